Context: an optimization exercise on an open-source flow, tuned for small area. The choices shown serve that exercise and are no tape-out recipe.
At most, simulation tests tie the RTL to the original design; equivalence was not proved.
Runs are listed by start time; runs that overlapped did not see each other's results, and the first one shown may already differ from the original design.
The series may have gaps, and a smaller design here may also do less where the tests do not look.
Function not checked in runs 1 to 6, 8 and 27: the RTL went through the layout flow alone.
In runs 12 to 29 the design's own scripts or RTL, not TritonCTS, make the clock network.
The clock input has no modelled driver; a real chip could not lean on it and would need a root buffer or a full tree.
No activity file was given, so power comes from the tool's default toggle rates.

**design/flow/design.v**
```verilog
module Task3(
	input [7:0] X0,
	input [7:0] X1,
	input [7:0] X2,
	input [7:0] X3,
	input [7:0] A0,
	input [7:0] A1,
	input [7:0] A2,
	input [7:0] A3,
	input clk,
	input rst,
	input enable,
	output ready,
	output valid,
	output [17:0] result
);
reg [3:0] cnt;
reg [7:0] a0, a1, a2, a3;
reg [7:0] xs0, xs1, xs2, xs3;
reg [9:0] h;
assign ready = (cnt == 4'd0) | (cnt == 4'd9);
assign valid = (cnt == 4'd9);
wire start = enable & ready;
wire first = (cnt == 4'd1);
wire last = (cnt == 4'd8);
wire inv = (cnt == 4'd7) | last;
always @(posedge clk) begin
	if (rst)
		cnt <= 4'd0;
	else if (start)
		cnt <= 4'd1;
	else if (ready)
		cnt <= 4'd0;
	else
		cnt <= cnt + 4'd1;
end
wire [9:0] hin = first ? 10'd512 : h;
wire b0 = xs0[0], b1 = xs1[0], b2 = xs2[0], b3 = xs3[0];
wire [7:0] pp0 = {~(a0[7] & b0), a0[6:0] & {7{b0}}};
wire [7:0] pp1 = {~(a1[7] & b1), a1[6:0] & {7{b1}}};
wire [7:0] pp2 = {~(a2[7] & b2), a2[6:0] & {7{b2}}};
wire [7:0] pp3 = {~(a3[7] & b3), a3[6:0] & {7{b3}}};
wire s1;
wire c2;
wire s3;
wire c4;
wire s5;
wire c6;
wire s7;
wire c8;
wire s9;
wire c10;
wire s11;
wire c12;
wire s13;
wire c14;
wire s15;
wire c16;
wire s17;
wire c18;
wire s19;
wire c20;
wire s21;
wire c22;
wire s23;
wire c24;
wire s25;
wire c26;
wire s27;
wire c28;
wire s29;
wire c30;
wire s31;
wire c32;
wire s33;
wire c34;
wire s35;
wire c36;
wire s37;
wire c38;
wire s39;
wire c40;
wire s41;
wire c42;
wire s43;
wire c44;
wire s45;
wire c46;
wire s47;
wire c48;
wire s49;
wire c50;
wire s51;
wire c52;
wire s53;
wire c54;
wire s55;
wire c56;
wire s57;
wire c58;
wire s59;
wire c60;
wire s61;
wire c62;
wire s63;
wire c64;
wire [10:0] sum;
assign s1 = hin[0] ^ pp0[0] ^ pp1[0];
assign c2 = (hin[0] & pp0[0]) | (hin[0] & pp1[0]) | (pp0[0] & pp1[0]);
assign s3 = pp2[0] ^ pp3[0] ^ s1;
assign c4 = (pp2[0] & pp3[0]) | (pp2[0] & s1) | (pp3[0] & s1);
assign s5 = hin[1] ^ pp0[1] ^ pp1[1];
assign c6 = (hin[1] & pp0[1]) | (hin[1] & pp1[1]) | (pp0[1] & pp1[1]);
assign s7 = pp2[1] ^ pp3[1] ^ c2;
assign c8 = (pp2[1] & pp3[1]) | (pp2[1] & c2) | (pp3[1] & c2);
assign s9 = s5 ^ c4 ^ s7;
assign c10 = (s5 & c4) | (s5 & s7) | (c4 & s7);
assign s11 = hin[2] ^ pp0[2] ^ pp1[2];
assign c12 = (hin[2] & pp0[2]) | (hin[2] & pp1[2]) | (pp0[2] & pp1[2]);
assign s13 = pp2[2] ^ pp3[2] ^ c6;
assign c14 = (pp2[2] & pp3[2]) | (pp2[2] & c6) | (pp3[2] & c6);
assign s15 = s11 ^ c8 ^ s13;
assign c16 = (s11 & c8) | (s11 & s13) | (c8 & s13);
assign s17 = c10 ^ s15;
assign c18 = c10 & s15;
assign s19 = hin[3] ^ pp0[3] ^ pp1[3];
assign c20 = (hin[3] & pp0[3]) | (hin[3] & pp1[3]) | (pp0[3] & pp1[3]);
assign s21 = pp2[3] ^ pp3[3] ^ c12;
assign c22 = (pp2[3] & pp3[3]) | (pp2[3] & c12) | (pp3[3] & c12);
assign s23 = s19 ^ c14 ^ s21;
assign c24 = (s19 & c14) | (s19 & s21) | (c14 & s21);
assign s25 = c16 ^ s23 ^ c18;
assign c26 = (c16 & s23) | (c16 & c18) | (s23 & c18);
assign s27 = hin[4] ^ pp0[4] ^ pp1[4];
assign c28 = (hin[4] & pp0[4]) | (hin[4] & pp1[4]) | (pp0[4] & pp1[4]);
assign s29 = pp2[4] ^ pp3[4] ^ c20;
assign c30 = (pp2[4] & pp3[4]) | (pp2[4] & c20) | (pp3[4] & c20);
assign s31 = s27 ^ c22 ^ s29;
assign c32 = (s27 & c22) | (s27 & s29) | (c22 & s29);
assign s33 = c24 ^ s31 ^ c26;
assign c34 = (c24 & s31) | (c24 & c26) | (s31 & c26);
assign s35 = hin[5] ^ pp0[5] ^ pp1[5];
assign c36 = (hin[5] & pp0[5]) | (hin[5] & pp1[5]) | (pp0[5] & pp1[5]);
assign s37 = pp2[5] ^ pp3[5] ^ c28;
assign c38 = (pp2[5] & pp3[5]) | (pp2[5] & c28) | (pp3[5] & c28);
assign s39 = s35 ^ c30 ^ s37;
assign c40 = (s35 & c30) | (s35 & s37) | (c30 & s37);
assign s41 = c32 ^ s39 ^ c34;
assign c42 = (c32 & s39) | (c32 & c34) | (s39 & c34);
assign s43 = hin[6] ^ pp0[6] ^ pp1[6];
assign c44 = (hin[6] & pp0[6]) | (hin[6] & pp1[6]) | (pp0[6] & pp1[6]);
assign s45 = pp2[6] ^ pp3[6] ^ c36;
assign c46 = (pp2[6] & pp3[6]) | (pp2[6] & c36) | (pp3[6] & c36);
assign s47 = s43 ^ c38 ^ s45;
assign c48 = (s43 & c38) | (s43 & s45) | (c38 & s45);
assign s49 = c40 ^ s47 ^ c42;
assign c50 = (c40 & s47) | (c40 & c42) | (s47 & c42);
assign s51 = hin[7] ^ pp0[7] ^ pp1[7];
assign c52 = (hin[7] & pp0[7]) | (hin[7] & pp1[7]) | (pp0[7] & pp1[7]);
assign s53 = pp2[7] ^ pp3[7] ^ c44;
assign c54 = (pp2[7] & pp3[7]) | (pp2[7] & c44) | (pp3[7] & c44);
assign s55 = s51 ^ c46 ^ s53;
assign c56 = (s51 & c46) | (s51 & s53) | (c46 & s53);
assign s57 = c48 ^ s55 ^ c50;
assign c58 = (c48 & s55) | (c48 & c50) | (s55 & c50);
assign s59 = hin[8] ^ c52 ^ c54;
assign c60 = (hin[8] & c52) | (hin[8] & c54) | (c52 & c54);
assign s61 = c56 ^ s59 ^ c58;
assign c62 = (c56 & s59) | (c56 & c58) | (s59 & c58);
assign s63 = hin[9] ^ c60 ^ c62;
assign c64 = (hin[9] & c60) | (hin[9] & c62) | (c60 & c62);
assign sum = {c64, s63, s61, s57, s49, s41, s33, s25, s17, s9, s3};
wire [9:0] hnext = sum[10:1] ^ {~last & inv, {9{inv}}};
wire rbit = sum[0] ^ last;
always @(posedge clk) begin
	if (ready) begin
		a0 <= A0; a1 <= A1; a2 <= A2; a3 <= A3;
		xs0 <= X0; xs1 <= X1; xs2 <= X2; xs3 <= X3;
	end else begin
		xs0 <= {rbit, xs0[7:1]};
		xs1 <= {X1[7], xs1[7:1]};
		xs2 <= {X2[7], xs2[7:1]};
		xs3 <= {X3[7], xs3[7:1]};
	end
	h <= hnext;
end
assign result = {h, xs0};
endmodule
```
**design/flow/constraint.sdc**
```tcl
create_clock -name core_clock -period 8.0 [get_ports {clk}]
set_input_delay 1.6000 -clock core_clock [delete_from_list [all_inputs] [get_ports {clk}]]
set_output_delay 1.6000 -clock core_clock [all_outputs]
set_load 0.01 [all_outputs]
```
**design/flow/run.sh**
```bash
#!/bin/bash
# synth_recipe.tcl (not shown) runs the flow's synth.tcl, then flattens the netlist and writes it again
# the make line also repeats each setting of config.mk as NAME=value (left out here)
make -C /OpenROAD-flow-scripts/flow DESIGN_CONFIG=/design/flow/config.mk WORK_HOME=/design/flow/orfs CLKGATE_MAP_FILE= SYNTH_SCRIPT=/design/flow/synth_recipe.tcl finish
```
**design/flow/config.mk**
```make
export PLATFORM = sky130hd
export DESIGN_NAME = Task3
export DESIGN_NICKNAME = Task3
export VERILOG_FILES = /design/flow/design.v
export SDC_FILE = /design/flow/constraint.sdc
export NUM_CORES = 4
export LEC_CHECK = 0
export CAP_MARGIN = 20
export CORE_MARGIN = 2
export CORE_UTILIZATION = 40
export SLEW_MARGIN = 20
```
==> run notes, run 1 <==
clock tree from TritonCTS=yes; type of element capturing the critical path=register; Worst setup SP type=register; part of the Yosys area used for sequential elements=0.522; count of warnings emitted by yosys=1; Worst path most repeated cell=sky130_fd_sc_hd__fa_1; crit-path leading delay family=adder cells; multiplexer share of the synthesized area=0.117; ys async rst share=0; initial cell density of the core=0.413; main combinational cell family by area after synthesis=adder cells; WL/cell=14.1 microns; Post-Route Skew=16.0 ps; hold bufs inserted after CTS=0; antenna fix cells=0; PwrDens=373 mW/mm^2; count of endpoints failing hold in the final timing report=0; compound-cell area share of the yosys netlist=0.0132; clock network latency to the later pin of the worst-skew pair=360 ps; area of the mapped netlist=0.00360 sq mm; final critical-path share of the clock period=0.716; adder-cell area share of the yosys netlist=0.186; core region area=0.00872 sq mm; initial antenna violation count=0; startpoint of the most critical hold path=xs3[1]$_DFF_P_; critical path peak fanout=10; deepest clock path buffer count=2; clock-pin slew on the worst setup and hold paths=90 ps; count of H-tree levels built during CTS=3; maximum clock frequency=0.175 GHz; via count of the first global-routing pass=2,245; GRT Util Overall=0.145; CP Data Arrival Time=5930 ps; worst path setup slack after routing=2270 ps; Leakage Power=0.00198 uW; Synth area leaders=sky130_fd_sc_hd__edfxtp_1 (27%), sky130_fd_sc_hd__dfxtp_1 (26%), sky130_fd_sc_hd__fa_1 (17%), sky130_fd_sc_hd__mux2_4 (11%), sky130_fd_sc_hd__and2_1 (3.8%); wire length of the first global-routing pass=10,700 microns; sink of the worst hold path=xs3[0]$_DFF_P_; most common library cell in the layout ignoring fill and taps=sky130_fd_sc_hd__clkdlybuf4s50_1; maximum number of pins on one net before global-route repair=64; post-layout min period=5730 ps; count of flip-flops with a built-in enable after synthesis=32; register-to-register setup slack=2270 ps; cell accounting for the most synthesized area=sky130_fd_sc_hd__edfxtp_1; floorplan row count=34; worst reg-to-reg path cell count=18; placed wire-length estimate after detailed placement=4780 microns; Crit path largest cell delay=490 ps; pre-CTS worst setup slack=2260 ps; simple-gate share of the synthesized area=0.0802; cell total after placement=445; cells along the critical path=inv_1, ha_1, nand3b_1, nand2_1, fa_1, fa_1, fa_1, inv_1, ha_1, fa_1, fa_1, fa_1, fa_1, fa_1, inv_1, fa_1, fa_1, xnor2_1; DRT Pass-1 Iters=4; Die Y=98.9 microns; share of the synthesized netlist area taken by xor and xnor gates=0.0292; number of flip-flops and latches in the synthesized netlist=78; remaining design rule violation count=0; final cell count without fillers=461; average cell area after synthesis=14.1 sq um; slew of the pin with the lowest slew margin=1000 ps; area share of the largest cell type after synthesis=0.267; gr ovfl total=0; Fillers=741; number of max-slew violations in the final report=0; vias after detailed routing=2,058; cell chosen for the clock root=sky130_fd_sc_hd__clkbuf_8; worst voltage drop across the vdd grid=0.164 mV; Iteration-0 DRC Markers=48; count of cells resized by post-cts repair=0; cell count after synthesis=256; number of input and output port buffers inserted=86; CP max stage cell=sky130_fd_sc_hd__fa_1; final setup violation count=0; kind of critical path=register to register; most frequent cells in the layout=sky130_fd_sc_hd__clkdlybuf4s50_1 (86), sky130_fd_sc_hd__dfxtp_1 (46), sky130_fd_sc_hd__inv_1 (35); distinct cell type count of the synthesized netlist=27; share of layout cells above drive strength 1=0.130; total nets after synthesis=358; final layout net count=450; setup repair after global routing missed its margin=no; RD Place Congestion=0.753; worst path required time=8200 ps; routed wire length=6500 microns; worst hold path depth=1; Chip Width=98.9 microns; flip-flop cell with the highest count after synthesis=sky130_fd_sc_hd__dfxtp_1; destination of the worst register-to-register timing path=h[8]$_DFF_P_; maximum capacitance violations=0; Crit path buffers/inverters=3; count of nets left with antenna violations after detail routing=0; Util after Layout=0.543; headroom to the max-slew limit=0.327; area of the die=0.00978 sq mm; startpoint of the most critical register-to-register path=cnt[1]$_SDFF_PP0_; buffers inserted by post-CTS timing repair=0; run status=complete, no violations; Vias/cell=4.46; worst hold slack across all endpoints=456 ps; top-level port count=87; Clock Sinks=78; clock buffers created by TritonCTS=9; min-delay worst type=register to register; summed negative setup slack over all endpoints=0 ps; Area Growth Syn to Fin=31.6%
[worst reg2reg max path, stage by stage, from the launching register on]
cell and delay (ps):
sky130_fd_sc_hd__dfxtp_1 370, sky130_fd_sc_hd__inv_1 70, sky130_fd_sc_hd__ha_1 240, sky130_fd_sc_hd__nand3b_1 340
sky130_fd_sc_hd__nand2_1 150, sky130_fd_sc_hd__fa_1 460, sky130_fd_sc_hd__fa_1 460, sky130_fd_sc_hd__fa_1 490
sky130_fd_sc_hd__inv_1 40, sky130_fd_sc_hd__ha_1 180, sky130_fd_sc_hd__fa_1 380, sky130_fd_sc_hd__fa_1 400
sky130_fd_sc_hd__fa_1 400, sky130_fd_sc_hd__fa_1 390, sky130_fd_sc_hd__fa_1 370, sky130_fd_sc_hd__inv_1 90
sky130_fd_sc_hd__fa_1 200, sky130_fd_sc_hd__fa_1 410, sky130_fd_sc_hd__xnor2_1 130
[power breakdown]
part | internal [uW] | switching, uW
sequential | 536 | 51.7
clock | 126 | 156
combinational | 472 | 425
total | 1130 | 633
[cell families (layout without fill, tap and decap cells)]
family	Yosys count	after routing
xor gates and xnor gates	12	12
muxes	29	29
DFF	78	78
buffers and inverters	41	138
AOI/OAI and AO/OA	7	7
and+or+nand+nor	54	54
adders and majority gates	35	35
[how the worst max path moves through the flow]
stage	cells past startpoint	slack, ps	start	endpoint
global route	18	1950	cnt[1]$_SDFF_PP0_	h[8]$_DFF_P_
floorplan	18	2730	cnt[1]$_SDFF_PP0_	h[8]$_DFF_P_
finish	18	2270	cnt[1]$_SDFF_PP0_	h[8]$_DFF_P_
CTS	18	2230	cnt[1]$_SDFF_PP0_	h[8]$_DFF_P_
detailed placement	18	2260	cnt[1]$_SDFF_PP0_	h[8]$_DFF_P_
global placement	18	2410	cnt[1]$_SDFF_PP0_	h[8]$_DFF_P_
[cell type report]
type                       count  area [sq um]  share of cell area
clock inverter                 6          50.0              0.0106
multi-input combinational    137          1540               0.324
timing repair buffer          87           868               0.183
clock buffer                  10           138              0.0290
sequential                    78          1880               0.397
inverter                      35           131              0.0277
tap                          108           135              0.0285
[stage by stage]
stage,instance area (sq um),power (uW)
2_1_floorplan,3600,1250
3_3_place_gp,4550,1490
3_5_place_dp,4550,1510
4_1_cts,4740,1800
5_1_grt,4740,1940
6_report,4740,1770
[layer usage]
layer | GRT usage | up-vias | part of all wire
met2 | 0.233 | 66 | 0.48
li1 | - | 1000 | -
met5 | 0 | - | 0
met4 | 0.0411 | 0 | 0.012
met3 | 0.0716 | 8 | 0.090
met1 | 0.172 | 984 | 0.42
[cells in the mapped netlist, drive strengths merged, types with 2 or more instances]
cell,instances
fa,31
o21ai,2
nand3b,2
nor3b,2
buf,6
and2,22
nor2b,2
nor3,2
mux2,28
inv,35
xnor2,5
a21oi,2
edfxtp,32
nand2,20
xor2,7
dfxtp,46
ha,4
nor2,3
[flip-flops by register name, indices dropped and copies added (netlist names)]
register and cells:
h 10, a0 8, a1 8, a2 8, a3 8, xs0 8
xs1 8, xs2 8, xs3 8, cnt 4
==> inputs of run 2 (changes only) <==
--- a/design/flow/config.mk
+++ b/design/flow/config.mk
@@ -5,6 +5,7 @@
 export SDC_FILE = /design/flow/constraint.sdc
 export NUM_CORES = 4
 export LEC_CHECK = 0
+export ABC_AREA = 1
 export CAP_MARGIN = 20
 export CORE_MARGIN = 2
 export CORE_UTILIZATION = 40
==> run 2 against run 1 <==
Power decreased by 18%. First-iteration DRC count up 42%. Highest routed layer unchanged. Final cell count grew 19%. Critical endpoint unchanged. Largest power group unchanged. Sequential power fell by 7.1%. Register-to-register slack gained 330 ps. Combinational power fell by 32%.
==> run notes, run 2 <==
deepest clock path buffer count=2; total routed wire length on the met1 layer=2970 microns; post-layout min period=5400 ps; WL/cell=12.6 microns; maximum clock frequency=0.185 GHz; Post-Route Skew=9.63 ps; headroom to the max-slew limit=0.530; total nets after synthesis=449; switching power=495 uW; flip-flop cell with the highest count after synthesis=sky130_fd_sc_hd__dfxtp_1; Worst path most repeated cell=sky130_fd_sc_hd__fa_1; slew of the pin with the lowest slew margin=705 ps; register-to-register setup slack=2600 ps; startpoint of the most critical register-to-register path=cnt[1]$_SDFF_PP0_; run status=complete, no violations; core region area=0.00868 sq mm; Crit path largest cell delay=500 ps; destination of the worst register-to-register timing path=h[8]$_DFF_P_; maximum number of pins on one net before global-route repair=63; ranking of synthesized cells by instance count=sky130_fd_sc_hd__nand2_1 (126), sky130_fd_sc_hd__inv_1 (60), sky130_fd_sc_hd__dfxtp_1 (46), sky130_fd_sc_hd__edfxtp_1 (32), sky130_fd_sc_hd__fa_1 (31); worst path setup slack after routing=2600 ps; final critical-path share of the clock period=0.675; startpoint of the most critical setup path=cnt[1]$_SDFF_PP0_; ys async rst share=0; top-level port count=87; part of the Yosys area used for sequential elements=0.529; number of flip-flops and latches in the synthesized netlist=78; area of the die=0.00966 sq mm; number of input and output port buffers inserted=86; GRT Util Overall=0.157; Clock Sinks=78; clock-pin slew on the worst setup and hold paths=90 ps; antenna fix cells=0; RD Place Congestion=0.773; CP Data Arrival Time=5640 ps; pre-CTS worst setup slack=2590 ps; Area Growth Syn to Fin=32.1%; final setup violation count=0; placed wire-length estimate after detailed placement=5060 microns; summed negative setup slack over all endpoints=0 ps; area taken by multi-input logic gates=0.00138 sq mm; count of endpoints failing hold in the final timing report=0; Most flops, register=h; Worst setup SP type=register; gr ovfl total=0; Iteration-0 DRC Markers=68; topmost layer with routed signal wires=met4; count of warnings emitted by yosys=1; Chip Width=98.3 microns; worst hold path depth=2; sink of the worst hold path=xs1[2]$_DFF_P_; cell accounting for the most synthesized area=sky130_fd_sc_hd__edfxtp_1; kind of critical path=register to register; count of flip-flops with a built-in enable after synthesis=32; final layout net count=536; area share of the largest cell type after synthesis=0.270; share of total power in the clock network=0.199; hold bufs inserted after CTS=0; startpoint of the most critical hold path=xs1[3]$_DFF_P_; most frequent cells in the layout=sky130_fd_sc_hd__nand2_1 (126), sky130_fd_sc_hd__clkdlybuf4s50_1 (86), sky130_fd_sc_hd__inv_1 (60); worst voltage drop across the vdd grid=0.126 mV; number of max-slew violations in the final report=0; FF+latch area=0.00188 sq mm; DRT Pass-1 Iters=4; max FFs per register=10; Design Power=1450 uW; min-delay worst type=register to register; Fillers=843; Util after Layout=0.541; met2 routed wirelength=3280 microns; floorplan row count=34; vias after detailed routing=2,369; worst path required time=8240 ps; initial antenna violation count=0; Internal=952 uW; cells along the critical path=inv_1, ha_1, nand2_1, nand2_1, fa_1, fa_1, fa_1, inv_1, ha_1, fa_1, fa_1, fa_1, fa_1, fa_1, inv_1, fa_1, fa_1, xnor2_1; count of cells resized by post-cts repair=0; critical path peak fanout=4; clock network latency to the later pin of the worst-skew pair=350 ps; Combinational Power Share=0.424; share of layout cells above drive strength 1=0.0615; cell count after synthesis=347; setup repair after global routing missed its margin=no; via count of the first global-routing pass=2,468; Die Y=98.3 microns; worst hold slack across all endpoints=422 ps; PwrDens=308 mW/mm^2; area of the mapped netlist=0.00356 sq mm; routed wire length=6880 microns; initial cell density of the core=0.410; worst reg-to-reg path cell count=18; CP max stage cell=sky130_fd_sc_hd__fa_1; cell chosen for the clock root=sky130_fd_sc_hd__clkbuf_8; Synth area leaders=sky130_fd_sc_hd__edfxtp_1 (27%), sky130_fd_sc_hd__dfxtp_1 (26%), sky130_fd_sc_hd__fa_1 (17%), sky130_fd_sc_hd__nand2_1 (13%), sky130_fd_sc_hd__inv_1 (6.3%); remaining design rule violation count=0; average cell area after synthesis=10.2 sq um; most common library cell in the layout ignoring fill and taps=sky130_fd_sc_hd__nand2_1; wire length of the first global-routing pass=11,800 microns; clock tree from TritonCTS=yes; switching share of power=0.342; maximum capacitance violations=0; type of element capturing the critical path=register; Leakage Power=0.00218 uW; buffers inserted by post-CTS timing repair=0; Met3 Routed Length=553 microns; count of H-tree levels built during CTS=3; proportion of power drawn by flip-flops and latches=0.378; distinct cell type count of the synthesized netlist=21; most repeated cell in the gate-level netlist after synthesis=sky130_fd_sc_hd__nand2_1; clock buffers created by TritonCTS=9; count of nets left with antenna violations after detail routing=0; Vias/cell=4.33
run 2: per-stage QoR:
step	area, sq um	cells
2_1_floorplan	3560	347
3_3_place_gp	4500	531
3_5_place_dp	4500	531
4_1_cts	4700	547
5_1_grt	4700	547
6_report	4700	547
run 2: critical path, delay by kind of cell (launching register included):
family	cells	cell delay, ps
buffers and inverters	3	200
adders and majority gates	12	4310
DFF	1	370
xor gates and xnor gates	1	140
and+or+nand+nor	2	280
run 2: layer usage:
metal  vias to the layer above  global-route usage
met2                        67               0.246
met4                         0              0.0379
met3                         8              0.0730
li1                       1192                   -
met5                         -                   0
met1                      1102               0.199
run 2: logic make-up after synthesis:
group / Yosys count / synth area share
simple gates: 148 / 0.168
flops: 78 / 0.529
xor+xnor: 12 / 0.0296
fa+ha+maj: 35 / 0.189
compound gates: 1 / 0.00141
buf+inv: 73 / 0.0834
run 2: worst max path at each step:
stage | end | slack, ps
after global placement | h[8]$_DFF_P_ | 2700
final | h[8]$_DFF_P_ | 2600
after floorplan | h[8]$_DFF_P_ | 2880
after global routing | h[8]$_DFF_P_ | 2270
after CTS | h[8]$_DFF_P_ | 2560
after detailed placement | h[8]$_DFF_P_ | 2590
run 2: power groups by stage:
stage          clock network, uW  logic [uW]  registers, uW
2_1_floorplan                  0         429            550
3_3_place_gp                   0         610            554
3_5_place_dp                   0         623            555
4_1_cts                      299         628            548
5_1_grt                      317         710            556
6_report                     287         613            546
run 2: cell type report:
| class | instances | share of cell area |
|---|---|---|
| sequential | 78 | 0.401 |
| multi-input combinational | 196 | 0.293 |
| timing repair buffer | 87 | 0.185 |
| inverter | 62 | 0.0496 |
| clock buffer | 11 | 0.0346 |
| tap | 108 | 0.0288 |
| clock inverter | 5 | 0.00799 |
==> inputs of run 3 (changes only) <==
==> design/flow/flow/run.sh (new file) <==
#!/bin/bash
# The standard layout, with the port buffers made of the smallest buffer
# cell instead of the delay cell buffer_ports picks by itself.
set -euo pipefail
export BUFFER_PORTS_ARGS="-buffer_cell sky130_fd_sc_hd__buf_1"
bash standard.sh finish > standard.log 2>&1
==> design/flow/standard.sh (new file) <==
#!/bin/bash
# synth_recipe.tcl (not shown) runs the flow's synth.tcl, then flattens the netlist and writes it again
# the make line also repeats each setting of config.mk as NAME=value (left out here)
make -C /OpenROAD-flow-scripts/flow DESIGN_CONFIG=/design/flow/config.mk WORK_HOME=/design/flow/orfs CLKGATE_MAP_FILE= SYNTH_SCRIPT=/design/flow/synth_recipe.tcl "${@:-finish}"
removed: design/flow/run.sh
==> run 3 against run 2 <==
Still clean on timing, DRC and antenna. Synthesized cell count unchanged. Global-route usage down 0.74 points. Via count down 0.51%. Core utilization down 6.1 points.
==> run notes, run 3 <==
count of warnings emitted by yosys=1; setup repair after global routing missed its margin=no; gr ovfl total=0; count of cells resized by post-cts repair=0; total nets after synthesis=449; final layout net count=536; core region area=0.00868 sq mm; final critical-path share of the clock period=0.676; deepest clock path buffer count=2; remaining design rule violation count=0; Iteration-0 DRC Markers=76; summed negative setup slack over all endpoints=0 ps; PwrDens=335 mW/mm^2; proportion of power drawn by flip-flops and latches=0.389; number of input and output port buffers inserted=86; count of H-tree levels built during CTS=3; cell chosen for the clock root=sky130_fd_sc_hd__clkbuf_8; Synth area leaders=sky130_fd_sc_hd__edfxtp_1 (27%), sky130_fd_sc_hd__dfxtp_1 (26%), sky130_fd_sc_hd__fa_1 (17%), sky130_fd_sc_hd__nand2_1 (13%), sky130_fd_sc_hd__inv_1 (6.3%); max FFs per register=10; Post-Route Skew=7.26 ps; most repeated cell in the gate-level netlist after synthesis=sky130_fd_sc_hd__nand2_1; most common library cell in the layout ignoring fill and taps=sky130_fd_sc_hd__nand2_1; run status=complete, no violations; worst reg-to-reg path cell count=18; worst hold slack across all endpoints=422 ps; maximum number of pins on one net before global-route repair=63; hold bufs inserted after CTS=0; min-delay worst type=register to register; WL/cell=12.2 microns; slew of the pin with the lowest slew margin=683 ps; clock buffers created by TritonCTS=9; critical path peak fanout=4; CP Data Arrival Time=5630 ps; Area Growth Syn to Fin=17.2%; via count of the first global-routing pass=2,401; clock tree from TritonCTS=yes; initial antenna violation count=0; GRT Util Overall=0.149; Worst setup SP type=register; register-to-register setup slack=2600 ps; DRT Pass-1 Iters=4; Clock Sinks=78; number of max-slew violations in the final report=0; headroom to the max-slew limit=0.544; RD Place Congestion=0.752; kind of critical path=register to register; last element of the critical path=h[8]$_DFF_P_; most frequent cells in the layout=sky130_fd_sc_hd__nand2_1 (126), sky130_fd_sc_hd__buf_1 (86), sky130_fd_sc_hd__inv_1 (60); Combinational Power Share=0.396; post-layout min period=5400 ps; share of layout cells above drive strength 1=0.0615; ys async rst share=0; average cell area after synthesis=10.2 sq um; count of nets left with antenna violations after detail routing=0; clock network latency to the later pin of the worst-skew pair=340 ps; area share of the largest cell type after synthesis=0.270; antenna fix cells=0; Vias/cell=4.31; floorplan row count=34; part of the Yosys area used for sequential elements=0.529; wire length of the first global-routing pass=11,300 microns; worst path required time=8230 ps; flip-flop cell with the highest count after synthesis=sky130_fd_sc_hd__dfxtp_1; buffers inserted by post-CTS timing repair=0; worst voltage drop across the vdd grid=0.118 mV; clock-pin slew on the worst setup and hold paths=90 ps; Chip Width=98.3 microns; top-level port count=87; switching share of power=0.357; maximum capacitance violations=0; switching power=498 uW; routed wire length=6680 microns; type of element capturing the critical path=register; share of total power in the clock network=0.215; Most flops, register=h; number of flip-flops and latches in the synthesized netlist=78; distinct cell type count of the synthesized netlist=21; startpoint of the most critical setup path=cnt[1]$_SDFF_PP0_; area of the die=0.00966 sq mm; Util after Layout=0.480; cell count after synthesis=347; final setup violation count=0; count of endpoints failing hold in the final timing report=0; area of the mapped netlist=0.00356 sq mm; maximum clock frequency=0.185 GHz; Internal=899 uW; startpoint of the most critical register-to-register path=cnt[1]$_SDFF_PP0_; ranking of synthesized cells by instance count=sky130_fd_sc_hd__nand2_1 (126), sky130_fd_sc_hd__inv_1 (60), sky130_fd_sc_hd__dfxtp_1 (46), sky130_fd_sc_hd__edfxtp_1 (32), sky130_fd_sc_hd__fa_1 (31); initial cell density of the core=0.410; destination of the worst register-to-register timing path=h[8]$_DFF_P_; count of flip-flops with a built-in enable after synthesis=32; placed wire-length estimate after detailed placement=4950 microns; cell accounting for the most synthesized area=sky130_fd_sc_hd__edfxtp_1; Die Y=98.3 microns; Leakage Power=0.00195 uW; vias after detailed routing=2,357
run 3: how the worst min path moves through the flow:
stage,startpoint,endpoint,slack [ps],cells past startpoint
final,xs2[7]$_DFF_P_,xs2[6]$_DFF_P_,420,2
after global routing,xs3[2]$_DFF_P_,xs3[1]$_DFF_P_,440,2
after CTS,xs3[1]$_DFF_P_,xs3[0]$_DFF_P_,430,2
after detailed placement,xs3[1]$_DFF_P_,xs3[0]$_DFF_P_,400,2
after global placement,xs1[7]$_DFF_P_,xs1[6]$_DFF_P_,400,2
after floorplan,xs1[1]$_DFF_P_,xs1[0]$_DFF_P_,400,2
run 3: cell type report:
type / instances / area, sq um
Fill cell: 883 / 4510
Sequential cell: 78 / 1880
Multi-Input combinational cell: 196 / 1380
Timing Repair Buffer: 87 / 330
Inverter: 62 / 233
Clock buffer: 11 / 174
Tap cell: 108 / 135
Clock inverter: 5 / 36.3
run 3: critical path, stage by stage (launching register included):
cell and delay (ps):
sky130_fd_sc_hd__dfxtp_1 350, sky130_fd_sc_hd__inv_1 70, sky130_fd_sc_hd__ha_1 200, sky130_fd_sc_hd__nand2_1 170, sky130_fd_sc_hd__nand2_1 110, sky130_fd_sc_hd__fa_1 440, sky130_fd_sc_hd__fa_1 460, sky130_fd_sc_hd__fa_1 490
sky130_fd_sc_hd__inv_1 40, sky130_fd_sc_hd__ha_1 180, sky130_fd_sc_hd__fa_1 390, sky130_fd_sc_hd__fa_1 400, sky130_fd_sc_hd__fa_1 400, sky130_fd_sc_hd__fa_1 390, sky130_fd_sc_hd__fa_1 360, sky130_fd_sc_hd__inv_1 80
sky130_fd_sc_hd__fa_1 200, sky130_fd_sc_hd__fa_1 410, sky130_fd_sc_hd__xnor2_1 140
run 3: cell families after synthesis:
| logic type | share of synthesized area |
|---|---|
| compound gates | 0.00141 |
| xor+xnor | 0.0296 |
| fa+ha+maj | 0.189 |
| buf+inv | 0.0834 |
| flops | 0.529 |
| simple gates | 0.168 |
run 3: layer usage:
layer / part of all wire / global-route usage / vias up
li1: - / - / 1191
met1: 0.44 / 0.196 / 1084
met2: 0.47 / 0.234 / 75
met3: 0.073 / 0.0587 / 7
met4: 0.012 / 0.0390 / 0
met5: 0 / 0 / -
run 3: power groups by stage:
stage / Combinational, uW / Clock [uW] / Sequential, uW
final: 553 / 301 / 544
after global placement: 546 / 0 / 554
after detailed placement: 565 / 0 / 553
after CTS: 571 / 309 / 545
after floorplan: 429 / 0 / 550
after global routing: 650 / 330 / 553
run 3: metrics by stage:
step | setup slack [ps] | std cells | power, uW | area (sq um)
floorplan | 2880 | 347 | 979 | 3560
global placement | 2710 | 531 | 1100 | 3960
detailed placement | 2580 | 531 | 1120 | 3960
CTS | 2560 | 547 | 1420 | 4170
global route | 2290 | 547 | 1530 | 4170
finish | 2600 | 547 | 1400 | 4170
==> inputs of run 4 (changes only) <==
==> design/flow/flow/run.sh (replaced) <==
#!/bin/bash
# The standard layout with two changes:
# - the port buffers are the smallest buffer cell instead of the delay cell
#   buffer_ports picks by itself;
# - Yosys's synth skips its early "abc -fast", so extract_fa sees the full
#   adders as the RTL writes them, without inverters between them.
set -euo pipefail
export BUFFER_PORTS_ARGS="-buffer_cell sky130_fd_sc_hd__buf_1"
export SYNTH_ARGS="-noabc"
bash standard.sh finish > standard.log 2>&1
==> run 4 against run 3 <==
Clock skew increased by 3.2 ps. Sequential share of layout area increased by 0.31 points. Setup slack got worse by 460 ps. Synthesized cell count is 1.7% lower. Critical endpoint unchanged. Power fell by 1.4%. Sequential power about the same. Critical path depth down 2. Area after synthesis up 0.39%. Global-route usage is 0.36 points higher. Maximum frequency fell by 7.8%.
==> run notes, run 4 <==
run status=complete, no violations; count of endpoints failing hold in the final timing report=0; clock network latency to the later pin of the worst-skew pair=350 ps; sink of the worst hold path=xs1[1]$_DFF_P_; worst voltage drop across the vdd grid=0.135 mV; proportion of power drawn by flip-flops and latches=0.393; type of element capturing the critical path=register; worst path setup slack after routing=2140 ps; cell accounting for the most synthesized area=sky130_fd_sc_hd__edfxtp_1; area share of the largest cell type after synthesis=0.269; summed negative setup slack over all endpoints=0 ps; count of nets left with antenna violations after detail routing=0; maximum clock frequency=0.171 GHz; antenna fix cells=0; average cell area after synthesis=10.5 sq um; count of warnings emitted by yosys=1; vias after detailed routing=2,364; total nets after synthesis=444; setup repair after global routing missed its margin=no; CP Data Arrival Time=6100 ps; Iteration-0 DRC Markers=77; share of total power in the clock network=0.206; number of flip-flops and latches in the synthesized netlist=78; initial cell density of the core=0.411; final setup violation count=0; ranking of synthesized cells by instance count=sky130_fd_sc_hd__nand2_1 (124), sky130_fd_sc_hd__inv_1 (52), sky130_fd_sc_hd__dfxtp_1 (46), sky130_fd_sc_hd__edfxtp_1 (32), sky130_fd_sc_hd__fa_1 (31); clock-pin slew on the worst setup and hold paths=90 ps; cell chosen for the clock root=sky130_fd_sc_hd__clkbuf_8; clock buffers created by TritonCTS=9; post-layout min period=5860 ps; final layout net count=530; area of the die=0.00970 sq mm; headroom to the max-slew limit=0.501; routed wire length=6980 microns; initial antenna violation count=0; Die Y=98.5 microns; RD Place Congestion=0.853; switching share of power=0.358; most repeated cell in the gate-level netlist after synthesis=sky130_fd_sc_hd__nand2_1; Post-Route Skew=10.5 ps; PwrDens=333 mW/mm^2; worst hold path depth=2; deepest clock path buffer count=2; startpoint of the most critical register-to-register path=cnt[0]$_SDFF_PP0_; gr ovfl total=0; number of max-slew violations in the final report=0; maximum number of pins on one net before global-route repair=64; Design Power=1380 uW; area of the mapped netlist=0.00357 sq mm; final critical-path share of the clock period=0.733; startpoint of the most critical hold path=xs1[2]$_DFF_P_; worst reg-to-reg path cell count=16; part of the Yosys area used for sequential elements=0.527; core region area=0.00868 sq mm; floorplan row count=34; remaining design rule violation count=0; placed wire-length estimate after detailed placement=5110 microns; via count of the first global-routing pass=2,471; Area Growth Syn to Fin=15.9%; DRT Pass-1 Iters=5; number of input and output port buffers inserted=86; destination of the worst register-to-register timing path=h[8]$_DFF_P_; max FFs per register=10; share of layout cells above drive strength 1=0.0671; clock tree from TritonCTS=yes; Synth area leaders=sky130_fd_sc_hd__edfxtp_1 (27%), sky130_fd_sc_hd__dfxtp_1 (26%), sky130_fd_sc_hd__fa_1 (17%), sky130_fd_sc_hd__nand2_1 (13%), sky130_fd_sc_hd__inv_1 (5.5%); critical path peak fanout=9; switching power=493 uW; ys async rst share=0; slew of the pin with the lowest slew margin=748 ps; Combinational Power Share=0.400; WL/cell=12.9 microns; Clock Sinks=78; pre-CTS worst setup slack=2130 ps; most common library cell in the layout ignoring fill and taps=sky130_fd_sc_hd__nand2_1; Worst setup SP type=register; count of cells resized by post-cts repair=0; hold bufs inserted after CTS=0; wire length of the first global-routing pass=11,500 microns; Internal=885 uW; GRT Util Overall=0.153; min-delay worst type=register to register; register-to-register setup slack=2140 ps; most frequent cells in the layout=sky130_fd_sc_hd__nand2_1 (124), sky130_fd_sc_hd__buf_1 (86), sky130_fd_sc_hd__inv_1 (52); flip-flop cell with the highest count after synthesis=sky130_fd_sc_hd__dfxtp_1; Chip Width=98.5 microns; count of H-tree levels built during CTS=3; count of flip-flops with a built-in enable after synthesis=32; distinct cell type count of the synthesized netlist=22; worst path required time=8240 ps; buffers inserted by post-CTS timing repair=0; maximum capacitance violations=0; kind of critical path=register to register; Most flops, register=h; Util after Layout=0.477; top-level port count=87; Leakage Power=0.00203 uW; Vias/cell=4.38; cell count after synthesis=341
## run 4: logic make-up (layout without fill, tap and decap cells)
group / after synthesis / after routing / synth area share
fa+ha+maj: 36 / 36 / 0.191
buf+inv: 66 / 157 / 0.0806
simple gates: 148 / 148 / 0.170
compound gates: 1 / 1 / 0.00140
flops: 78 / 78 / 0.527
xor+xnor: 12 / 12 / 0.0294
## run 4: power groups by stage
stage                     logic (uW)  registers [uW]  clock network [uW]
after floorplan                  418             550                   0
after global placement           538             553                   0
after detailed placement         562             552                   0
after CTS                        568             545                 292
after global routing             633             552                 310
final                            552             542                 284
## run 4: stage by stage
step | instances | cell area, sq um | hold WS, ps
detailed placement | 524 | 3950 | 406
floorplan | 341 | 3570 | 396
finish | 540 | 4140 | 422
global route | 540 | 4140 | 447
global placement | 524 | 3950 | 401
CTS | 540 | 4140 | 427
## run 4: metal layers
metal	global-route usage	wire (microns)
met1	0.185	2900
met2	0.263	3560
met3	0.0489	468
met4	0.0443	51
met5	0	0
## run 4: worst max path at each step
stage,from,endpoint,depth (start not counted),slack (ps)
finish,cnt[0]$_SDFF_PP0_,h[8]$_DFF_P_,16,2140
global route,cnt[0]$_SDFF_PP0_,h[8]$_DFF_P_,16,1830
CTS,cnt[0]$_SDFF_PP0_,h[8]$_DFF_P_,16,2100
detailed placement,cnt[0]$_SDFF_PP0_,h[8]$_DFF_P_,16,2130
global placement,cnt[0]$_SDFF_PP0_,h[8]$_DFF_P_,16,2240
floorplan,cnt[0]$_SDFF_PP0_,h[8]$_DFF_P_,16,2410
## run 4: area by class of cell
class	instances	area, sq um
Clock buffer	11	151
Clock inverter	5	38.8
Fill cell	866	4540
Sequential cell	78	1880
Multi-Input combinational cell	197	1400
Inverter	55	209
Tap cell	108	135
Timing Repair Buffer	86	323
## run 4: critical path, cell delays in order, from the launching register on
cell and delay, ps:
sky130_fd_sc_hd__dfxtp_1 430, sky130_fd_sc_hd__ha_1 220, sky130_fd_sc_hd__nand2_1 100, sky130_fd_sc_hd__inv_2 160, sky130_fd_sc_hd__nor2_1 90, sky130_fd_sc_hd__fa_1 440
sky130_fd_sc_hd__fa_1 500, sky130_fd_sc_hd__fa_1 420, sky130_fd_sc_hd__ha_1 210, sky130_fd_sc_hd__fa_1 420, sky130_fd_sc_hd__fa_1 430, sky130_fd_sc_hd__fa_1 420
sky130_fd_sc_hd__fa_1 420, sky130_fd_sc_hd__fa_1 420, sky130_fd_sc_hd__fa_1 410, sky130_fd_sc_hd__fa_1 470, sky130_fd_sc_hd__xor2_1 180
==> inputs of run 5 (changes only) <==
--- a/design/flow/config.mk
+++ b/design/flow/config.mk
@@ -9,4 +9,7 @@
 export CAP_MARGIN = 20
 export CORE_MARGIN = 2
 export CORE_UTILIZATION = 40
+export CTS_BUF_LIST = sky130_fd_sc_hd__clkbuf_8
+export CTS_CLUSTER_DIAMETER = 200
+export CTS_CLUSTER_SIZE = 40
 export SLEW_MARGIN = 20
==> run 5 against run 4 <==
Highest routed layer unchanged. Sequential share of layout area unchanged. Largest cell class unchanged. Clock power about the same. Critical path depth unchanged. Non-clock buffer count unchanged. Area after synthesis unchanged. Via count unchanged. Global-route usage unchanged. Sequential cell count unchanged. Critical endpoint unchanged. Still clean. Maximum frequency unchanged. First-iteration DRC count unchanged.
==> run notes, run 5 <==
Synth area leaders=sky130_fd_sc_hd__edfxtp_1 (27%), sky130_fd_sc_hd__dfxtp_1 (26%), sky130_fd_sc_hd__fa_1 (17%), sky130_fd_sc_hd__nand2_1 (13%), sky130_fd_sc_hd__inv_1 (5.5%); Clock Sinks=78; final std cell area, no fill=0.00414 sq mm; slew of the pin with the lowest slew margin=748 ps; top-level port count=87; vias after detailed routing=2,364; average cell area after synthesis=10.5 sq um; share of layout cells above drive strength 1=0.0671; Worst path most repeated cell=sky130_fd_sc_hd__fa_1; via count of the first global-routing pass=2,471; headroom to the max-slew limit=0.501; clock-pin slew on the worst setup and hold paths=90 ps; min-delay worst type=register to register; final critical-path share of the clock period=0.733; count of nets left with antenna violations after detail routing=0; initial antenna violation count=0; summed negative setup slack over all endpoints=0 ps; clock network latency to the later pin of the worst-skew pair=350 ps; final layout net count=530; count of flip-flops with a built-in enable after synthesis=32; Crit path buffers/inverters=1; area of the die=0.00970 sq mm; count of warnings emitted by yosys=1; cells along the critical path=ha_1, nand2_1, inv_2, nor2_1, fa_1, fa_1, fa_1, ha_1, fa_1, fa_1, fa_1, fa_1, fa_1, fa_1, fa_1, xor2_1; number of max-slew violations in the final report=0; initial cell density of the core=0.411; cell accounting for the most synthesized area=sky130_fd_sc_hd__edfxtp_1; deepest clock path buffer count=2; number of flip-flops and latches in the synthesized netlist=78; maximum number of pins on one net before global-route repair=64; total nets after synthesis=444; WL/cell=12.9 microns; core region area=0.00868 sq mm; CP Data Arrival Time=6100 ps; remaining design rule violation count=0; count of endpoints failing hold in the final timing report=0; Most flops, register=h; hold bufs inserted after CTS=0; gr ovfl total=0; crit-path leading delay family=adder cells; floorplan row count=34; type of element capturing the critical path=register; wire length of the first global-routing pass=11,500 microns; placed wire-length estimate after detailed placement=5110 microns; Leakage Power=0.00203 uW; Vias/cell=4.38; placed cell area=0.00395 sq mm; cell chosen for the clock root=sky130_fd_sc_hd__clkbuf_8; ranking of synthesized cells by instance count=sky130_fd_sc_hd__nand2_1 (124), sky130_fd_sc_hd__inv_1 (52), sky130_fd_sc_hd__dfxtp_1 (46), sky130_fd_sc_hd__edfxtp_1 (32), sky130_fd_sc_hd__fa_1 (31); worst hold slack across all endpoints=422 ps; RD Place Congestion=0.853; flip-flop cell with the highest count after synthesis=sky130_fd_sc_hd__dfxtp_1; critical path peak fanout=9; Crit path largest cell delay=500 ps; Area Growth Syn to Fin=15.9%; distinct cell type count of the synthesized netlist=22; count of H-tree levels built during CTS=3; area share of the largest cell type after synthesis=0.269; final setup violation count=0; CP max stage cell=sky130_fd_sc_hd__fa_1; Die Y=98.5 microns; most repeated cell in the gate-level netlist after synthesis=sky130_fd_sc_hd__nand2_1; simple-gate share of the synthesized area=0.170; area of the mapped netlist=0.00357 sq mm; run status=complete, no violations; routed wire length=6980 microns; worst voltage drop across the vdd grid=0.135 mV; share of the synthesized netlist area taken by xor and xnor gates=0.0294; buffers inserted by post-CTS timing repair=0; main combinational cell family by area after synthesis=adder cells; Post-Route Skew=10.5 ps; count of cells resized by post-cts repair=0; ys async rst share=0; compound-cell area share of the yosys netlist=0.00140; Util after Layout=0.477; Iteration-0 DRC Markers=77; post-layout min period=5860 ps; clock buffers created by TritonCTS=9; clock tree from TritonCTS=yes; Worst setup SP type=register; maximum capacitance violations=0; part of the Yosys area used for sequential elements=0.527; DRT Pass-1 Iters=5; number of input and output port buffers inserted=86; GRT Util Overall=0.153; cell count after synthesis=341; setup repair after global routing missed its margin=no; antenna fix cells=0; kind of critical path=register to register; adder-cell area share of the yosys netlist=0.191; Chip Width=98.5 microns; multiplexer share of the synthesized area=0; maximum clock frequency=0.171 GHz; Design Power=1380 uW; most frequent cells in the layout=sky130_fd_sc_hd__nand2_1 (124), sky130_fd_sc_hd__buf_1 (86), sky130_fd_sc_hd__inv_1 (52); register-to-register setup slack=2140 ps; PwrDens=333 mW/mm^2; most common library cell in the layout ignoring fill and taps=sky130_fd_sc_hd__nand2_1; max FFs per register=10; worst path required time=8240 ps
run 5: cell counts after synthesis:
Identical to the previous run, type by type.
run 5: logic make-up (layout without fill, tap and decap cells):
kind of cell,Yosys count,after routing
adders and majority gates,36,36
AOI/OAI and AO/OA,1,1
and+or+nand+nor,148,148
xor gates and xnor gates,12,12
DFF,78,78
buffers and inverters,66,157
run 5: through the flow:
stage,std cells,worst slack (ps)
6_report,540,2140
5_1_grt,540,1830
4_1_cts,540,2100
3_5_place_dp,524,2130
3_3_place_gp,524,2240
2_1_floorplan,341,2410
run 5: final timing paths:
| kind | from | endpoint | cells past startpoint |
|---|---|---|---|
| hold / removal | xs1[2]$_DFF_P_ | xs1[1]$_DFF_P_ | 2 |
| setup reg to reg | cnt[0]$_SDFF_PP0_ | h[8]$_DFF_P_ | 16 |
| hold reg to reg | xs1[2]$_DFF_P_ | xs1[1]$_DFF_P_ | 2 |
| setup / recovery | cnt[0]$_SDFF_PP0_ | h[8]$_DFF_P_ | 16 |
run 5: routing by layer:
metal,up-vias,global-route usage,wire length [microns]
li1,1189,-,-
met4,0,0.0443,51
met3,8,0.0489,468
met5,-,0,0
met1,1090,0.185,2900
met2,77,0.263,3560
run 5: final cells by class:
cell class	count	area, sq um
Clock buffer	11	151
Clock inverter	5	38.8
Fill cell	866	4540
Inverter	55	209
Multi-Input combinational cell	197	1400
Sequential cell	78	1880
Tap cell	108	135
Timing Repair Buffer	86	323
run 5: where the power goes:
group	leakage (uW)	switching, uW	internal [uW]
Sequential	0.000708	40.6	502
Clock	0.000101	151	133
Combinational	0.00123	301	251
run 5: tightest hold or removal path, delay by kind of cell (launching register included):
family           cells  cell delay (ps)
flip-flops           1              310
AND/OR/NAND/NOR      2               90
==> inputs of run 6 (changes only) <==
--- a/design/flow/config.mk
+++ b/design/flow/config.mk
@@ -9,7 +9,7 @@
 export CAP_MARGIN = 20
 export CORE_MARGIN = 2
 export CORE_UTILIZATION = 40
-export CTS_BUF_LIST = sky130_fd_sc_hd__clkbuf_8
-export CTS_CLUSTER_DIAMETER = 200
-export CTS_CLUSTER_SIZE = 40
+export CTS_BUF_LIST = sky130_fd_sc_hd__clkbuf_16
+export CTS_CLUSTER_DIAMETER = 500
+export CTS_CLUSTER_SIZE = 100
 export SLEW_MARGIN = 20
==> run 6 against run 5 <==
Via count decreased by 0.13%. Clock-buffer cell count decreased by 2. Clock power rose by 31%. Maximum frequency decreased by 0.34%. Sequential share of layout area is 0.88 points lower. Non-clock buffer count stayed put. Sequential power about the same. Register-to-register slack got worse by 20 ps. Critical path type unchanged. Critical endpoint unchanged.
==> run notes, run 6 <==
Most flops, register=h; flip-flop cell with the highest count after synthesis=sky130_fd_sc_hd__dfxtp_1; sink of the worst hold path=xs1[1]$_DFF_P_; register-to-register setup slack=2120 ps; worst hold slack across all endpoints=416 ps; most repeated cell in the gate-level netlist after synthesis=sky130_fd_sc_hd__nand2_1; startpoint of the most critical register-to-register path=cnt[0]$_SDFF_PP0_; ranking of synthesized cells by instance count=sky130_fd_sc_hd__nand2_1 (124), sky130_fd_sc_hd__inv_1 (52), sky130_fd_sc_hd__dfxtp_1 (46), sky130_fd_sc_hd__edfxtp_1 (32), sky130_fd_sc_hd__fa_1 (31); count of endpoints failing hold in the final timing report=0; gr ovfl total=0; count of flip-flops with a built-in enable after synthesis=32; number of flip-flops and latches in the synthesized netlist=78; worst reg-to-reg path cell count=16; final critical-path share of the clock period=0.735; cell total after placement=524; wire length of the first global-routing pass=11,700 microns; cell count after synthesis=341; worst voltage drop across the vdd grid=0.170 mV; critical path peak fanout=9; number of max-slew violations in the final report=0; ys async rst share=0; average cell area after synthesis=10.5 sq um; initial antenna violation count=0; count of nets left with antenna violations after detail routing=0; final layout net count=530; destination of the worst register-to-register timing path=h[8]$_DFF_P_; CP Data Arrival Time=6090 ps; Worst setup SP type=register; final cell count without fillers=540; count of cells resized by post-cts repair=0; clock network latency to the later pin of the worst-skew pair=330 ps; worst hold path depth=2; min-delay worst type=register to register; floorplan row count=34; cell accounting for the most synthesized area=sky130_fd_sc_hd__edfxtp_1; most common library cell in the layout ignoring fill and taps=sky130_fd_sc_hd__nand2_1; Iteration-0 DRC Markers=78; hold bufs inserted after CTS=0; Vias/cell=4.37; count of warnings emitted by yosys=1; via count of the first global-routing pass=2,520; placed wire-length estimate after detailed placement=5110 microns; maximum clock frequency=0.170 GHz; headroom to the max-slew limit=0.499; DRT Pass-1 Iters=5; final std cell area, no fill=0.00422 sq mm; routed wire length=7060 microns; setup repair after global routing missed its margin=no; maximum capacitance violations=0; initial cell density of the core=0.411; area of the mapped netlist=0.00357 sq mm; Die Y=98.5 microns; most frequent cells in the layout=sky130_fd_sc_hd__nand2_1 (124), sky130_fd_sc_hd__buf_1 (86), sky130_fd_sc_hd__inv_1 (52); post-layout min period=5880 ps; Area Growth Syn to Fin=18.2%; startpoint of the most critical hold path=xs1[2]$_DFF_P_; clock-pin slew on the worst setup and hold paths=60 ps; maximum number of pins on one net before global-route repair=64; WL/cell=13.1 microns; Chip Width=98.5 microns; remaining design rule violation count=0; part of the Yosys area used for sequential elements=0.527; GRT Util Overall=0.155; kind of critical path=register to register; clock tree from TritonCTS=yes; worst path setup slack after routing=2120 ps; Synth area leaders=sky130_fd_sc_hd__edfxtp_1 (27%), sky130_fd_sc_hd__dfxtp_1 (26%), sky130_fd_sc_hd__fa_1 (17%), sky130_fd_sc_hd__nand2_1 (13%), sky130_fd_sc_hd__inv_1 (5.5%); distinct cell type count of the synthesized netlist=22; cell chosen for the clock root=sky130_fd_sc_hd__clkbuf_16; max FFs per register=10; summed negative setup slack over all endpoints=0 ps; count of H-tree levels built during CTS=3; share of layout cells above drive strength 1=0.0625; area of the die=0.00970 sq mm; slew of the pin with the lowest slew margin=751 ps; clock buffers created by TritonCTS=9; run status=complete, no violations; worst path required time=8210 ps; deepest clock path buffer count=2; Post-Route Skew=5.85 ps; number of input and output port buffers inserted=86; antenna fix cells=0; core region area=0.00868 sq mm; PwrDens=349 mW/mm^2; total nets after synthesis=444; placed cell area=0.00395 sq mm; area share of the largest cell type after synthesis=0.269; type of element capturing the critical path=register; vias after detailed routing=2,361; pre-CTS worst setup slack=2130 ps; final setup violation count=0; RD Place Congestion=0.853; top-level port count=87; buffers inserted by post-CTS timing repair=0; Clock Sinks=78; Leakage Power=0.00207 uW
run 6: cell counts after synthesis:
No cell type changed its count.
run 6: area by class of cell:
class,count,area [sq um]
fillers,860,4460
flip-flops and latches,78,1880
multi-input cells,197,1400
repair buffers,86,323
clock buffers,9,225
inverters,55,209
well taps,108,135
clock inverters,7,46.3
run 6: critical path: stages (launching register included):
cell,delay [ps]
sky130_fd_sc_hd__dfxtp_1,420
sky130_fd_sc_hd__ha_1,220
sky130_fd_sc_hd__nand2_1,100
sky130_fd_sc_hd__inv_2,170
sky130_fd_sc_hd__nor2_1,90
sky130_fd_sc_hd__fa_1,450
sky130_fd_sc_hd__fa_1,510
sky130_fd_sc_hd__fa_1,420
sky130_fd_sc_hd__ha_1,210
sky130_fd_sc_hd__fa_1,420
sky130_fd_sc_hd__fa_1,430
sky130_fd_sc_hd__fa_1,430
sky130_fd_sc_hd__fa_1,420
sky130_fd_sc_hd__fa_1,420
sky130_fd_sc_hd__fa_1,410
sky130_fd_sc_hd__fa_1,460
sky130_fd_sc_hd__xor2_1,180
run 6: stage by stage:
step,total power [uW],util
after detailed placement,1110,0.455
after CTS,1500,0.486
after floorplan,968,-
after global routing,1590,0.486
after global placement,1090,0.455
final,1470,0.486
run 6: power by group:
part / leakage [uW] / internal (uW) / switching, uW
sequential: 0.000708 / 502 / 40.7
clock: 0.000136 / 211 / 162
combinational: 0.00123 / 251 / 304
total: 0.00207 / 965 / 507
run 6: worst max-delay path by stage:
stage	start	to	slack (ps)	cells after the start
floorplan	cnt[0]$_SDFF_PP0_	h[8]$_DFF_P_	2410	16
global placement	cnt[0]$_SDFF_PP0_	h[8]$_DFF_P_	2240	16
detailed placement	cnt[0]$_SDFF_PP0_	h[8]$_DFF_P_	2130	16
CTS	cnt[0]$_SDFF_PP0_	h[8]$_DFF_P_	2090	16
global route	cnt[0]$_SDFF_PP0_	h[8]$_DFF_P_	1850	16
finish	cnt[0]$_SDFF_PP0_	h[8]$_DFF_P_	2120	16
run 6: logic make-up (layout without fill, tap and decap cells):
logic type | count (synthesis) | count (layout) | synth area share
buf+inv | 66 | 157 | 0.0806
flops | 78 | 78 | 0.527
simple gates | 148 | 148 | 0.170
compound gates | 1 | 1 | 0.00140
fa+ha+maj | 36 | 36 | 0.191
xor+xnor | 12 | 12 | 0.0294
run 6: per-layer routing:
layer,GRT usage,vias to the layer above,part of all wire
li1,-,1188,-
met1,0.184,1092,0.43
met2,0.269,75,0.51
met3,0.0560,6,0.061
met4,0.0379,0,0.0065
met5,0,-,0
==> inputs of run 7 (changes only) <==
==> design/flow/design.v (replaced) <==
module Task3(
	input [7:0] X0,
	input [7:0] X1,
	input [7:0] X2,
	input [7:0] X3,
	input [7:0] A0,
	input [7:0] A1,
	input [7:0] A2,
	input [7:0] A3,
	input clk,
	input rst,
	input enable,
	output ready,
	output valid,
	output [17:0] result
);
reg [3:0] cnt;
reg [7:0] a0, a1, a2, a3;
reg [7:0] xs0, xs1, xs2, xs3;
reg [9:0] h;
assign ready = (cnt == 4'd0) | (cnt == 4'd9);
assign valid = (cnt == 4'd9);
wire start = enable & ready;
wire first = (cnt == 4'd1);
wire c7 = (cnt == 4'd7);
wire last = (cnt == 4'd8);
always @(posedge clk) begin
	if (rst)
		cnt <= 4'd0;
	else if (start)
		cnt <= 4'd1;
	else if (ready)
		cnt <= 4'd0;
	else
		cnt <= cnt + 4'd1;
end
wire [9:0] nhin = first ? 10'h1ff : h;
wire b0 = xs0[0], b1 = xs1[0], b2 = xs2[0], b3 = xs3[0];
wire [7:0] npp0 = {a0[7] & b0, ~(a0[6:0] & {7{b0}})};
wire [7:0] npp1 = {a1[7] & b1, ~(a1[6:0] & {7{b1}})};
wire [7:0] npp2 = {a2[7] & b2, ~(a2[6:0] & {7{b2}})};
wire [7:0] npp3 = {a3[7] & b3, ~(a3[6:0] & {7{b3}})};
wire s1;
wire c2;
wire s3;
wire c4;
wire s5;
wire c6;
wire s7;
wire c8;
wire s9;
wire c10;
wire s11;
wire c12;
wire s13;
wire c14;
wire s15;
wire c16;
wire s17;
wire c18;
wire s19;
wire c20;
wire s21;
wire c22;
wire s23;
wire c24;
wire s25;
wire c26;
wire s27;
wire c28;
wire s29;
wire c30;
wire s31;
wire c32;
wire s33;
wire c34;
wire s35;
wire c36;
wire s37;
wire c38;
wire s39;
wire c40;
wire s41;
wire c42;
wire s43;
wire c44;
wire s45;
wire c46;
wire s47;
wire c48;
wire s49;
wire c50;
wire s51;
wire c52;
wire s53;
wire c54;
wire s55;
wire c56;
wire s57;
wire c58;
wire s59;
wire c60;
wire s61;
wire c62;
wire s63;
wire c64;
wire [10:0] ns;    
assign s1 = nhin[0] ^ npp0[0] ^ npp1[0];
assign c2 = (nhin[0] & npp0[0]) | (nhin[0] & npp1[0]) | (npp0[0] & npp1[0]);
assign s3 = npp2[0] ^ npp3[0] ^ s1;
assign c4 = (npp2[0] & npp3[0]) | (npp2[0] & s1) | (npp3[0] & s1);
assign s5 = nhin[1] ^ npp0[1] ^ npp1[1];
assign c6 = (nhin[1] & npp0[1]) | (nhin[1] & npp1[1]) | (npp0[1] & npp1[1]);
assign s7 = npp2[1] ^ npp3[1] ^ c2;
assign c8 = (npp2[1] & npp3[1]) | (npp2[1] & c2) | (npp3[1] & c2);
assign s9 = s5 ^ c4 ^ s7;
assign c10 = (s5 & c4) | (s5 & s7) | (c4 & s7);
assign s11 = nhin[2] ^ npp0[2] ^ npp1[2];
assign c12 = (nhin[2] & npp0[2]) | (nhin[2] & npp1[2]) | (npp0[2] & npp1[2]);
assign s13 = npp2[2] ^ npp3[2] ^ c6;
assign c14 = (npp2[2] & npp3[2]) | (npp2[2] & c6) | (npp3[2] & c6);
assign s15 = s11 ^ c8 ^ s13;
assign c16 = (s11 & c8) | (s11 & s13) | (c8 & s13);
assign s17 = ~(c10 ^ s15);
assign c18 = c10 | s15;
assign s19 = nhin[3] ^ npp0[3] ^ npp1[3];
assign c20 = (nhin[3] & npp0[3]) | (nhin[3] & npp1[3]) | (npp0[3] & npp1[3]);
assign s21 = npp2[3] ^ npp3[3] ^ c12;
assign c22 = (npp2[3] & npp3[3]) | (npp2[3] & c12) | (npp3[3] & c12);
assign s23 = s19 ^ c14 ^ s21;
assign c24 = (s19 & c14) | (s19 & s21) | (c14 & s21);
assign s25 = c16 ^ s23 ^ c18;
assign c26 = (c16 & s23) | (c16 & c18) | (s23 & c18);
assign s27 = nhin[4] ^ npp0[4] ^ npp1[4];
assign c28 = (nhin[4] & npp0[4]) | (nhin[4] & npp1[4]) | (npp0[4] & npp1[4]);
assign s29 = npp2[4] ^ npp3[4] ^ c20;
assign c30 = (npp2[4] & npp3[4]) | (npp2[4] & c20) | (npp3[4] & c20);
assign s31 = s27 ^ c22 ^ s29;
assign c32 = (s27 & c22) | (s27 & s29) | (c22 & s29);
assign s33 = c24 ^ s31 ^ c26;
assign c34 = (c24 & s31) | (c24 & c26) | (s31 & c26);
assign s35 = nhin[5] ^ npp0[5] ^ npp1[5];
assign c36 = (nhin[5] & npp0[5]) | (nhin[5] & npp1[5]) | (npp0[5] & npp1[5]);
assign s37 = npp2[5] ^ npp3[5] ^ c28;
assign c38 = (npp2[5] & npp3[5]) | (npp2[5] & c28) | (npp3[5] & c28);
assign s39 = s35 ^ c30 ^ s37;
assign c40 = (s35 & c30) | (s35 & s37) | (c30 & s37);
assign s41 = c32 ^ s39 ^ c34;
assign c42 = (c32 & s39) | (c32 & c34) | (s39 & c34);
assign s43 = nhin[6] ^ npp0[6] ^ npp1[6];
assign c44 = (nhin[6] & npp0[6]) | (nhin[6] & npp1[6]) | (npp0[6] & npp1[6]);
assign s45 = npp2[6] ^ npp3[6] ^ c36;
assign c46 = (npp2[6] & npp3[6]) | (npp2[6] & c36) | (npp3[6] & c36);
assign s47 = s43 ^ c38 ^ s45;
assign c48 = (s43 & c38) | (s43 & s45) | (c38 & s45);
assign s49 = c40 ^ s47 ^ c42;
assign c50 = (c40 & s47) | (c40 & c42) | (s47 & c42);
assign s51 = nhin[7] ^ npp0[7] ^ npp1[7];
assign c52 = (nhin[7] & npp0[7]) | (nhin[7] & npp1[7]) | (npp0[7] & npp1[7]);
assign s53 = npp2[7] ^ npp3[7] ^ c44;
assign c54 = (npp2[7] & npp3[7]) | (npp2[7] & c44) | (npp3[7] & c44);
assign s55 = s51 ^ c46 ^ s53;
assign c56 = (s51 & c46) | (s51 & s53) | (c46 & s53);
assign s57 = c48 ^ s55 ^ c50;
assign c58 = (c48 & s55) | (c48 & c50) | (s55 & c50);
assign s59 = nhin[8] ^ c52 ^ c54;
assign c60 = (nhin[8] & c52) | (nhin[8] & c54) | (c52 & c54);
assign s61 = c56 ^ s59 ^ c58;
assign c62 = (c56 & s59) | (c56 & c58) | (s59 & c58);
assign s63 = nhin[9] ^ c60 ^ c62;
assign c64 = (nhin[9] & c60) | (nhin[9] & c62) | (c60 & c62);
assign ns = {c64, s63, s61, s57, s49, s41, s33, s25, s17, s9, s3};
wire [9:0] hnext = ns[10:1] ^ {c7 | last, {9{c7}}};
wire rbit = ns[0] ^ ~last;
always @(posedge clk) begin
	if (ready) begin
		a0 <= A0; a1 <= A1; a2 <= A2; a3 <= A3;
		xs0 <= X0; xs1 <= X1; xs2 <= X2; xs3 <= X3;
	end else begin
		xs0 <= {rbit, xs0[7:1]};
		xs1 <= {X1[7], xs1[7:1]};
		xs2 <= {X2[7], xs2[7:1]};
		xs3 <= {X3[7], xs3[7:1]};
	end
	h <= hnext;
end
assign result = {h, xs0};
endmodule
--- a/design/flow/config.mk
+++ b/design/flow/config.mk
@@ -9,7 +9,4 @@
 export CAP_MARGIN = 20
 export CORE_MARGIN = 2
 export CORE_UTILIZATION = 40
-export CTS_BUF_LIST = sky130_fd_sc_hd__clkbuf_16
-export CTS_CLUSTER_DIAMETER = 500
-export CTS_CLUSTER_SIZE = 100
 export SLEW_MARGIN = 20
==> run 7 against run 6 <==
Global-route usage down 0.81 points. Final cell count up 2.0%. First-iteration DRC count down 40%. Setup slack worse by 150 ps. Area after synthesis up 1.7%. Synthesized cell count up 3.5%. Power down 5.4%. Critical path depth up 3. Final area down 0.71%. Critical path type unchanged. Critical endpoint unchanged. Highest routed layer unchanged.
==> run notes, run 7 <==
placed cell area=0.00400 sq mm; clock-pin slew on the worst setup and hold paths=90 ps; share of layout cells above drive strength 1=0.0632; clock tree from TritonCTS=yes; Crit path largest cell delay=510 ps; Crit path buffers/inverters=4; Chip Width=99.3 microns; min-delay worst type=register to register; worst path required time=8210 ps; Synth area leaders=sky130_fd_sc_hd__edfxtp_1 (26%), sky130_fd_sc_hd__dfxtp_1 (25%), sky130_fd_sc_hd__fa_1 (17%), sky130_fd_sc_hd__nand2_1 (13%), sky130_fd_sc_hd__inv_1 (6.6%); cell chosen for the clock root=sky130_fd_sc_hd__clkbuf_8; crit-path leading delay family=adder cells; Util after Layout=0.478; total nets after synthesis=456; area share of the largest cell type after synthesis=0.265; Clock Sinks=78; placed wire-length estimate after detailed placement=4880 microns; routed wire length=6700 microns; most common library cell in the layout ignoring fill and taps=sky130_fd_sc_hd__nand2_1; final critical-path share of the clock period=0.754; Vias/cell=4.31; count of cells resized by post-cts repair=0; antenna fix cells=0; number of flip-flops and latches in the synthesized netlist=78; Iteration-0 DRC Markers=47; ranking of synthesized cells by instance count=sky130_fd_sc_hd__nand2_1 (124), sky130_fd_sc_hd__inv_1 (64), sky130_fd_sc_hd__dfxtp_1 (46), sky130_fd_sc_hd__edfxtp_1 (32), sky130_fd_sc_hd__fa_1 (31); summed negative setup slack over all endpoints=0 ps; PwrDens=332 mW/mm^2; RD Place Congestion=0.762; Fillers=865; worst hold path depth=2; area of the mapped netlist=0.00363 sq mm; Most flops, register=h; worst voltage drop across the vdd grid=0.139 mV; clock network latency to the later pin of the worst-skew pair=350 ps; run status=complete, no violations; Design Power=1390 uW; maximum capacitance violations=0; vias after detailed routing=2,373; initial cell density of the core=0.414; most repeated cell in the gate-level netlist after synthesis=sky130_fd_sc_hd__nand2_1; cell count after synthesis=353; core region area=0.00876 sq mm; wire length of the first global-routing pass=11,300 microns; via count of the first global-routing pass=2,447; setup repair after global routing missed its margin=no; final layout net count=541; count of H-tree levels built during CTS=3; type of element capturing the critical path=register; headroom to the max-slew limit=0.508; flip-flop cell with the highest count after synthesis=sky130_fd_sc_hd__dfxtp_1; count of nets left with antenna violations after detail routing=0; count of flip-flops with a built-in enable after synthesis=32; floorplan row count=34; DRT Pass-1 Iters=6; maximum number of pins on one net before global-route repair=64; CP max stage cell=sky130_fd_sc_hd__fa_1; critical path peak fanout=10; cells along the critical path=ha_1, nand2_1, inv_2, nor2_1, fa_1, fa_1, inv_1, fa_1, inv_1, ha_1, inv_1, fa_1, fa_1, fa_1, fa_1, fa_1, fa_1, fa_1, xnor2_1; ys async rst share=0; average cell area after synthesis=10.3 sq um; kind of critical path=register to register; number of gates on the worst path with buffers counted=19; final std cell area, no fill=0.00419 sq mm; Post-Route Skew=14.2 ps; part of the Yosys area used for sequential elements=0.518; deepest clock path buffer count=2; number of max-slew violations in the final report=0; max FFs per register=10; WL/cell=12.2 microns; gr ovfl total=0; remaining design rule violation count=0; most frequent cells in the layout=sky130_fd_sc_hd__nand2_1 (124), sky130_fd_sc_hd__buf_1 (86), sky130_fd_sc_hd__inv_1 (64); GRT Util Overall=0.147; final setup violation count=0; CP Data Arrival Time=6250 ps; worst reg-to-reg path cell count=19; Die Y=99.3 microns; Leakage Power=0.00200 uW; buffers inserted by post-CTS timing repair=0; distinct cell type count of the synthesized netlist=22; Worst path most repeated cell=sky130_fd_sc_hd__fa_1; area of the die=0.00985 sq mm; slew of the pin with the lowest slew margin=738 ps; top-level port count=87; count of warnings emitted by yosys=1; hold bufs inserted after CTS=0; post-layout min period=6030 ps; number of input and output port buffers inserted=86; Worst setup SP type=register; maximum clock frequency=0.166 GHz; count of endpoints failing hold in the final timing report=0; Area Growth Syn to Fin=15.4%; cell accounting for the most synthesized area=sky130_fd_sc_hd__edfxtp_1; clock buffers created by TritonCTS=9; initial antenna violation count=0
==> run 7: cells by family (layout without fill, tap and decap cells) <==
| logic type | after synthesis | count (layout) | synth area share |
|---|---|---|---|
| adder cells (fa/ha/maj) | 36 | 36 | 0.188 |
| XOR/XNOR | 12 | 12 | 0.0290 |
| buffers and inverters | 78 | 168 | 0.0938 |
| AO/OA/AOI/OAI | 1 | 1 | 0.00138 |
| flip-flops | 78 | 78 | 0.518 |
| AND/OR/NAND/NOR | 148 | 148 | 0.169 |
==> run 7: where the power goes <==
part / total [uW] / internal [uW] / switching, uW
logic: 569 / 269 / 300
registers: 543 / 502 / 41.2
clock network: 279 / 133 / 147
==> run 7: final timing paths <==
| check | from | end | slack (ps) |
|---|---|---|---|
| worst min-delay path | xs3[3]$_DFF_P_ | xs3[2]$_DFF_P_ | 420 |
| worst min register to register | xs3[3]$_DFF_P_ | xs3[2]$_DFF_P_ | 420 |
| worst max-delay path | cnt[0]$_SDFF_PP0_ | h[8]$_DFF_P_ | 1970 |
| worst max register to register | cnt[0]$_SDFF_PP0_ | h[8]$_DFF_P_ | 1970 |
==> run 7: per-stage QoR <==
step	setup WS [ps]	hold WS [ps]	std cells
3_5_place_dp	1930	406	535
6_report	1970	425	551
2_1_floorplan	2320	396	353
3_3_place_gp	2100	401	535
5_1_grt	1750	444	551
4_1_cts	1920	426	551
==> run 7: cell type report <==
class / instances / area (sq um) / area share
timing repair buffer: 86 / 323 / 0.0770
clock buffer: 11 / 151 / 0.0361
tap: 108 / 135 / 0.0322
multi-input combinational: 197 / 1410 / 0.336
clock inverter: 5 / 41.3 / 0.00985
sequential: 78 / 1880 / 0.449
inverter: 66 / 250 / 0.0597
==> run 7: worst register-to-register path, delay by kind of cell (launching register included) <==
kind	cells	cell delay, ps
simple gates	2	170
flops	1	460
xor+xnor	1	150
buf+inv	4	350
fa+ha+maj	12	4760
==> run 7: metal layers <==
metal | up-vias | global-route usage | routed length [microns]
met3 | 11 | 0.0569 | 550
met4 | 0 | 0.0527 | 135
li1 | 1202 | - | -
met2 | 84 | 0.240 | 3140
met5 | - | 0 | 0
met1 | 1076 | 0.177 | 2870
==> inputs of run 8 (changes only) <==
==> design/flow/design.v: back to that of run 1 <==
==> design/flow/flow/run.sh (replaced) <==
#!/bin/bash
# The standard layout with these changes:
# - the port buffers are the smallest buffer cell instead of the delay cell
#   buffer_ports picks by itself;
# - Yosys's synth skips its early "abc -fast";
# - after the standard synthesis, flow/netopt.py removes the inverters that
#   extract_fa leaves around the full adders (it flips full adders and some
#   two-input gates to inverted logic instead); flip-flops are untouched.
set -euo pipefail
export BUFFER_PORTS_ARGS="-buffer_cell sky130_fd_sc_hd__buf_1"
export SYNTH_ARGS="-noabc"
R=orfs/results/$FLOW_PLATFORM/Task3/base
bash standard.sh synth > synth.log 2>&1
cp $R/1_2_yosys.v yosys_standard.v
python3 flow/netopt.py yosys_standard.v $R/1_2_yosys.v > netopt.log 2>&1
touch $R/1_2_yosys.v
bash standard.sh finish > finish.log 2>&1
==> design/flow/flow/netopt.py (new file) <==
#!/usr/bin/env python3
"""Inverter clean-up on a Yosys netlist of sky130hd cells.

Yosys's extract_fa leaves inverters around the full adders it finds. A full
adder is self-dual: inverting its three inputs inverts both outputs. This
script removes every inverter it can, chooses for each full adder whether it
works on inverted signals, and for some two-input gates whether they give the
inverted function (nand2 <-> and2, nor2 <-> or2, xor2 <-> xnor2), so that as
few inverters as possible are needed; then puts back one inverter per signal
that some input still needs inverted. Flip-flops are not touched.

Usage: netopt.py IN.v OUT.v
"""
import re, sys, random

P = "sky130_fd_sc_hd__"
OUTPINS = {"X", "Y", "Q", "Q_N", "SUM", "COUT", "HI", "LO", "GCLK"}
AREA = {"inv_1": 3.7536, "nand2_1": 3.7536, "and2_1": 6.256, "nor2_1": 3.7536,
        "or2_1": 6.256, "xor2_1": 8.7584, "xnor2_1": 8.7584}
OUTPIN = {"nand2_1": "Y", "and2_1": "X", "nor2_1": "Y", "or2_1": "X", "xor2_1": "X", "xnor2_1": "Y"}
SWAP = {"nand2_1": "and2_1", "and2_1": "nand2_1", "nor2_1": "or2_1", "or2_1": "nor2_1",
        "xor2_1": "xnor2_1", "xnor2_1": "xor2_1"}

src = open(sys.argv[1]).read()
if re.search(r"^\s*assign\b", src, re.M):
    open(sys.argv[2], "w").write(src)
    print("netopt: netlist has assign statements; left as it is")
    sys.exit(0)

inst_re = re.compile(r"^(\s*)(" + P + r"\w+)\s+(\S+)\s*\((.*?)\);\n", re.S | re.M)
pin_re = re.compile(r"\.(\w+)\(([^()]*)\)")
m0 = inst_re.search(src)
head = src[:m0.start()]
insts = []
last = m0.start()
tail_parts = []
for m in inst_re.finditer(src):
    if src[last:m.start()].strip():
        raise SystemExit("netopt: unexpected text between instances")
    pins = [(p, n.strip()) for p, n in pin_re.findall(m.group(4))]
    insts.append({"type": m.group(2)[len(P):], "name": m.group(3), "pins": pins})
    last = m.end()
tail = src[last:]

# port nets
ports = set()
for kind, rng, names in re.findall(r"^\s*(input|output)\s*(\[\d+:\d+\])?\s*([^;]+);", head, re.M):
    for nm in names.split(","):
        nm = nm.strip()
        if rng:
            hi, lo = map(int, rng[1:-1].split(":"))
            for b in range(min(hi, lo), max(hi, lo) + 1):
                ports.add(f"{nm}[{b}]")
        else:
            ports.add(nm)

driver = {}
for k, it in enumerate(insts):
    for p, n in it["pins"]:
        if p in OUTPINS:
            driver[n] = (k, p)

def is_inv(it):
    return re.fullmatch(r"inv_\d+", it["type"]) is not None

removable = set()
for k, it in enumerate(insts):
    if is_inv(it):
        out = dict(it["pins"])["Y"]
        if out not in ports:
            removable.add(k)

def lit(net):
    q = 0
    seen = 0
    while net in driver and driver[net][0] in removable:
        net = dict(insts[driver[net][0]]["pins"])["A"]
        q ^= 1
        seen += 1
        if seen > 50:
            raise SystemExit("netopt: inverter loop")
    return net, q

# variables: FA flips and gate swaps, by instance index
var_of_root = {}
fa = [k for k, it in enumerate(insts) if it["type"] == "fa_1"]
swp = [k for k, it in enumerate(insts) if it["type"] in SWAP and k not in removable]
for k in fa + swp:
    for p, n in insts[k]["pins"]:
        if p in OUTPINS:
            var_of_root[n] = k
fixed_roots = {r for r in var_of_root if r in ports}

# consumers: (instance, pin index, root, q, consumer var or None)
cons = []
for k, it in enumerate(insts):
    if k in removable:
        continue
    for j, (p, n) in enumerate(it["pins"]):
        if p in OUTPINS or n == "" or n.startswith("1'"):
            continue
        r, q = lit(n)
        cons.append((k, j, r, q, k if it["type"] == "fa_1" else None))
# port outputs driven through removable inverters cannot happen (kept), ports as roots are fixed
roots = {}
for c in cons:
    roots.setdefault(c[2], []).append(c)

state = {k: 0 for k in fa + swp}

def phys(r):
    k = var_of_root.get(r)
    return state[k] if k is not None else 0

def cost():
    tot = 0.0
    for k in swp:
        t = insts[k]["type"]
        tot += AREA[SWAP[t]] if state[k] else AREA[t]
    for r, cl in roots.items():
        pr = phys(r)
        if any((q ^ (state[cv] if cv is not None else 0)) != pr for _, _, _, q, cv in cl):
            tot += AREA["inv_1"]
    for r in fixed_roots:
        if phys(r):
            tot += 1e6
    return tot

variables = fa + swp
best = cost()
start_cost = best
best_state = dict(state)
random.seed(1)
cur = best
for it_ in range(40):
    improved = True
    while improved:
        improved = False
        for k in variables:
            state[k] ^= 1
            c = cost()
            if c < cur - 1e-9:
                cur = c
                improved = True
            else:
                state[k] ^= 1
    if cur < best - 1e-9:
        best = cur
        best_state = dict(state)
    # perturb from the best
    state = dict(best_state)
    for k in random.sample(variables, min(len(variables), random.randint(2, 8))):
        state[k] ^= 1
    cur = cost()
state = best_state

def esc(n):
    return n + " " if n.startswith("\\") else n

# rebuild
n_inv_before = sum(1 for k in removable)
newinsts = []
invnet = {}
extra_wires = []
for r, cl in roots.items():
    pr = phys(r)
    if any((q ^ (state[cv] if cv is not None else 0)) != pr for _, _, _, q, cv in cl):
        nn = "_ninv_" + re.sub(r"[^A-Za-z0-9_]", "_", r) + "_"
        invnet[r] = nn
        extra_wires.append(nn)
pins_new = {k: list(it["pins"]) for k, it in enumerate(insts)}
for k, j, r, q, cv in cons:
    want = q ^ (state[cv] if cv is not None else 0)
    p = pins_new[k][j][0]
    pins_new[k][j] = (p, r if want == phys(r) else invnet[r])
out = [head.rstrip("\n") + "\n"]
for w in extra_wires:
    out.append(f"  wire {w};\n")
for k, it in enumerate(insts):
    if k in removable:
        continue
    t = it["type"]
    if k in state and state[k] and k in swp:
        t = SWAP[t]
    pl = pins_new[k]
    if t != it["type"]:
        o = OUTPIN[t]
        pl = [(o if p in OUTPINS else p, n) for p, n in pl]
    pins = ",\n".join(f"    .{p}({esc(n)})" for p, n in pl)
    out.append(f"  {P}{t} {it['name']} (\n{pins}\n  );\n")
for i, (r, nn) in enumerate(invnet.items()):
    out.append(f"  {P}inv_1 _ninv{i}_ (\n    .A({esc(r)}),\n    .Y({nn})\n  );\n")
out.append(tail)
open(sys.argv[2], "w").write("".join(out))
print(f"netopt: {len(fa)} full adders ({sum(state[k] for k in fa)} flipped), "
      f"{len(swp)} swappable gates ({sum(state[k] for k in swp)} swapped), "
      f"inverters {n_inv_before} removed, {len(invnet)} added; "
      f"modelled area {start_cost:.1f} -> {best:.1f}")
==> run 8 against run 7 <==
Clock power increased by 7.2%. Routed wire length decreased by 1.9%. Die area decreased by 3.4%. Core utilization decreased by 0.26 points. Power decreased by 0.62%. Global-route usage increased by 0.56 points. Setup slack improved by 85 ps. Maximum frequency increased by 1.4%. Synthesized cell count decreased by 14%. Non-clock buffer count unchanged.
==> run notes, run 8 <==
most common library cell in the layout ignoring fill and taps=sky130_fd_sc_hd__nand2_1; antenna fix cells=0; count of H-tree levels built during CTS=3; max FFs per register=10; average cell area after synthesis=11.5 sq um; cells along the critical path=ha_1, nand2_1, inv_1, nor2_1, fa_1, fa_1, fa_1, ha_1, fa_1, fa_1, fa_1, fa_1, fa_1, fa_1, fa_1, xor2_1; cell chosen for the clock root=sky130_fd_sc_hd__clkbuf_8; floorplan row count=34; run status=complete, no violations; Vias/cell=4.40; summed negative setup slack over all endpoints=0 ps; headroom to the max-slew limit=0.395; maximum number of pins on one net before global-route repair=64; maximum capacitance violations=0; cell count after synthesis=304; count of cells resized by post-cts repair=0; maximum clock frequency=0.168 GHz; hold bufs inserted after CTS=0; count of endpoints failing hold in the final timing report=0; routed wire length=6570 microns; min-delay worst type=register to register; number of input and output port buffers inserted=86; area of the mapped netlist=0.00350 sq mm; core region area=0.00859 sq mm; Worst setup SP type=register; Area Growth Syn to Fin=16.7%; via count of the first global-routing pass=2,428; gr ovfl total=0; initial antenna violation count=0; deepest clock path buffer count=2; RD Place Congestion=0.772; final layout net count=493; Iteration-0 DRC Markers=33; final critical-path share of the clock period=0.744; clock network latency to the later pin of the worst-skew pair=360 ps; kind of critical path=register to register; buffers inserted by post-CTS timing repair=0; worst path required time=8240 ps; vias after detailed routing=2,214; Chip Width=97.6 microns; top-level port count=87; crit-path leading delay family=adder cells; area of the die=0.00952 sq mm; Worst path most repeated cell=sky130_fd_sc_hd__fa_1; number of max-slew violations in the final report=0; WL/cell=13.1 microns; CP Data Arrival Time=6180 ps; remaining design rule violation count=0; worst hold slack across all endpoints=424 ps; Clock Sinks=78; final setup violation count=0; slew of the pin with the lowest slew margin=907 ps; type of element capturing the critical path=register; post-layout min period=5950 ps; clock buffers created by TritonCTS=9; critical path peak fanout=9; initial cell density of the core=0.407; wire length of the first global-routing pass=11,200 microns; Crit path buffers/inverters=1; share of layout cells above drive strength 1=0.0658; Leakage Power=0.00178 uW; Post-Route Skew=10.2 ps; setup repair after global routing missed its margin=no; Most flops, register=h; count of nets left with antenna violations after detail routing=0; CP max stage cell=sky130_fd_sc_hd__fa_1; GRT Util Overall=0.152; DRT Pass-1 Iters=4; Die Y=97.6 microns; PwrDens=338 mW/mm^2; worst voltage drop across the vdd grid=0.130 mV; total nets after synthesis=407; clock tree from TritonCTS=yes; most frequent cells in the layout=sky130_fd_sc_hd__nand2_1 (95), sky130_fd_sc_hd__buf_1 (86), sky130_fd_sc_hd__dfxtp_1 (46); Util after Layout=0.476; clock-pin slew on the worst setup and hold paths=90 ps; count of warnings emitted by yosys=1; placed wire-length estimate after detailed placement=4860 microns; Crit path largest cell delay=490 ps
run 8: path summary, 6_finish.rpt:
kind | slack [ps] | endpoint | cells after the start | from
min | 420 | xs2[1]$_DFF_P_ | 2 | xs2[2]$_DFF_P_
max | 2050 | h[8]$_DFF_P_ | 16 | cnt[0]$_SDFF_PP0_
min reg2reg | 420 | xs2[1]$_DFF_P_ | 2 | xs2[2]$_DFF_P_
max reg2reg | 2050 | h[8]$_DFF_P_ | 16 | cnt[0]$_SDFF_PP0_
run 8: area by class of cell:
class | instances | area, sq um
flip-flops and latches | 78 | 1880
inverters | 18 | 67.6
fillers | 841 | 4510
multi-input cells | 197 | 1470
clock buffers | 10 | 149
repair buffers | 86 | 323
well taps | 108 | 135
clock inverters | 6 | 57.6
run 8: through the flow:
| step | area, sq um | cells | setup WS [ps] | total power, uW |
|---|---|---|---|---|
| 3_5_place_dp | 3880 | 487 | 2020 | 1100 |
| 3_3_place_gp | 3880 | 487 | 2140 | 1080 |
| 5_1_grt | 4090 | 503 | 1790 | 1500 |
| 4_1_cts | 4090 | 503 | 1980 | 1410 |
| 2_1_floorplan | 3500 | 304 | 2360 | 963 |
| 6_report | 4090 | 503 | 2050 | 1380 |
run 8: power by group:
group	switching, uW	internal (uW)	leakage [uW]	total [uW]
clock	159	140	0.000108	299
sequential	38.5	502	0.000708	540
combinational	291	253	0.000964	544
total	488	894	0.00178	1380
run 8: layer usage:
metal | routed length [microns] | part of all wire | GRT usage
met1 | 2940 | 0.45 | 0.191
met5 | 0 | 0 | 0
met2 | 3070 | 0.47 | 0.240
met3 | 531 | 0.081 | 0.0662
met4 | 37 | 0.0056 | 0.0470
run 8: tightest hold or removal path: stages (launching register included):
cell	delay (ps)
sky130_fd_sc_hd__dfxtp_1	320
sky130_fd_sc_hd__nand2_1	40
sky130_fd_sc_hd__nand2_1	40
==> inputs of run 9 (changes only) <==
==> design/flow/design.v: back to that of run 7 <==
==> run 9 against run 8 <==
Power is 0.22% higher. Clock power decreased by 5%. Critical path depth rose by 2. Non-clock buffer count stayed put. Highest routed layer unchanged. Largest power group unchanged. Global-route usage up 0.30 points. Maximum frequency decreased by 4.2%. Still clean. Sequential power barely moved. Final cell count shrank 1.6%.
==> run notes, run 9 <==
deepest clock path buffer count=2; WL/cell=13.4 microns; routed wire length=6640 microns; post-layout min period=6210 ps; number of input and output port buffers inserted=86; headroom to the max-slew limit=0.386; total nets after synthesis=403; type of element capturing the critical path=register; count of endpoints failing hold in the final timing report=0; area of the die=0.00941 sq mm; final setup violation count=0; worst reg-to-reg path cell count=18; most frequent cells in the layout=sky130_fd_sc_hd__nand2_1 (119), sky130_fd_sc_hd__buf_1 (86), sky130_fd_sc_hd__dfxtp_1 (46); Vias/cell=4.39; max FFs per register=10; most common library cell in the layout ignoring fill and taps=sky130_fd_sc_hd__nand2_1; final critical-path share of the clock period=0.777; number of max-slew violations in the final report=0; Most flops, register=h; Worst path most repeated cell=sky130_fd_sc_hd__fa_1; worst voltage drop across the vdd grid=0.157 mV; area of the mapped netlist=0.00346 sq mm; slew of the pin with the lowest slew margin=921 ps; core region area=0.00830 sq mm; Clock Sinks=78; RD Place Congestion=0.843; clock-pin slew on the worst setup and hold paths=90 ps; clock network latency to the later pin of the worst-skew pair=350 ps; count of H-tree levels built during CTS=3; summed negative setup slack over all endpoints=0 ps; count of warnings emitted by yosys=1; Met3 Routed Length=583 microns; cell chosen for the clock root=sky130_fd_sc_hd__clkbuf_8; worst hold path depth=2; min-delay worst type=register to register; wire length of the first global-routing pass=11,500 microns; topmost layer with routed signal wires=met4; kind of critical path=register to register; gr ovfl total=0; average cell area after synthesis=11.5 sq um; run status=complete, no violations; met2 routed wirelength=3150 microns; maximum clock frequency=0.161 GHz; initial antenna violation count=0; Worst setup SP type=register; Area Growth Syn to Fin=16.0%; PwrDens=345 mW/mm^2; placed wire-length estimate after detailed placement=4750 microns; setup repair after global routing missed its margin=no; Leakage Power=0.00161 uW; hold bufs inserted after CTS=0; CP Data Arrival Time=6430 ps; via count of the first global-routing pass=2,404; Internal=904 uW; total routed wire length on the met1 layer=2870 microns; proportion of power drawn by flip-flops and latches=0.390; clock tree from TritonCTS=yes; Post-Route Skew=10.8 ps; switching share of power=0.348; antenna fix cells=0; critical path peak fanout=10; final layout net count=488; worst path required time=8210 ps; vias after detailed routing=2,171; Iteration-0 DRC Markers=83; floorplan row count=33; Chip Width=97.0 microns; GRT Util Overall=0.155; Die Y=97.0 microns; buffers inserted by post-CTS timing repair=0; top-level port count=87; remaining design rule violation count=0; pre-CTS worst setup slack=1800 ps; count of cells resized by post-cts repair=0; count of nets left with antenna violations after detail routing=0; CP max stage cell=sky130_fd_sc_hd__fa_1; clock buffers created by TritonCTS=9; worst path setup slack after routing=1790 ps; share of layout cells above drive strength 1=0.0667; Util after Layout=0.483; DRT Pass-1 Iters=4; share of total power in the clock network=0.205; cells along the critical path=inv_1, ha_1, and2_1, or2_1, fa_1, fa_1, fa_1, inv_1, ha_1, inv_1, fa_1, fa_1, fa_1, fa_1, fa_1, fa_1, fa_1, xnor2_1; maximum number of pins on one net before global-route repair=64; switching power=482 uW; Combinational Power Share=0.405; maximum capacitance violations=0; Crit path largest cell delay=540 ps; cell count after synthesis=300; initial cell density of the core=0.417
## run 9: cell count changes in the layout (fill, tap and decap cells not counted), moves of 2 or more
cell,previous run,this run
sky130_fd_sc_hd__xnor2_1,2,9
sky130_fd_sc_hd__inv_1,18,13
sky130_fd_sc_hd__or2_1,0,7
sky130_fd_sc_hd__xor2_1,10,3
sky130_fd_sc_hd__nand2_1,95,119
sky130_fd_sc_hd__nor2_1,9,2
sky130_fd_sc_hd__and2_1,29,5
sky130_fd_sc_hd__inv_8,3,1
## run 9: path summary, 6_finish.rpt
kind,endpoint,from,slack [ps]
setup / recovery,h[8]$_DFF_P_,cnt[1]$_SDFF_PP0_,1790
hold / removal,xs1[0]$_DFF_P_,xs1[1]$_DFF_P_,420
setup reg to reg,h[8]$_DFF_P_,cnt[1]$_SDFF_PP0_,1790
hold reg to reg,xs1[0]$_DFF_P_,xs1[1]$_DFF_P_,420
## run 9: worst max-delay path, delay by kind of cell, from the launching register on
| family | cells | cell delay, ps |
|---|---|---|
| adder cells (fa/ha/maj) | 12 | 4780 |
| AND/OR/NAND/NOR | 2 | 560 |
| XOR/XNOR | 1 | 140 |
| buffers and inverters | 3 | 210 |
| flip-flops | 1 | 390 |
## run 9: final cells by class
| cell class | instances | area (sq um) |
|---|---|---|
| fill | 802 | 4290 |
| sequential | 78 | 1880 |
| multi-input combinational | 197 | 1440 |
| timing repair buffer | 86 | 323 |
| clock buffer | 10 | 138 |
| tap | 105 | 131 |
| clock inverter | 6 | 52.6 |
| inverter | 13 | 48.8 |
## run 9: layer usage
metal  global-route usage  vias to the layer above
met5                    0                        -
met4               0.0358                        0
met3               0.0708                        4
met2                0.255                       73
li1                     -                     1095
met1                0.188                      999
## run 9: through the flow
step | hold slack [ps] | total power, uW | cells | area [sq um]
2_1_floorplan | 396 | 986 | 300 | 3460
3_3_place_gp | 399 | 1100 | 479 | 3820
3_5_place_dp | 404 | 1120 | 479 | 3820
4_1_cts | 426 | 1410 | 495 | 4010
5_1_grt | 442 | 1510 | 495 | 4010
6_report | 425 | 1390 | 495 | 4010
## run 9: power by group through the flow
stage	combinational, uW	clock, uW	sequential (uW)
floorplan	437	0	548
global placement	551	0	551
detailed placement	568	0	551
CTS	579	293	543
global route	654	310	549
finish	561	284	540
==> inputs of run 10 (changes only) <==
--- a/design/flow/flow/run.sh
+++ b/design/flow/flow/run.sh
@@ -9,6 +9,7 @@
 set -euo pipefail
 export BUFFER_PORTS_ARGS="-buffer_cell sky130_fd_sc_hd__buf_1"
 export SYNTH_ARGS="-noabc"
+export CTS_ARGS="-sink_clustering_enable -sink_clustering_size 40 -sink_clustering_max_diameter 400 -buf_list sky130_fd_sc_hd__clkbuf_8 -dont_use_dummy_load -repair_clock_nets"
 R=orfs/results/$FLOW_PLATFORM/Task3/base
 bash standard.sh synth > synth.log 2>&1
 cp $R/1_2_yosys.v yosys_standard.v
==> run 10 against run 9 <==
Still clean. Power decreased by 5.0%. Hold slack got worse by 8.9 ps. Sequential share of layout area increased by 0.79 points. Area after synthesis unchanged. Sequential cell count unchanged. Critical path type unchanged. Largest cell class unchanged.
==> run notes, run 10 <==
CP max stage cell=sky130_fd_sc_hd__fa_1; summed negative setup slack over all endpoints=0 ps; final critical-path share of the clock period=0.773; WL/cell=13.3 microns; gr ovfl total=0; cell total after placement=479; clock tree from TritonCTS=yes; total nets after synthesis=403; type of element capturing the critical path=register; initial cell density of the core=0.417; deepest clock path buffer count=2; final layout net count=488; proportion of power drawn by flip-flops and latches=0.411; Area Growth Syn to Fin=14.1%; area taken by multi-input logic gates=0.00144 sq mm; clock buffers created by TritonCTS=9; placed wire-length estimate after detailed placement=4750 microns; share of total power in the clock network=0.168; final cell count without fillers=488; max FFs per register=10; Clock Sinks=78; antenna fix cells=0; headroom to the max-slew limit=0.382; Leakage Power=0.00157 uW; CP Data Arrival Time=6370 ps; FF+latch area=0.00188 sq mm; Crit path largest cell delay=540 ps; switching power=441 uW; number of input and output port buffers inserted=86; area of the die=0.00941 sq mm; remaining design rule violation count=0; Combinational Power Share=0.421; worst path setup slack after routing=1820 ps; routed wire length=6470 microns; floorplan row count=33; Post-Route Skew=28.3 ps; maximum clock frequency=0.162 GHz; Crit path buffers/inverters=3; worst voltage drop across the vdd grid=0.122 mV; most common library cell in the layout ignoring fill and taps=sky130_fd_sc_hd__nand2_1; via count of the first global-routing pass=2,361; Internal=876 uW; number of max-slew violations in the final report=0; DRT Pass-1 Iters=4; count of endpoints failing hold in the final timing report=0; worst hold path depth=2; count of cells resized by post-cts repair=0; core region area=0.00830 sq mm; switching share of power=0.335; hold bufs inserted after CTS=0; initial antenna violation count=0; crit-path leading delay family=adder cells; worst path required time=8190 ps; Worst path most repeated cell=sky130_fd_sc_hd__fa_1; cells along the critical path=inv_1, ha_1, and2_1, or2_1, fa_1, fa_1, fa_1, inv_1, ha_1, inv_1, fa_1, fa_1, fa_1, fa_1, fa_1, fa_1, fa_1, xnor2_1; pre-CTS worst setup slack=1800 ps; Iteration-0 DRC Markers=79; RD Place Congestion=0.843; slew of the pin with the lowest slew margin=926 ps; Design Power=1320 uW; average cell area after synthesis=11.5 sq um; kind of critical path=register to register; cell chosen for the clock root=sky130_fd_sc_hd__clkbuf_8; number of gates on the worst path with buffers counted=18; PwrDens=334 mW/mm^2; buffers inserted by post-CTS timing repair=0; GRT Util Overall=0.152; clock network latency to the later pin of the worst-skew pair=350 ps; clock-pin slew on the worst setup and hold paths=90 ps; Chip Width=97.0 microns; worst reg-to-reg path cell count=18; count of warnings emitted by yosys=1; min-delay worst type=register to register; Die Y=97.0 microns; count of H-tree levels built during CTS=3; cell count after synthesis=300; count of nets left with antenna violations after detail routing=0; run status=complete, no violations; most frequent cells in the layout=sky130_fd_sc_hd__nand2_1 (119), sky130_fd_sc_hd__buf_1 (86), sky130_fd_sc_hd__dfxtp_1 (46); top-level port count=87; Fillers=802; Vias/cell=4.42; Most flops, register=h; final setup violation count=0; critical path peak fanout=10; share of layout cells above drive strength 1=0.0496; vias after detailed routing=2,157; Worst setup SP type=register; area of the mapped netlist=0.00346 sq mm; post-layout min period=6180 ps; maximum number of pins on one net before global-route repair=64; setup repair after global routing missed its margin=no; wire length of the first global-routing pass=11,200 microns; maximum capacitance violations=0
-- run 10: stage by stage --
stage | instance area (sq um) | util | hold slack [ps]
6_report | 3950 | 0.476 | 416
5_1_grt | 3950 | 0.476 | 430
4_1_cts | 3950 | 0.476 | 422
3_5_place_dp | 3820 | 0.461 | 404
3_3_place_gp | 3820 | 0.461 | 399
2_1_floorplan | 3460 | - | 396
-- run 10: cell type report --
class / instances / share of cell area
Timing Repair Buffer: 86 / 0.0818
Clock buffer: 9 / 0.0314
Sequential cell: 78 / 0.477
Multi-Input combinational cell: 197 / 0.364
Tap cell: 105 / 0.0333
Inverter: 13 / 0.0124
-- run 10: path summary, 6_finish.rpt --
kind	startpoint	end	slack, ps
max	cnt[1]$_SDFF_PP0_	h[8]$_DFF_P_	1820
max reg2reg	cnt[1]$_SDFF_PP0_	h[8]$_DFF_P_	1820
min	xs2[3]$_DFF_P_	xs2[2]$_DFF_P_	420
min reg2reg	xs2[3]$_DFF_P_	xs2[2]$_DFF_P_	420
-- run 10: power by group through the flow --
stage	Combinational (uW)	Sequential, uW	Clock [uW]
global route	647	550	246
floorplan	437	548	0
global placement	551	551	0
finish	554	541	222
detailed placement	568	551	0
CTS	570	543	231
-- run 10: worst reg2reg max path: stages, from the launching register on --
cell and delay (ps):
sky130_fd_sc_hd__dfxtp_1 380, sky130_fd_sc_hd__inv_1 80, sky130_fd_sc_hd__ha_1 220, sky130_fd_sc_hd__and2_1 280, sky130_fd_sc_hd__or2_1 280, sky130_fd_sc_hd__fa_1 460
sky130_fd_sc_hd__fa_1 540, sky130_fd_sc_hd__fa_1 420, sky130_fd_sc_hd__inv_1 70, sky130_fd_sc_hd__ha_1 130, sky130_fd_sc_hd__inv_1 50, sky130_fd_sc_hd__fa_1 410
sky130_fd_sc_hd__fa_1 430, sky130_fd_sc_hd__fa_1 430, sky130_fd_sc_hd__fa_1 420, sky130_fd_sc_hd__fa_1 430, sky130_fd_sc_hd__fa_1 420, sky130_fd_sc_hd__fa_1 450
sky130_fd_sc_hd__xnor2_1 140
-- run 10: metal layers --
metal  vias to the layer above  share of wire  track usage
li1                       1086              -            -
met1                       994           0.44        0.186
met2                        72           0.47        0.245
met3                         5          0.083       0.0665
met4                         0         0.0057       0.0423
met5                         -              0            0
==> inputs of run 11 (changes only) <==
--- a/design/flow/flow/run.sh
+++ b/design/flow/flow/run.sh
@@ -9,7 +9,7 @@
 set -euo pipefail
 export BUFFER_PORTS_ARGS="-buffer_cell sky130_fd_sc_hd__buf_1"
 export SYNTH_ARGS="-noabc"
-export CTS_ARGS="-sink_clustering_enable -sink_clustering_size 40 -sink_clustering_max_diameter 400 -buf_list sky130_fd_sc_hd__clkbuf_8 -dont_use_dummy_load -repair_clock_nets"
+export CTS_ARGS="-sink_clustering_enable -sink_clustering_size 80 -sink_clustering_max_diameter 500 -buf_list sky130_fd_sc_hd__clkbuf_16 -dont_use_dummy_load -repair_clock_nets"
 R=orfs/results/$FLOW_PLATFORM/Task3/base
 bash standard.sh synth > synth.log 2>&1
 cp $R/1_2_yosys.v yosys_standard.v
==> run 11 against run 10 <==
Core utilization rose by 1.2 points. Sequential power barely moved. Synthesized cell count did not move. Global-route usage shrank 0.093 points. Clock power grew 48%. Routed wire length fell by 0.40%. Area after synthesis unchanged. Final cell count is the same. Critical path depth did not move. Via count is 0.79% higher. Final area rose by 2.6%. Critical path type unchanged.
==> run notes, run 11 <==
critical path peak fanout=10; clock buffers created by TritonCTS=9; number of input and output port buffers inserted=86; Util after Layout=0.488; maximum capacitance violations=0; proportion of power drawn by flip-flops and latches=0.380; count of endpoints failing hold in the final timing report=0; cell count after synthesis=300; post-layout min period=6180 ps; remaining design rule violation count=0; clock tree from TritonCTS=yes; share of layout cells above drive strength 1=0.0496; deepest clock path buffer count=2; area of the mapped netlist=0.00346 sq mm; final critical-path share of the clock period=0.772; WL/cell=13.2 microns; max FFs per register=10; count of nets left with antenna violations after detail routing=0; count of warnings emitted by yosys=1; Post-Route Skew=17.8 ps; CP Data Arrival Time=6350 ps; count of H-tree levels built during CTS=3; min-delay worst type=register to register; area of the die=0.00941 sq mm; Iteration-0 DRC Markers=81; Area Growth Syn to Fin=17.0%; gr ovfl total=0; final layout net count=488; buffers inserted by post-CTS timing repair=0; maximum clock frequency=0.162 GHz; Internal=973 uW; most common library cell in the layout ignoring fill and taps=sky130_fd_sc_hd__nand2_1; worst voltage drop across the vdd grid=0.150 mV; share of total power in the clock network=0.231; PwrDens=352 mW/mm^2; Die Y=97.0 microns; initial antenna violation count=0; switching share of power=0.317; final std cell area, no fill=0.00405 sq mm; core region area=0.00830 sq mm; top-level port count=87; last element of the critical path=h[8]$_DFF_P_; GRT Util Overall=0.151; average cell area after synthesis=11.5 sq um; summed negative setup slack over all endpoints=0 ps; CP max stage cell=sky130_fd_sc_hd__fa_1; Leakage Power=0.00162 uW; vias after detailed routing=2,174; final setup violation count=0; cells along the critical path=inv_1, ha_1, and2_1, or2_1, fa_1, fa_1, fa_1, inv_1, ha_1, inv_1, fa_1, fa_1, fa_1, fa_1, fa_1, fa_1, fa_1, xnor2_1; most frequent cells in the layout=sky130_fd_sc_hd__nand2_1 (119), sky130_fd_sc_hd__buf_1 (86), sky130_fd_sc_hd__dfxtp_1 (46); floorplan row count=33; initial cell density of the core=0.417; maximum number of pins on one net before global-route repair=64; setup repair after global routing missed its margin=no; Most flops, register=h; startpoint of the most critical setup path=cnt[1]$_SDFF_PP0_; crit-path leading delay family=adder cells; startpoint of the most critical register-to-register path=cnt[1]$_SDFF_PP0_; Crit path buffers/inverters=3; antenna fix cells=0; DRT Pass-1 Iters=4; slew of the pin with the lowest slew margin=907 ps; RD Place Congestion=0.843; headroom to the max-slew limit=0.395; Combinational Power Share=0.389; Vias/cell=4.45; run status=complete, no violations; kind of critical path=register to register; hold bufs inserted after CTS=0; Worst path most repeated cell=sky130_fd_sc_hd__fa_1; clock network latency to the later pin of the worst-skew pair=320 ps; via count of the first global-routing pass=2,357; destination of the worst register-to-register timing path=h[8]$_DFF_P_; wire length of the first global-routing pass=11,200 microns; Chip Width=97.0 microns; Clock Sinks=78; number of gates on the worst path with buffers counted=18; Crit path largest cell delay=540 ps; placed cell area=0.00382 sq mm; type of element capturing the critical path=register; count of cells resized by post-cts repair=0; register-to-register setup slack=1820 ps; Worst setup SP type=register; switching power=452 uW; number of max-slew violations in the final report=0; cell chosen for the clock root=sky130_fd_sc_hd__clkbuf_16; worst path required time=8170 ps; clock-pin slew on the worst setup and hold paths=60 ps; placed wire-length estimate after detailed placement=4750 microns; routed wire length=6440 microns; total nets after synthesis=403; worst reg-to-reg path cell count=18
==> run 11: worst min-delay path by stage <==
stage | from | to | slack [ps] | depth (start not counted)
after global routing | xs2[3]$_DFF_P_ | xs2[2]$_DFF_P_ | 440 | 2
after global placement | xs1[3]$_DFF_P_ | xs1[2]$_DFF_P_ | 400 | 2
after detailed placement | xs1[7]$_DFF_P_ | xs1[6]$_DFF_P_ | 400 | 2
after floorplan | xs1[1]$_DFF_P_ | xs1[0]$_DFF_P_ | 400 | 2
after CTS | xs2[3]$_DFF_P_ | xs2[2]$_DFF_P_ | 420 | 2
final | xs2[3]$_DFF_P_ | xs2[2]$_DFF_P_ | 420 | 2
==> run 11: cell type report <==
| type | instances | area (sq um) |
|---|---|---|
| fill | 785 | 4250 |
| timing repair buffer | 86 | 323 |
| tap | 105 | 131 |
| sequential | 78 | 1880 |
| clock buffer | 9 | 225 |
| multi-input combinational | 197 | 1440 |
| inverter | 13 | 48.8 |
==> run 11: power by group through the flow <==
stage               combinational, uW  sequential, uW  clock (uW)
global placement                  551             551           0
global route                      646             550         358
detailed placement                568             551           0
floorplan                         437             548           0
finish                            554             542         329
CTS                               571             544         341
==> run 11: through the flow <==
stage / total power, uW / setup slack [ps] / instances / hold slack (ps)
3_3_place_gp: 1100 / 1940 / 479 / 399
6_report: 1430 / 1820 / 488 / 417
4_1_cts: 1460 / 1750 / 488 / 419
5_1_grt: 1550 / 1490 / 488 / 438
3_5_place_dp: 1120 / 1800 / 479 / 404
2_1_floorplan: 986 / 2160 / 300 / 396
==> run 11: metal layers <==
metal | up-vias | part of all wire | global-route usage
met3 | 2 | 0.083 | 0.0643
met4 | 0 | 0.0029 | 0.0293
met2 | 76 | 0.48 | 0.248
met1 | 1006 | 0.44 | 0.187
li1 | 1090 | - | -
met5 | - | 0 | 0
==> run 11: worst min-delay path, delay by kind of cell, from the launching register on <==
| kind | cells | cell delay (ps) |
|---|---|---|
| and+or+nand+nor | 2 | 90 |
| DFF | 1 | 310 |
==> inputs of run 12 (changes only) <==
--- a/design/flow/flow/run.sh
+++ b/design/flow/flow/run.sh
@@ -9,7 +9,9 @@
 set -euo pipefail
 export BUFFER_PORTS_ARGS="-buffer_cell sky130_fd_sc_hd__buf_1"
 export SYNTH_ARGS="-noabc"
-export CTS_ARGS="-sink_clustering_enable -sink_clustering_size 80 -sink_clustering_max_diameter 500 -buf_list sky130_fd_sc_hd__clkbuf_16 -dont_use_dummy_load -repair_clock_nets"
+export POST_CTS_TCL=$PWD/flow/clocktree.tcl
+export CLKTREE_NBUF=4
+export CLKTREE_CELL=sky130_fd_sc_hd__clkbuf_8
 R=orfs/results/$FLOW_PLATFORM/Task3/base
 bash standard.sh synth > synth.log 2>&1
 cp $R/1_2_yosys.v yosys_standard.v
==> design/flow/flow/clocktree.tcl (new file) <==
# POST_CTS hook: replace the clock tree that CTS built by a one-level tree:
# the clock port drives CLKTREE_NBUF buffers (CLKTREE_CELL), each of which
# drives the clock pins of one group of flip-flops (groups made by splitting
# the flip-flops in halves by position). Then the buffers are legalized.
set nbuf [expr {[info exists ::env(CLKTREE_NBUF)] ? $::env(CLKTREE_NBUF) : 2}]
set cell [expr {[info exists ::env(CLKTREE_CELL)] ? $::env(CLKTREE_CELL) : "sky130_fd_sc_hd__clkbuf_8"}]
set db [ord::get_db]
set block [ord::get_db_block]
set master [$db findMaster $cell]
set clknet [$block findNet clk]

# flip-flop clock pins anywhere in the clock network
set sinks {}
foreach inst [$block getInsts] {
  set mname [[$inst getMaster] getName]
  if {[regexp {__(e?dfxtp|dfrtp|dfxbp|sdfxtp|edfxbp)_} $mname]} {
    lappend sinks [$inst findITerm CLK]
  }
}
# remove what CTS inserted: every non-flip-flop cell on the clock nets
# (buffers, inverters, dummy loads), then the nets CTS made
set cnets {}
foreach n [$block getNets] {
  if {$n eq $clknet || [$n getSigType] eq "CLOCK"} { lappend cnets $n }
}
set dead {}
foreach n $cnets {
  foreach it [$n getITerms] {
    set inst [$it getInst]
    if {[regexp {__(e?dfxtp|dfrtp|dfxbp|sdfxtp|edfxbp)_} [[$inst getMaster] getName]]} { continue }
    dict set dead [$inst getName] $inst
  }
}
set removed 0
dict for {nm inst} $dead {
  foreach it [$inst getITerms] { if {[$it getNet] ne "NULL"} { $it disconnect } }
  odb::dbInst_destroy $inst
  incr removed
}
foreach it $sinks { $it disconnect }
foreach n $cnets {
  if {$n ne $clknet} { odb::dbNet_destroy $n }
}
puts "clocktree: removed $removed clock buffers, [llength $sinks] sinks"

proc centre {its} {
  set sx 0; set sy 0
  foreach it $its {
    set b [[$it getInst] getBBox]
    set sx [expr {$sx + ([$b xMin] + [$b xMax]) / 2.0}]
    set sy [expr {$sy + ([$b yMin] + [$b yMax]) / 2.0}]
  }
  set n [llength $its]
  return [list [expr {$sx / $n}] [expr {$sy / $n}]]
}
proc split_groups {its k} {
  if {$k <= 1} { return [list $its] }
  set xs {}; set ys {}
  foreach it $its {
    set b [[$it getInst] getBBox]
    lappend xs [list $it [expr {([$b xMin] + [$b xMax]) / 2}] [expr {([$b yMin] + [$b yMax]) / 2}]]
  }
  set xv [lsort -real [lmap e $xs {lindex $e 1}]]
  set yv [lsort -real [lmap e $xs {lindex $e 2}]]
  set axis [expr {([lindex $xv end] - [lindex $xv 0]) >= ([lindex $yv end] - [lindex $yv 0]) ? 1 : 2}]
  set sorted [lsort -real -index $axis $xs]
  set h [expr {[llength $sorted] / 2}]
  set a [lmap e [lrange $sorted 0 [expr {$h - 1}]] {lindex $e 0}]
  set b [lmap e [lrange $sorted $h end] {lindex $e 0}]
  return [concat [split_groups $a [expr {$k / 2}]] [split_groups $b [expr {$k / 2}]]]
}
set groups [split_groups $sinks $nbuf]
set i 0
foreach g $groups {
  set inst [odb::dbInst_create $block $master "clktree_buf_$i"]
  set net [odb::dbNet_create $block "clktree_net_$i"]
  $net setSigType CLOCK
  [$inst findITerm A] connect $clknet
  [$inst findITerm X] connect $net
  foreach it $g { $it connect $net }
  lassign [centre $g] cx cy
  $inst setLocation [expr {int($cx)}] [expr {int($cy)}]
  $inst setPlacementStatus PLACED
  puts "clocktree: clktree_buf_$i drives [llength $g] flip-flops"
  incr i
}
foreach it [$clknet getITerms] {
  puts "clocktree: clk drives [[$it getInst] getName]/[[$it getMTerm] getName]"
}
detailed_placement
estimate_parasitics -placement
report_clock_skew
==> run 12 against run 11 <==
Sequential power about the same. Register-to-register slack worse by 30 ps. Still clean. Via count down 2.8%. Critical path type unchanged. Core utilization down 2.1 points. First-iteration DRC count down 4.9%.
==> run notes, run 12 <==
top-level port count=87; placed wire-length estimate after detailed placement=4750 microns; count of warnings emitted by yosys=1; switching share of power=0.339; maximum number of pins on one net before global-route repair=64; initial cell density of the core=0.417; worst hold path depth=2; final layout net count=483; Worst setup SP type=register; Leakage Power=0.00153 uW; DRT Pass-1 Iters=4; post-layout min period=6200 ps; via count of the first global-routing pass=2,342; count of nets left with antenna violations after detail routing=0; Clock Sinks=78; run status=complete, no violations; floorplan row count=33; slew of the pin with the lowest slew margin=910 ps; worst voltage drop across the vdd grid=0.122 mV; share of total power in the clock network=0.116; Post-Route Skew=6.19 ps; worst path required time=8050 ps; most common library cell in the layout ignoring fill and taps=sky130_fd_sc_hd__nand2_1; area of the mapped netlist=0.00346 sq mm; GRT Util Overall=0.150; maximum capacitance violations=0; wire length of the first global-routing pass=11,200 microns; clock-pin slew on the worst setup and hold paths=110 ps; share of layout cells above drive strength 1=0.0370; min-delay worst type=register to register; Die Y=97.0 microns; cell count after synthesis=300; initial antenna violation count=0; average cell area after synthesis=11.5 sq um; number of input and output port buffers inserted=86; type of element capturing the critical path=register; startpoint of the most critical register-to-register path=cnt[1]$_SDFF_PP0_; clock network latency to the later pin of the worst-skew pair=170 ps; vias after detailed routing=2,114; core region area=0.00830 sq mm; Fillers=799; worst path setup slack after routing=1800 ps; Combinational Power Share=0.451; sink of the worst hold path=xs1[6]$_DFF_P_; pre-CTS worst setup slack=1800 ps; Internal=823 uW; worst reg-to-reg path cell count=18; remaining design rule violation count=0; max FFs per register=10; number of max-slew violations in the final report=0; maximum clock frequency=0.161 GHz; antenna fix cells=0; most frequent cells in the layout=sky130_fd_sc_hd__nand2_1 (119), sky130_fd_sc_hd__buf_1 (86), sky130_fd_sc_hd__dfxtp_1 (46); final critical-path share of the clock period=0.776; RD Place Congestion=0.843; routed wire length=6460 microns; total nets after synthesis=403; CP Data Arrival Time=6250 ps; kind of critical path=register to register; final setup violation count=0; summed negative setup slack over all endpoints=0 ps; count of endpoints failing hold in the final timing report=0; Vias/cell=4.38; WL/cell=13.4 microns; switching power=421 uW; Most flops, register=h; startpoint of the most critical hold path=xs1[7]$_DFF_P_; area of the die=0.00941 sq mm; setup repair after global routing missed its margin=no; critical path peak fanout=10; Area Growth Syn to Fin=12.1%; Chip Width=97.0 microns; destination of the worst register-to-register timing path=h[8]$_DFF_P_; gr ovfl total=0; headroom to the max-slew limit=0.393; register-to-register setup slack=1800 ps; proportion of power drawn by flip-flops and latches=0.434; Iteration-0 DRC Markers=77; PwrDens=321 mW/mm^2
-- run 12: worst max-delay path by stage --
stage | start | endpoint
final | cnt[1]$_SDFF_PP0_ | h[8]$_DFF_P_
after global routing | cnt[1]$_SDFF_PP0_ | h[8]$_DFF_P_
after detailed placement | cnt[1]$_SDFF_PP0_ | h[8]$_DFF_P_
after global placement | cnt[1]$_SDFF_PP0_ | h[8]$_DFF_P_
after floorplan | cnt[1]$_SDFF_PP0_ | h[8]$_DFF_P_
-- run 12: area by class of cell --
type / count / area [sq um] / share of cell area
Tap cell: 105 / 131 / 0.0339
Multi-Input combinational cell: 197 / 1440 / 0.371
Sequential cell: 78 / 1880 / 0.485
Timing Repair Buffer: 86 / 323 / 0.0833
Buffer: 4 / 55.1 / 0.0142
Inverter: 13 / 48.8 / 0.0126
-- run 12: metrics by stage --
step	hold WS [ps]	cell area, sq um	util	instances	total power [uW]
2_1_floorplan	396	3460	-	300	986
3_3_place_gp	399	3820	0.461	479	1100
3_5_place_dp	404	3820	0.461	479	1120
5_1_grt	441	3880	0.467	483	1370
6_report	430	3880	0.467	483	1240
-- run 12: per-layer routing --
layer  global-route usage  routed length (microns)
met4               0.0228                       47
met1                0.189                     2840
met5                    0                        0
met3               0.0600                      559
met2                0.249                     3020
-- run 12: power groups by stage --
| stage | registers (uW) | clock network (uW) | logic [uW] |
|---|---|---|---|
| after floorplan | 548 | 0 | 437 |
| after global placement | 551 | 0 | 551 |
| after detailed placement | 551 | 0 | 568 |
| after global routing | 549 | 165 | 654 |
| final | 540 | 144 | 561 |
-- run 12: worst max-delay path: stages, from the launching register on --
cell	delay, ps
sky130_fd_sc_hd__dfxtp_1	400
sky130_fd_sc_hd__inv_1	80
sky130_fd_sc_hd__ha_1	220
sky130_fd_sc_hd__and2_1	280
sky130_fd_sc_hd__or2_1	280
sky130_fd_sc_hd__fa_1	460
sky130_fd_sc_hd__fa_1	540
sky130_fd_sc_hd__fa_1	410
sky130_fd_sc_hd__inv_1	80
sky130_fd_sc_hd__ha_1	160
sky130_fd_sc_hd__inv_1	60
sky130_fd_sc_hd__fa_1	410
sky130_fd_sc_hd__fa_1	430
sky130_fd_sc_hd__fa_1	430
sky130_fd_sc_hd__fa_1	420
sky130_fd_sc_hd__fa_1	430
sky130_fd_sc_hd__fa_1	420
sky130_fd_sc_hd__fa_1	450
sky130_fd_sc_hd__xnor2_1	140
==> inputs of run 13 (changes only) <==
--- a/design/flow/design.v
+++ b/design/flow/design.v
@@ -14,25 +14,25 @@
 	output valid,
 	output [17:0] result
 );
-reg [3:0] cnt;
+reg rdy, vld;
+reg [2:0] c;
 reg [7:0] a0, a1, a2, a3;
 reg [7:0] xs0, xs1, xs2, xs3;
 reg [9:0] h;
-assign ready = (cnt == 4'd0) | (cnt == 4'd9);
-assign valid = (cnt == 4'd9);
-wire start = enable & ready;
-wire first = (cnt == 4'd1);
-wire c7 = (cnt == 4'd7);
-wire last = (cnt == 4'd8);
+assign ready = rdy;
+assign valid = vld;
+wire first = (c == 3'd0);
+wire prelast = (c == 3'd6);
+wire last = (c == 3'd7);
 always @(posedge clk) begin
-	if (rst)
-		cnt <= 4'd0;
-	else if (start)
-		cnt <= 4'd1;
-	else if (ready)
-		cnt <= 4'd0;
-	else
-		cnt <= cnt + 4'd1;
+	if (rst) begin
+		rdy <= 1'b1;
+		vld <= 1'b0;
+	end else begin
+		rdy <= rdy ? ~enable : last;
+		vld <= ~rdy & last;
+	end
+	c <= rdy ? 3'd0 : c + 3'd1;
 end
 wire [9:0] nhin = first ? 10'h1ff : h;
 wire b0 = xs0[0], b1 = xs1[0], b2 = xs2[0], b3 = xs3[0];
@@ -170,10 +170,10 @@
 assign s63 = nhin[9] ^ c60 ^ c62;
 assign c64 = (nhin[9] & c60) | (nhin[9] & c62) | (c60 & c62);
 assign ns = {c64, s63, s61, s57, s49, s41, s33, s25, s17, s9, s3};
-wire [9:0] hnext = ns[10:1] ^ {c7 | last, {9{c7}}};
+wire [9:0] hnext = ns[10:1] ^ {prelast | last, {9{prelast}}};
 wire rbit = ns[0] ^ ~last;
 always @(posedge clk) begin
-	if (ready) begin
+	if (rdy) begin
 		a0 <= A0; a1 <= A1; a2 <= A2; a3 <= A3;
 		xs0 <= X0; xs1 <= X1; xs2 <= X2; xs3 <= X3;
 	end else begin
==> design/flow/flow/run.sh (replaced) <==
#!/bin/bash
# The standard layout with these changes:
# - the port buffers are the smallest buffer cell instead of the delay cell
#   buffer_ports picks by itself;
# - Yosys's synth skips its early "abc -fast";
# - after the standard synthesis, flow/netopt.py removes the inverters that
#   extract_fa leaves around the full adders (it flips full adders and some
#   two-input gates to inverted logic instead) and sizes gates that synthesis
#   sized up back to size 1; flip-flops are untouched;
# - after CTS, flow/clocktree.tcl replaces the clock tree by one level of
#   CLKTREE_NBUF buffers, each driving one group of nearby flip-flops.
set -euo pipefail
export BUFFER_PORTS_ARGS="-buffer_cell sky130_fd_sc_hd__buf_1"
export SYNTH_ARGS="-noabc"
export POST_CTS_TCL=$PWD/flow/clocktree.tcl
export CLKTREE_NBUF=${CLKTREE_NBUF:-4}
export CLKTREE_CELL=${CLKTREE_CELL:-sky130_fd_sc_hd__clkbuf_8}
R=orfs/results/$FLOW_PLATFORM/Task3/base
bash standard.sh synth > synth.log 2>&1
cp $R/1_2_yosys.v yosys_standard.v
python3 flow/netopt.py yosys_standard.v $R/1_2_yosys.v --downsize > netopt.log 2>&1
touch $R/1_2_yosys.v
bash standard.sh finish > finish.log 2>&1
--- a/design/flow/flow/netopt.py
+++ b/design/flow/flow/netopt.py
@@ -9,7 +9,7 @@
 few inverters as possible are needed; then puts back one inverter per signal
 that some input still needs inverted. Flip-flops are not touched.
 
-Usage: netopt.py IN.v OUT.v
+Usage: netopt.py IN.v OUT.v [--downsize]
 """
 import re, sys, random
 
@@ -157,7 +157,10 @@
 def esc(n):
     return n + " " if n.startswith("\\") else n
 
-# rebuild
+# rebuild; with DOWNSIZE, gates that synthesis sized up go back to size 1
+# (the placer's repair adds buffers where a net then needs them)
+DOWNSIZE = "--downsize" in sys.argv
+ndown = [0]
 n_inv_before = sum(1 for k in removable)
 newinsts = []
 invnet = {}
@@ -182,8 +185,12 @@
     t = it["type"]
     if k in state and state[k] and k in swp:
         t = SWAP[t]
+    m = re.fullmatch(r"(nand2|nand3|nand4|nor2|nor3|nor4|or2|or3|and2|and3|inv|xor2|xnor2|a21oi|o21ai|mux2)_(2|4|6|8)", t)
+    if m and DOWNSIZE:
+        t = m.group(1) + "_1"
+        ndown[0] += 1
     pl = pins_new[k]
-    if t != it["type"]:
+    if k in swp and state[k]:
         o = OUTPIN[t]
         pl = [(o if p in OUTPINS else p, n) for p, n in pl]
     pins = ",\n".join(f"    .{p}({esc(n)})" for p, n in pl)
@@ -195,4 +202,4 @@
 print(f"netopt: {len(fa)} full adders ({sum(state[k] for k in fa)} flipped), "
       f"{len(swp)} swappable gates ({sum(state[k] for k in swp)} swapped), "
       f"inverters {n_inv_before} removed, {len(invnet)} added; "
-      f"modelled area {start_cost:.1f} -> {best:.1f}")
+      f"modelled area {start_cost:.1f} -> {best:.1f}; {ndown[0]} gates downsized")
==> run 13 against run 12 <==
First-iteration DRC count shrank 10%. Sequential share of layout area grew 1.3 points. Die area shrank 2.2%. Hold slack lost 7.1 ps. Sequential power shrank 5.0%. Critical path depth grew 1. Still clean on timing, DRC and antenna. Final cell count shrank 0.62%.
==> run notes, run 13 <==
Iteration-0 DRC Markers=69; max FFs per register=10; Clock Sinks=79; area of the die=0.00920 sq mm; most common library cell in the layout ignoring fill and taps=sky130_fd_sc_hd__nand2_1; run status=complete, no violations; clock-pin slew on the worst setup and hold paths=120 ps; slew of the pin with the lowest slew margin=915 ps; startpoint of the most critical setup path=c[0]$_SDFF_PP0_; antenna fix cells=0; most frequent cells in the layout=sky130_fd_sc_hd__nand2_1 (124), sky130_fd_sc_hd__buf_1 (86), sky130_fd_sc_hd__dfxtp_1 (46); Area Growth Syn to Fin=13.1%; pre-CTS worst setup slack=1860 ps; post-layout min period=6090 ps; Most flops, register=h; via count of the first global-routing pass=2,227; count of warnings emitted by yosys=1; Leakage Power=0.00151 uW; met2 usage=0.258; final critical-path share of the clock period=0.762; initial cell density of the core=0.411; grt met3 use=0.0486; worst voltage drop across the vdd grid=0.0980 mV; number of input and output port buffers inserted=86; total nets after synthesis=400; setup repair after global routing missed its margin=no; DRT Pass-1 Iters=4; RD Place Congestion=0.814; floorplan row count=33; WL/cell=13.3 microns; worst path setup slack after routing=1910 ps; vias after detailed routing=2,133; startpoint of the most critical hold path=xs2[1]$_DFF_P_; remaining design rule violation count=0; Post-Route Skew=8.93 ps; area of the mapped netlist=0.00338 sq mm; maximum capacitance violations=0; placed wire-length estimate after detailed placement=4630 microns; worst path required time=8060 ps; core region area=0.00822 sq mm; min-delay worst type=register to register; Chip Width=95.9 microns; final layout net count=480; count of nets left with antenna violations after detail routing=0; gr ovfl total=0; summed negative setup slack over all endpoints=0 ps; routing layer with the top usage in global route=met2; maximum clock frequency=0.164 GHz; critical path peak fanout=10; GRT Util Overall=0.149; share of layout cells above drive strength 1=0.0160; final setup violation count=0; global routing met1 resource utilization=0.183; number of max-slew violations in the final report=0; startpoint of the most critical register-to-register path=c[0]$_SDFF_PP0_; wire length of the first global-routing pass=10,200 microns; Worst setup SP type=register; average cell area after synthesis=11.4 sq um; cell count after synthesis=297; initial antenna violation count=0; PwrDens=259 mW/mm^2; maximum number of pins on one net before global-route repair=67; clock network latency to the later pin of the worst-skew pair=180 ps; top-level port count=87; Util after Layout=0.465; routed wire length=6400 microns; headroom to the max-slew limit=0.389; register-to-register setup slack=1910 ps; Die Y=95.9 microns; CP Data Arrival Time=6160 ps; Vias/cell=4.44; count of endpoints failing hold in the final timing report=0; type of element capturing the critical path=register; kind of critical path=register to register
run 13: final timing paths:
kind / to / cells after the start
setup / recovery: h[8]$_DFF_P_ / 19
hold / removal: xs2[0]$_DFF_P_ / 2
setup reg to reg: h[8]$_DFF_P_ / 19
hold reg to reg: xs2[0]$_DFF_P_ / 2
run 13: power breakdown:
group          switching (uW)  internal [uW]  total [uW]
clock                     102           47.0         149
combinational             170            157         327
sequential               31.1            482         513
run 13: through the flow:
step                      instance area (sq um)  hold WS (ps)  power, uW  cells
final                                      3820           423        989    480
after global routing                       3820           452       1070    480
after detailed placement                   3770           405        857    476
after global placement                     3770           399        849    476
after floorplan                            3380           396        766    297
run 13: critical path, stage by stage (launching register included):
cell                      delay, ps
sky130_fd_sc_hd__dfxtp_1        360
sky130_fd_sc_hd__inv_1           90
sky130_fd_sc_hd__ha_1           150
sky130_fd_sc_hd__inv_1           30
sky130_fd_sc_hd__nor2_1         450
sky130_fd_sc_hd__or2_1          210
sky130_fd_sc_hd__fa_1           420
sky130_fd_sc_hd__fa_1           440
sky130_fd_sc_hd__fa_1           430
sky130_fd_sc_hd__inv_1           80
sky130_fd_sc_hd__ha_1           150
sky130_fd_sc_hd__inv_1           50
sky130_fd_sc_hd__fa_1           410
sky130_fd_sc_hd__fa_1           430
sky130_fd_sc_hd__fa_1           430
sky130_fd_sc_hd__fa_1           430
sky130_fd_sc_hd__fa_1           430
sky130_fd_sc_hd__fa_1           420
sky130_fd_sc_hd__fa_1           450
sky130_fd_sc_hd__xnor2_1        130
run 13: layer usage:
| layer | up-vias | part of all wire |
|---|---|---|
| met2 | 63 | 0.48 |
| met4 | 0 | 0.0080 |
| met1 | 1002 | 0.44 |
| met5 | - | 0 |
| li1 | 1064 | - |
| met3 | 4 | 0.065 |
run 13: final cells by class:
| cell class | instances | area, sq um |
|---|---|---|
| buffer | 4 | 55.1 |
| fill | 789 | 4390 |
| inverter | 11 | 41.3 |
| multi-input combinational | 194 | 1360 |
| sequential | 79 | 1900 |
| tap | 105 | 131 |
| timing repair buffer | 87 | 330 |
==> inputs of run 14 (changes only) <==
--- a/design/flow/flow/clocktree.tcl
+++ b/design/flow/flow/clocktree.tcl
@@ -1,7 +1,7 @@
 # POST_CTS hook: replace the clock tree that CTS built by a one-level tree:
 # the clock port drives CLKTREE_NBUF buffers (CLKTREE_CELL), each of which
 # drives the clock pins of one group of flip-flops (groups made by splitting
-# the flip-flops in halves by position). Then the buffers are legalized.
+# the flip-flops recursively by position). Then the buffers are legalized.
 set nbuf [expr {[info exists ::env(CLKTREE_NBUF)] ? $::env(CLKTREE_NBUF) : 2}]
 set cell [expr {[info exists ::env(CLKTREE_CELL)] ? $::env(CLKTREE_CELL) : "sky130_fd_sc_hd__clkbuf_8"}]
 set db [ord::get_db]
@@ -64,10 +64,11 @@
   set yv [lsort -real [lmap e $xs {lindex $e 2}]]
   set axis [expr {([lindex $xv end] - [lindex $xv 0]) >= ([lindex $yv end] - [lindex $yv 0]) ? 1 : 2}]
   set sorted [lsort -real -index $axis $xs]
-  set h [expr {[llength $sorted] / 2}]
+  set ka [expr {$k / 2}]
+  set h [expr {int(round([llength $sorted] * double($ka) / $k))}]
   set a [lmap e [lrange $sorted 0 [expr {$h - 1}]] {lindex $e 0}]
   set b [lmap e [lrange $sorted $h end] {lindex $e 0}]
-  return [concat [split_groups $a [expr {$k / 2}]] [split_groups $b [expr {$k / 2}]]]
+  return [concat [split_groups $a $ka] [split_groups $b [expr {$k - $ka}]]]
 }
 set groups [split_groups $sinks $nbuf]
 set i 0
--- a/design/flow/flow/netopt.py
+++ b/design/flow/flow/netopt.py
@@ -53,6 +53,58 @@
                 ports.add(f"{nm}[{b}]")
         else:
             ports.add(nm)
+
+# clean-up before the polarity search:
+# - merge cells of the same type with the same inputs (Yosys's extract_fa
+#   can make the same half adder twice);
+# - a half adder with one output used becomes an and2 (carry) or xor2 (sum).
+def loads_of():
+    ld = {}
+    for it in insts:
+        for p, n in it["pins"]:
+            if p not in OUTPINS:
+                ld[n] = ld.get(n, 0) + 1
+    return ld
+ports_text = head
+nmerged = 0
+changed = True
+while changed:
+    changed = False
+    seen = {}
+    for k, it in enumerate(insts):
+        if it is None or re.match(r"(e?dfxtp|dfrtp|dfxbp|sdfxtp|edfxbp|clk)", it["type"]):
+            continue
+        ins = tuple(sorted((p, n) for p, n in it["pins"] if p not in OUTPINS))
+        key = (it["type"], ins)
+        if key in seen:
+            j = seen[key]
+            ren = {}
+            for p, n in it["pins"]:
+                if p in OUTPINS:
+                    other = dict(insts[j]["pins"])[p]
+                    ren[n] = other
+            if any(n in ports for n in ren):
+                continue
+            for it2 in insts:
+                if it2 is None:
+                    continue
+                it2["pins"] = [(p, ren.get(n, n) if p not in OUTPINS else n) for p, n in it2["pins"]]
+            insts[k] = None
+            nmerged += 1
+            changed = True
+            break
+        seen[key] = k
+insts = [it for it in insts if it is not None]
+nha = 0
+ld = loads_of()
+for it in insts:
+    if it["type"] == "ha_1":
+        d = dict(it["pins"])
+        su, co = ld.get(d["SUM"], 0) or d["SUM"] in ports, ld.get(d["COUT"], 0) or d["COUT"] in ports
+        if su and not co:
+            it["type"] = "xor2_1"; it["pins"] = [("A", d["A"]), ("B", d["B"]), ("X", d["SUM"])]; nha += 1
+        elif co and not su:
+            it["type"] = "and2_1"; it["pins"] = [("A", d["A"]), ("B", d["B"]), ("X", d["COUT"])]; nha += 1
 
 driver = {}
 for k, it in enumerate(insts):
@@ -199,7 +251,8 @@
     out.append(f"  {P}inv_1 _ninv{i}_ (\n    .A({esc(r)}),\n    .Y({nn})\n  );\n")
 out.append(tail)
 open(sys.argv[2], "w").write("".join(out))
-print(f"netopt: {len(fa)} full adders ({sum(state[k] for k in fa)} flipped), "
+print(f"netopt: {nmerged} duplicate cells merged, {nha} half adders made single gates; "
+      f"{len(fa)} full adders ({sum(state[k] for k in fa)} flipped), "
       f"{len(swp)} swappable gates ({sum(state[k] for k in swp)} swapped), "
       f"inverters {n_inv_before} removed, {len(invnet)} added; "
       f"modelled area {start_cost:.1f} -> {best:.1f}; {ndown[0]} gates downsized")
==> run 14 against run 13 <==
Still clean. Via count fell by 1.2%. Clock power barely moved. Maximum frequency is 0.48% higher. Final area decreased by 0.65%. Die area is 1.1% lower. Sequential share of layout area is 0.33 points higher. Setup slack improved by 29 ps. Synthesized cell count decreased by 1.3%. Critical endpoint unchanged. Largest power group unchanged. Highest routed layer unchanged.
==> run notes, run 14 <==
worst voltage drop across the vdd grid=0.127 mV; maximum number of pins on one net before global-route repair=67; gr ovfl total=0; top-level port count=87; pre-CTS worst setup slack=1880 ps; PwrDens=262 mW/mm^2; share of total power in the clock network=0.148; placed wire-length estimate after detailed placement=4420 microns; count of endpoints failing hold in the final timing report=0; share of layout cells above drive strength 1=0.0160; vias after detailed routing=2,108; Post-Route Skew=8.61 ps; wire length of the first global-routing pass=10,000 microns; type of element capturing the critical path=register; GRT Util Overall=0.147; register-to-register setup slack=1940 ps; worst reg-to-reg path cell count=19; summed negative setup slack over all endpoints=0 ps; initial cell density of the core=0.411; Design Power=995 uW; core region area=0.00813 sq mm; Iteration-0 DRC Markers=71; Vias/cell=4.40; startpoint of the most critical hold path=xs1[2]$_DFF_P_; initial antenna violation count=0; count of warnings emitted by yosys=1; maximum clock frequency=0.165 GHz; critical path peak fanout=10; Chip Width=95.4 microns; final setup violation count=0; min-delay worst type=register to register; routed wire length=6140 microns; destination of the worst register-to-register timing path=h[8]$_DFF_P_; count of nets left with antenna violations after detail routing=0; Clock Sinks=79; run status=complete, no violations; Leakage Power=0.00149 uW; clock-pin slew on the worst setup and hold paths=120 ps; post-layout min period=6060 ps; slew of the pin with the lowest slew margin=889 ps; total nets after synthesis=393; max FFs per register=10; RD Place Congestion=0.730; Area Growth Syn to Fin=13.7%; number of max-slew violations in the final report=0; Combinational Power Share=0.336; worst path setup slack after routing=1940 ps; floorplan row count=33; Internal=689 uW; cell count after synthesis=293; area of the die=0.00910 sq mm; number of input and output port buffers inserted=86; clock network latency to the later pin of the worst-skew pair=170 ps; worst path required time=8060 ps; average cell area after synthesis=11.4 sq um; last element of the critical path=h[8]$_DFF_P_; headroom to the max-slew limit=0.407; most frequent cells in the layout=sky130_fd_sc_hd__nand2_1 (124), sky130_fd_sc_hd__buf_1 (86), sky130_fd_sc_hd__dfxtp_1 (46); startpoint of the most critical setup path=c[0]$_SDFF_PP0_; proportion of power drawn by flip-flops and latches=0.516; final layout net count=476; WL/cell=12.8 microns; startpoint of the most critical register-to-register path=c[0]$_SDFF_PP0_; antenna fix cells=0; switching power=305 uW; switching share of power=0.307; maximum capacitance violations=0; setup repair after global routing missed its margin=no; remaining design rule violation count=0; Fillers=807; via count of the first global-routing pass=2,124; area of the mapped netlist=0.00334 sq mm; Worst setup SP type=register; Most flops, register=h; final critical-path share of the clock period=0.758; kind of critical path=register to register; Die Y=95.4 microns; CP Data Arrival Time=6130 ps; most common library cell in the layout ignoring fill and taps=sky130_fd_sc_hd__nand2_1; DRT Pass-1 Iters=4
[run 14: layer usage]
metal | GRT usage | share of wire | wire, microns | vias to the layer above
li1 | - | - | - | 1056
met1 | 0.191 | 0.44 | 2730 | 990
met2 | 0.243 | 0.48 | 2930 | 59
met3 | 0.0498 | 0.071 | 435 | 3
met4 | 0.0286 | 0.0080 | 49 | 0
met5 | 0 | 0 | 0 | -
[run 14: power groups by stage]
stage                     Sequential [uW]  Combinational (uW)  Clock [uW]
after floorplan                       527                 237           0
after global placement                522                 327           0
after detailed placement              522                 338           0
after global routing                  520                 387         166
final                                 513                 334         147
[run 14: how the worst min path moves through the flow]
| stage | to | slack, ps | cells past startpoint |
|---|---|---|---|
| floorplan | c[0]$_SDFF_PP0_ | 390 | 1 |
| global placement | xs3[6]$_DFF_P_ | 400 | 2 |
| detailed placement | xs1[1]$_DFF_P_ | 400 | 2 |
| global route | xs2[4]$_DFF_P_ | 450 | 2 |
| finish | xs1[1]$_DFF_P_ | 430 | 2 |
[run 14: worst max-delay path: stages, from the launching register on]
cell                      delay (ps)
sky130_fd_sc_hd__dfxtp_1         340
sky130_fd_sc_hd__inv_1            70
sky130_fd_sc_hd__ha_1            140
sky130_fd_sc_hd__inv_1            40
sky130_fd_sc_hd__nor2_1          470
sky130_fd_sc_hd__or2_1           210
sky130_fd_sc_hd__fa_1            420
sky130_fd_sc_hd__fa_1            430
sky130_fd_sc_hd__fa_1            430
sky130_fd_sc_hd__inv_1            70
sky130_fd_sc_hd__ha_1            130
sky130_fd_sc_hd__inv_1            50
sky130_fd_sc_hd__fa_1            410
sky130_fd_sc_hd__fa_1            430
sky130_fd_sc_hd__fa_1            430
sky130_fd_sc_hd__fa_1            430
sky130_fd_sc_hd__fa_1            430
sky130_fd_sc_hd__fa_1            420
sky130_fd_sc_hd__fa_1            460
sky130_fd_sc_hd__xnor2_1         140
[run 14: layout make-up]
cell class,instances,area [sq um],area share
Buffer,4,55.1,0.0145
Inverter,11,41.3,0.0109
Multi-Input combinational cell,193,1340,0.352
Sequential cell,79,1900,0.501
Tap cell,105,131,0.0346
Timing Repair Buffer,87,330,0.0870
[run 14: stage by stage]
step / instance area, sq um / cells / hold WS, ps / util
after floorplan: 3340 / 293 / 394 / -
after global placement: 3740 / 475 / 401 / 0.460
after detailed placement: 3740 / 475 / 404 / 0.460
after global routing: 3800 / 479 / 450 / 0.467
final: 3800 / 479 / 430 / 0.467
==> inputs of run 15 (changes only) <==
--- a/design/flow/config.mk
+++ b/design/flow/config.mk
@@ -5,7 +5,7 @@
 export SDC_FILE = /design/flow/constraint.sdc
 export NUM_CORES = 4
 export LEC_CHECK = 0
-export ABC_AREA = 1
+export ABC_AREA = 0
 export CAP_MARGIN = 20
 export CORE_MARGIN = 2
 export CORE_UTILIZATION = 40
==> run 15 against run 14 <==
Critical path type unchanged. Largest power group unchanged. Via count down 9.8%. Final cell count down 13%. Die area up 1.1%. Routed wire length down 1.6%. First-iteration DRC count down 31%. Final area up 1.5%. Power up 2.9%.
==> run notes, run 15 <==
Leakage Power=0.00146 uW; WL/cell=14.5 microns; setup repair after global routing missed its margin=no; clock-pin slew on the worst setup and hold paths=120 ps; Post-Route Skew=5.53 ps; maximum capacitance violations=0; via count of the first global-routing pass=1,979; Area Growth Syn to Fin=14.1%; final critical-path share of the clock period=0.723; final setup violation count=0; cell count after synthesis=226; count of endpoints failing hold in the final timing report=0; critical path peak fanout=10; worst hold slack across all endpoints=440 ps; Most flops, register=h; Chip Width=95.9 microns; final layout net count=414; vias after detailed routing=1,902; Clock Sinks=79; Worst setup SP type=register; min-delay worst type=register to register; remaining design rule violation count=0; worst voltage drop across the vdd grid=0.122 mV; maximum number of pins on one net before global-route repair=70; Vias/cell=4.56; gr ovfl total=0; cells along the critical path=inv_1, ha_1, nor2b_1, nor2_1, fa_1, fa_1, fa_1, ha_1, fa_1, fa_1, fa_1, fa_1, inv_1, fa_1, fa_1, fa_1, xnor2_1; Util after Layout=0.469; count of warnings emitted by yosys=1; share of layout cells above drive strength 1=0.0192; Die Y=95.9 microns; maximum clock frequency=0.173 GHz; antenna fix cells=0; core region area=0.00822 sq mm; total nets after synthesis=326; post-layout min period=5780 ps; type of element capturing the critical path=register; max FFs per register=10; slew of the pin with the lowest slew margin=858 ps; initial antenna violation count=0; number of max-slew violations in the final report=0; floorplan row count=33; summed negative setup slack over all endpoints=0 ps; area of the die=0.00920 sq mm; worst path required time=8060 ps; most frequent cells in the layout=sky130_fd_sc_hd__buf_1 (86), sky130_fd_sc_hd__dfxtp_1 (46), sky130_fd_sc_hd__edfxtp_1 (32); Crit path largest cell delay=610 ps; RD Place Congestion=0.757; headroom to the max-slew limit=0.428; initial cell density of the core=0.411; average cell area after synthesis=14.9 sq um; placed wire-length estimate after detailed placement=4500 microns; number of input and output port buffers inserted=86; Worst path most repeated cell=sky130_fd_sc_hd__fa_1; GRT Util Overall=0.144; CP Data Arrival Time=5840 ps; wire length of the first global-routing pass=9830 microns; clock network latency to the later pin of the worst-skew pair=170 ps; top-level port count=87; most common library cell in the layout ignoring fill and taps=sky130_fd_sc_hd__buf_1; Iteration-0 DRC Markers=49; run status=complete, no violations; DRT Pass-1 Iters=4; area of the mapped netlist=0.00338 sq mm; CP max stage cell=sky130_fd_sc_hd__nor2b_1; PwrDens=266 mW/mm^2; count of nets left with antenna violations after detail routing=0; routed wire length=6040 microns; kind of critical path=register to register
-- run 15: cell count changes in the layout (fill, tap and decap cells not counted), sizes merged, moves of 2 or more --
| cell | delta |
|---|---|
| inv | +2 |
| mux2 | +28 |
| nor2b | +4 |
| or2 | -6 |
| nand3 | -2 |
| nand2 | -118 |
| and2 | +24 |
-- run 15: layout make-up --
cell class / count / area (sq um)
plain buffers: 4 / 55.1
fillers: 780 / 4360
inverters: 13 / 48.8
flip-flops and latches: 79 / 1900
repair buffers: 87 / 330
well taps: 105 / 131
multi-input cells: 129 / 1390
-- run 15: power breakdown --
group	total (uW)	leakage, uW	switching, uW	internal (uW)
registers	514	0.000717	30.1	483
clock network	144	0.0000288	96.8	46.9
logic	367	0.000709	187	180
total	1020	0.00146	314	710
-- run 15: final timing paths --
kind | start | endpoint | slack [ps] | depth (start not counted)
max | c[0]$_SDFF_PP0_ | h[8]$_DFF_P_ | 2220 | 17
min | c[0]$_SDFF_PP0_ | c[0]$_SDFF_PP0_ | 440 | 1
max reg2reg | c[0]$_SDFF_PP0_ | h[8]$_DFF_P_ | 2220 | 17
min reg2reg | c[0]$_SDFF_PP0_ | c[0]$_SDFF_PP0_ | 440 | 1
-- run 15: metrics by stage --
stage	setup slack [ps]	cell area (sq um)	power, uW	cells
after floorplan	2820	3380	794	226
after global placement	2330	3800	884	413
after detailed placement	2160	3800	897	413
after global routing	1910	3860	1110	417
final	2220	3860	1020	417
-- run 15: per-layer routing --
layer | vias up | GRT usage | share of wire | wire [microns]
met5 | - | 0 | 0 | 0
met4 | 0 | 0.0464 | 0.013 | 81
met3 | 5 | 0.0431 | 0.072 | 435
met2 | 54 | 0.231 | 0.46 | 2790
met1 | 938 | 0.190 | 0.45 | 2730
li1 | 905 | - | - | -
-- run 15: worst max-delay path, delay by kind of cell (launching register included) --
kind / cells / cell delay [ps]
adder cells (fa/ha/maj): 12 / 4260
AND/OR/NAND/NOR: 2 / 770
flip-flops: 1 / 340
buffers and inverters: 2 / 150
XOR/XNOR: 1 / 140
==> inputs of run 16 (changes only) <==
==> design/flow/config.mk (replaced) <==
export PLATFORM = sky130hd
export DESIGN_NAME = Task3
export DESIGN_NICKNAME = Task3
export VERILOG_FILES = /design/flow/design.v
export SDC_FILE = /design/flow/constraint.sdc
export NUM_CORES = 4
export LEC_CHECK = 0
export ABC_AREA = 1
export CAP_MARGIN = 20
export CORE_MARGIN = 2
export CORE_UTILIZATION = 60
export SLEW_MARGIN = 20
==> run 16 against run 15 <==
Final area fell by 2.6%. Routed wire length fell by 6.6%. Register-to-register slack got worse by 310 ps. Clock skew rose by 4.3 ps. Highest routed layer unchanged. Via count rose by 11%. Still clean. Die area fell by 33%. Sequential power barely moved. Critical path type unchanged.
==> run notes, run 16 <==
run status=complete, no violations; count of warnings emitted by yosys=1; worst path required time=8050 ps; routed wire length=5650 microns; RD Place Congestion=0.807; initial cell density of the core=0.614; top-level port count=87; crit-path leading delay family=adder cells; cell count after synthesis=293; placed wire-length estimate after detailed placement=4070 microns; maximum number of pins on one net before global-route repair=68; via count of the first global-routing pass=2,120; count of nets left with antenna violations after detail routing=0; most frequent cells in the layout=sky130_fd_sc_hd__nand2_1 (124), sky130_fd_sc_hd__buf_1 (86), sky130_fd_sc_hd__dfxtp_1 (46); kind of critical path=register to register; average cell area after synthesis=11.4 sq um; number of max-slew violations in the final report=0; Worst path most repeated cell=sky130_fd_sc_hd__fa_1; wire length of the first global-routing pass=9430 microns; worst voltage drop across the vdd grid=0.148 mV; slew of the pin with the lowest slew margin=897 ps; PwrDens=262 mW/mm^2; final layout net count=476; Crit path buffers/inverters=4; Design Power=983 uW; type of element capturing the critical path=register; remaining design rule violation count=0; CP Data Arrival Time=6150 ps; min-delay worst type=register to register; share of layout cells above drive strength 1=0.0160; Post-Route Skew=9.81 ps; initial antenna violation count=0; worst hold slack across all endpoints=429 ps; final critical-path share of the clock period=0.762; Crit path largest cell delay=490 ps; critical path peak fanout=10; final setup violation count=0; WL/cell=12.7 microns; max FFs per register=10; Iteration-0 DRC Markers=54; Worst setup SP type=register; clock network latency to the later pin of the worst-skew pair=170 ps; Most flops, register=h; area of the mapped netlist=0.00334 sq mm; startpoint of the most critical hold path=c[0]$_SDFF_PP0_; gr ovfl total=0; maximum clock frequency=0.164 GHz; vias after detailed routing=2,102; antenna fix cells=0; startpoint of the most critical register-to-register path=c[0]$_SDFF_PP0_; Vias/cell=4.71; cells along the critical path=inv_1, ha_1, inv_1, nor2_1, or2_1, fa_1, fa_1, fa_1, inv_1, ha_1, inv_1, fa_1, fa_1, fa_1, fa_1, fa_1, fa_1, fa_1, xnor2_1; number of input and output port buffers inserted=86; clock-pin slew on the worst setup and hold paths=120 ps; area of the die=0.00618 sq mm; Area Growth Syn to Fin=12.5%; maximum capacitance violations=0; Die Y=78.6 microns; headroom to the max-slew limit=0.401; core region area=0.00544 sq mm; GRT Util Overall=0.201; post-layout min period=6100 ps; DRT Pass-1 Iters=4; Leakage Power=0.00149 uW; total nets after synthesis=393; setup repair after global routing missed its margin=no; count of endpoints failing hold in the final timing report=0; Clock Sinks=79; CP max stage cell=sky130_fd_sc_hd__nor2_1; most common library cell in the layout ignoring fill and taps=sky130_fd_sc_hd__nand2_1; floorplan row count=27; summed negative setup slack over all endpoints=0 ps; startpoint of the most critical setup path=c[0]$_SDFF_PP0_; Chip Width=78.6 microns
==> run 16: cell count changes in the layout (fill, tap and decap cells not counted), sizes merged, moves of 2 or more <==
cell | before | now
and2 | 30 | 6
or2 | 3 | 9
inv | 13 | 11
nand3 | 0 | 2
nand2 | 6 | 124
nor2b | 4 | 0
mux2 | 28 | 0
==> run 16: per-stage QoR <==
stage | utilization | cell area (sq um) | setup slack [ps] | instances
2_1_floorplan | - | 3340 | 2330 | 293
3_3_place_gp | 0.680 | 3700 | 2040 | 442
3_5_place_dp | 0.680 | 3700 | 1890 | 442
5_1_grt | 0.691 | 3760 | 1520 | 446
6_report | 0.691 | 3760 | 1900 | 446
==> run 16: worst paths after layout <==
kind,endpoint,slack [ps],cells after the start
min reg2reg,c[0]$_SDFF_PP0_,430,1
max,h[8]$_DFF_P_,1900,19
max reg2reg,h[8]$_DFF_P_,1900,19
min,c[0]$_SDFF_PP0_,430,1
==> run 16: power breakdown <==
| group | internal, uW | switching [uW] |
|---|---|---|
| combinational | 159 | 172 |
| sequential | 482 | 29.2 |
| clock | 46.8 | 94.3 |
==> run 16: final cells by class <==
type / instances / area [sq um]
Sequential cell: 79 / 1900
Tap cell: 72 / 90.1
Timing Repair Buffer: 87 / 330
Inverter: 11 / 41.3
Multi-Input combinational cell: 193 / 1340
Fill cell: 435 / 1680
Buffer: 4 / 55.1
==> run 16: routing by layer <==
layer | up-vias | share of wire | GRT usage
met5 | - | 0 | 0
met4 | 0 | 0.0078 | 0.0456
met3 | 4 | 0.065 | 0.0609
met2 | 62 | 0.49 | 0.338
met1 | 979 | 0.43 | 0.259
li1 | 1057 | - | -
==> run 16: worst register-to-register path: stages (launching register included) <==
cell	delay (ps)
sky130_fd_sc_hd__dfxtp_1	330
sky130_fd_sc_hd__inv_1	70
sky130_fd_sc_hd__ha_1	150
sky130_fd_sc_hd__inv_1	40
sky130_fd_sc_hd__nor2_1	490
sky130_fd_sc_hd__or2_1	220
sky130_fd_sc_hd__fa_1	430
sky130_fd_sc_hd__fa_1	440
sky130_fd_sc_hd__fa_1	430
sky130_fd_sc_hd__inv_1	60
sky130_fd_sc_hd__ha_1	150
sky130_fd_sc_hd__inv_1	50
sky130_fd_sc_hd__fa_1	420
sky130_fd_sc_hd__fa_1	420
sky130_fd_sc_hd__fa_1	420
sky130_fd_sc_hd__fa_1	420
sky130_fd_sc_hd__fa_1	430
sky130_fd_sc_hd__fa_1	420
sky130_fd_sc_hd__fa_1	450
sky130_fd_sc_hd__xnor2_1	140
==> inputs of run 17 (changes only) <==
--- a/design/flow/flow/netopt.py
+++ b/design/flow/flow/netopt.py
@@ -136,6 +136,8 @@
 # variables: FA flips and gate swaps, by instance index
 var_of_root = {}
 fa = [k for k, it in enumerate(insts) if it["type"] == "fa_1"]
+# a half adder may take both inputs inverted: then it is built as xor2 + nor2
+ha = [k for k, it in enumerate(insts) if it["type"] == "ha_1"]
 swp = [k for k, it in enumerate(insts) if it["type"] in SWAP and k not in removable]
 for k in fa + swp:
     for p, n in insts[k]["pins"]:
@@ -152,13 +154,13 @@
         if p in OUTPINS or n == "" or n.startswith("1'"):
             continue
         r, q = lit(n)
-        cons.append((k, j, r, q, k if it["type"] == "fa_1" else None))
+        cons.append((k, j, r, q, k if it["type"] in ("fa_1", "ha_1") else None))
 # port outputs driven through removable inverters cannot happen (kept), ports as roots are fixed
 roots = {}
 for c in cons:
     roots.setdefault(c[2], []).append(c)
 
-state = {k: 0 for k in fa + swp}
+state = {k: 0 for k in fa + swp + ha}
 
 def phys(r):
     k = var_of_root.get(r)
@@ -178,7 +180,7 @@
             tot += 1e6
     return tot
 
-variables = fa + swp
+variables = fa + swp + ha
 best = cost()
 start_cost = best
 best_state = dict(state)
@@ -242,6 +244,11 @@
         t = m.group(1) + "_1"
         ndown[0] += 1
     pl = pins_new[k]
+    if k in ha and state[k]:
+        d = dict(pl)
+        out.append(f"  {P}xor2_1 {esc(it['name'] + '_x')}(\n    .A({esc(d['A'])}),\n    .B({esc(d['B'])}),\n    .X({esc(d['SUM'])})\n  );\n")
+        out.append(f"  {P}nor2_1 {esc(it['name'] + '_n')}(\n    .A({esc(d['A'])}),\n    .B({esc(d['B'])}),\n    .Y({esc(d['COUT'])})\n  );\n")
+        continue
     if k in swp and state[k]:
         o = OUTPIN[t]
         pl = [(o if p in OUTPINS else p, n) for p, n in pl]
@@ -253,6 +260,7 @@
 open(sys.argv[2], "w").write("".join(out))
 print(f"netopt: {nmerged} duplicate cells merged, {nha} half adders made single gates; "
       f"{len(fa)} full adders ({sum(state[k] for k in fa)} flipped), "
+      f"{len(ha)} half adders ({sum(state[k] for k in ha)} as xor2+nor2), "
       f"{len(swp)} swappable gates ({sum(state[k] for k in swp)} swapped), "
       f"inverters {n_inv_before} removed, {len(invnet)} added; "
       f"modelled area {start_cost:.1f} -> {best:.1f}; {ndown[0]} gates downsized")
==> run 17 against run 16 <==
Still clean. Sequential share of layout area is 0.15 points higher. Synthesized cell count is 0.34% lower. Clock power hardly changed. Via count shrank 0.24%. Hold slack improved by 1.7 ps. Power grew 0.86%. Register-to-register slack improved by 90 ps. Final area shrank 0.30%. Sequential cell count unchanged. Critical path depth fell by 2. Combinational power up 1%. Critical path type unchanged.
==> run notes, run 17 <==
run status=complete, no violations; Crit path buffers/inverters=2; number of max-slew violations in the final report=0; most frequent cells in the layout=sky130_fd_sc_hd__nand2_1 (124), sky130_fd_sc_hd__buf_1 (86), sky130_fd_sc_hd__dfxtp_1 (46); final std cell area, no fill=0.00374 sq mm; initial antenna violation count=0; Fillers=459; number of input and output port buffers inserted=86; clock-pin slew on the worst setup and hold paths=120 ps; most common library cell in the layout ignoring fill and taps=sky130_fd_sc_hd__nand2_1; top-level port count=87; clock network latency to the later pin of the worst-skew pair=170 ps; slew of the pin with the lowest slew margin=853 ps; routed wire length=5750 microns; Crit path largest cell delay=500 ps; critical path peak fanout=10; kind of critical path=register to register; area of the die=0.00616 sq mm; Die Y=78.5 microns; crit-path leading delay family=adder cells; max FFs per register=10; maximum clock frequency=0.166 GHz; Most flops, register=h; min-delay worst type=register to register; Chip Width=78.5 microns; type of element capturing the critical path=register; CP Data Arrival Time=6070 ps; Area Growth Syn to Fin=12.5%; final setup violation count=0; Worst setup SP type=register; count of warnings emitted by yosys=1; floorplan row count=27; setup repair after global routing missed its margin=no; share of layout cells above drive strength 1=0.0161; FF+latch area=0.00190 sq mm; total nets after synthesis=390; final critical-path share of the clock period=0.751; Worst path most repeated cell=sky130_fd_sc_hd__fa_1; WL/cell=12.9 microns; DRT Pass-1 Iters=4; GRT Util Overall=0.204; vias after detailed routing=2,097; maximum capacitance violations=0; gr ovfl total=0; Internal=691 uW; area of the mapped netlist=0.00333 sq mm; count of nets left with antenna violations after detail routing=0; worst voltage drop across the vdd grid=0.125 mV; via count of the first global-routing pass=2,092; antenna fix cells=0; count of endpoints failing hold in the final timing report=0; remaining design rule violation count=0; Post-Route Skew=9.81 ps; final layout net count=473; switching power=300 uW; share of total power in the clock network=0.145; Design Power=992 uW; summed negative setup slack over all endpoints=0 ps; headroom to the max-slew limit=0.431; post-layout min period=6010 ps; switching share of power=0.303; Combinational Power Share=0.338; proportion of power drawn by flip-flops and latches=0.517; wire length of the first global-routing pass=9470 microns; Leakage Power=0.00147 uW; Iteration-0 DRC Markers=66; maximum number of pins on one net before global-route repair=67; Clock Sinks=79; cell count after synthesis=292; cells along the critical path=nor2_1, inv_1, nor2_1, or2_1, fa_1, fa_1, fa_1, nor2_1, inv_1, fa_1, fa_1, fa_1, fa_1, fa_1, fa_1, fa_1, xnor2_1; worst path required time=8060 ps; area taken by multi-input logic gates=0.00134 sq mm; Vias/cell=4.71; CP max stage cell=sky130_fd_sc_hd__nor2_1; placed wire-length estimate after detailed placement=4210 microns; placed cell area=0.00369 sq mm; PwrDens=265 mW/mm^2; core region area=0.00544 sq mm; average cell area after synthesis=11.4 sq um; initial cell density of the core=0.612; RD Place Congestion=0.782
-- run 17: cell types whose count changed in the layout (fill, tap and decap cells not counted), sizes merged --
cell | before | now
ha | 2 | 0
inv | 11 | 8
xor2 | 1 | 3
nor2 | 9 | 11
-- run 17: power groups by stage --
| stage | clock network (uW) | registers (uW) | logic, uW |
|---|---|---|---|
| global route | 159 | 519 | 387 |
| detailed placement | 0 | 522 | 343 |
| finish | 144 | 513 | 335 |
| global placement | 0 | 522 | 323 |
| floorplan | 0 | 528 | 239 |
-- run 17: area by class of cell --
cell class | instances | share of cell area
Sequential cell | 79 | 0.508
Multi-Input combinational cell | 195 | 0.357
Timing Repair Buffer | 87 | 0.0882
Tap cell | 72 | 0.0241
Buffer | 4 | 0.0147
Inverter | 8 | 0.00802
-- run 17: stage by stage --
stage / util / std cells / setup slack, ps / hold slack (ps)
2_1_floorplan: - / 292 / 2500 / 396
3_3_place_gp: 0.678 / 441 / 2130 / 399
3_5_place_dp: 0.678 / 441 / 1970 / 404
5_1_grt: 0.689 / 445 / 1600 / 451
6_report: 0.689 / 445 / 1990 / 431
-- run 17: worst paths after layout --
| path | endpoint | start | slack (ps) | cells after the start |
|---|---|---|---|---|
| worst min-delay path | xs3[1]$_DFF_P_ | xs3[2]$_DFF_P_ | 430 | 2 |
| worst max-delay path | h[8]$_DFF_P_ | c[0]$_SDFF_PP0_ | 1990 | 17 |
| worst min register to register | xs3[1]$_DFF_P_ | xs3[2]$_DFF_P_ | 430 | 2 |
| worst max register to register | h[8]$_DFF_P_ | c[0]$_SDFF_PP0_ | 1990 | 17 |
-- run 17: tightest hold or removal path, stage by stage (launching register included) --
cell and delay [ps]:
sky130_fd_sc_hd__dfxtp_1 320, sky130_fd_sc_hd__nand2_1 40, sky130_fd_sc_hd__nand2_1 40
-- run 17: per-layer routing --
layer	track usage	vias to the layer above	share of wire
met5	0	-	0
met4	0.0579	0	0.015
met3	0.0494	7	0.054
met2	0.350	66	0.49
met1	0.260	967	0.44
li1	-	1057	-
==> inputs of run 18 (changes only) <==
--- a/design/flow/flow/netopt.py
+++ b/design/flow/flow/netopt.py
@@ -257,10 +257,65 @@
 for i, (r, nn) in enumerate(invnet.items()):
     out.append(f"  {P}inv_1 _ninv{i}_ (\n    .A({esc(r)}),\n    .Y({nn})\n  );\n")
 out.append(tail)
-open(sys.argv[2], "w").write("".join(out))
+text = "".join(out)
+
+# nand2(nand2(a, b), nand2(c, d)) = a&b | c&d: one a22o_1 (8.76) instead of
+# three nand2_1 (11.26), when the inner nands drive nothing else
+def a22o_pass(text):
+    ms = list(inst_re.finditer(text))
+    cells = []
+    for m in ms:
+        pins = [(p, n.strip()) for p, n in pin_re.findall(m.group(4))]
+        cells.append([m.group(2)[len(P):], m.group(3), pins, m])
+    drv = {}
+    nload = {}
+    for i, (t, nm, pins, m) in enumerate(cells):
+        for p, n in pins:
+            if p in OUTPINS:
+                drv[n] = i
+            else:
+                nload[n] = nload.get(n, 0) + 1
+    drop = set()
+    repl = {}
+    count = 0
+    for i, (t, nm, pins, m) in enumerate(cells):
+        if t != "nand2_1" or i in drop:
+            continue
+        d = dict(pins)
+        inner = []
+        for pin in ("A", "B"):
+            n = d[pin]
+            j = drv.get(n)
+            if j is None or j == i or j in drop or cells[j][0] != "nand2_1" or nload.get(n, 0) != 1 or n in ports:
+                break
+            inner.append(j)
+        if len(inner) != 2 or inner[0] == inner[1]:
+            continue
+        d1, d2 = dict(cells[inner[0]][2]), dict(cells[inner[1]][2])
+        repl[i] = (f"  {P}a22o_1 {nm} (\n    .A1({esc(d1['A'])}),\n    .A2({esc(d1['B'])}),\n"
+                   f"    .B1({esc(d2['A'])}),\n    .B2({esc(d2['B'])}),\n    .X({esc(d['Y'])})\n  );\n")
+        drop.update(inner)
+        count += 1
+    res = []
+    last = 0
+    for i, (t, nm, pins, m) in enumerate(cells):
+        res.append(text[last:m.start()])
+        if i in drop:
+            pass
+        elif i in repl:
+            res.append(repl[i])
+        else:
+            res.append(m.group(0))
+        last = m.end()
+    res.append(text[last:])
+    return "".join(res), count
+
+text, na22 = a22o_pass(text)
+open(sys.argv[2], "w").write(text)
 print(f"netopt: {nmerged} duplicate cells merged, {nha} half adders made single gates; "
       f"{len(fa)} full adders ({sum(state[k] for k in fa)} flipped), "
       f"{len(ha)} half adders ({sum(state[k] for k in ha)} as xor2+nor2), "
       f"{len(swp)} swappable gates ({sum(state[k] for k in swp)} swapped), "
       f"inverters {n_inv_before} removed, {len(invnet)} added; "
-      f"modelled area {start_cost:.1f} -> {best:.1f}; {ndown[0]} gates downsized")
+      f"modelled area {start_cost:.1f} -> {best:.1f}; {ndown[0]} gates downsized; "
+      f"{na22} nand2 triples made a22o")
==> run 18 against run 17 <==
Still clean on timing, DRC and antenna. Final cell count is 14% lower. Sequential power hardly changed. Power is 0.56% lower. Setup slack improved by 97 ps. Critical path type unchanged.
==> run notes, run 18 <==
run status=complete, no violations; area taken by multi-input logic gates=0.00126 sq mm; Post-Route Skew=8.89 ps; maximum clock frequency=0.169 GHz; Worst path most repeated cell=sky130_fd_sc_hd__fa_1; Crit path largest cell delay=470 ps; initial cell density of the core=0.629; area of the mapped netlist=0.00325 sq mm; topmost layer with routed signal wires=met4; register-to-register setup slack=2090 ps; startpoint of the most critical hold path=xs2[3]$_DFF_P_; DRT Pass-1 Iters=4; Vias/cell=5.12; average cell area after synthesis=14.0 sq um; Most flops, register=h; max FFs per register=10; pre-CTS worst setup slack=2030 ps; count of warnings emitted by yosys=1; Met3 Routed Length=352 microns; PwrDens=269 mW/mm^2; Crit path buffers/inverters=2; Worst setup SP type=register; critical path peak fanout=10; share of layout cells above drive strength 1=0.0192; met2 routed wirelength=3070 microns; most common library cell in the layout ignoring fill and taps=sky130_fd_sc_hd__buf_1; number of max-slew violations in the final report=0; clock network latency to the later pin of the worst-skew pair=170 ps; count of nets left with antenna violations after detail routing=0; via count of the first global-routing pass=2,027; RD Place Congestion=0.766; top-level port count=87; final setup violation count=0; headroom to the max-slew limit=0.410; type of element capturing the critical path=register; slew of the pin with the lowest slew margin=884 ps; GRT Util Overall=0.207; setup repair after global routing missed its margin=no; count of endpoints failing hold in the final timing report=0; maximum capacitance violations=0; cell count after synthesis=232; min-delay worst type=register to register; kind of critical path=register to register; WL/cell=15.0 microns; Chip Width=77.6 microns; Clock Sinks=79; CP Data Arrival Time=5970 ps; worst voltage drop across the vdd grid=0.154 mV; total nets after synthesis=330; Area Growth Syn to Fin=12.7%; CP max stage cell=sky130_fd_sc_hd__fa_1; final std cell area, no fill=0.00367 sq mm; clock-pin slew on the worst setup and hold paths=120 ps; post-layout min period=5910 ps; antenna fix cells=0; worst path setup slack after routing=2090 ps; destination of the worst register-to-register timing path=h[8]$_DFF_P_; FF+latch area=0.00190 sq mm; maximum number of pins on one net before global-route repair=67; startpoint of the most critical register-to-register path=c[0]$_SDFF_PP0_; summed negative setup slack over all endpoints=0 ps; worst reg-to-reg path cell count=17; cells along the critical path=nor2_1, inv_1, nor2_1, or2_1, fa_1, fa_1, fa_1, nor2_1, inv_1, fa_1, fa_1, fa_1, fa_1, fa_1, fa_1, fa_1, xnor2_1; vias after detailed routing=1,961; Die Y=77.6 microns; most frequent cells in the layout=sky130_fd_sc_hd__buf_1 (86), sky130_fd_sc_hd__dfxtp_1 (46), sky130_fd_sc_hd__nand2_1 (34); gr ovfl total=0; worst path required time=8060 ps; core region area=0.00517 sq mm; sink of the worst hold path=xs2[2]$_DFF_P_; routed wire length=5750 microns; number of input and output port buffers inserted=86; floorplan row count=26; wire length of the first global-routing pass=9510 microns; total routed wire length on the met1 layer=2260 microns; crit-path leading delay family=adder cells; initial antenna violation count=0; placed cell area=0.00361 sq mm; worst hold path depth=1; final layout net count=413; remaining design rule violation count=0; Fillers=371; placed wire-length estimate after detailed placement=4230 microns; final critical-path share of the clock period=0.739; Leakage Power=0.00135 uW; area of the die=0.00603 sq mm; Iteration-0 DRC Markers=76
run 18: worst max path at each step:
stage / slack, ps / end / cells after the start / start
after floorplan: 2500 / h[8]$_DFF_P_ / 17 / c[0]$_SDFF_PP0_
after global placement: 2160 / h[8]$_DFF_P_ / 17 / c[0]$_SDFF_PP0_
after detailed placement: 2030 / h[8]$_DFF_P_ / 17 / c[0]$_SDFF_PP0_
final: 2090 / h[8]$_DFF_P_ / 17 / c[0]$_SDFF_PP0_
after global routing: 1740 / h[8]$_DFF_P_ / 17 / c[0]$_SDFF_PP0_
run 18: layer usage:
layer  track usage  vias to the layer above
met5             0                        -
met4        0.0536                        0
met3        0.0488                        6
met2         0.362                       57
met1         0.261                      961
li1              -                      937
run 18: final cells by class:
class                           count  area share
Multi-Input combinational cell    135       0.344
Buffer                              4      0.0150
Tap cell                           70      0.0239
Sequential cell                    79       0.519
Timing Repair Buffer               87      0.0901
Inverter                            8     0.00819
run 18: metrics by stage:
stage / total power (uW) / util / instances / hold WS (ps)
2_1_floorplan: 767 / - / 232 / 428
3_3_place_gp: 849 / 0.698 / 379 / 436
3_5_place_dp: 861 / 0.698 / 379 / 439
5_1_grt: 1060 / 0.709 / 383 / 478
6_report: 986 / 0.709 / 383 / 466
run 18: where the power goes:
part	switching, uW	internal, uW
Sequential	29.9	482
Combinational	168	165
Clock	94.8	46.8
Total	292	694
==> inputs of run 19 (changes only) <==
--- a/design/flow/design.v
+++ b/design/flow/design.v
@@ -177,12 +177,13 @@
 		a0 <= A0; a1 <= A1; a2 <= A2; a3 <= A3;
 		xs0 <= X0; xs1 <= X1; xs2 <= X2; xs3 <= X3;
 	end else begin
-		xs0 <= {rbit, xs0[7:1]};
-		xs1 <= {X1[7], xs1[7:1]};
-		xs2 <= {X2[7], xs2[7:1]};
-		xs3 <= {X3[7], xs3[7:1]};
+		a0 <= a1; a1 <= a2; a2 <= a3; a3 <= a0;
+		xs0 <= {rbit, xs1[7:1]};
+		xs1 <= {X1[7], xs2[7:1]};
+		xs2 <= {X2[7], xs3[7:1]};
+		xs3 <= {X3[7], xs0[7:1]};
 	end
 	h <= hnext;
 end
-assign result = {h, xs0};
+assign result = {h, xs0[7], xs3[6], xs2[5], xs1[4], xs0[3], xs3[2], xs2[1], xs1[0]};
 endmodule
==> run 19 against run 18 <==
Maximum frequency decreased by 1.4%. Core utilization is 0.77 points lower. Global-route usage up 0.55 points. Power decreased by 0.52%. Sequential cell count is the same. Via count up 13%. Clock skew increased by 4.4 ps. Hold slack worse by 1.8 ps. Final area down 1.1%. Die area grew 0.32%. Setup slack lost 86 ps.
==> run notes, run 19 <==
core region area=0.00517 sq mm; average cell area after synthesis=12.0 sq um; switching share of power=0.309; DRT Pass-1 Iters=5; Area Growth Syn to Fin=11.1%; PwrDens=270 mW/mm^2; critical path peak fanout=10; RD Place Congestion=0.814; Post-Route Skew=13.3 ps; slew of the pin with the lowest slew margin=1000 ps; type of element capturing the critical path=register; initial cell density of the core=0.631; headroom to the max-slew limit=0.331; worst voltage drop across the vdd grid=0.168 mV; kind of critical path=register to register; run status=complete, no violations; number of max-slew violations in the final report=0; Iteration-0 DRC Markers=100; clock-pin slew on the worst setup and hold paths=120 ps; via count of the first global-routing pass=2,154; Vias/cell=5.34; Most flops, register=h; most common library cell in the layout ignoring fill and taps=sky130_fd_sc_hd__buf_1; pre-CTS worst setup slack=1970 ps; routing layer with the top usage in global route=met2; Chip Width=77.8 microns; vias after detailed routing=2,218; grt met3 use=0.0337; setup repair after global routing missed its margin=no; worst path required time=8050 ps; clock network latency to the later pin of the worst-skew pair=170 ps; area of the mapped netlist=0.00326 sq mm; remaining design rule violation count=0; final layout net count=445; area of the die=0.00605 sq mm; initial antenna violation count=0; floorplan row count=26; Internal=677 uW; top-level port count=87; Leakage Power=0.00142 uW; proportion of power drawn by flip-flops and latches=0.510; Fillers=411; global routing met1 resource utilization=0.296; final critical-path share of the clock period=0.749; Worst setup SP type=register; maximum number of pins on one net before global-route repair=64; placed wire-length estimate after detailed placement=4380 microns; routed wire length=6170 microns; number of input and output port buffers inserted=86; Clock Sinks=79; WL/cell=14.9 microns; share of layout cells above drive strength 1=0.0203; gr ovfl total=0; GRT Util Overall=0.213; maximum capacitance violations=0; count of endpoints failing hold in the final timing report=0; min-delay worst type=register to register; cell count after synthesis=271; Die Y=77.8 microns; worst path setup slack after routing=2000 ps; final setup violation count=0; summed negative setup slack over all endpoints=0 ps; wire length of the first global-routing pass=10,100 microns; max FFs per register=10; switching power=303 uW; total nets after synthesis=369; CP Data Arrival Time=6050 ps; Combinational Power Share=0.344; antenna fix cells=0; met2 usage=0.350; count of warnings emitted by yosys=1; maximum clock frequency=0.167 GHz; count of nets left with antenna violations after detail routing=0; most frequent cells in the layout=sky130_fd_sc_hd__buf_1 (86), sky130_fd_sc_hd__dfxtp_1 (78), sky130_fd_sc_hd__a22o_1 (62); share of total power in the clock network=0.146; post-layout min period=6000 ps
==> run 19: metal layers <==
metal / up-vias / part of all wire / wire length (microns)
met4: 0 / 0.014 / 88
met2: 58 / 0.49 / 2990
met5: - / 0 / 0
met1: 1088 / 0.45 / 2760
li1: 1064 / - / -
met3: 8 / 0.053 / 324
==> run 19: metrics by stage <==
step / util / area (sq um) / total power, uW / hold WS (ps) / cells
2_1_floorplan: - / 3260 / 761 / 428 / 271
3_3_place_gp: 0.691 / 3570 / 836 / 435 / 411
3_5_place_dp: 0.691 / 3570 / 847 / 439 / 411
5_1_grt: 0.701 / 3630 / 1050 / 480 / 415
6_report: 0.701 / 3630 / 981 / 464 / 415
==> run 19: critical path, cell delays in order (launching register included) <==
cell and delay [ps]:
sky130_fd_sc_hd__dfxtp_1 370, sky130_fd_sc_hd__nor2_1 110, sky130_fd_sc_hd__inv_1 40, sky130_fd_sc_hd__nor2_1 490
sky130_fd_sc_hd__or2_1 220, sky130_fd_sc_hd__fa_1 430, sky130_fd_sc_hd__fa_1 440, sky130_fd_sc_hd__fa_1 470
sky130_fd_sc_hd__nor2_1 120, sky130_fd_sc_hd__inv_1 60, sky130_fd_sc_hd__fa_1 410, sky130_fd_sc_hd__fa_1 420
sky130_fd_sc_hd__fa_1 420, sky130_fd_sc_hd__fa_1 420, sky130_fd_sc_hd__fa_1 430, sky130_fd_sc_hd__fa_1 410
sky130_fd_sc_hd__fa_1 460, sky130_fd_sc_hd__xnor2_1 140
==> run 19: path summary, 6_finish.rpt <==
kind	start	to	slack, ps	cells after the start
worst min-delay path	xs1[1]$_DFF_P_	xs0[0]$_DFF_P_	460	1
worst max-delay path	c[0]$_SDFF_PP0_	h[8]$_DFF_P_	2000	17
worst min register to register	xs1[1]$_DFF_P_	xs0[0]$_DFF_P_	460	1
worst max register to register	c[0]$_SDFF_PP0_	h[8]$_DFF_P_	2000	17
==> run 19: power by group through the flow <==
stage                     registers [uW]  logic, uW  clock network [uW]
after floorplan                      504        258                   0
after global placement               507        329                   0
after detailed placement             508        340                   0
after global routing                 506        386                 160
final                                500        338                 143
==> run 19: area by class of cell <==
| cell class | instances | area (sq um) | share of cell area |
|---|---|---|---|
| Buffer | 4 | 55.1 | 0.0152 |
| Inverter | 8 | 30.0 | 0.00828 |
| Multi-Input combinational cell | 167 | 1540 | 0.425 |
| Sequential cell | 79 | 1580 | 0.436 |
| Tap cell | 70 | 87.6 | 0.0241 |
| Timing Repair Buffer | 87 | 330 | 0.0911 |
==> inputs of run 20 (changes only) <==
--- a/design/flow/design.v
+++ b/design/flow/design.v
@@ -17,11 +17,11 @@
 reg rdy, vld;
 reg [2:0] c;
 reg [7:0] a0, a1, a2, a3;
-reg [7:0] xs0, xs1, xs2, xs3;
+reg [7:1] xs0, xs1, xs2, xs3;
+reg rb;
 reg [9:0] h;
 assign ready = rdy;
 assign valid = vld;
-wire first = (c == 3'd0);
 wire prelast = (c == 3'd6);
 wire last = (c == 3'd7);
 always @(posedge clk) begin
@@ -32,14 +32,21 @@
 		rdy <= rdy ? ~enable : last;
 		vld <= ~rdy & last;
 	end
-	c <= rdy ? 3'd0 : c + 3'd1;
+	c <= (rdy | rst) ? 3'd1 : c + 3'd1;
 end
-wire [9:0] nhin = first ? 10'h1ff : h;
-wire b0 = xs0[0], b1 = xs1[0], b2 = xs2[0], b3 = xs3[0];
-wire [7:0] npp0 = {a0[7] & b0, ~(a0[6:0] & {7{b0}})};
-wire [7:0] npp1 = {a1[7] & b1, ~(a1[6:0] & {7{b1}})};
-wire [7:0] npp2 = {a2[7] & b2, ~(a2[6:0] & {7{b2}})};
-wire [7:0] npp3 = {a3[7] & b3, ~(a3[6:0] & {7{b3}})};
+wire [7:0] ma0 = rdy ? A0 : a1;
+wire [7:0] ma1 = rdy ? A1 : a2;
+wire [7:0] ma2 = rdy ? A2 : a3;
+wire [7:0] ma3 = rdy ? A3 : a0;
+wire b0 = rdy ? X0[0] : xs1[1];
+wire b1 = rdy ? X1[0] : xs2[1];
+wire b2 = rdy ? X2[0] : xs3[1];
+wire b3 = rdy ? X3[0] : xs0[1];
+wire [9:0] nhin = rdy ? 10'h1ff : h;
+wire [7:0] npp0 = {ma0[7] & b0, ~(ma0[6:0] & {7{b0}})};
+wire [7:0] npp1 = {ma1[7] & b1, ~(ma1[6:0] & {7{b1}})};
+wire [7:0] npp2 = {ma2[7] & b2, ~(ma2[6:0] & {7{b2}})};
+wire [7:0] npp3 = {ma3[7] & b3, ~(ma3[6:0] & {7{b3}})};
 wire s1;
 wire c2;
 wire s3;
@@ -173,17 +180,17 @@
 wire [9:0] hnext = ns[10:1] ^ {prelast | last, {9{prelast}}};
 wire rbit = ns[0] ^ ~last;
 always @(posedge clk) begin
+	a0 <= ma0; a1 <= ma1; a2 <= ma2; a3 <= ma3;
 	if (rdy) begin
-		a0 <= A0; a1 <= A1; a2 <= A2; a3 <= A3;
-		xs0 <= X0; xs1 <= X1; xs2 <= X2; xs3 <= X3;
+		xs0 <= X0[7:1]; xs1 <= X1[7:1]; xs2 <= X2[7:1]; xs3 <= X3[7:1];
 	end else begin
-		a0 <= a1; a1 <= a2; a2 <= a3; a3 <= a0;
-		xs0 <= {rbit, xs1[7:1]};
-		xs1 <= {X1[7], xs2[7:1]};
-		xs2 <= {X2[7], xs3[7:1]};
-		xs3 <= {X3[7], xs0[7:1]};
+		xs0 <= {rb, xs1[7:2]};
+		xs1 <= {X1[7], xs2[7:2]};
+		xs2 <= {X2[7], xs3[7:2]};
+		xs3 <= {X3[7], xs0[7:2]};
 	end
+	rb <= rbit;
 	h <= hnext;
 end
-assign result = {h, xs0[7], xs3[6], xs2[5], xs1[4], xs0[3], xs3[2], xs2[1], xs1[0]};
+assign result = {h, rb, xs0[7], xs3[6], xs2[5], xs1[4], xs0[3], xs3[2], xs2[1]};
 endmodule
==> run 20 against run 19 <==
Still clean on timing, DRC and antenna. Setup slack got worse by 470 ps. Sequential share of layout area decreased by 5.1 points. Critical path depth is the same. Routed wire length up 5.4%. Clock skew is 0.98 ps higher. Final cell count is 27% higher. Hold slack got worse by 42 ps.
==> run notes, run 20 <==
run status=complete, no violations; startpoint of the most critical register-to-register path=rdy$_SDFF_PP1_; worst path required time=8050 ps; count of nets left with antenna violations after detail routing=0; total nets after synthesis=476; min-delay worst type=register to register; worst reg-to-reg path cell count=16; Area Growth Syn to Fin=9.00%; setup repair after global routing missed its margin=no; cells along the critical path=buf_1, inv_1, a22o_1, nor2_1, fa_1, fa_1, fa_1, ha_1, fa_1, fa_1, fa_1, fa_1, inv_1, fa_1, fa_1, fa_1, xnor2_1; floorplan row count=28; vias after detailed routing=2,498; kind of critical path=primary input to register; CP Data Arrival Time=6520 ps; maximum number of pins on one net before global-route repair=47; average cell area after synthesis=9.65 sq um; remaining design rule violation count=0; Clock Sinks=76; Worst path most repeated cell=sky130_fd_sc_hd__fa_1; WL/cell=12.4 microns; final critical-path share of the clock period=0.808; antenna fix cells=0; startpoint of the most critical hold path=c[0]$_SDFF_PP1_; number of max-slew violations in the final report=0; clock-pin slew on the worst setup and hold paths=110 ps; type of element capturing the critical path=register; final setup violation count=0; maximum clock frequency=0.155 GHz; critical path peak fanout=8; RD Place Congestion=0.785; sink of the worst hold path=c[0]$_SDFF_PP1_; cell count after synthesis=376; area of the mapped netlist=0.00363 sq mm; crit-path leading delay family=adder cells; worst voltage drop across the vdd grid=0.225 mV; count of warnings emitted by yosys=1; wire length of the first global-routing pass=10,400 microns; most frequent cells in the layout=sky130_fd_sc_hd__inv_1 (118), sky130_fd_sc_hd__buf_1 (86), sky130_fd_sc_hd__dfxtp_1 (75); count of endpoints failing hold in the final timing report=0; Post-Route Skew=14.3 ps; initial antenna violation count=0; headroom to the max-slew limit=0.636; Leakage Power=0.00210 uW; final layout net count=552; clock network latency to the later pin of the worst-skew pair=170 ps; Most flops, register=h; Design Power=1100 uW; GRT Util Overall=0.205; slew of the pin with the lowest slew margin=546 ps; via count of the first global-routing pass=2,387; number of input and output port buffers inserted=86; area of the die=0.00669 sq mm; max FFs per register=10; maximum capacitance violations=0; Chip Width=81.8 microns; destination of the worst register-to-register timing path=h[8]$_DFF_P_; Util after Layout=0.672; placed wire-length estimate after detailed placement=4790 microns; core region area=0.00589 sq mm; Vias/cell=4.76; initial cell density of the core=0.617; Worst setup SP type=primary input; most common library cell in the layout ignoring fill and taps=sky130_fd_sc_hd__inv_1; Crit path largest cell delay=500 ps; summed negative setup slack over all endpoints=0 ps; CP max stage cell=sky130_fd_sc_hd__fa_1; PwrDens=279 mW/mm^2; worst hold path depth=1; post-layout min period=6470 ps; gr ovfl total=0; routed wire length=6500 microns; DRT Pass-1 Iters=4; register-to-register setup slack=2010 ps; top-level port count=87; share of layout cells above drive strength 1=0.0178; Iteration-0 DRC Markers=60; Die Y=81.8 microns; Crit path buffers/inverters=3
[run 20: changes by cell type in the layout (fill, tap and decap cells not counted), sizes merged, moves of 2 or more]
cell	previous run	this run
nor2	11	45
ha	0	2
dfxtp	79	76
and2	6	1
or2	9	2
inv	8	119
xor2	3	1
nand2	34	8
[run 20: worst max-delay path by stage]
stage,slack [ps],start,to,cells after the start
finish,1530,X1[0],h[8]$_DFF_P_,17
detailed placement,1310,X1[0],h[8]$_DFF_P_,17
global route,1220,X1[0],h[8]$_DFF_P_,17
global placement,1450,X0[0],h[8]$_DFF_P_,17
floorplan,1740,X1[0],h[8]$_DFF_P_,16
[run 20: worst reg2reg max path: cells and delay by family, from the launching register on]
| family | cells | cell delay, ps |
|---|---|---|
| AND/OR/NAND/NOR | 1 | 200 |
| XOR/XNOR | 1 | 130 |
| adder cells (fa/ha/maj) | 11 | 4010 |
| flip-flops | 1 | 690 |
| AO/OA/AOI/OAI | 1 | 440 |
| buffers and inverters | 2 | 380 |
[run 20: layout make-up]
class                   count  area, sq um
flip-flops and latches     76         1520
repair buffers             88          338
fillers                   515         1930
plain buffers               4         55.1
multi-input cells         163         1500
well taps                  75         93.8
inverters                 119          447
[run 20: metal layers]
| metal | vias to the layer above | GRT usage | wire length, microns | share of wire |
|---|---|---|---|---|
| li1 | 1270 | - | - | - |
| met1 | 1172 | 0.269 | 2940 | 0.45 |
| met2 | 52 | 0.350 | 3210 | 0.49 |
| met3 | 4 | 0.0352 | 287 | 0.044 |
| met4 | 0 | 0.0550 | 63 | 0.0097 |
| met5 | - | 0 | 0 | 0 |
[run 20: power by group]
group | internal, uW | switching (uW)
Sequential | 449 | 29.1
Combinational | 232 | 251
Clock | 46.8 | 94.4
[run 20: metrics by stage]
| step | worst slack (ps) | cell area, sq um | hold slack [ps] | instances |
|---|---|---|---|---|
| 3_3_place_gp | 1450 | 3900 | 384 | 521 |
| 2_1_floorplan | 1740 | 3630 | 374 | 376 |
| 3_5_place_dp | 1310 | 3900 | 394 | 521 |
| 6_report | 1530 | 3960 | 422 | 525 |
| 5_1_grt | 1220 | 3960 | 437 | 525 |
==> inputs of run 21 (changes only) <==
--- a/design/flow/flow/netopt.py
+++ b/design/flow/flow/netopt.py
@@ -133,19 +133,46 @@
             raise SystemExit("netopt: inverter loop")
     return net, q
 
-# variables: FA flips and gate swaps, by instance index
-var_of_root = {}
+# variables, by instance index k:
+#  full adder: ("f", k) flips inputs and outputs together (self-dual);
+#  half adder: ("h", k) takes both inputs inverted (built as xor2 + nor2);
+#  and2/nand2/or2/nor2: ("o", k) output phase, ("i", k) De Morgan: inverted
+#    inputs (and2(x, y) = nor2(~x, ~y), ...);
+#  xor2/xnor2: ("o", k) output phase.
+FAM = {"nand2_1": (0, 1), "and2_1": (0, 0), "nor2_1": (1, 0), "or2_1": (1, 1)}
+FAMT = {v: k for k, v in FAM.items()}
+XORF = {"xor2_1": 0, "xnor2_1": 1}
+XORT = {0: "xor2_1", 1: "xnor2_1"}
 fa = [k for k, it in enumerate(insts) if it["type"] == "fa_1"]
-# a half adder may take both inputs inverted: then it is built as xor2 + nor2
 ha = [k for k, it in enumerate(insts) if it["type"] == "ha_1"]
-swp = [k for k, it in enumerate(insts) if it["type"] in SWAP and k not in removable]
-for k in fa + swp:
+fam = [k for k, it in enumerate(insts) if it["type"] in FAM and k not in removable]
+xrs = [k for k, it in enumerate(insts) if it["type"] in XORF]
+variables = [("f", k) for k in fa] + [("h", k) for k in ha] + \
+    [(v, k) for k in fam for v in ("o", "i")] + [("o", k) for k in xrs]
+state = {v: 0 for v in variables}
+
+def outphase(k):
+    if ("f", k) in state:
+        return state[("f", k)]
+    return state.get(("o", k), 0)
+
+def inflip(k):
+    if ("f", k) in state:
+        return state[("f", k)]
+    if ("h", k) in state:
+        return state[("h", k)]
+    return state.get(("i", k), 0)
+
+root_of_inst = {}
+var_of_root = {}
+for k in fa + fam + xrs:
     for p, n in insts[k]["pins"]:
         if p in OUTPINS:
             var_of_root[n] = k
+            root_of_inst.setdefault(k, []).append(n)
 fixed_roots = {r for r in var_of_root if r in ports}
 
-# consumers: (instance, pin index, root, q, consumer var or None)
+# consumers: (instance, pin index, root, q)
 cons = []
 for k, it in enumerate(insts):
     if k in removable:
@@ -154,57 +181,76 @@
         if p in OUTPINS or n == "" or n.startswith("1'"):
             continue
         r, q = lit(n)
-        cons.append((k, j, r, q, k if it["type"] in ("fa_1", "ha_1") else None))
-# port outputs driven through removable inverters cannot happen (kept), ports as roots are fixed
+        cons.append((k, j, r, q))
 roots = {}
 for c in cons:
     roots.setdefault(c[2], []).append(c)
-
-state = {k: 0 for k in fa + swp + ha}
+inputs_of = {}
+for c in cons:
+    inputs_of.setdefault(c[0], set()).add(c[2])
 
 def phys(r):
     k = var_of_root.get(r)
-    return state[k] if k is not None else 0
+    return outphase(k) if k is not None else 0
+
+def need_inv(r):
+    pr = phys(r)
+    return any((q ^ inflip(k)) != pr for k, _, _, q in roots.get(r, ()))
+
+def gate_cost(k):
+    t = insts[k]["type"]
+    if t in FAM:
+        i, o = FAM[t]
+        return AREA[FAMT[(i ^ state[("i", k)], o ^ state[("o", k)])]]
+    return 0.0
+
+def root_cost(r):
+    c = AREA["inv_1"] if need_inv(r) else 0.0
+    if r in fixed_roots and phys(r):
+        c += 1e6
+    return c
 
 def cost():
-    tot = 0.0
-    for k in swp:
-        t = insts[k]["type"]
-        tot += AREA[SWAP[t]] if state[k] else AREA[t]
-    for r, cl in roots.items():
-        pr = phys(r)
-        if any((q ^ (state[cv] if cv is not None else 0)) != pr for _, _, _, q, cv in cl):
-            tot += AREA["inv_1"]
-    for r in fixed_roots:
-        if phys(r):
-            tot += 1e6
-    return tot
+    return sum(root_cost(r) for r in roots) + sum(gate_cost(k) for k in fam) + \
+        sum(1e6 for r in fixed_roots if phys(r))
+
+def affected(v):
+    k = v[1]
+    rs = set(inputs_of.get(k, ()))
+    rs.update(root_of_inst.get(k, ()))
+    return k, rs
+
+aff = {v: affected(v) for v in variables}
+
+def local(v):
+    k, rs = aff[v]
+    return sum(root_cost(r) for r in rs) + gate_cost(k) + sum(1e6 for r in rs if r in fixed_roots and phys(r) and r not in roots)
 
-variables = fa + swp + ha
 best = cost()
 start_cost = best
 best_state = dict(state)
 random.seed(1)
 cur = best
-for it_ in range(40):
+for it_ in range(60):
     improved = True
     while improved:
         improved = False
-        for k in variables:
-            state[k] ^= 1
-            c = cost()
-            if c < cur - 1e-9:
-                cur = c
+        for v in variables:
+            before = local(v)
+            state[v] ^= 1
+            after = local(v)
+            if after < before - 1e-9:
+                cur += after - before
                 improved = True
             else:
-                state[k] ^= 1
+                state[v] ^= 1
+    cur = cost()
     if cur < best - 1e-9:
         best = cur
         best_state = dict(state)
-    # perturb from the best
     state = dict(best_state)
-    for k in random.sample(variables, min(len(variables), random.randint(2, 8))):
-        state[k] ^= 1
+    for v in random.sample(variables, min(len(variables), random.randint(2, 10))):
+        state[v] ^= 1
     cur = cost()
 state = best_state
 
@@ -220,14 +266,13 @@
 invnet = {}
 extra_wires = []
 for r, cl in roots.items():
-    pr = phys(r)
-    if any((q ^ (state[cv] if cv is not None else 0)) != pr for _, _, _, q, cv in cl):
+    if need_inv(r):
         nn = "_ninv_" + re.sub(r"[^A-Za-z0-9_]", "_", r) + "_"
         invnet[r] = nn
         extra_wires.append(nn)
 pins_new = {k: list(it["pins"]) for k, it in enumerate(insts)}
-for k, j, r, q, cv in cons:
-    want = q ^ (state[cv] if cv is not None else 0)
+for k, j, r, q in cons:
+    want = q ^ inflip(k)
     p = pins_new[k][j][0]
     pins_new[k][j] = (p, r if want == phys(r) else invnet[r])
 out = [head.rstrip("\n") + "\n"]
@@ -237,19 +282,22 @@
     if k in removable:
         continue
     t = it["type"]
-    if k in state and state[k] and k in swp:
-        t = SWAP[t]
+    if t in FAM and k in fam:
+        i, o = FAM[t]
+        t = FAMT[(i ^ state[("i", k)], o ^ state[("o", k)])]
+    elif t in XORF:
+        t = XORT[XORF[t] ^ state[("o", k)]]
     m = re.fullmatch(r"(nand2|nand3|nand4|nor2|nor3|nor4|or2|or3|and2|and3|inv|xor2|xnor2|a21oi|o21ai|mux2)_(2|4|6|8)", t)
     if m and DOWNSIZE:
         t = m.group(1) + "_1"
         ndown[0] += 1
     pl = pins_new[k]
-    if k in ha and state[k]:
+    if k in ha and state[("h", k)]:
         d = dict(pl)
         out.append(f"  {P}xor2_1 {esc(it['name'] + '_x')}(\n    .A({esc(d['A'])}),\n    .B({esc(d['B'])}),\n    .X({esc(d['SUM'])})\n  );\n")
         out.append(f"  {P}nor2_1 {esc(it['name'] + '_n')}(\n    .A({esc(d['A'])}),\n    .B({esc(d['B'])}),\n    .Y({esc(d['COUT'])})\n  );\n")
         continue
-    if k in swp and state[k]:
+    if t != it["type"]:
         o = OUTPIN[t]
         pl = [(o if p in OUTPINS else p, n) for p, n in pl]
     pins = ",\n".join(f"    .{p}({esc(n)})" for p, n in pl)
@@ -260,7 +308,8 @@
 text = "".join(out)
 
 # nand2(nand2(a, b), nand2(c, d)) = a&b | c&d: one a22o_1 (8.76) instead of
-# three nand2_1 (11.26), when the inner nands drive nothing else
+# three nand2_1 (11.26), when the inner nands drive nothing else; the same
+# for nor2(nor2(a, b), nor2(c, d)) = (a|b)&(c|d), one o22a_1
 def a22o_pass(text):
     ms = list(inst_re.finditer(text))
     cells = []
@@ -279,20 +328,21 @@
     repl = {}
     count = 0
     for i, (t, nm, pins, m) in enumerate(cells):
-        if t != "nand2_1" or i in drop:
+        if t not in ("nand2_1", "nor2_1") or i in drop:
             continue
         d = dict(pins)
         inner = []
         for pin in ("A", "B"):
             n = d[pin]
             j = drv.get(n)
-            if j is None or j == i or j in drop or cells[j][0] != "nand2_1" or nload.get(n, 0) != 1 or n in ports:
+            if j is None or j == i or j in drop or cells[j][0] != t or nload.get(n, 0) != 1 or n in ports:
                 break
             inner.append(j)
         if len(inner) != 2 or inner[0] == inner[1]:
             continue
         d1, d2 = dict(cells[inner[0]][2]), dict(cells[inner[1]][2])
-        repl[i] = (f"  {P}a22o_1 {nm} (\n    .A1({esc(d1['A'])}),\n    .A2({esc(d1['B'])}),\n"
+        big = "a22o_1" if t == "nand2_1" else "o22a_1"
+        repl[i] = (f"  {P}{big} {nm} (\n    .A1({esc(d1['A'])}),\n    .A2({esc(d1['B'])}),\n"
                    f"    .B1({esc(d2['A'])}),\n    .B2({esc(d2['B'])}),\n    .X({esc(d['Y'])})\n  );\n")
         drop.update(inner)
         count += 1
@@ -313,9 +363,9 @@
 text, na22 = a22o_pass(text)
 open(sys.argv[2], "w").write(text)
 print(f"netopt: {nmerged} duplicate cells merged, {nha} half adders made single gates; "
-      f"{len(fa)} full adders ({sum(state[k] for k in fa)} flipped), "
-      f"{len(ha)} half adders ({sum(state[k] for k in ha)} as xor2+nor2), "
-      f"{len(swp)} swappable gates ({sum(state[k] for k in swp)} swapped), "
+      f"{len(fa)} full adders ({sum(state[('f', k)] for k in fa)} flipped), "
+      f"{len(ha)} half adders ({sum(state[('h', k)] for k in ha)} as xor2+nor2), "
+      f"{len(fam)} and/or gates ({sum(state[('o', k)] | state[('i', k)] for k in fam)} changed), "
       f"inverters {n_inv_before} removed, {len(invnet)} added; "
       f"modelled area {start_cost:.1f} -> {best:.1f}; {ndown[0]} gates downsized; "
-      f"{na22} nand2 triples made a22o")
+      f"{na22} nand2/nor2 triples made a22o/o22a")
==> run 21 against run 20 <==
Largest power group unchanged. Maximum frequency down 0.27%. Final cell count decreased by 7.8%. Critical path type unchanged. Area after synthesis fell by 2.7%. Sequential cell count unchanged. Global-route usage rose by 1.4 points.
==> run notes, run 21 <==
crit-path leading delay family=adder cells; min-delay worst type=register to register; RD Place Congestion=0.815; most frequent cells in the layout=sky130_fd_sc_hd__buf_1 (86), sky130_fd_sc_hd__dfxtp_1 (76), sky130_fd_sc_hd__or2_1 (42); max FFs per register=10; cell count after synthesis=338; Worst setup SP type=primary input; top-level port count=87; average cell area after synthesis=10.5 sq um; vias after detailed routing=2,389; floorplan row count=27; Vias/cell=4.94; via count of the first global-routing pass=2,301; placed wire-length estimate after detailed placement=4960 microns; total nets after synthesis=438; count of warnings emitted by yosys=1; maximum clock frequency=0.154 GHz; Internal=732 uW; pre-CTS worst setup slack=1260 ps; Design Power=1110 uW; GRT Util Overall=0.219; type of element capturing the critical path=register; proportion of power drawn by flip-flops and latches=0.428; maximum capacitance violations=0; routed wire length=6640 microns; Crit path buffers/inverters=2; summed negative setup slack over all endpoints=0 ps; setup repair after global routing missed its margin=no; clock-pin slew on the worst setup and hold paths=120 ps; antenna fix cells=0; WL/cell=13.7 microns; Area Growth Syn to Fin=9.10%; CP max stage cell=sky130_fd_sc_hd__fa_1; slew of the pin with the lowest slew margin=682 ps; count of nets left with antenna violations after detail routing=0; number of max-slew violations in the final report=0; wire length of the first global-routing pass=10,600 microns; core region area=0.00561 sq mm; Die Y=80.7 microns; area of the mapped netlist=0.00353 sq mm; maximum number of pins on one net before global-route repair=46; kind of critical path=primary input to register; Leakage Power=0.00172 uW; share of total power in the clock network=0.130; DRT Pass-1 Iters=4; switching share of power=0.340; Util after Layout=0.687; worst voltage drop across the vdd grid=0.193 mV; placed cell area=0.00380 sq mm; Most flops, register=h; clock network latency to the later pin of the worst-skew pair=170 ps; area of the die=0.00652 sq mm; number of input and output port buffers inserted=86; final layout net count=514; headroom to the max-slew limit=0.545; initial antenna violation count=0; share of layout cells above drive strength 1=0.0146; Combinational Power Share=0.442; Worst path most repeated cell=sky130_fd_sc_hd__fa_1; switching power=377 uW; Crit path largest cell delay=490 ps; Clock Sinks=76; count of endpoints failing hold in the final timing report=0; Post-Route Skew=13.5 ps; Fillers=481; post-layout min period=6490 ps; final setup violation count=0; Chip Width=80.7 microns; PwrDens=288 mW/mm^2; remaining design rule violation count=0; worst path setup slack after routing=1510 ps; initial cell density of the core=0.630; CP Data Arrival Time=6550 ps; cells along the critical path=buf_1, or2_1, nand2_1, nor2_1, fa_1, fa_1, fa_1, ha_1, fa_1, fa_1, fa_1, fa_1, inv_1, fa_1, fa_1, fa_1, xnor2_1; final std cell area, no fill=0.00385 sq mm; most common library cell in the layout ignoring fill and taps=sky130_fd_sc_hd__buf_1; run status=complete, no violations; worst path required time=8060 ps; gr ovfl total=0; final critical-path share of the clock period=0.811; critical path peak fanout=5; Iteration-0 DRC Markers=78
[run 21: metrics by stage]
| stage | std cells | hold slack (ps) |
|---|---|---|
| 2_1_floorplan | 338 | 374 |
| 3_3_place_gp | 480 | 389 |
| 3_5_place_dp | 480 | 390 |
| 5_1_grt | 484 | 426 |
| 6_report | 484 | 414 |
[run 21: layer usage]
layer  global-route usage  share of wire
met1                0.273           0.43
met2                0.377           0.48
met3               0.0674          0.074
met4               0.0441         0.0080
met5                    0              0
[run 21: path summary, 6_finish.rpt]
| check | start | to | slack, ps | cells past startpoint |
|---|---|---|---|---|
| worst min register to register | c[0]$_SDFF_PP1_ | c[0]$_SDFF_PP1_ | 410 | 1 |
| worst max-delay path | X1[0] | h[8]$_DFF_P_ | 1510 | 17 |
| worst max register to register | rdy$_SDFF_PP1_ | h[8]$_DFF_P_ | 1880 | 17 |
| worst min-delay path | c[0]$_SDFF_PP1_ | c[0]$_SDFF_PP1_ | 410 | 1 |
[run 21: final cells by class]
cell class / instances / area [sq um] / share of cell area
Multi-Input combinational cell: 203 / 1700 / 0.440
Sequential cell: 76 / 1520 / 0.395
Timing Repair Buffer: 88 / 338 / 0.0877
Inverter: 41 / 154 / 0.0399
Tap cell: 72 / 90.1 / 0.0234
Buffer: 4 / 55.1 / 0.0143
[run 21: power groups by stage]
| stage | registers [uW] | logic (uW) | clock network, uW |
|---|---|---|---|
| 3_5_place_dp | 484 | 494 | 0 |
| 6_report | 474 | 491 | 144 |
| 5_1_grt | 480 | 567 | 159 |
| 2_1_floorplan | 491 | 370 | 0 |
| 3_3_place_gp | 482 | 468 | 0 |
==> inputs of run 22 (changes only) <==
--- a/design/flow/design.v
+++ b/design/flow/design.v
@@ -17,11 +17,11 @@
 reg rdy, vld;
 reg [2:0] c;
 reg [7:0] a0, a1, a2, a3;
-reg [7:1] xs0, xs1, xs2, xs3;
-reg rb;
+reg [7:0] xs0, xs1, xs2, xs3;
 reg [9:0] h;
 assign ready = rdy;
 assign valid = vld;
+wire first = (c == 3'd0);
 wire prelast = (c == 3'd6);
 wire last = (c == 3'd7);
 always @(posedge clk) begin
@@ -32,21 +32,14 @@
 		rdy <= rdy ? ~enable : last;
 		vld <= ~rdy & last;
 	end
-	c <= (rdy | rst) ? 3'd1 : c + 3'd1;
+	c <= rdy ? 3'd0 : c + 3'd1;
 end
-wire [7:0] ma0 = rdy ? A0 : a1;
-wire [7:0] ma1 = rdy ? A1 : a2;
-wire [7:0] ma2 = rdy ? A2 : a3;
-wire [7:0] ma3 = rdy ? A3 : a0;
-wire b0 = rdy ? X0[0] : xs1[1];
-wire b1 = rdy ? X1[0] : xs2[1];
-wire b2 = rdy ? X2[0] : xs3[1];
-wire b3 = rdy ? X3[0] : xs0[1];
-wire [9:0] nhin = rdy ? 10'h1ff : h;
-wire [7:0] npp0 = {ma0[7] & b0, ~(ma0[6:0] & {7{b0}})};
-wire [7:0] npp1 = {ma1[7] & b1, ~(ma1[6:0] & {7{b1}})};
-wire [7:0] npp2 = {ma2[7] & b2, ~(ma2[6:0] & {7{b2}})};
-wire [7:0] npp3 = {ma3[7] & b3, ~(ma3[6:0] & {7{b3}})};
+wire [9:0] nhin = first ? 10'h1ff : h;
+wire b0 = xs0[0], b1 = xs1[0], b2 = xs2[0], b3 = xs3[0];
+wire [7:0] npp0 = {a0[7] & b0, ~(a0[6:0] & {7{b0}})};
+wire [7:0] npp1 = {a1[7] & b1, ~(a1[6:0] & {7{b1}})};
+wire [7:0] npp2 = {a2[7] & b2, ~(a2[6:0] & {7{b2}})};
+wire [7:0] npp3 = {a3[7] & b3, ~(a3[6:0] & {7{b3}})};
 wire s1;
 wire c2;
 wire s3;
@@ -180,17 +173,17 @@
 wire [9:0] hnext = ns[10:1] ^ {prelast | last, {9{prelast}}};
 wire rbit = ns[0] ^ ~last;
 always @(posedge clk) begin
-	a0 <= ma0; a1 <= ma1; a2 <= ma2; a3 <= ma3;
 	if (rdy) begin
-		xs0 <= X0[7:1]; xs1 <= X1[7:1]; xs2 <= X2[7:1]; xs3 <= X3[7:1];
+		a0 <= A0; a1 <= A1; a2 <= A2; a3 <= A3;
+		xs0 <= X0; xs1 <= X1; xs2 <= X2; xs3 <= X3;
 	end else begin
-		xs0 <= {rb, xs1[7:2]};
-		xs1 <= {X1[7], xs2[7:2]};
-		xs2 <= {X2[7], xs3[7:2]};
-		xs3 <= {X3[7], xs0[7:2]};
+		a0 <= a1; a1 <= a2; a2 <= a3; a3 <= a0;
+		xs0 <= {rbit, xs1[7:1]};
+		xs1 <= {X1[7], xs2[7:1]};
+		xs2 <= {X2[7], xs3[7:1]};
+		xs3 <= {X3[7], xs0[7:1]};
 	end
-	rb <= rbit;
 	h <= hnext;
 end
-assign result = {h, rb, xs0[7], xs3[6], xs2[5], xs1[4], xs0[3], xs3[2], xs2[1]};
+assign result = {h, xs0[7], xs3[6], xs2[5], xs1[4], xs0[3], xs3[2], xs2[1], xs1[0]};
 endmodule
==> design/flow/flow/run.sh (replaced) <==
#!/bin/bash
# The standard layout with these changes:
# - the port buffers are the smallest buffer cell instead of the delay cell
#   buffer_ports picks by itself;
# - Yosys's synth skips its early "abc -fast";
# - after the standard synthesis (flip-flops untouched from here on):
#   flow/netopt.py removes the inverters that extract_fa leaves around the
#   full adders (it flips full adders and two-input gates to inverted logic
#   instead), merges duplicate cells and sizes gates back to size 1;
#   flow/remap.sh maps the remaining plain gates again with ABC's area
#   mapper; flow/netopt.py runs once more;
# - after CTS, flow/clocktree.tcl replaces the clock tree by one level of
#   CLKTREE_NBUF buffers, each driving one group of nearby flip-flops.
set -euo pipefail
export PATH=$FLOW_HOME/../tools/install/yosys/bin:$PATH
export BUFFER_PORTS_ARGS="-buffer_cell sky130_fd_sc_hd__buf_1"
export SYNTH_ARGS="-noabc"
export POST_CTS_TCL=$PWD/flow/clocktree.tcl
export CLKTREE_NBUF=${CLKTREE_NBUF:-4}
export CLKTREE_CELL=${CLKTREE_CELL:-sky130_fd_sc_hd__clkbuf_8}
R=orfs/results/$FLOW_PLATFORM/Task3/base
bash standard.sh synth > synth.log 2>&1
cp $R/1_2_yosys.v yosys_standard.v
python3 flow/netopt.py yosys_standard.v netopt1.v --downsize > netopt1.log 2>&1
bash flow/remap.sh netopt1.v remap.v > remap.log 2>&1
python3 flow/netopt.py remap.v $R/1_2_yosys.v --downsize > netopt2.log 2>&1
touch $R/1_2_yosys.v
bash standard.sh finish > finish.log 2>&1
==> design/flow/flow/fixassign.py (new file) <==
#!/usr/bin/env python3
"""fixassign.py IN.v OUT.v: keep only module Task3 of a Yosys netlist and
replace "assign port = {nets}" aliases by naming those nets after the port
bits, so that the netlist has no assign statements."""
import re, sys
t = open(sys.argv[1]).read()
m = re.search(r"^module Task3\(.*?^endmodule\n", t, re.S | re.M)
t = m.group(0)
widths = {}
for kind, rng, names in re.findall(r"^\s*(input|output)\s*(\[\d+:\d+\])?\s*([^;]+);", t, re.M):
    for nm in names.split(","):
        nm = nm.strip()
        if rng:
            hi, lo = map(int, rng[1:-1].split(":"))
            widths[nm] = list(range(hi, lo - 1, -1)) if hi >= lo else list(range(hi, lo + 1))
        else:
            widths[nm] = None
ren = {}
def tokens(rhs):
    rhs = rhs.strip()
    if rhs.startswith("{"):
        rhs = rhs[1:-1]
    out = []
    for tok in re.findall(r"\\\S+\s|[A-Za-z_][\w$]*(?:\[\d+\])?|\d+'[bh][0-9a-fA-FxzXZ]+", rhs):
        out.append(tok.strip())
    return out
keep = []
for line in t.split("\n"):
    mm = re.match(r"\s*assign\s+(\S+)\s*=\s*(.*);\s*$", line)
    if not mm:
        keep.append(line)
        continue
    lhs, rhs = mm.group(1), mm.group(2)
    toks = tokens(rhs)
    if lhs in widths:
        bits = [lhs] if widths[lhs] is None else [f"{lhs}[{b}]" for b in widths[lhs]]
    else:
        bits = [lhs]
    if len(bits) != len(toks) or any("'" in x for x in toks):
        raise SystemExit(f"fixassign: cannot handle: {line}")
    for b, x in zip(bits, toks):
        if x in ren or x.split("[")[0] in widths:
            raise SystemExit(f"fixassign: cannot handle: {line}")
        ren[x] = b
t = "\n".join(keep)
def sub(mo):
    n = mo.group(1).strip()
    return "(" + ren.get(n, n) + (" " if ren.get(n, n).startswith("\\") else "") + ")"
t = re.sub(r"\(([^()]*)\)", lambda mo: sub(mo) if mo.group(1).strip() in ren else mo.group(0), t)
open(sys.argv[2], "w").write(t)
print(f"fixassign: {len(ren)} nets renamed")
--- a/design/flow/flow/netopt.py
+++ b/design/flow/flow/netopt.py
@@ -113,7 +113,7 @@
             driver[n] = (k, p)
 
 def is_inv(it):
-    return re.fullmatch(r"inv_\d+", it["type"]) is not None
+    return re.fullmatch(r"(clk)?inv_\d+", it["type"]) is not None
 
 removable = set()
 for k, it in enumerate(insts):
==> design/flow/flow/remap.abc (new file) <==
strash
dch
amap
topo
strash
dch -f
amap
topo
==> design/flow/flow/remap.sh (new file) <==
#!/bin/bash
# remap.sh IN.v OUT.v : map again, with ABC's area mapper (remap.abc), all the
# gates of a sky130hd netlist except its flip-flops, full adders and half
# adders, which stay as they are (same instances, same names).
set -euo pipefail
HERE=$(cd "$(dirname "$0")" && pwd)
PLAT=${FLOW_HOME:-/OpenROAD-flow-scripts/flow}/platforms/sky130hd
LIB=$PLAT/lib/sky130_fd_sc_hd__tt_025C_1v80.lib
DONT="$(sed -n '/DONT_USE_CELLS/,/^$/p' $PLAT/config.mk | grep -o 'sky130_fd_sc_hd__[a-z0-9_]*' | sed 's/^/-dont_use /' | tr '\n' ' ')"
TMP=$(mktemp -d remap.XXXXXX)
yosys -p "
read_liberty -ignore_miss_func $LIB
read_verilog $1
hierarchy -top Task3
setattr -mod -set keep_hierarchy 1 sky130_fd_sc_hd__fa_* sky130_fd_sc_hd__ha_* sky130_fd_sc_hd__*df*
flatten
opt_clean
abc -liberty $LIB $DONT -script $HERE/remap.abc
opt_clean -purge
splitnets
stat -liberty $LIB
write_verilog -noattr -noexpr $TMP/all.v
"
python3 $HERE/fixassign.py $TMP/all.v $2
rm -rf $TMP
==> run 22 against run 21 <==
Critical endpoint unchanged. Global-route usage rose by 2.4 points. Still clean. Core utilization rose by 2.7 points. Via count fell by 6.2%. Hold slack improved by 50 ps. Highest routed layer unchanged.
==> run notes, run 22 <==
run status=complete, no violations; most frequent cells in the layout=sky130_fd_sc_hd__buf_1 (86), sky130_fd_sc_hd__dfxtp_1 (78), sky130_fd_sc_hd__o22a_1 (56); wire length of the first global-routing pass=11,200 microns; placed wire-length estimate after detailed placement=4580 microns; clock-pin slew on the worst setup and hold paths=110 ps; via count of the first global-routing pass=2,471; startpoint of the most critical setup path=c[0]$_SDFF_PP0_; DRT Pass-1 Iters=4; Worst path most repeated cell=sky130_fd_sc_hd__fa_1; startpoint of the most critical hold path=xs2[2]$_DFF_P_; Vias/cell=5.28; Iteration-0 DRC Markers=80; Internal=746 uW; PwrDens=314 mW/mm^2; initial cell density of the core=0.616; area of the die=0.00581 sq mm; count of warnings emitted by yosys=1; register-to-register setup slack=2110 ps; Post-Route Skew=7.74 ps; Worst setup SP type=register; core region area=0.00507 sq mm; post-layout min period=5890 ps; Leakage Power=0.00136 uW; maximum clock frequency=0.170 GHz; GRT Util Overall=0.243; Fillers=399; number of max-slew violations in the final report=0; Most flops, register=h; placed cell area=0.00356 sq mm; routed wire length=6360 microns; floorplan row count=26; Combinational Power Share=0.436; share of layout cells above drive strength 1=0.0254; type of element capturing the critical path=register; Die Y=76.2 microns; total nets after synthesis=360; setup repair after global routing missed its margin=no; cells along the critical path=nor3_1, buf_4, or2_0, fa_1, fa_1, fa_1, inv_1, nand2_1, fa_1, fa_1, fa_1, fa_1, fa_1, fa_1, fa_1, nor2_1, a21oi_1; final setup violation count=0; final cell count without fillers=424; final std cell area, no fill=0.00362 sq mm; pre-CTS worst setup slack=2100 ps; CP max stage cell=sky130_fd_sc_hd__fa_1; Clock Sinks=79; worst voltage drop across the vdd grid=0.183 mV; gr ovfl total=0; min-delay worst type=register to register; switching share of power=0.345; cell total after placement=420; maximum capacitance violations=0; worst path required time=8110 ps; startpoint of the most critical register-to-register path=c[0]$_SDFF_PP0_; remaining design rule violation count=0; max FFs per register=10; slew of the pin with the lowest slew margin=866 ps; critical path peak fanout=10; share of total power in the clock network=0.126; headroom to the max-slew limit=0.422; CP Data Arrival Time=6000 ps; Crit path largest cell delay=540 ps; switching power=393 uW; Area Growth Syn to Fin=15.8%; antenna fix cells=0; clock network latency to the later pin of the worst-skew pair=170 ps; most common library cell in the layout ignoring fill and taps=sky130_fd_sc_hd__buf_1; Util after Layout=0.714; cell count after synthesis=262; number of input and output port buffers inserted=86; maximum number of pins on one net before global-route repair=69; summed negative setup slack over all endpoints=0 ps; area of the mapped netlist=0.00313 sq mm; RD Place Congestion=0.816; final layout net count=454; proportion of power drawn by flip-flops and latches=0.438; initial antenna violation count=0; top-level port count=87; Chip Width=76.2 microns; final critical-path share of the clock period=0.737; count of nets left with antenna violations after detail routing=0; average cell area after synthesis=11.9 sq um; kind of critical path=register to register; count of endpoints failing hold in the final timing report=0; WL/cell=15.0 microns; worst path setup slack after routing=2110 ps; vias after detailed routing=2,240
[run 22: power by group through the flow]
stage               clock network (uW)  registers (uW)  logic (uW)
detailed placement                   0             508         497
floorplan                            0             518         358
global route                       160             507         585
finish                             143             499         497
global placement                     0             507         476
[run 22: worst paths after layout]
check,depth (start not counted),to
setup / recovery,17,h[8]$_DFF_P_
hold reg to reg,1,xs1[1]$_DFF_P_
setup reg to reg,17,h[8]$_DFF_P_
hold / removal,1,xs1[1]$_DFF_P_
[run 22: area by class of cell]
type / instances / area [sq um] / share of cell area
Multi-Input combinational cell: 173 / 1520 / 0.420
Sequential cell: 79 / 1580 / 0.437
Inverter: 10 / 38.8 / 0.0107
Buffer: 4 / 55.1 / 0.0152
Timing Repair Buffer: 88 / 338 / 0.0933
Tap cell: 70 / 87.6 / 0.0242
[run 22: through the flow]
step / hold WS, ps / power, uW
after global routing: 486 / 1250
after global placement: 438 / 983
after detailed placement: 442 / 1000
final: 464 / 1140
after floorplan: 430 / 876
[run 22: per-layer routing]
metal	wire length [microns]	track usage	vias up
li1	-	-	1107
met1	2680	0.308	1069
met2	3290	0.427	59
met3	324	0.0450	5
met4	70	0.0655	0
met5	0	0	-
[run 22: worst max-delay path, delay by kind of cell (launching register included)]
kind            cells  cell delay [ps]
fa+ha+maj          10             4530
flops               1              460
simple gates        4              440
buf+inv             2              270
compound gates      1              130
==> inputs of run 23 (changes only) <==
--- a/design/flow/design.v
+++ b/design/flow/design.v
@@ -17,11 +17,11 @@
 reg rdy, vld;
 reg [2:0] c;
 reg [7:0] a0, a1, a2, a3;
-reg [7:0] xs0, xs1, xs2, xs3;
+reg [7:1] xs0, xs1, xs2, xs3;
+reg rb;
 reg [9:0] h;
 assign ready = rdy;
 assign valid = vld;
-wire first = (c == 3'd0);
 wire prelast = (c == 3'd6);
 wire last = (c == 3'd7);
 always @(posedge clk) begin
@@ -32,14 +32,21 @@
 		rdy <= rdy ? ~enable : last;
 		vld <= ~rdy & last;
 	end
-	c <= rdy ? 3'd0 : c + 3'd1;
+	c <= (rdy | rst) ? 3'd1 : c + 3'd1;
 end
-wire [9:0] nhin = first ? 10'h1ff : h;
-wire b0 = xs0[0], b1 = xs1[0], b2 = xs2[0], b3 = xs3[0];
-wire [7:0] npp0 = {a0[7] & b0, ~(a0[6:0] & {7{b0}})};
-wire [7:0] npp1 = {a1[7] & b1, ~(a1[6:0] & {7{b1}})};
-wire [7:0] npp2 = {a2[7] & b2, ~(a2[6:0] & {7{b2}})};
-wire [7:0] npp3 = {a3[7] & b3, ~(a3[6:0] & {7{b3}})};
+wire [7:0] ma0 = rdy ? A0 : a1;
+wire [7:0] ma1 = rdy ? A1 : a2;
+wire [7:0] ma2 = rdy ? A2 : a3;
+wire [7:0] ma3 = rdy ? A3 : a0;
+wire b0 = rdy ? X0[0] : xs1[1];
+wire b1 = rdy ? X1[0] : xs2[1];
+wire b2 = rdy ? X2[0] : xs3[1];
+wire b3 = rdy ? X3[0] : xs0[1];
+wire [9:0] nhin = rdy ? 10'h1ff : h;
+wire [7:0] npp0 = {ma0[7] & b0, ~(ma0[6:0] & {7{b0}})};
+wire [7:0] npp1 = {ma1[7] & b1, ~(ma1[6:0] & {7{b1}})};
+wire [7:0] npp2 = {ma2[7] & b2, ~(ma2[6:0] & {7{b2}})};
+wire [7:0] npp3 = {ma3[7] & b3, ~(ma3[6:0] & {7{b3}})};
 wire s1;
 wire c2;
 wire s3;
@@ -173,17 +180,17 @@
 wire [9:0] hnext = ns[10:1] ^ {prelast | last, {9{prelast}}};
 wire rbit = ns[0] ^ ~last;
 always @(posedge clk) begin
+	a0 <= ma0; a1 <= ma1; a2 <= ma2; a3 <= ma3;
 	if (rdy) begin
-		a0 <= A0; a1 <= A1; a2 <= A2; a3 <= A3;
-		xs0 <= X0; xs1 <= X1; xs2 <= X2; xs3 <= X3;
+		xs0 <= X0[7:1]; xs1 <= X1[7:1]; xs2 <= X2[7:1]; xs3 <= X3[7:1];
 	end else begin
-		a0 <= a1; a1 <= a2; a2 <= a3; a3 <= a0;
-		xs0 <= {rbit, xs1[7:1]};
-		xs1 <= {X1[7], xs2[7:1]};
-		xs2 <= {X2[7], xs3[7:1]};
-		xs3 <= {X3[7], xs0[7:1]};
+		xs0 <= {rb, xs1[7:2]};
+		xs1 <= {X1[7], xs2[7:2]};
+		xs2 <= {X2[7], xs3[7:2]};
+		xs3 <= {X3[7], xs0[7:2]};
 	end
+	rb <= rbit;
 	h <= hnext;
 end
-assign result = {h, xs0[7], xs3[6], xs2[5], xs1[4], xs0[3], xs3[2], xs2[1], xs1[0]};
+assign result = {h, rb, xs0[7], xs3[6], xs2[5], xs1[4], xs0[3], xs3[2], xs2[1]};
 endmodule
==> run 23 against run 22 <==
Final area fell by 0.97%. First-iteration DRC count rose by 33%. Final cell count rose by 6.4%. Sequential cell count fell by 3. Core utilization rose by 0.23 points. Sequential power barely moved. Power rose by 4.3%.
==> run notes, run 23 <==
Fillers=409; final layout net count=483; share of layout cells above drive strength 1=0.0315; post-layout min period=6330 ps; cells along the critical path=buf_1, o22ai_1, buf_4, nor2_1, fa_1, fa_1, fa_1, ha_1, fa_1, fa_1, fa_1, fa_1, inv_1, fa_1, fa_1, fa_1, nand2_1, o21ai_0; routed wire length=5990 microns; proportion of power drawn by flip-flops and latches=0.419; max FFs per register=10; vias after detailed routing=2,328; Vias/cell=5.16; Internal=759 uW; cell count after synthesis=285; antenna fix cells=0; critical path peak fanout=8; Worst setup SP type=primary input; worst reg-to-reg path cell count=18; area of the mapped netlist=0.00308 sq mm; most frequent cells in the layout=sky130_fd_sc_hd__buf_1 (86), sky130_fd_sc_hd__dfxtp_1 (75), sky130_fd_sc_hd__nor2_1 (43); Area Growth Syn to Fin=16.6%; min-delay worst type=register to register; Leakage Power=0.00152 uW; run status=complete, no violations; placed wire-length estimate after detailed placement=4330 microns; total nets after synthesis=385; Die Y=75.6 microns; area of the die=0.00571 sq mm; WL/cell=13.3 microns; via count of the first global-routing pass=2,058; setup repair after global routing missed its margin=no; FF+latch area=0.00152 sq mm; share of total power in the clock network=0.115; initial cell density of the core=0.614; number of max-slew violations in the final report=0; count of warnings emitted by yosys=1; initial antenna violation count=0; floorplan row count=26; Combinational Power Share=0.466; wire length of the first global-routing pass=9400 microns; RD Place Congestion=0.806; Iteration-0 DRC Markers=106; final cell count without fillers=451; Crit path buffers/inverters=3; final setup violation count=0; CP Data Arrival Time=6390 ps; area taken by multi-input logic gates=0.00140 sq mm; Clock Sinks=76; remaining design rule violation count=0; CP max stage cell=sky130_fd_sc_hd__fa_1; DRT Pass-1 Iters=4; switching share of power=0.361; maximum capacitance violations=0; average cell area after synthesis=10.8 sq um; Most flops, register=h; clock-pin slew on the worst setup and hold paths=110 ps; slew of the pin with the lowest slew margin=701 ps; clock network latency to the later pin of the worst-skew pair=160 ps; PwrDens=331 mW/mm^2; worst voltage drop across the vdd grid=0.218 mV; Crit path largest cell delay=540 ps; crit-path leading delay family=adder cells; top-level port count=87; Post-Route Skew=6.91 ps; type of element capturing the critical path=register; Worst path most repeated cell=sky130_fd_sc_hd__fa_1; number of input and output port buffers inserted=86; cell total after placement=447; core region area=0.00501 sq mm; summed negative setup slack over all endpoints=0 ps; maximum number of pins on one net before global-route repair=45; worst hold path depth=1; most common library cell in the layout ignoring fill and taps=sky130_fd_sc_hd__buf_1; Chip Width=75.6 microns; count of nets left with antenna violations after detail routing=0; final critical-path share of the clock period=0.792; worst path required time=8050 ps; maximum clock frequency=0.158 GHz; count of endpoints failing hold in the final timing report=0; switching power=429 uW; gr ovfl total=0; number of gates on the worst path with buffers counted=18; kind of critical path=primary input to register; headroom to the max-slew limit=0.532; GRT Util Overall=0.223
==> run 23: changes by cell type in the layout (fill, tap and decap cells not counted), sizes merged, moves of 7 or more <==
cell   change
or2        -7
inv       +31
o21ai      +7
a21oi     -12
nand2     -19
nor2      +26
o22a      -31
o22ai     +35
==> run 23: power groups by stage <==
stage	sequential [uW]	clock (uW)	combinational (uW)
global placement	506	0	531
global route	508	156	649
finish	498	137	553
floorplan	522	0	383
detailed placement	507	0	550
==> run 23: final timing paths <==
path	to	startpoint	slack [ps]
min reg2reg	c[0]$_SDFF_PP1_	c[0]$_SDFF_PP1_	450
max	h[8]$_DFF_P_	X1[0]	1670
max reg2reg	h[8]$_DFF_P_	rdy$_SDFF_PP1_	1900
min	c[0]$_SDFF_PP1_	c[0]$_SDFF_PP1_	450
==> run 23: cell type report <==
type | instances | area share
plain buffers | 4 | 0.0153
inverters | 40 | 0.0419
multi-input cells | 169 | 0.391
flip-flops and latches | 76 | 0.424
well taps | 70 | 0.0244
repair buffers | 92 | 0.103
==> run 23: metrics by stage <==
step	hold WS [ps]	area [sq um]	power, uW	setup WS, ps	util
global route	472	3590	1310	1430	0.716
floorplan	403	3080	905	298	-
finish	451	3590	1190	1670	0.716
detailed placement	429	3530	1060	1510	0.705
global placement	420	3530	1040	1580	0.705
==> run 23: worst reg2reg max path, stage by stage, from the launching register on <==
cell	delay, ps
sky130_fd_sc_hd__dfxtp_2	690
sky130_fd_sc_hd__inv_2	450
sky130_fd_sc_hd__o22ai_1	250
sky130_fd_sc_hd__buf_4	200
sky130_fd_sc_hd__nor2_1	80
sky130_fd_sc_hd__fa_1	410
sky130_fd_sc_hd__fa_1	540
sky130_fd_sc_hd__fa_1	430
sky130_fd_sc_hd__ha_1	210
sky130_fd_sc_hd__fa_1	410
sky130_fd_sc_hd__fa_1	430
sky130_fd_sc_hd__fa_1	430
sky130_fd_sc_hd__fa_1	390
sky130_fd_sc_hd__inv_1	80
sky130_fd_sc_hd__fa_1	190
sky130_fd_sc_hd__fa_1	200
sky130_fd_sc_hd__fa_1	430
sky130_fd_sc_hd__nand2_1	80
sky130_fd_sc_hd__o21ai_0	80
==> run 23: routing by layer <==
layer,GRT usage,share of wire
met5,0,0
met4,0.0468,0.0092
met3,0.0622,0.060
met2,0.380,0.51
met1,0.288,0.42
==> inputs of run 24 (changes only) <==
--- a/design/flow/flow/netopt.py
+++ b/design/flow/flow/netopt.py
@@ -9,9 +9,9 @@
 few inverters as possible are needed; then puts back one inverter per signal
 that some input still needs inverted. Flip-flops are not touched.
 
-Usage: netopt.py IN.v OUT.v [--downsize]
+Usage: netopt.py IN.v OUT.v [--downsize] [--anneal] [--seed=N]
 """
-import re, sys, random
+import os, re, sys, random
 
 P = "sky130_fd_sc_hd__"
 OUTPINS = {"X", "Y", "Q", "Q_N", "SUM", "COUT", "HI", "LO", "GCLK"}
@@ -21,6 +21,14 @@
 SWAP = {"nand2_1": "and2_1", "and2_1": "nand2_1", "nor2_1": "or2_1", "or2_1": "nor2_1",
         "xor2_1": "xnor2_1", "xnor2_1": "xor2_1"}
 
+LIBF = os.path.join(os.environ.get("FLOW_HOME", "/OpenROAD-flow-scripts/flow"),
+                    "platforms/sky130hd/lib/sky130_fd_sc_hd__tt_025C_1v80.lib")
+CAREA = {}
+_lib = open(LIBF).read()
+for _m in re.finditer(r'cell\s*\(\s*"?sky130_fd_sc_hd__(\w+)"?\s*\)\s*\{', _lib):
+    _a = re.search(r"area\s*:\s*([\d.]+)", _lib[_m.end():_m.end() + 5000])
+    if _a:
+        CAREA[_m.group(1)] = float(_a.group(1))
 src = open(sys.argv[1]).read()
 if re.search(r"^\s*assign\b", src, re.M):
     open(sys.argv[2], "w").write(src)
@@ -143,10 +151,16 @@
 FAMT = {v: k for k, v in FAM.items()}
 XORF = {"xor2_1": 0, "xnor2_1": 1}
 XORT = {0: "xor2_1", 1: "xnor2_1"}
+# other cells whose output can be taken inverted by changing the cell
+OPH = {"o22ai_1": "o22a_1", "o22a_1": "o22ai_1", "a22oi_1": "a22o_1", "a22o_1": "a22oi_1",
+       "nand3_1": "and3_1", "and3_1": "nand3_1", "nor3_1": "or3_1", "or3_1": "nor3_1",
+       "a21oi_1": "a21o_1", "a21o_1": "a21oi_1", "o21ai_0": "o21a_1", "o21a_1": "o21ai_0"}
+for _t in OPH:
+    OUTPIN[_t] = "Y" if _t.endswith("i_1") or _t.endswith("i_0") or _t.startswith("n") else "X"
 fa = [k for k, it in enumerate(insts) if it["type"] == "fa_1"]
 ha = [k for k, it in enumerate(insts) if it["type"] == "ha_1"]
 fam = [k for k, it in enumerate(insts) if it["type"] in FAM and k not in removable]
-xrs = [k for k, it in enumerate(insts) if it["type"] in XORF]
+xrs = [k for k, it in enumerate(insts) if it["type"] in XORF or it["type"] in OPH]
 variables = [("f", k) for k in fa] + [("h", k) for k in ha] + \
     [(v, k) for k in fam for v in ("o", "i")] + [("o", k) for k in xrs]
 state = {v: 0 for v in variables}
@@ -202,6 +216,8 @@
     if t in FAM:
         i, o = FAM[t]
         return AREA[FAMT[(i ^ state[("i", k)], o ^ state[("o", k)])]]
+    if t in OPH:
+        return CAREA[OPH[t]] if state[("o", k)] else CAREA[t]
     return 0.0
 
 def root_cost(r):
@@ -211,7 +227,7 @@
     return c
 
 def cost():
-    return sum(root_cost(r) for r in roots) + sum(gate_cost(k) for k in fam) + \
+    return sum(root_cost(r) for r in roots) + sum(gate_cost(k) for k in fam + xrs) + \
         sum(1e6 for r in fixed_roots if phys(r))
 
 def affected(v):
@@ -226,32 +242,65 @@
     k, rs = aff[v]
     return sum(root_cost(r) for r in rs) + gate_cost(k) + sum(1e6 for r in rs if r in fixed_roots and phys(r) and r not in roots)
 
+start_cost = cost()
+if "--flipfa" in sys.argv:
+    for k in fa:
+        state[("f", k)] = 1
 best = cost()
-start_cost = best
 best_state = dict(state)
-random.seed(1)
+SEED = int(([a.split("=")[1] for a in sys.argv if a.startswith("--seed=")] or ["1"])[0])
+random.seed(SEED)
+import math
 cur = best
-for it_ in range(60):
-    improved = True
-    while improved:
-        improved = False
-        for v in variables:
-            before = local(v)
+if "--anneal" in sys.argv:
+    # simulated annealing on single moves
+    T0, T1 = 4.0, 0.05
+    N = 60 * len(variables) + 20000
+    for it_ in range(N):
+        T = T0 * (T1 / T0) ** (it_ / N)
+        v = variables[random.randrange(len(variables))]
+        before = local(v)
+        state[v] ^= 1
+        d = local(v) - before
+        if d <= 0 or random.random() < math.exp(-d / T):
+            cur += d
+            if cur < best - 1e-9:
+                best = cur
+                best_state = dict(state)
+        else:
             state[v] ^= 1
-            after = local(v)
-            if after < before - 1e-9:
-                cur += after - before
-                improved = True
-            else:
+else:
+    for it_ in range(60):
+        improved = True
+        while improved:
+            improved = False
+            for v in variables:
+                before = local(v)
                 state[v] ^= 1
-    cur = cost()
-    if cur < best - 1e-9:
-        best = cur
-        best_state = dict(state)
-    state = dict(best_state)
-    for v in random.sample(variables, min(len(variables), random.randint(2, 10))):
+                if local(v) < before - 1e-9:
+                    improved = True
+                else:
+                    state[v] ^= 1
+        cur = cost()
+        if cur < best - 1e-9:
+            best = cur
+            best_state = dict(state)
+        state = dict(best_state)
+        for v in random.sample(variables, min(len(variables), random.randint(2, 10))):
+            state[v] ^= 1
+state = dict(best_state)
+improved = True
+while improved:
+    improved = False
+    for v in variables:
+        before = local(v)
         state[v] ^= 1
-    cur = cost()
+        if local(v) < before - 1e-9:
+            improved = True
+        else:
+            state[v] ^= 1
+best = cost()
+best_state = dict(state)
 state = best_state
 
 def esc(n):
@@ -287,6 +336,8 @@
         t = FAMT[(i ^ state[("i", k)], o ^ state[("o", k)])]
     elif t in XORF:
         t = XORT[XORF[t] ^ state[("o", k)]]
+    elif t in OPH and state[("o", k)]:
+        t = OPH[t]
     m = re.fullmatch(r"(nand2|nand3|nand4|nor2|nor3|nor4|or2|or3|and2|and3|inv|xor2|xnor2|a21oi|o21ai|mux2)_(2|4|6|8)", t)
     if m and DOWNSIZE:
         t = m.group(1) + "_1"
@@ -297,7 +348,7 @@
         out.append(f"  {P}xor2_1 {esc(it['name'] + '_x')}(\n    .A({esc(d['A'])}),\n    .B({esc(d['B'])}),\n    .X({esc(d['SUM'])})\n  );\n")
         out.append(f"  {P}nor2_1 {esc(it['name'] + '_n')}(\n    .A({esc(d['A'])}),\n    .B({esc(d['B'])}),\n    .Y({esc(d['COUT'])})\n  );\n")
         continue
-    if t != it["type"]:
+    if t != it["type"] and t in OUTPIN:
         o = OUTPIN[t]
         pl = [(o if p in OUTPINS else p, n) for p, n in pl]
     pins = ",\n".join(f"    .{p}({esc(n)})" for p, n in pl)
--- a/design/flow/config.mk
+++ b/design/flow/config.mk
@@ -6,7 +6,7 @@
 export NUM_CORES = 4
 export LEC_CHECK = 0
 export ABC_AREA = 1
-export CAP_MARGIN = 20
+export CAP_MARGIN = 0
 export CORE_MARGIN = 2
 export CORE_UTILIZATION = 60
-export SLEW_MARGIN = 20
+export SLEW_MARGIN = 0
==> run 24 against run 23 <==
Still clean on timing, DRC and antenna. Combinational power is 0.9% lower. Setup slack improved by 35 ps. Final cell count is the same. Global-route usage fell by 0.49 points. Maximum frequency up 0.56%. Largest power group unchanged.
==> run notes, run 24 <==
run status=complete, no violations; most common library cell in the layout ignoring fill and taps=sky130_fd_sc_hd__buf_1; Met3 Routed Length=332 microns; maximum capacitance violations=0; CP Data Arrival Time=6350 ps; Worst setup SP type=primary input; Chip Width=75.6 microns; topmost layer with routed signal wires=met4; Most flops, register=h; maximum number of pins on one net before global-route repair=45; most frequent cells in the layout=sky130_fd_sc_hd__buf_1 (86), sky130_fd_sc_hd__dfxtp_1 (75), sky130_fd_sc_hd__nor2_1 (43); clock-pin slew on the worst setup and hold paths=110 ps; setup repair after global routing missed its margin=no; wire length of the first global-routing pass=9250 microns; kind of critical path=primary input to register; type of element capturing the critical path=register; initial antenna violation count=0; maximum clock frequency=0.159 GHz; Vias/cell=5.19; Iteration-0 DRC Markers=79; clock network latency to the later pin of the worst-skew pair=160 ps; top-level port count=87; number of input and output port buffers inserted=86; Fillers=420; final setup violation count=0; area taken by multi-input logic gates=0.00140 sq mm; Die Y=75.6 microns; placed cell area=0.00353 sq mm; WL/cell=13.0 microns; core region area=0.00501 sq mm; met2 routed wirelength=2980 microns; Clock Sinks=76; count of warnings emitted by yosys=1; PwrDens=330 mW/mm^2; initial cell density of the core=0.614; slew of the pin with the lowest slew margin=627 ps; antenna fix cells=0; area of the die=0.00571 sq mm; total nets after synthesis=385; number of max-slew violations in the final report=0; GRT Util Overall=0.218; worst path required time=8050 ps; startpoint of the most critical setup path=X1[0]; DRT Pass-1 Iters=4; final layout net count=483; total routed wire length on the met1 layer=2470 microns; share of layout cells above drive strength 1=0.0315; cell count after synthesis=285; count of endpoints failing hold in the final timing report=0; critical path peak fanout=8; Util after Layout=0.716; RD Place Congestion=0.810; final std cell area, no fill=0.00359 sq mm; area of the mapped netlist=0.00308 sq mm; summed negative setup slack over all endpoints=0 ps; post-layout min period=6300 ps; final critical-path share of the clock period=0.787; via count of the first global-routing pass=2,115; routed wire length=5870 microns; worst voltage drop across the vdd grid=0.198 mV; Leakage Power=0.00152 uW; max FFs per register=10; placed wire-length estimate after detailed placement=4380 microns; headroom to the max-slew limit=0.582; average cell area after synthesis=10.8 sq um; count of nets left with antenna violations after detail routing=0; gr ovfl total=0; vias after detailed routing=2,340; Area Growth Syn to Fin=16.6%; FF+latch area=0.00152 sq mm; remaining design rule violation count=0; min-delay worst type=register to register; Post-Route Skew=6.14 ps; startpoint of the most critical register-to-register path=rdy$_SDFF_PP1_; startpoint of the most critical hold path=c[0]$_SDFF_PP1_; floorplan row count=26; worst hold slack across all endpoints=449 ps
-- run 24: path summary, 6_finish.rpt --
path                                   endpoint  slack (ps)  depth (start not counted)
worst max-delay path               h[8]$_DFF_P_        1700                         18
worst min register to register  c[0]$_SDFF_PP1_         450                          1
worst min-delay path            c[0]$_SDFF_PP1_         450                          1
worst max register to register     h[8]$_DFF_P_        1900                         18
-- run 24: layout make-up --
type,instances,share of cell area
Multi-Input combinational cell,169,0.391
Buffer,4,0.0153
Inverter,40,0.0419
Tap cell,70,0.0244
Sequential cell,76,0.424
Timing Repair Buffer,92,0.103
-- run 24: where the power goes --
group,switching [uW],internal (uW)
registers,34.7,464
logic,303,245
clock network,90.8,46.7
-- run 24: metrics by stage --
stage | setup slack [ps] | cells | total power, uW
after floorplan | 298 | 285 | 905
after global placement | 1580 | 447 | 1030
after detailed placement | 1480 | 447 | 1060
after global routing | 1440 | 451 | 1310
final | 1700 | 451 | 1180
-- run 24: critical path, stage by stage --
cell and delay (ps):
sky130_fd_sc_hd__buf_1 70, sky130_fd_sc_hd__o22ai_1 60, sky130_fd_sc_hd__buf_4 210, sky130_fd_sc_hd__nor2_1 170, sky130_fd_sc_hd__fa_1 470, sky130_fd_sc_hd__fa_1 430, sky130_fd_sc_hd__fa_1 440, sky130_fd_sc_hd__ha_1 220
sky130_fd_sc_hd__fa_1 410, sky130_fd_sc_hd__fa_1 420, sky130_fd_sc_hd__fa_1 430, sky130_fd_sc_hd__fa_1 390, sky130_fd_sc_hd__inv_1 80, sky130_fd_sc_hd__fa_1 190, sky130_fd_sc_hd__fa_1 190, sky130_fd_sc_hd__fa_1 420
sky130_fd_sc_hd__nand2_1 70, sky130_fd_sc_hd__o21ai_0 80
-- run 24: metal layers --
metal,global-route usage,up-vias
met5,0,-
met3,0.0529,9
li1,-,1158
met4,0.0409,0
met1,0.285,1101
met2,0.376,72
==> inputs of run 25 (changes only) <==
--- a/design/flow/flow/run.sh
+++ b/design/flow/flow/run.sh
@@ -8,7 +8,8 @@
 #   full adders (it flips full adders and two-input gates to inverted logic
 #   instead), merges duplicate cells and sizes gates back to size 1;
 #   flow/remap.sh maps the remaining plain gates again with ABC's area
-#   mapper; flow/netopt.py runs once more;
+#   mapper; flow/netopt.py runs once more. This is tried with a few seeds of
+#   netopt's search and the smallest netlist is kept;
 # - after CTS, flow/clocktree.tcl replaces the clock tree by one level of
 #   CLKTREE_NBUF buffers, each driving one group of nearby flip-flops.
 set -euo pipefail
@@ -21,8 +22,17 @@
 R=orfs/results/$FLOW_PLATFORM/Task3/base
 bash standard.sh synth > synth.log 2>&1
 cp $R/1_2_yosys.v yosys_standard.v
-python3 flow/netopt.py yosys_standard.v netopt1.v --downsize > netopt1.log 2>&1
-bash flow/remap.sh netopt1.v remap.v > remap.log 2>&1
-python3 flow/netopt.py remap.v $R/1_2_yosys.v --downsize > netopt2.log 2>&1
+best=""
+best_area=""
+for seed in 1 2 3 4; do
+  python3 flow/netopt.py yosys_standard.v netopt1_$seed.v --downsize --seed=$seed > netopt1_$seed.log 2>&1
+  bash flow/remap.sh netopt1_$seed.v remap_$seed.v > remap_$seed.log 2>&1
+  python3 flow/netopt.py remap_$seed.v netopt2_$seed.v --downsize > netopt2_$seed.log 2>&1
+  area=$(grep -o 'cell area [0-9.]*' netopt2_$seed.log | awk '{print $3}')
+  echo "seed $seed: cell area $area" >> choice.log
+  if [[ -z "$best" ]] || awk "BEGIN{exit !($area < $best_area)}"; then best=$seed; best_area=$area; fi
+done
+echo "kept seed $best" >> choice.log
+cp netopt2_$best.v $R/1_2_yosys.v
 touch $R/1_2_yosys.v
 bash standard.sh finish > finish.log 2>&1
--- a/design/flow/flow/netopt.py
+++ b/design/flow/flow/netopt.py
@@ -413,10 +413,11 @@
 
 text, na22 = a22o_pass(text)
 open(sys.argv[2], "w").write(text)
+cell_area = sum(CAREA.get(m.group(2)[len(P):], 0.0) for m in inst_re.finditer(text))
 print(f"netopt: {nmerged} duplicate cells merged, {nha} half adders made single gates; "
       f"{len(fa)} full adders ({sum(state[('f', k)] for k in fa)} flipped), "
       f"{len(ha)} half adders ({sum(state[('h', k)] for k in ha)} as xor2+nor2), "
       f"{len(fam)} and/or gates ({sum(state[('o', k)] | state[('i', k)] for k in fam)} changed), "
       f"inverters {n_inv_before} removed, {len(invnet)} added; "
       f"modelled area {start_cost:.1f} -> {best:.1f}; {ndown[0]} gates downsized; "
-      f"{na22} nand2/nor2 triples made a22o/o22a")
+      f"{na22} nand2/nor2 triples made a22o/o22a; cell area {cell_area:.2f}")
--- a/design/flow/config.mk
+++ b/design/flow/config.mk
@@ -6,7 +6,7 @@
 export NUM_CORES = 4
 export LEC_CHECK = 0
 export ABC_AREA = 1
-export CAP_MARGIN = 0
+export CAP_MARGIN = 20
 export CORE_MARGIN = 2
 export CORE_UTILIZATION = 60
-export SLEW_MARGIN = 0
+export SLEW_MARGIN = 20
==> run 25 against run 24 <==
Hold slack improved by 12 ps. Highest routed layer unchanged. First-iteration DRC count rose by 20%. Core utilization fell by 0.47 points. Critical path type unchanged. Clock skew up 3.1 ps.
==> run notes, run 25 <==
core region area=0.00501 sq mm; count of warnings emitted by yosys=1; most common library cell in the layout ignoring fill and taps=sky130_fd_sc_hd__buf_1; max FFs per register=10; Iteration-0 DRC Markers=95; WL/cell=13.5 microns; Worst setup SP type=primary input; final layout net count=480; GRT Util Overall=0.230; final critical-path share of the clock period=0.794; Design Power=1210 uW; sink of the worst hold path=xs3[1]$_DFF_P_; PwrDens=338 mW/mm^2; antenna fix cells=0; CP Data Arrival Time=6400 ps; Vias/cell=5.15; Post-Route Skew=9.24 ps; cells along the critical path=buf_1, o22ai_1, buf_4, nor2_1, fa_1, fa_1, fa_1, ha_1, fa_1, fa_1, fa_1, fa_1, inv_1, fa_1, fa_1, fa_1, nor2_1, a21oi_1; count of nets left with antenna violations after detail routing=0; area of the die=0.00570 sq mm; floorplan row count=26; headroom to the max-slew limit=0.477; worst hold path depth=1; vias after detailed routing=2,313; final setup violation count=0; Chip Width=75.5 microns; maximum number of pins on one net before global-route repair=74; top-level port count=87; clock-pin slew on the worst setup and hold paths=110 ps; number of max-slew violations in the final report=0; cell count after synthesis=285; setup repair after global routing missed its margin=no; startpoint of the most critical register-to-register path=rdy$_SDFF_PP1_; slew of the pin with the lowest slew margin=784 ps; maximum capacitance violations=0; DRT Pass-1 Iters=4; placed wire-length estimate after detailed placement=4420 microns; total nets after synthesis=384; worst reg-to-reg path cell count=18; number of input and output port buffers inserted=86; register-to-register setup slack=2040 ps; worst voltage drop across the vdd grid=0.226 mV; initial cell density of the core=0.612; routed wire length=6070 microns; summed negative setup slack over all endpoints=0 ps; Worst path most repeated cell=sky130_fd_sc_hd__fa_1; via count of the first global-routing pass=2,182; Most flops, register=h; post-layout min period=6360 ps; destination of the worst register-to-register timing path=h[8]$_DFF_P_; run status=complete, no violations; type of element capturing the critical path=register; worst path required time=8050 ps; RD Place Congestion=0.790; wire length of the first global-routing pass=9820 microns; gr ovfl total=0; average cell area after synthesis=10.8 sq um; share of layout cells above drive strength 1=0.0264; kind of critical path=primary input to register; critical path peak fanout=8; Area Growth Syn to Fin=16.2%; Util after Layout=0.711; CP max stage cell=sky130_fd_sc_hd__fa_1; min-delay worst type=register to register; startpoint of the most critical hold path=xs0[2]$_DFF_P_; startpoint of the most critical setup path=X1[0]; count of endpoints failing hold in the final timing report=0; clock network latency to the later pin of the worst-skew pair=170 ps; maximum clock frequency=0.157 GHz; Clock Sinks=76; most frequent cells in the layout=sky130_fd_sc_hd__buf_1 (86), sky130_fd_sc_hd__dfxtp_1 (75), sky130_fd_sc_hd__nor2_1 (54); Crit path largest cell delay=470 ps; Die Y=75.5 microns; remaining design rule violation count=0; Leakage Power=0.00149 uW; area of the mapped netlist=0.00307 sq mm; initial antenna violation count=0
==> run 25: cell count changes in the layout (fill, tap and decap cells not counted), moves of 2 or more <==
| cell | change |
|---|---|
| sky130_fd_sc_hd__o21ai_0 | -9 |
| sky130_fd_sc_hd__and3_1 | -2 |
| sky130_fd_sc_hd__buf_4 | -2 |
| sky130_fd_sc_hd__nand2_1 | -9 |
| sky130_fd_sc_hd__a21oi_1 | +8 |
| sky130_fd_sc_hd__nor2_1 | +11 |
==> run 25: report_power, final <==
group / switching [uW] / internal [uW] / total (uW)
Combinational: 315 / 258 / 573
Sequential: 29.2 / 464 / 493
Clock: 91.8 / 46.7 / 139
==> run 25: metal layers <==
metal / track usage / share of wire
met2: 0.398 / 0.51
met5: 0 / 0
met3: 0.0503 / 0.053
met4: 0.0468 / 0.0072
met1: 0.302 / 0.43
==> run 25: cell type report <==
| class | count | area, sq um |
|---|---|---|
| fillers | 431 | 1450 |
| flip-flops and latches | 76 | 1520 |
| plain buffers | 4 | 55.1 |
| repair buffers | 90 | 353 |
| multi-input cells | 169 | 1400 |
| inverters | 40 | 150 |
| well taps | 70 | 87.6 |
==> run 25: worst max path at each step <==
stage	to	slack (ps)
2_1_floorplan	h[8]$_DFF_P_	270
3_3_place_gp	h[8]$_DFF_P_	1540
3_5_place_dp	h[8]$_DFF_P_	1410
5_1_grt	h[8]$_DFF_P_	1340
6_report	h[8]$_DFF_P_	1640
==> run 25: per-stage QoR <==
step	area [sq um]	instances	setup slack (ps)	hold WS [ps]
finish	3560	449	1640	460
global route	3560	449	1340	483
detailed placement	3510	445	1410	439
global placement	3510	445	1540	430
floorplan	3070	285	268	425
==> run 25: critical path, delay by kind of cell <==
| family | cells | cell delay [ps] |
|---|---|---|
| and+or+nand+nor | 2 | 270 |
| adders and majority gates | 11 | 4050 |
| AOI/OAI and AO/OA | 2 | 110 |
| buffers and inverters | 3 | 360 |
==> inputs of run 26 (changes only) <==
--- a/design/flow/design.v
+++ b/design/flow/design.v
@@ -14,24 +14,21 @@
 	output valid,
 	output [17:0] result
 );
-reg rdy, vld;
+reg rdy;
 reg [2:0] c;
 reg [7:0] a0, a1, a2, a3;
 reg [7:1] xs0, xs1, xs2, xs3;
 reg rb;
 reg [9:0] h;
 assign ready = rdy;
-assign valid = vld;
+assign valid = rdy & ~c[0];
 wire prelast = (c == 3'd6);
 wire last = (c == 3'd7);
 always @(posedge clk) begin
-	if (rst) begin
+	if (rst)
 		rdy <= 1'b1;
-		vld <= 1'b0;
-	end else begin
+	else
 		rdy <= rdy ? ~enable : last;
-		vld <= ~rdy & last;
-	end
 	c <= (rdy | rst) ? 3'd1 : c + 3'd1;
 end
 wire [7:0] ma0 = rdy ? A0 : a1;
==> run 26 against run 25 <==
Combinational power shrank 0.9%. Critical endpoint unchanged. Die area shrank 0.61%. Largest cell class unchanged. Sequential power is essentially flat.
==> run notes, run 26 <==
placed cell area=0.00348 sq mm; Die Y=75.3 microns; max FFs per register=10; critical path peak fanout=8; headroom to the max-slew limit=0.412; summed negative setup slack over all endpoints=0 ps; antenna fix cells=0; FF+latch area=0.00150 sq mm; DRT Pass-1 Iters=4; initial cell density of the core=0.632; final setup violation count=0; Clock Sinks=75; most frequent cells in the layout=sky130_fd_sc_hd__buf_1 (86), sky130_fd_sc_hd__dfxtp_1 (74), sky130_fd_sc_hd__nor2_1 (54); PwrDens=339 mW/mm^2; kind of critical path=primary input to register; Design Power=1200 uW; remaining design rule violation count=0; run status=complete, no violations; Chip Width=75.3 microns; final cell count without fillers=445; number of max-slew violations in the final report=0; area taken by multi-input logic gates=0.00140 sq mm; Util after Layout=0.735; final layout net count=479; final critical-path share of the clock period=0.845; clock-pin slew on the worst setup and hold paths=110 ps; via count of the first global-routing pass=2,261; Crit path largest cell delay=650 ps; floorplan row count=25; Area Growth Syn to Fin=16.2%; Worst path most repeated cell=sky130_fd_sc_hd__fa_1; Crit path buffers/inverters=2; wire length of the first global-routing pass=10,200 microns; initial antenna violation count=0; type of element capturing the critical path=register; placed wire-length estimate after detailed placement=4580 microns; count of nets left with antenna violations after detail routing=0; total nets after synthesis=383; Vias/cell=5.22; Fillers=412; post-layout min period=6760 ps; top-level port count=87; CP max stage cell=sky130_fd_sc_hd__o22ai_1; crit-path leading delay family=adder cells; Worst setup SP type=primary input; worst voltage drop across the vdd grid=0.327 mV; routed wire length=6350 microns; setup repair after global routing missed its margin=no; RD Place Congestion=0.815; final std cell area, no fill=0.00354 sq mm; worst path required time=8060 ps; cell count after synthesis=284; Post-Route Skew=8.31 ps; vias after detailed routing=2,322; number of input and output port buffers inserted=86; Leakage Power=0.00148 uW; CP Data Arrival Time=6820 ps; average cell area after synthesis=10.7 sq um; share of layout cells above drive strength 1=0.0265; clock network latency to the later pin of the worst-skew pair=170 ps; count of warnings emitted by yosys=1; maximum number of pins on one net before global-route repair=63; WL/cell=14.3 microns; gr ovfl total=0; count of endpoints failing hold in the final timing report=0; cells along the critical path=buf_1, o22ai_1, nor2_1, fa_1, fa_1, fa_1, ha_1, fa_1, fa_1, fa_1, fa_1, inv_1, fa_1, fa_1, fa_1, nor2_1, a21oi_1; maximum clock frequency=0.148 GHz; area of the mapped netlist=0.00305 sq mm; min-delay worst type=register to register; area of the die=0.00566 sq mm; most common library cell in the layout ignoring fill and taps=sky130_fd_sc_hd__buf_1; slew of the pin with the lowest slew margin=882 ps; core region area=0.00482 sq mm; cell total after placement=441; Iteration-0 DRC Markers=112; Most flops, register=h; maximum capacitance violations=0; GRT Util Overall=0.243
## run 26: cell types whose count changed in the layout (fill, tap and decap cells not counted), sizes merged
cell,previous run,this run
dfxtp,76,75
## run 26: stage by stage
stage | setup WS (ps) | hold WS, ps
2_1_floorplan | 221 | 420
3_3_place_gp | 1220 | 432
3_5_place_dp | 1030 | 435
5_1_grt | 901 | 485
6_report | 1240 | 457
## run 26: final cells by class
class | instances | share of cell area
multi-input cells | 169 | 0.394
repair buffers | 90 | 0.0997
well taps | 67 | 0.0237
plain buffers | 4 | 0.0156
inverters | 40 | 0.0424
flip-flops and latches | 75 | 0.425
## run 26: per-layer routing
layer | track usage | routed length, microns
met2 | 0.423 | 3210
met5 | 0 | 0
met1 | 0.309 | 2780
met4 | 0.0565 | 57
met3 | 0.0589 | 303
## run 26: path summary, 6_finish.rpt
kind | cells past startpoint | endpoint | start | slack, ps
worst min register to register | 1 | xs3[1]$_DFF_P_ | xs0[2]$_DFF_P_ | 460
worst max register to register | 17 | h[8]$_DFF_P_ | rdy$_SDFF_PP1_ | 2030
worst min-delay path | 1 | xs3[1]$_DFF_P_ | xs0[2]$_DFF_P_ | 460
worst max-delay path | 17 | h[8]$_DFF_P_ | X0[0] | 1240
## run 26: where the power goes
part	internal, uW	switching (uW)	leakage, uW	total (uW)
clock	46.8	92.3	0.0000288	139
sequential	459	31.7	0.000632	491
combinational	260	309	0.000824	568
==> inputs of run 27 (changes only) <==
--- a/design/flow/design.v
+++ b/design/flow/design.v
@@ -15,6 +15,7 @@
 	output [17:0] result
 );
 reg rdy;
+reg nrdy;    
 reg [2:0] c;
 reg [7:0] a0, a1, a2, a3;
 reg [7:1] xs0, xs1, xs2, xs3;
@@ -25,18 +26,21 @@
 wire prelast = (c == 3'd6);
 wire last = (c == 3'd7);
 always @(posedge clk) begin
-	if (rst)
+	if (rst) begin
 		rdy <= 1'b1;
-	else
+		nrdy <= 1'b0;
+	end else begin
 		rdy <= rdy ? ~enable : last;
+		nrdy <= rdy ? enable : ~last;
+	end
 	c <= (rdy | rst) ? 3'd1 : c + 3'd1;
 end
-wire [7:0] ma0 = rdy ? A0 : a1;
-wire [7:0] ma1 = rdy ? A1 : a2;
+wire [7:0] ma0 = nrdy ? a1 : A0;
+wire [7:0] ma1 = nrdy ? a2 : A1;
 wire [7:0] ma2 = rdy ? A2 : a3;
 wire [7:0] ma3 = rdy ? A3 : a0;
-wire b0 = rdy ? X0[0] : xs1[1];
-wire b1 = rdy ? X1[0] : xs2[1];
+wire b0 = nrdy ? xs1[1] : X0[0];
+wire b1 = nrdy ? xs2[1] : X1[0];
 wire b2 = rdy ? X2[0] : xs3[1];
 wire b3 = rdy ? X3[0] : xs0[1];
 wire [9:0] nhin = rdy ? 10'h1ff : h;
@@ -178,11 +182,14 @@
 wire rbit = ns[0] ^ ~last;
 always @(posedge clk) begin
 	a0 <= ma0; a1 <= ma1; a2 <= ma2; a3 <= ma3;
-	if (rdy) begin
-		xs0 <= X0[7:1]; xs1 <= X1[7:1]; xs2 <= X2[7:1]; xs3 <= X3[7:1];
-	end else begin
+	if (nrdy) begin
 		xs0 <= {rb, xs1[7:2]};
 		xs1 <= {X1[7], xs2[7:2]};
+	end else begin
+		xs0 <= X0[7:1]; xs1 <= X1[7:1];
+	end
+	if (rdy) begin xs2 <= X2[7:1]; xs3 <= X3[7:1];
+	end else begin
 		xs2 <= {X2[7], xs3[7:2]};
 		xs3 <= {X3[7], xs0[7:2]};
 	end
==> run 27 against run 26 <==
Die area increased by 1.0%. Combinational power down 22%. Register-to-register slack got worse by 250 ps. Critical path depth stayed put. Routed wire length increased by 0.85%. Sequential share of layout area grew 0.18 points. Final cell count increased by 1.1%. Sequential power decreased by 3%. Synthesized cell count increased by 1.1%. Core utilization decreased by 2.7 points. Clock power barely moved.
==> run notes, run 27 <==
run status=complete, no violations; share of layout cells above drive strength 1=0.0184; maximum capacitance violations=0; count of endpoints failing hold in the final timing report=0; register-to-register setup slack=1780 ps; gr ovfl total=0; final critical-path share of the clock period=0.835; Worst setup SP type=primary input; topmost layer with routed signal wires=met4; initial antenna violation count=0; Met3 Routed Length=325 microns; number of max-slew violations in the final report=0; Chip Width=75.7 microns; worst path required time=8070 ps; CP Data Arrival Time=6750 ps; critical path peak fanout=8; type of element capturing the critical path=register; top-level port count=87; Iteration-0 DRC Markers=88; kind of critical path=primary input to register; Area Growth Syn to Fin=15.8%; worst hold slack across all endpoints=442 ps; slew of the pin with the lowest slew margin=1010 ps; cell total after placement=446; count of warnings emitted by yosys=1; vias after detailed routing=2,352; Die Y=75.7 microns; headroom to the max-slew limit=0.329; clock network latency to the later pin of the worst-skew pair=170 ps; worst voltage drop across the vdd grid=0.209 mV; worst reg-to-reg path cell count=17; worst path setup slack after routing=1320 ps; floorplan row count=26; clock-pin slew on the worst setup and hold paths=120 ps; Most flops, register=h; antenna fix cells=0; number of input and output port buffers inserted=86; most common library cell in the layout ignoring fill and taps=sky130_fd_sc_hd__buf_1; final setup violation count=0; total nets after synthesis=387; Fillers=426; routed wire length=6400 microns; placed wire-length estimate after detailed placement=4710 microns; total routed wire length on the met1 layer=2810 microns; maximum clock frequency=0.150 GHz; startpoint of the most critical register-to-register path=nrdy$_SDFF_PP0_; most frequent cells in the layout=sky130_fd_sc_hd__buf_1 (86), sky130_fd_sc_hd__dfxtp_1 (76), sky130_fd_sc_hd__nor2_1 (43); Post-Route Skew=12.5 ps; final layout net count=482; PwrDens=296 mW/mm^2; maximum number of pins on one net before global-route repair=42; post-layout min period=6680 ps; GRT Util Overall=0.243; setup repair after global routing missed its margin=no; Vias/cell=5.23; destination of the worst register-to-register timing path=h[8]$_DFF_P_; Leakage Power=0.00151 uW; remaining design rule violation count=0; DRT Pass-1 Iters=4; met2 routed wirelength=3160 microns; Clock Sinks=76; wire length of the first global-routing pass=10,200 microns; max FFs per register=10; min-delay worst type=register to register; average cell area after synthesis=10.7 sq um; count of nets left with antenna violations after detail routing=0; cell count after synthesis=287; RD Place Congestion=0.824; startpoint of the most critical hold path=xs2[2]$_DFF_P_; core region area=0.00504 sq mm; pre-CTS worst setup slack=1080 ps; worst hold path depth=1; sink of the worst hold path=xs1[1]$_DFF_P_; via count of the first global-routing pass=2,278; area of the mapped netlist=0.00308 sq mm; area of the die=0.00572 sq mm; summed negative setup slack over all endpoints=0 ps; WL/cell=14.2 microns; final cell count without fillers=450; initial cell density of the core=0.611
-- run 27: worst max-delay path by stage --
stage               startpoint           end
detailed placement       X0[0]  h[8]$_DFF_P_
global route             X1[0]  h[8]$_DFF_P_
finish                   X1[0]  h[8]$_DFF_P_
floorplan                X1[0]  h[8]$_DFF_P_
global placement         X1[0]  h[8]$_DFF_P_
-- run 27: critical path: stages --
cell	delay (ps)
sky130_fd_sc_hd__buf_1	70
sky130_fd_sc_hd__o22ai_1	580
sky130_fd_sc_hd__nor2_1	160
sky130_fd_sc_hd__fa_1	450
sky130_fd_sc_hd__fa_1	530
sky130_fd_sc_hd__fa_1	410
sky130_fd_sc_hd__ha_1	210
sky130_fd_sc_hd__fa_1	420
sky130_fd_sc_hd__fa_1	430
sky130_fd_sc_hd__fa_1	440
sky130_fd_sc_hd__fa_1	400
sky130_fd_sc_hd__inv_1	80
sky130_fd_sc_hd__fa_1	200
sky130_fd_sc_hd__fa_1	190
sky130_fd_sc_hd__fa_1	430
sky130_fd_sc_hd__nand2_1	70
sky130_fd_sc_hd__o21ai_0	80
-- run 27: routing by layer --
| layer | track usage | vias up |
|---|---|---|
| li1 | - | 1149 |
| met1 | 0.315 | 1126 |
| met2 | 0.410 | 68 |
| met3 | 0.0622 | 9 |
| met4 | 0.0624 | 0 |
| met5 | 0 | - |
-- run 27: power breakdown --
group / switching [uW] / internal [uW] / leakage [uW]
Sequential: 24.4 / 449 / 0.000640
Combinational: 242 / 201 / 0.000837
Clock: 95.0 / 46.8 / 0.0000288
-- run 27: per-stage QoR --
| stage | total power (uW) | cell area [sq um] | util |
|---|---|---|---|
| finish | 1060 | 3570 | 0.708 |
| detailed placement | 933 | 3510 | 0.697 |
| floorplan | 808 | 3080 | - |
| global placement | 915 | 3510 | 0.697 |
| global route | 1160 | 3570 | 0.708 |
-- run 27: area by class of cell --
cell class                 count  area (sq um)  share of cell area
tap                           70          87.6              0.0245
sequential                    76          1520               0.426
buffer                         4          55.1              0.0154
timing repair buffer          89           345              0.0968
inverter                      42           158              0.0442
multi-input combinational    169          1400               0.393
==> inputs of run 28 (changes only) <==
--- a/design/flow/design.v
+++ b/design/flow/design.v
@@ -15,7 +15,6 @@
 	output [17:0] result
 );
 reg rdy;
-reg nrdy;    
 reg [2:0] c;
 reg [7:0] a0, a1, a2, a3;
 reg [7:1] xs0, xs1, xs2, xs3;
@@ -26,21 +25,18 @@
 wire prelast = (c == 3'd6);
 wire last = (c == 3'd7);
 always @(posedge clk) begin
-	if (rst) begin
+	if (rst)
 		rdy <= 1'b1;
-		nrdy <= 1'b0;
-	end else begin
+	else
 		rdy <= rdy ? ~enable : last;
-		nrdy <= rdy ? enable : ~last;
-	end
 	c <= (rdy | rst) ? 3'd1 : c + 3'd1;
 end
-wire [7:0] ma0 = nrdy ? a1 : A0;
-wire [7:0] ma1 = nrdy ? a2 : A1;
+wire [7:0] ma0 = rdy ? A0 : a1;
+wire [7:0] ma1 = rdy ? A1 : a2;
 wire [7:0] ma2 = rdy ? A2 : a3;
 wire [7:0] ma3 = rdy ? A3 : a0;
-wire b0 = nrdy ? xs1[1] : X0[0];
-wire b1 = nrdy ? xs2[1] : X1[0];
+wire b0 = rdy ? X0[0] : xs1[1];
+wire b1 = rdy ? X1[0] : xs2[1];
 wire b2 = rdy ? X2[0] : xs3[1];
 wire b3 = rdy ? X3[0] : xs0[1];
 wire [9:0] nhin = rdy ? 10'h1ff : h;
@@ -182,14 +178,11 @@
 wire rbit = ns[0] ^ ~last;
 always @(posedge clk) begin
 	a0 <= ma0; a1 <= ma1; a2 <= ma2; a3 <= ma3;
-	if (nrdy) begin
+	if (rdy) begin
+		xs0 <= X0[7:1]; xs1 <= X1[7:1]; xs2 <= X2[7:1]; xs3 <= X3[7:1];
+	end else begin
 		xs0 <= {rb, xs1[7:2]};
 		xs1 <= {X1[7], xs2[7:2]};
-	end else begin
-		xs0 <= X0[7:1]; xs1 <= X1[7:1];
-	end
-	if (rdy) begin xs2 <= X2[7:1]; xs3 <= X3[7:1];
-	end else begin
 		xs2 <= {X2[7], xs3[7:2]};
 		xs3 <= {X3[7], xs0[7:2]};
 	end
--- a/design/flow/flow/run.sh
+++ b/design/flow/flow/run.sh
@@ -9,7 +9,8 @@
 #   instead), merges duplicate cells and sizes gates back to size 1;
 #   flow/remap.sh maps the remaining plain gates again with ABC's area
 #   mapper; flow/netopt.py runs once more. This is tried with a few seeds of
-#   netopt's search and the smallest netlist is kept;
+#   netopt's search, and with all full adders flipped at its start, and the
+#   smallest netlist is kept;
 # - after CTS, flow/clocktree.tcl replaces the clock tree by one level of
 #   CLKTREE_NBUF buffers, each driving one group of nearby flip-flops.
 set -euo pipefail
@@ -24,15 +25,17 @@
 cp $R/1_2_yosys.v yosys_standard.v
 best=""
 best_area=""
-for seed in 1 2 3 4; do
-  python3 flow/netopt.py yosys_standard.v netopt1_$seed.v --downsize --seed=$seed > netopt1_$seed.log 2>&1
+for cand in 1 2 3 4 f1 f2 f3; do
+  case $cand in f*) opts="--flipfa --seed=${cand#f}" ;; *) opts="--seed=$cand" ;; esac
+  seed=$cand
+  python3 flow/netopt.py yosys_standard.v netopt1_$seed.v --downsize $opts > netopt1_$seed.log 2>&1
   bash flow/remap.sh netopt1_$seed.v remap_$seed.v > remap_$seed.log 2>&1
   python3 flow/netopt.py remap_$seed.v netopt2_$seed.v --downsize > netopt2_$seed.log 2>&1
   area=$(grep -o 'cell area [0-9.]*' netopt2_$seed.log | awk '{print $3}')
-  echo "seed $seed: cell area $area" >> choice.log
+  echo "candidate $seed ($opts): cell area $area" >> choice.log
   if [[ -z "$best" ]] || awk "BEGIN{exit !($area < $best_area)}"; then best=$seed; best_area=$area; fi
 done
-echo "kept seed $best" >> choice.log
+echo "kept candidate $best" >> choice.log
 cp netopt2_$best.v $R/1_2_yosys.v
 touch $R/1_2_yosys.v
 bash standard.sh finish > finish.log 2>&1
==> run 28 against run 27 <==
Still clean. Hold slack better by 5.9 ps. Clock skew down 4.2 ps. Die area down 1.5%. Final area down 1.2%. Global-route usage about the same. Core utilization up 2.9 points. Routed wire length down 2.5%. Critical endpoint unchanged. Highest routed layer unchanged.
==> run notes, run 28 <==
min-delay worst type=register to register; wire length of the first global-routing pass=10,100 microns; Die Y=75.1 microns; critical path peak fanout=8; CP max stage cell=sky130_fd_sc_hd__fa_1; Util after Layout=0.736; core region area=0.00479 sq mm; type of element capturing the critical path=register; placed wire-length estimate after detailed placement=4660 microns; WL/cell=14.2 microns; headroom to the max-slew limit=0.486; maximum number of pins on one net before global-route repair=58; Iteration-0 DRC Markers=119; switching power=425 uW; RD Place Congestion=0.793; Design Power=1180 uW; GRT Util Overall=0.243; Most flops, register=h; CP Data Arrival Time=6940 ps; slew of the pin with the lowest slew margin=771 ps; final critical-path share of the clock period=0.856; area of the die=0.00564 sq mm; Crit path largest cell delay=560 ps; Clock Sinks=75; Internal=759 uW; Post-Route Skew=8.25 ps; via count of the first global-routing pass=2,289; worst voltage drop across the vdd grid=0.270 mV; total nets after synthesis=378; routed wire length=6240 microns; PwrDens=336 mW/mm^2; clock network latency to the later pin of the worst-skew pair=170 ps; count of endpoints failing hold in the final timing report=0; run status=complete, no violations; share of total power in the clock network=0.116; Worst path most repeated cell=sky130_fd_sc_hd__fa_1; Combinational Power Share=0.468; number of input and output port buffers inserted=86; most frequent cells in the layout=sky130_fd_sc_hd__buf_1 (86), sky130_fd_sc_hd__dfxtp_1 (74), sky130_fd_sc_hd__nor2_1 (52); maximum clock frequency=0.146 GHz; clock-pin slew on the worst setup and hold paths=110 ps; remaining design rule violation count=0; average cell area after synthesis=10.9 sq um; post-layout min period=6850 ps; most common library cell in the layout ignoring fill and taps=sky130_fd_sc_hd__buf_1; number of max-slew violations in the final report=0; initial antenna violation count=0; kind of critical path=primary input to register; vias after detailed routing=2,334; count of warnings emitted by yosys=1; crit-path leading delay family=adder cells; final setup violation count=0; antenna fix cells=0; gr ovfl total=0; maximum capacitance violations=0; Worst setup SP type=primary input; summed negative setup slack over all endpoints=0 ps; Crit path buffers/inverters=2; Chip Width=75.1 microns; setup repair after global routing missed its margin=no; DRT Pass-1 Iters=4; initial cell density of the core=0.633; floorplan row count=25; share of layout cells above drive strength 1=0.0268; max FFs per register=10; Leakage Power=0.00148 uW; final layout net count=474; cells along the critical path=buf_1, o22ai_1, buf_4, nor2_1, fa_1, fa_1, fa_1, ha_1, fa_1, fa_1, fa_1, fa_1, fa_1, fa_1, fa_1, nor2_1, a21oi_1; cell count after synthesis=279; count of nets left with antenna violations after detail routing=0; Vias/cell=5.30; worst path required time=8100 ps; proportion of power drawn by flip-flops and latches=0.415; area of the mapped netlist=0.00303 sq mm; Fillers=378; Area Growth Syn to Fin=16.3%; switching share of power=0.359; top-level port count=87
-- run 28: final timing paths --
kind | from | end | slack (ps) | cells past startpoint
worst min register to register | c[0]$_SDFF_PP1_ | c[0]$_SDFF_PP1_ | 450 | 1
worst max register to register | rdy$_SDFF_PP1_ | h[8]$_DFF_P_ | 1720 | 17
worst min-delay path | c[0]$_SDFF_PP1_ | c[0]$_SDFF_PP1_ | 450 | 1
worst max-delay path | X1[0] | h[8]$_DFF_P_ | 1150 | 17
-- run 28: worst reg2reg max path, stage by stage, from the launching register on --
cell and delay [ps]:
sky130_fd_sc_hd__dfxtp_2 550, sky130_fd_sc_hd__inv_2 310, sky130_fd_sc_hd__o22ai_1 200, sky130_fd_sc_hd__buf_4 210, sky130_fd_sc_hd__nor2_1 90, sky130_fd_sc_hd__fa_1 420, sky130_fd_sc_hd__fa_1 560, sky130_fd_sc_hd__fa_1 420
sky130_fd_sc_hd__ha_1 210, sky130_fd_sc_hd__fa_1 410, sky130_fd_sc_hd__fa_1 430, sky130_fd_sc_hd__fa_1 440, sky130_fd_sc_hd__fa_1 430, sky130_fd_sc_hd__fa_1 420, sky130_fd_sc_hd__fa_1 420, sky130_fd_sc_hd__fa_1 510
sky130_fd_sc_hd__nor2_1 50, sky130_fd_sc_hd__a21oi_1 130
-- run 28: cell type report --
type	instances	area, sq um	area share
inverter	35	131	0.0373
timing repair buffer	90	353	0.100
multi-input combinational	169	1400	0.397
buffer	4	55.1	0.0156
sequential	75	1500	0.426
tap	67	83.8	0.0238
-- run 28: routing by layer --
layer / routed length (microns) / global-route usage / vias to the layer above
met1: 2640 / 0.317 / 1126
met4: 59 / 0.0575 / 0
met2: 3170 / 0.413 / 68
met3: 364 / 0.0576 / 6
li1: - / - / 1134
met5: 0 / 0 / -
-- run 28: power groups by stage --
stage,Clock [uW],Combinational [uW],Sequential [uW]
after global routing,156,637,499
after global placement,0,534,498
after floorplan,0,387,517
final,138,554,492
after detailed placement,0,561,500
-- run 28: per-stage QoR --
stage | area (sq um) | std cells | worst slack [ps] | hold slack, ps
6_report | 3520 | 440 | 1150 | 448
5_1_grt | 3520 | 440 | 877 | 474
3_5_place_dp | 3470 | 436 | 935 | 428
3_3_place_gp | 3470 | 436 | 1060 | 424
2_1_floorplan | 3030 | 279 | 661 | 408
==> inputs of run 29 (changes only) <==
--- a/design/flow/config.mk
+++ b/design/flow/config.mk
@@ -9,4 +9,5 @@
 export CAP_MARGIN = 20
 export CORE_MARGIN = 2
 export CORE_UTILIZATION = 60
+export GPL_TIMING_DRIVEN = 0
 export SLEW_MARGIN = 20
==> run 29 against run 28 <==
Die area did not move. Final area fell by 0.21%. Critical path depth unchanged. Hold slack improved by 14 ps. Power is 0.71% lower. Still clean on timing, DRC and antenna. Setup slack worse by 530 ps. Critical endpoint unchanged. Area after synthesis unchanged. Clock skew increased by 5.8 ps. Largest cell class unchanged.
==> run notes, run 29 <==
count of endpoints failing hold in the final timing report=0; DRT Pass-1 Iters=4; FF+latch area=0.00151 sq mm; final layout net count=471; gr ovfl total=0; run status=complete, no violations; final setup violation count=0; most common library cell in the layout ignoring fill and taps=sky130_fd_sc_hd__buf_1; area taken by multi-input logic gates=0.00140 sq mm; kind of critical path=register to register; slew of the pin with the lowest slew margin=972 ps; critical path peak fanout=73; Most flops, register=h; Worst setup SP type=register; initial cell density of the core=0.633; RD Place Congestion=0.792; pre-CTS worst setup slack=418 ps; setup repair after global routing missed its margin=no; Post-Route Skew=14.1 ps; clock network latency to the later pin of the worst-skew pair=170 ps; most frequent cells in the layout=sky130_fd_sc_hd__buf_1 (86), sky130_fd_sc_hd__dfxtp_1 (74), sky130_fd_sc_hd__nor2_1 (52); Iteration-0 DRC Markers=112; placed cell area=0.00346 sq mm; Clock Sinks=75; grt met3 use=0.0576; final critical-path share of the clock period=0.922; GRT Util Overall=0.242; area of the die=0.00564 sq mm; startpoint of the most critical setup path=rdy$_SDFF_PP1_; WL/cell=14.8 microns; wire length of the first global-routing pass=10,200 microns; Fillers=373; post-layout min period=7380 ps; worst path required time=8100 ps; number of input and output port buffers inserted=86; Chip Width=75.1 microns; count of nets left with antenna violations after detail routing=0; placed wire-length estimate after detailed placement=4480 microns; Vias/cell=5.31; CP Data Arrival Time=7480 ps; floorplan row count=25; routing layer with the top usage in global route=met2; Die Y=75.1 microns; worst voltage drop across the vdd grid=0.249 mV; total nets after synthesis=378; maximum capacitance violations=0; final std cell area, no fill=0.00352 sq mm; Util after Layout=0.735; maximum number of pins on one net before global-route repair=74; Leakage Power=0.00147 uW; average cell area after synthesis=10.9 sq um; met2 usage=0.411; share of layout cells above drive strength 1=0.0189; type of element capturing the critical path=register; vias after detailed routing=2,321; via count of the first global-routing pass=2,271; antenna fix cells=0; count of warnings emitted by yosys=1; number of max-slew violations in the final report=0; max FFs per register=10; remaining design rule violation count=0; initial antenna violation count=0; top-level port count=87; routed wire length=6470 microns; min-delay worst type=register to register; area of the mapped netlist=0.00303 sq mm; startpoint of the most critical hold path=xs2[2]$_DFF_P_; clock-pin slew on the worst setup and hold paths=120 ps; cell count after synthesis=279; PwrDens=334 mW/mm^2; core region area=0.00479 sq mm; worst path setup slack after routing=624 ps; global routing met1 resource utilization=0.315; maximum clock frequency=0.136 GHz; startpoint of the most critical register-to-register path=rdy$_SDFF_PP1_; headroom to the max-slew limit=0.352; Area Growth Syn to Fin=16.0%
-- run 29: cell type report --
class | count | share of cell area
Sequential cell | 75 | 0.428
Multi-Input combinational cell | 169 | 0.398
Timing Repair Buffer | 87 | 0.0975
Inverter | 35 | 0.0374
Tap cell | 67 | 0.0238
Buffer | 4 | 0.0157
-- run 29: path summary, 6_finish.rpt --
path	end	slack [ps]	cells after the start
max reg2reg	h[8]$_DFF_P_	620	17
min	xs1[1]$_DFF_P_	460	1
min reg2reg	xs1[1]$_DFF_P_	460	1
max	h[8]$_DFF_P_	620	17
-- run 29: report_power, final --
group	internal (uW)	switching [uW]	total, uW
clock network	46.7	89.4	136
registers	459	42.1	501
logic	250	288	538
total	756	419	1180
-- run 29: critical path: stages, from the launching register on --
cell and delay [ps]:
sky130_fd_sc_hd__dfxtp_4 860, sky130_fd_sc_hd__inv_2 360, sky130_fd_sc_hd__buf_12 290, sky130_fd_sc_hd__o22ai_1 750, sky130_fd_sc_hd__nor2_1 170, sky130_fd_sc_hd__fa_1 460
sky130_fd_sc_hd__fa_1 530, sky130_fd_sc_hd__fa_1 430, sky130_fd_sc_hd__ha_1 210, sky130_fd_sc_hd__fa_1 410, sky130_fd_sc_hd__fa_1 430, sky130_fd_sc_hd__fa_1 420
sky130_fd_sc_hd__fa_1 440, sky130_fd_sc_hd__fa_1 440, sky130_fd_sc_hd__fa_1 420, sky130_fd_sc_hd__fa_1 510, sky130_fd_sc_hd__nor2_1 50, sky130_fd_sc_hd__a21oi_1 120
-- run 29: metal layers --
layer	routed length [microns]	part of all wire	vias up
met5	0	0	-
met4	106	0.016	0
met3	318	0.049	12
met2	3250	0.50	65
met1	2790	0.43	1110
li1	-	-	1134
-- run 29: stage by stage --
| stage | TNS, ps | std cells | hold WS [ps] | power (uW) |
|---|---|---|---|---|
| 6_report | 0 | 437 | 461 | 1180 |
| 5_1_grt | 0 | 437 | 479 | 1290 |
| 3_5_place_dp | 0 | 433 | 439 | 1040 |
| 3_3_place_gp | -1880 | 432 | 423 | 1020 |
| 2_1_floorplan | 0 | 279 | 408 | 904 |

separate check: timing with driven ports:
The results above use ideal ports. As a check the final layouts listed here were re-extracted and re-timed, cells and wires unchanged.
Step 1 sets driving cells, clkbuf_16 on the clock port and buf_2 on the other inputs (assumed; they add their load-dependent delay and slew).
Step 2, shift: input delay + t, output delay - t, t = (earliest + latest rising clock arrival at the registers) / 2. This alone moves slack from input paths to output paths.
Three values: no drivers, after step 1, after step 2; two values: the first two.
| run | t, ns | setup WS [ns] | latest minus earliest clock arrival (ns) | worst data-port slew with drivers (ns) |
|---|---|---|---|---|
| run 1 | 0.380 | 2.273 / 2.273 / 2.273 | 0.016 / 0.016 | 0.04 |
| run 2 | 0.377 | 2.599 / 2.599 / 2.599 | 0.013 / 0.013 | 0.05 |
| run 3 | 0.366 | 2.596 / 2.596 / 2.596 | 0.008 / 0.009 | 0.04 |
| run 4 | 0.376 | 2.138 / 2.138 / 2.138 | 0.012 / 0.013 | 0.04 |
| run 5 | 0.376 | 2.138 / 2.138 / 2.138 | 0.012 / 0.013 | 0.04 |
| run 6 | 0.360 | 2.118 / 2.118 / 2.118 | 0.007 / 0.007 | 0.04 |
| run 7 | 0.371 | 1.965 / 1.965 / 1.965 | 0.016 / 0.016 | 0.05 |
| run 8 | 0.379 | 2.051 / 2.051 / 2.051 | 0.011 / 0.011 | 0.04 |
| run 9 | 0.373 | 1.788 / 1.788 / 1.788 | 0.012 / 0.011 | 0.06 |
| run 10 | 0.360 | 1.819 / 1.819 / 1.819 | 0.032 / 0.032 | 0.06 |
| run 11 | 0.347 | 1.821 / 1.821 / 1.821 | 0.021 / 0.021 | 0.06 |
| run 12 | 0.226 | 1.795 / 1.795 / 1.795 | 0.006 / 0.006 | 0.06 |
| run 13 | 0.230 | 1.907 / 1.907 / 1.907 | 0.009 / 0.009 | 0.04 |
| run 14 | 0.230 | 1.936 / 1.936 / 1.936 | 0.009 / 0.009 | 0.04 |
| run 15 | 0.225 | 2.218 / 2.218 / 2.218 | 0.007 / 0.006 | 0.05 |
| run 16 | 0.225 | 1.904 / 1.904 / 1.904 | 0.010 / 0.010 | 0.04 |
| run 17 | 0.224 | 1.994 / 1.994 / 1.994 | 0.010 / 0.011 | 0.04 |
| run 18 | 0.223 | 2.090 / 2.090 / 2.090 | 0.010 / 0.010 | 0.04 |
| run 19 | 0.223 | 2.004 / 2.004 / 2.004 | 0.015 / 0.015 | 0.04 |
| run 20 | 0.223 | 1.532 / 1.561 / 1.338 | 0.015 / 0.015 | 0.04 |
| run 21 | 0.227 | 1.515 / 1.554 / 1.328 | 0.014 / 0.013 | 0.04 |
| run 22 | 0.225 | 2.107 / 2.107 / 2.107 | 0.009 / 0.009 | 0.04 |
| run 23 | 0.222 | 1.667 / 1.705 / 1.484 | 0.007 / 0.007 | 0.04 |
| run 24 | 0.218 | 1.702 / 1.735 / 1.517 | 0.006 / 0.006 | 0.04 |
| run 25 | 0.222 | 1.645 / 1.679 / 1.457 | 0.012 / 0.012 | 0.04 |
| run 26 | 0.224 | 1.239 / 1.278 / 1.054 | 0.010 / 0.011 | 0.04 |
| run 27 | 0.224 | 1.317 / 1.353 / 1.129 | 0.012 / 0.013 | 0.04 |
| run 28 | 0.220 | 1.153 / 1.187 / 0.967 | 0.008 / 0.008 | 0.04 |
| run 29 | 0.219 | 0.624 / 0.624 / 0.462 | 0.015 / 0.014 | 0.05 |
After both steps every run listed still meets setup and hold. The setup slack of run 20, which loses most, moves by +0.029 ns with the drivers and by -0.194 ns with both steps.
